Source: an optimization exercise on an open RTL-to-GDS flow (aim: small area and few clock cycles). Production flows keep margins and buffers that such runs may drop.
RTL that was checked went through simulation tests only; none was proved equivalent to the original.
Order is by start time. A run may have started before the one above it ended, and the first run may already hold edits.
Not every run is shown, and edits may drop behaviour that the tests do not exercise.
The RTL of runs 2 and 3 was laid out without a check of its function.
Power is estimated from default activity; no workload was simulated.

===== flow/config.mk =====
export PLATFORM = sky130hd
export DESIGN_NAME = mips_top
export DESIGN_NICKNAME = mips_top
export VERILOG_FILES = /design/flow/design.v
export SDC_FILE = /design/flow/constraint.sdc
export NUM_CORES = 4
export LEC_CHECK = 0
export CAP_MARGIN = 20
export CORE_MARGIN = 2
export CORE_UTILIZATION = 40
export PLACE_DENSITY = 0.6
export SLEW_MARGIN = 20

===== flow/constraint.sdc =====
create_clock -name core_clock -period 8.0 [get_ports {clk}]
set_input_delay 1.6000 -clock core_clock [delete_from_list [all_inputs] [get_ports {clk}]]
set_output_delay 1.6000 -clock core_clock [all_outputs]
set_load 0.01 [all_outputs]

===== flow/design.v =====
`timescale 1ns / 1ps
module Ctr(
	 input reset, 
    input [5:0] opCode,
    output reg regDst,
    output reg aluSrc,
    output reg memToReg,
    output reg regWrite,
    output reg memRead,
    output reg memWrite,
    output reg branch,
    output reg [1:0] aluOp,
    output reg jump
    );
	always @ (opCode or reset)
	begin
	if(reset)
	begin
				regDst = 0;
				aluSrc = 0;
				memToReg = 0;
				regWrite = 0;
				memRead = 0;
				memWrite = 0;
				branch =0;
				aluOp = 2'b00;
				jump = 0;
	end
	else
	case (opCode)
			6'b000010:
			begin
				regDst = 0;
				aluSrc = 0;
				memToReg = 0;
				regWrite = 0;
				memRead = 0;
				memWrite = 0;
				branch =0;
				aluOp = 2'b00;
				jump = 1;
			end
			6'b000000:
			begin
				regDst = 1;
				aluSrc = 0;
				memToReg = 0;
				regWrite = 1;
				memRead = 0;
				memWrite = 0;
				branch =0;
				aluOp = 2'b10;
				jump = 0;
			end
			6'b100011:
			begin
				regDst = 0;
				aluSrc = 1;
				memToReg = 1;
				regWrite = 1;
				memRead = 1;
				memWrite = 0;
				branch =0;
				aluOp = 2'b00;
				jump = 0;
			end
			6'b101011:
			begin
				regDst = 0;
				aluSrc = 1;
				memToReg = 1;
				regWrite = 0;
				memRead = 0;
				memWrite = 1;
				branch =0;
				aluOp = 2'b00;
				jump = 0;
			end
			6'b000100:
			begin
				regDst = 0;
				aluSrc = 0;
				memToReg = 1;
				regWrite = 0;
				memRead = 0;
				memWrite = 0;
				branch =1;
				aluOp = 2'b01;
				jump = 0;
			end
			default:
			begin
				regDst = 0;
				aluSrc = 0;
				memToReg = 0;
				regWrite = 0;
				memRead = 0;
				memWrite = 0;
				branch =0;
				aluOp = 2'b00;
				jump = 0;
			end
		endcase
		end
endmodule
`timescale 1ns / 1ps
module AluCtr(    
	 input reset,
	 input [1:0] aluOp,
    input [5:0] funct,
    output reg [3:0] aluCtr);
	 always @ (aluOp or funct or reset)
	 if(reset)
		aluCtr=0;
	 else
	 begin
	 casex ({aluOp, funct})
		8'b1xxx0000:aluCtr = 4'b0010;
		8'b1xxx0010:aluCtr = 4'b0110;
		8'b1xxx0100:aluCtr = 4'b0000;
		8'b1xxx0101:aluCtr = 4'b0001;
		8'b1xxx1010:aluCtr = 4'b0111;
		8'bx1xxxxxx:aluCtr = 4'b0110;
		8'b00xxxxxx:aluCtr = 4'b0010;
		default:aluCtr = 4'b1111;
	 endcase
	 end
endmodule
`timescale 1ns / 1ps
module ALU(
	 input reset,
	 input [31:0] input1,
	 input [31:0] input2,
	 input [3:0] aluCtr,
	 output reg zero,
	 output reg[31:0] aluRes);
	 always @ (input1 or input2 or aluCtr or reset)
	 begin 
			if(reset)
			begin
			zero=0;
			aluRes=0;
			end
			else if (aluCtr == 4'b0010)  
			begin
				aluRes = input1 + input2;
				if (aluRes == 0)
					zero = 1;
				else 
					zero = 0;
			end
			else if (aluCtr == 4'b0110) 
			begin
				aluRes = input1 - input2;
				if (aluRes == 0)
					zero = 1;
				else 
					zero = 0;
			end
			else if (aluCtr == 4'b0000) 
			begin
				aluRes = input1 & input2;
				if (aluRes == 0)
					zero = 1;
				else
					zero = 0;
			end
			else if (aluCtr == 4'b0001)  
			begin
				aluRes = input1 | input2;
				if (aluRes == 0)
					zero = 1;
				else 
					zero = 0;
			end
			else if (aluCtr == 4'b0111)  
			begin
				if (input1 < input2)
					aluRes = 1;
				else
					aluRes = 0;
				if (aluRes == 0)
					zero = 1;
				else 
					zero = 0;
			end
			else if (aluCtr == 4'b1100) 
			begin
				aluRes = input1 ^ input2;
				if (aluRes == 0)
					zero = 1;
				else 
					zero = 0;
			end
			else
			begin
				aluRes = 0;
				zero = 1;
			end
	end
endmodule
`timescale 1ns / 1ps
module register(
    input clock_in,
	 input reset,
    input [25:21] readReg1,
    input [20:16] readReg2,
    input [4:0] writeReg,
    input [31:0] writeData,
    input regWrite,
    output reg [31:0] readData1,
    output reg [31:0] readData2,
	 output [7:0] register1,
	 output [7:0] register2,
	 output [7:0] register3,
	 output [7:0] register4);
	 reg [31:0] regFile[15:0];
	assign register1=regFile[1][7:0];
	assign register2=regFile[2][7:0];
	assign register3=regFile[3][7:0];
	assign register4=regFile[4][7:0];
	 always @ (*)
	 begin
		if(reset)
		begin
			readData1=0;
			readData2=0;
		end
		else
		begin
				readData1 = regFile[readReg1[24:21]];
				readData2 = regFile[readReg2[19:16]];
		end
	 end
	 always @ (posedge clock_in)
	 begin
		if(reset)
		begin
		regFile[0] <= 32'b00000000000000000000000000000000;
		regFile[1] <= 32'b00000000000000000000000000000001;
		regFile[2] <= 32'b00000000000000000000000000000010;
		regFile[3] <= 32'b00000000000000000000000000000011;
		regFile[4] <= 32'b00000000000000000000000000000100;
		regFile[5] <= 32'b00000000000000000000000000000101;
		regFile[6] <= 32'b00000000000000000000000000000110;
		regFile[7] <= 32'b00000000000000000000000000000111;	 
		regFile[8] <= 32'b00000000000000000000000000001000;
		regFile[9] <= 32'b00000000000000000000000000001001;
		regFile[10] <= 32'b00000000000000000000000000001010;
		regFile[11] <= 32'b00000000000000000000000000001011;
		regFile[12] <= 32'b00000000000000000000000000001100;
		regFile[13] <= 32'b00000000000000000000000000001101;
		regFile[14] <= 32'b00000000000000000000000000001110;
		regFile[15] <= 32'b00000000000000000000000000001111;
		end
		else
		begin
				if(regWrite == 1)
					regFile[writeReg[3:0]] <= writeData;
		end
	 end
endmodule
`timescale 1ns / 1ps
module signext(
    input [15:0] inst,
	 input reset,
    output reg [31:0] data
    );
	always @ (inst or reset)
	begin 
	if(reset)
		data=0;
		else if (inst[15] == 0)
			data = {16'b0000000000000000,inst};
		else
			data = {16'b1111111111111111,inst};
		end
endmodule
`timescale 1ns / 1ps
module mips_top(
    input         clk,
    input         reset,
    output [31:0] imem_addr,
    input  [31:0] imem_data,
    output [31:0] dmem_addr,
    output [31:0] dmem_wdata,
    output        dmem_we,
    input  [31:0] dmem_rdata
    );
	reg  [31:0] pc;
	wire [31:0] inst = imem_data;
	wire regDst, aluSrc, memToReg, regWrite, memRead, memWrite, branch, jump;
	wire [1:0] aluOp;
	wire [3:0] aluCtr;
	wire [31:0] readData1, readData2, immExt, aluRes;
	wire zero;
	wire [7:0] r1, r2, r3, r4;
	Ctr mainCtr(
		.reset(reset), .opCode(inst[31:26]),
		.regDst(regDst), .aluSrc(aluSrc), .memToReg(memToReg),
		.regWrite(regWrite), .memRead(memRead), .memWrite(memWrite),
		.branch(branch), .aluOp(aluOp), .jump(jump));
	AluCtr aluCtrl(
		.reset(reset), .aluOp(aluOp), .funct(inst[5:0]), .aluCtr(aluCtr));
	wire [4:0]  writeReg  = regDst ? inst[15:11] : inst[20:16];
	wire [31:0] writeData = memToReg ? dmem_rdata : aluRes;
	register regs(
		.clock_in(clk), .reset(reset),
		.readReg1(inst[25:21]), .readReg2(inst[20:16]),
		.writeReg(writeReg), .writeData(writeData), .regWrite(regWrite),
		.readData1(readData1), .readData2(readData2),
		.register1(r1), .register2(r2), .register3(r3), .register4(r4));
	signext ext(.inst(inst[15:0]), .reset(reset), .data(immExt));
	ALU alu(
		.reset(reset), .input1(readData1),
		.input2(aluSrc ? immExt : readData2),
		.aluCtr(aluCtr), .zero(zero), .aluRes(aluRes));
	wire [31:0] pcPlus4  = pc + 32'd4;
	wire [31:0] pcBranch = pcPlus4 + {immExt[29:0], 2'b00};
	wire [31:0] pcJump   = {pcPlus4[31:28], inst[25:0], 2'b00};
	always @(posedge clk)
	begin
		if (reset)
			pc <= 32'd0;
		else if (jump)
			pc <= pcJump;
		else if (branch & zero)
			pc <= pcBranch;
		else
			pc <= pcPlus4;
	end
	assign imem_addr  = pc;
	assign dmem_addr  = aluRes;
	assign dmem_wdata = readData2;
	assign dmem_we    = memWrite;
endmodule

===== flow/run.sh =====
#!/bin/bash
# synth_recipe.tcl (not shown) runs the flow's synth.tcl, then flattens the netlist and writes it again
# the make line also repeats each setting of config.mk as NAME=value (left out here)
make -C /OpenROAD-flow-scripts/flow DESIGN_CONFIG=/design/flow/config.mk WORK_HOME=/design/flow/orfs CLKGATE_MAP_FILE= SYNTH_SCRIPT=/design/flow/synth_recipe.tcl finish

==> run_results.csv, run 1 <==
group,metric,value,unit
synthesis,async_flop_share,0,%
pwr,p_leak,16.91,nW
synthesis,ys_types,91,
timing,max-slew-margin-rel,24.57,%
synthesis,avgSynthCellArea,11.59,um^2
timing,period_share,99.02,%
global_route,antenna_found_initial,1,
routing,drt_wl_total,132.8,mm
die,start_util,40.29,%
job,maxCapViolCount,0,
timing,clock_skew,16.33,ps
global_route,grt_pass1_wl,190.6,mm
timing,timing.hold.ws,614.7,ps
global_route,grt_remaining_overflow,0,
routing,num_vias,29127,
cts,cts_hold_buf,0,
cts,clk_path_buf_depth,3,
timing,max_freq,0.1262,GHz
timing,slew_viol_final,0,
synthesis,synthCells,3068,
cells_and_area,drive_gt1_share,30.98,%
global_route,grt_max_degree,49,
worst_setup_path,ff2ff_setup_slack,1920,ps
die,die_h,302.1,um
cts,cts.sinks,542,
worst_setup_path,timing_worst_setup_path_type,"in2out",
routing,wl_per_cell,27.58,um
timing,hold_viol,0,
place,dpl_worst_slack,-757.7,ps
place,io_buffers,160,
cells_and_area,area_growth,26.21,%
routing,vias_per_cell,6.050,
place,hpwl,90.05,mm
die,rows,109,
pwr,p_per_area,178.8,nW/um^2
routing,antenna_left,0,
synthesis,syn_area,35550,um^2
worst_setup_path,critPathLaunchType,"input port",
pwr,peakVddDrop,0.1403,mV
timing,final.setup.tns,0,ps
cts,clkTransAtPathRegs,60,ps
worst_setup_path,worstPathRequired,6400,ps
timing,tightest_slew,1131,ps
cts,h-tree-depth,2,
cts,clock_latency,650,ps
timing,finalSetupViolCount,0,
global_route,grt_pass1_vias,28725,
routing,drtIter0Drc,3452,
routing,drcViolationCount,0,
synthesis,ys_seq_elements,542,
pwr,fin_total_pwr,8.023,mW
worst_setup_path,reg2reg_depth,22,
die,ioPinCount,163,
synthesis,synth-edff-count,512,
cells_and_area,mostFrequentLayoutCell,"nor2_1",
outcome,run_status,"no timing/DRC/antenna violations",
routing,dr.pass1.iters,6,
cells_and_area,mostFrequentLayoutCells,"nor2_1 (626), buf_4 (523), edfxtp_1 (512)",
die,core_area,88240,um^2
timing,setup_ws,78.78,ps
hold_path,hold_path_class,"reg2reg",
die,die-area,91270,um^2
synthesis,synthFlopType,"edfxtp_1",
die,dieWidth,302.1,um
place,gp_congestion,0.9765,
place,place_area,41930,um^2
cts,numCtsBuffers,57,
global_route,grtUsageTotal,28.63,%
worst_setup_path,worstPathMaxFanout,13,
cts,cts_tree,"yes",
worst_setup_path,arrival,6320,ps
cts,clockRootBuffer,"clkbuf_16",
synthesis,ys_seq_area_share,44.94,%
cells_and_area,final_nets,3797,
cells_and_area,post-route-cell-area,44870,um^2
hold_path,whs_path_depth,3,
timing,layout_min_cycle_time,7921,ps
synthesis,yosysWarnings,6,
worst_setup_path,end_kind,"output pin",
[synthesized netlist by cell type (6+ instances only)]
cell type,instances,area share [%]
nand4_1,16,0.28
buf_1,44,0.46
a21oi_1,136,1.9
o21ai_0,66,0.93
and3_1,16,0.28
mux2i_1,98,2.8
inv_1,109,1.2
nor4_1,12,0.21
o211ai_1,9,0.19
a221oi_1,12,0.30
a211oi_1,68,1.4
nor2_1,631,6.7
a21o_1,26,0.55
buf_2,15,0.21
o21bai_1,19,0.40
a221o_1,7,0.20
and2_1,9,0.16
ha_1,125,4.4
nand2b_1,48,0.84
nor3_1,37,0.52
a211o_1,32,0.79
o21a_1,11,0.23
xor2_1,21,0.52
nand2_1,89,0.94
a31oi_1,16,0.28
xnor2_1,59,1.5
o221ai_1,10,0.25
or2_2,13,0.23
or3_1,7,0.12
edfxtp_1,512,43
clkbuf_1,182,1.9
o31ai_1,13,0.27
nor2b_1,94,1.7
dfxtp_1,30,1.7
nand3_1,57,0.80
mux2_2,6,0.19
o22ai_1,13,0.23
mux4_2,288,18
[report_power, final]
group | leakage (nW) | switching, mW | internal (mW) | total (mW)
clock | 0.903 | 1.22 | 1.51 | 2.73
sequential | 5.50 | 0.0502 | 3.19 | 3.24
combinational | 10.5 | 1.10 | 0.953 | 2.06
[logic make-up (layout without fill, tap and decap cells)]
kind of cell    after synthesis  in the layout  share of synthesized area (%)
simple gates               1053           1053                          13.32
buf+inv                     362            941                          4.002
fa+ha+maj                   128            128                          4.568
compound gates              510            510                          9.996
flops                       542            542                          44.94
xor+xnor                     80             80                          1.971
other cells                   1              3                        0.01055
mux                         392            392                          21.20
[critical path, cell delays in order]
cell and delay [ps]:
buf_16 160, buf_4 170, mux4_2 490, mux4_2 560, nor2b_1 190, mux2i_2 220, ha_1 290, buf_4 170
nor4_2 270, buf_4 160, nand2_1 80, nor3_4 250, o31a_1 300, o21ai_2 100, o211a_4 270, o31a_1 300
a311oi_2 320, a221oi_2 90, buf_4 150, dlymetal6s2s_1 160
[timing repair]
item                                   4_1_cts  5_1_grt
endpoints found under the hold margin        0        0
setup buffers                               27       21
pin swaps                                   29       36
gates cloned                                 1        1
resized for setup                           82       93
setup endpoints to repair                   23       23
[metrics by stage]
step	utilization, %	instances
floorplan	-	3069
global placement	47.51	4659
detailed placement	47.51	4659
CTS	50.27	4791
global route	50.85	4813
finish	50.85	4814
[per-layer routing]
layer	part of all wire (%)	vias to the layer above	wire length (um)	global-route usage, %
met5	0	-	0	0
met4	4.0	0	5356	10.45
met3	10	271	13580	5.042
met2	47	1687	62990	47.62
met1	38	14530	50850	37.63
li1	-	12639	-	-
[path summary, 6_finish.rpt]
path / from / end
worst max-delay path: imem_data[16] / dmem_addr[31]
worst min-delay path: pc[31]$_SDFF_PP0_ / pc[31]$_SDFF_PP0_
worst max register to register: regs.regFile[15][23]$_SDFFCE_PN0P_ / pc[5]$_SDFF_PP0_
worst min register to register: pc[31]$_SDFF_PP0_ / pc[31]$_SDFF_PP0_
[registers in the layout, summed over array words and instances, names as in the netlist]
name	count
pc	30
regs.regFile	512
[final cells by class]
class | instances | area, um^2
Tap cell | 1165 | 1458
Sequential cell | 542 | 15980
Clock inverter | 42 | 432.9
Inverter | 114 | 430.4
Clock buffer | 62 | 1445
Antenna cell | 1 | 2.502
Fill cell | 7672 | 43370
Timing Repair Buffer | 723 | 6306
Multi-Input combinational cell | 2165 | 18820
Testbench counts, summed over its fixed seeds: cycles 74,808.
==> run 2, diff against run 1 <==
==> flow/design.v (replaced) <==
`timescale 1ns / 1ps
module rf_aoi222(input a0, a1, b0, b1, c0, c1, output y);
	assign y = ~((a0 & a1) | (b0 & b1) | (c0 & c1));
endmodule
module rf_nand2(input a, b, output y);
	assign y = ~(a & b);
endmodule
module rf_nand6(input [5:0] a, output y);
	assign y = ~(&a);
endmodule
module rf_sel16(input [15:0] d, input [15:0] s, output y);
	wire [5:0] n;
	rf_aoi222 g0(d[0],  s[0],  d[1],  s[1],  d[2],  s[2],  n[0]);
	rf_aoi222 g1(d[3],  s[3],  d[4],  s[4],  d[5],  s[5],  n[1]);
	rf_aoi222 g2(d[6],  s[6],  d[7],  s[7],  d[8],  s[8],  n[2]);
	rf_aoi222 g3(d[9],  s[9],  d[10], s[10], d[11], s[11], n[3]);
	rf_aoi222 g4(d[12], s[12], d[13], s[13], d[14], s[14], n[4]);
	rf_nand2  g5(d[15], s[15], n[5]);
	rf_nand6  g6(n, y);
endmodule
module rf_read(input [3:0] sel, input [511:0] q, output [31:0] y);
	wire [15:0] oh = 16'd1 << sel;
	genvar i, j;
	generate
		for (j = 0; j < 32; j = j + 1) begin : bit_
			wire [15:0] col;
			for (i = 0; i < 16; i = i + 1) begin : reg_
				assign col[i] = q[32*i + j];
			end
			rf_sel16 m(.d(col), .s(oh), .y(y[j]));
		end
	endgenerate
endmodule
`timescale 1ns / 1ps
module mips_top(
    input         clk,
    input         reset,
    output [31:0] imem_addr,
    input  [31:0] imem_data,
    output [31:0] dmem_addr,
    output [31:0] dmem_wdata,
    output        dmem_we,
    input  [31:0] dmem_rdata
    );
	wire [31:0] inst = imem_data;
	wire [5:0]  op   = inst[31:26];
	wire [3:0]  fn   = inst[3:0];
	wire isR   = (op == 6'b000000);
	wire isLW  = (op == 6'b100011);
	wire isSW  = (op == 6'b101011);
	wire isBEQ = (op == 6'b000100);
	wire isJ   = (op == 6'b000010);
	reg  [31:2] pc;
	reg  [31:0] rf [0:15];
	wire [511:0] q;
	genvar gi;
	generate
		for (gi = 0; gi < 16; gi = gi + 1) begin : rfq
			assign q[32*gi +: 32] = rf[gi];
		end
	endgenerate
	wire [31:0] a, b;
	rf_read rda(.sel(inst[24:21]), .q(q), .y(a));
	rf_read rdb(.sel(inst[19:16]), .q(q), .y(b));
	wire [31:0] imm = {{16{inst[15]}}, inst[15:0]};
	wire        sub  = ~op[5] & (op[2] | fn[1]);
	wire [31:0] bop  = op[5] ? imm : b;
	wire [32:0] sum  = {1'b0, a} + {1'b0, bop ^ {32{sub}}} + {32'd0, sub};
	wire        ltu  = ~sum[32];
	wire        eq   = (sum[31:0] == 32'd0);
	reg  [31:0] rres;
	always @(*) begin
		case (fn)
			4'b0000, 4'b0010: rres = sum[31:0];
			4'b0100:          rres = a & b;
			4'b0101:          rres = a | b;
			4'b1010:          rres = {31'd0, ltu};
			default:          rres = 32'd0;
		endcase
	end
	wire        we   = isR | isLW;
	wire [3:0]  wreg = isR ? inst[14:11] : inst[19:16];
	wire [31:0] wd   = isLW ? dmem_rdata : rres;
	wire [31:0] wd0  = reset ? 32'd0 : wd;
	wire [3:0]  wd1  = reset ? 4'hf : wd[3:0];
	integer k, i;
	always @(posedge clk) begin
		for (k = 0; k < 16; k = k + 1)
			if (reset | (we & (wreg == k))) begin
				rf[k][31:4] <= wd0[31:4];
				for (i = 0; i < 4; i = i + 1)
					rf[k][i] <= ((k >> i) & 1) ? wd1[i] : wd0[i];
			end
	end
	wire [31:2] pc4 = pc + 30'd1;
	wire [31:2] pcb = pc4 + imm[29:0];
	always @(posedge clk) begin
		if (reset)
			pc <= 30'd0;
		else if (isJ)
			pc <= {pc4[31:28], inst[25:0]};
		else if (isBEQ & eq)
			pc <= pcb;
		else
			pc <= pc4;
	end
	assign imem_addr  = {pc, 2'b00};
	assign dmem_addr  = sum[31:0];
	assign dmem_wdata = b;
	assign dmem_we    = isSW & ~reset;
endmodule
--- a/flow/config.mk
+++ b/flow/config.mk
@@ -11,2 +11,3 @@
 export PLACE_DENSITY = 0.6
 export SLEW_MARGIN = 20
+export SYNTH_HIERARCHICAL = 1
==> run 2 against run 1 <==
Against the previous run: maximum frequency up 0.56%; critical path type unchanged; combinational power down 3%; power decreased by 1.1%; still clean; synthesized cell count is 30% lower.
==> run_results.csv, run 2 <==
group,metric,value,unit
synthesis,async_flop_share,0,%
die,core_area,68710,um^2
worst_setup_path,cp_common_cell,"buf_4",
worst_setup_path,crit_start,"imem_data[17]",
synthesis,synth_top_family_by_area,"compound AO/OA/AOI/OAI gates",
worst_setup_path,slowest_stage,"o311ai_1",
timing,max-slew-margin-rel,23.72,%
synthesis,synthCells,2151,
worst_setup_path,end_kind,"output pin",
worst_setup_path,cp_cell_sequence,"dlygate4sd2_1 > buf_4 > nor4b_4 > buf_12 > buf_12 > a222oi_1 > nand3_1 > xor2_1 > o21ai_0 > ha_1 > buf_4 > nor2_1 > nor2_1 > buf_4 > nand2_1 > o311ai_1 > clkdlybuf4s50_1",
synthesis,synth_top_area_cell,"edfxtp_1",
pwr,fin_total_pwr,7.938,mW
timing,clock_skew,28.16,ps
global_route,grt_remaining_overflow,0,
die,die-area,71640,um^2
synthesis,synth-simple-area-share,12.65,%
cts,cts_hold_buf,0,
cts,cts.sinks,542,
routing,dr.pass1.iters,14,
cells_and_area,reg.largest.list,"rf: 512 flops, pc: 30 flops",
cells_and_area,diodes,0,
cells_and_area,nFillCells,5921,
global_route,antenna_found_initial,2,
timing,slew_viol_final,0,
cts,cts_tree,"yes",
worst_setup_path,critPathLaunchType,"input port",
synthesis,synth-edff-count,512,
hold_path,hold_path_class,"reg2reg",
worst_setup_path,worstPathMaxFanout,12,
pwr,p_leak,13.03,nW
synthesis,synth_fa_ha_area_share,4.221,%
die,rows,96,
worst_setup_path,crit_family,"buffers and inverters",
synthesis,synthMuxAreaShare,0.6120,%
cells_and_area,final_nets,2787,
outcome,run_status,"no timing/DRC/antenna violations",
cts,clock_latency,640,ps
routing,wl_per_cell,30.83,um
routing,drcViolationCount,0,
cells_and_area,area_growth,27.67,%
worst_setup_path,cpPeakStageDelay,930,ps
timing,layout_min_cycle_time,7877,ps
worst_setup_path,r2r_start,"rf[12][0]$_DFFE_PP_",
cells_and_area,mostFrequentLayoutCell,"edfxtp_1",
timing,rsz0062_at_grt,"true",
synthesis,synthFlopType,"edfxtp_1",
worst_setup_path,worstPathRequired,6400,ps
synthesis,synth_common_cells,"edfxtp_1 (512), a222oi_1 (321), nand2_1 (138)",
cts,numCtsBuffers,58,
synthesis,ys_seq_area_share,57.45,%
timing,hold_viol,0,
cts,clockRootBuffer,"clkbuf_16",
worst_setup_path,cp.buffers_inverters,7,
synthesis,ys_types,78,
cells_and_area,largest-register,"rf",
pwr,peakVddDrop,0.1727,mV
worst_setup_path,timing_worst_setup_path_type,"in2out",
synthesis,avgSynthCellArea,12.93,um^2
global_route,grtUsageTotal,30.59,%
routing,num_vias,24736,
die,dieWidth,267.7,um
timing,max_freq,0.1269,GHz
timing,period_share,98.47,%
synthesis,yosysWarnings,8,
routing,drt_wl_total,112.0,mm
cells_and_area,mostFrequentLayoutCells,"edfxtp_1 (512), a222oi_1 (321), buf_4 (310)",
cts,clk_path_buf_depth,3,
synthesis,ys_seq_elements,542,
timing,tightest_slew,1140,ps
routing,vias_per_cell,6.812,
timing,finalSetupViolCount,0,
cts,clkTransAtPathRegs,60,ps
synthesis,syn_area,27810,um^2
job,maxCapViolCount,0,
cells_and_area,largest_reg_flops,512,
global_route,grt_pass1_vias,24461,
die,ioPinCount,163,
global_route,grt_pass1_wl,160.3,mm
cts,h-tree-depth,2,
place,io_buffers,160,
routing,drtIter0Drc,5215,
hold_path,hold_path.startpoint,"pc[31]$_SDFF_PP0_",
cells_and_area,fin_util,51.67,%
cells_and_area,drive_gt1_share,20.07,%
synthesis,yosysTopAreaCellShare,55.29,%
die,die_h,267.7,um
place,gp_congestion,0.9532,
synthesis,yosys.area_share.xor_xnor,2.929,%
global_route,grt_max_degree,50,
place,hpwl,73.57,mm
synthesis,synth.area.top_cells,"edfxtp_1 (55%), a222oi_1 (12%), ha_1 (2.9%), and4_1 (2.3%), dfxtp_1 (2.2%)",
pwr,p_per_area,223.6,nW/um^2
worst_setup_path,arrival,6280,ps
die,start_util,40.47,%
routing,antenna_left,0,
synthesis,post-synth-top-count-cell,"edfxtp_1",
synthesis,synth_compound_area_share,20.50,%
## run 2: changes by cell type in the layout (fill, tap and decap cells not counted), moves of 36 or more
cell / previous run / this run
a21oi_1: 118 / 49
a222oi_1: 0 / 321
and4_1: 3 / 70
buf_4: 523 / 310
ha_1: 120 / 64
inv_1: 108 / 31
mux2i_1: 92 / 17
mux4_2: 288 / 0
nand2_1: 78 / 133
nand3_1: 52 / 88
nor2_1: 626 / 110
nor2b_1: 88 / 5
## run 2: cell families after synthesis
| logic type | after synthesis |
|---|---|
| other cells | 1 |
| xor+xnor | 93 |
| fa+ha+maj | 99 |
| mux | 17 |
| flops | 542 |
| buf+inv | 100 |
| simple gates | 611 |
| compound gates | 688 |
## run 2: routing by layer
layer	vias to the layer above	share of wire, %	global-route usage, %
met5	-	0.018	0
met1	11986	38	40.33
li1	10411	-	-
met2	1972	45	48.11
met4	4	5.1	14.72
met3	363	12	6.409
## run 2: final cells by class
type                    instances  area (um^2)  share of cell area [%]
inverters                      32        120.1                  0.3384
flip-flops and latches        542        15980                   45.00
clock buffers                  69         1493                   4.205
well taps                     931         1165                   3.281
multi-input cells            1510        11770                   33.16
repair buffers                510         4667                   13.15
clock inverters                37        306.5                  0.8635
## run 2: path summary, 6_finish.rpt
kind	depth (start not counted)	slack, ps	to
worst max-delay path	17	120	dmem_addr[5]
worst min-delay path	3	600	pc[31]$_SDFF_PP0_
worst max register to register	19	2310	rf[14][30]$_DFFE_PP_
worst min register to register	3	600	pc[31]$_SDFF_PP0_
## run 2: stage by stage
step	setup TNS (ps)	instance area (um^2)	hold WS, ps	setup WS [ps]	std cells
6_report	0	35500	596.7	122.5	3631
5_1_grt	-62.32	35500	658.2	-57.60	3631
4_1_cts	-9.889	35310	609.8	-9.889	3621
3_5_place_dp	-3541	33320	594.1	-479.3	3509
3_3_place_gp	-2593	33320	581.4	-382.1	3509
2_1_floorplan	0	27810	620.0	246.8	2152
## run 2: repair_timing
| action | CTS | global route |
|---|---|---|
| setup buffers | 6 | 7 |
| endpoints found under the setup margin | 17 | 21 |
| cloned | 0 | 1 |
| gates resized for setup | 43 | 39 |
| pin swaps | 17 | 24 |
## run 2: per-module statistics from Yosys (local to each module, per instance), excerpt
module | times used | area (um^2)
mips_top | 1 | 22930
rf_read | 2 | 276.5
rf_nand6 | 64 | 13.76
rf_aoi222 | 320 | 10.01
rf_nand2 | 64 | 3.754
## run 2: tightest hold or removal path, delay by kind of cell (launching register included)
kind          cells  cell delay, ps
mux               1              50
simple gates      1              60
flops             1             350
xor+xnor          1              90
## run 2: power breakdown
part           total (mW)  internal [mW]  switching [mW]  leakage (nW)
combinational        1.99          0.864            1.12          6.63
sequential           3.36           3.27          0.0830          5.51
clock                2.59           1.46            1.14         0.885
==> run 3, diff against run 2 <==
--- a/flow/config.mk
+++ b/flow/config.mk
@@ -8,6 +8,7 @@
 export CAP_MARGIN = 20
 export CORE_MARGIN = 2
-export CORE_UTILIZATION = 40
-export PLACE_DENSITY = 0.6
+export CORE_UTILIZATION = 65
+export GPL_TIMING_DRIVEN = 0
+export PLACE_DENSITY = 0.75
 export SLEW_MARGIN = 20
 export SYNTH_HIERARCHICAL = 1
==> run 3 against run 2 <==
Against the previous run: now fails the layout checks on negative setup slack; utilization is 30 points higher; power is 1.1% lower; clock power is 4% higher; worst setup slack worse by 230 ps; cell count is 15% lower; first-iteration DRC count is 44% higher; hold slack better by 25 ps; critical endpoint is now dmem_addr[26].
==> run_results.csv, run 3 <==
group,metric,value,unit
cells_and_area,reg.largest.list,"rf: 512 flops, pc: 30 flops",
cts,numCtsBuffers,55,
routing,drcViolationCount,0,
timing,max-slew-margin-rel,16.03,%
die,core_area,42040,um^2
routing,drtIter0Drc,7514,
worst_setup_path,end_kind,"output pin",
routing,wl_per_cell,38.55,um
global_route,grt_use_met2,73.98,%
place,hpwl,71.76,mm
worst_setup_path,cp_common_cell,"buf_4",
global_route,grt_max_degree,33,
synthesis,ys_types,78,
worst_setup_path,cpPeakStageDelay,570,ps
cells_and_area,mostFrequentLayoutCells,"edfxtp_1 (512), a222oi_1 (321), clkdlybuf4s50_1 (139)",
synthesis,yosysTopAreaCellShare,55.29,%
job,maxCapViolCount,0,
timing,setup_ws,-110.3,ps
timing,max_freq,0.1233,GHz
synthesis,synth.area.top_cells,"edfxtp_1 (55%), a222oi_1 (12%), ha_1 (2.9%), and4_1 (2.3%), dfxtp_1 (2.2%)",
worst_setup_path,crit_family,"compound AO/OA/AOI/OAI gates",
cells_and_area,area_growth,23.10,%
worst_setup_path,critPathLaunchType,"input port",
die,ioPinCount,163,
cells_and_area,post-route-cell-area,34230,um^2
timing,rsz0062_at_grt,"true",
cts,cts_tree,"yes",
outcome,so_faults,"negative setup slack",
synthesis,synthCells,2151,
worst_setup_path,cp_cell_sequence,"clkbuf_4 > buf_12 > buf_4 > nor4b_4 > buf_4 > a222oi_1 > nand3_1 > xor2_1 > o21ai_0 > ha_2 > o211a_1 > a211oi_4 > a2111o_1 > a31o_4 > o21a_4 > o211ai_1 > buf_4 > clkdlybuf4s50_1",
synthesis,synth_top_area_cell,"edfxtp_1",
die,die_h,210.8,um
synthesis,post-synth-top-count-cell,"edfxtp_1",
cells_and_area,fin_util,81.42,%
global_route,grt_pass1_wl,166.6,mm
global_route,grtUsageTotal,52.83,%
place,dp_cells,2916,
place,gp_congestion,1.009,
timing,layout_min_cycle_time,8110,ps
routing,antenna_left,0,
worst_setup_path,reg2reg_to,"pc[25]$_SDFF_PP0_",
cells_and_area,final_cells,3077,
place,place_area,31500,um^2
pwr,peakVddDrop,0.2220,mV
cts,h-tree-depth,2,
outcome,run_status,"complete, but fails checks",
timing,hold_viol,0,
cts,clock_latency,660,ps
hold_path,holdPathEnd,"pc[31]$_SDFF_PP0_",
routing,drt_wl_total,118.6,mm
routing,num_vias,26341,
worst_setup_path,reg2reg_depth,21,
worst_setup_path,ff2ff_setup_slack,1940,ps
timing,slew_viol_final,0,
timing,finalSetupViolCount,4,
die,dieWidth,210.8,um
die,die-area,44450,um^2
cells_and_area,mostFrequentLayoutCell,"edfxtp_1",
timing,tightest_slew,1259,ps
cells_and_area,drive_gt1_share,13.96,%
cells_and_area,largest-register,"rf",
synthesis,async_flop_share,0,%
cts,cts.sinks,542,
worst_setup_path,worstPathRequired,6400,ps
global_route,grt_remaining_overflow,0,
worst_setup_path,cp.buffers_inverters,6,
hold_path,whs_path_depth,3,
routing,dr.pass1.iters,14,
pwr,p_per_area,229.3,nW/um^2
synthesis,ys_seq_elements,542,
synthesis,synth_common_cells,"edfxtp_1 (512), a222oi_1 (321), nand2_1 (138)",
global_route,use_met1,61.61,%
synthesis,synthFlopType,"edfxtp_1",
worst_setup_path,arrival,6510,ps
cells_and_area,largest_reg_flops,512,
timing,period_share,101.4,%
hold_path,hold_path_class,"reg2reg",
pwr,p_leak,12.22,nW
synthesis,ys_seq_area_share,57.45,%
cts,clk_path_buf_depth,3,
hold_path,hold_path.startpoint,"pc[31]$_SDFF_PP0_",
worst_setup_path,slowest_stage,"nor4b_4",
synthesis,synth-edff-count,512,
place,io_buffers,157,
routing,vias_per_cell,8.561,
timing,final.setup.tns,-173.7,ps
worst_setup_path,worstPathMaxFanout,11,
synthesis,avgSynthCellArea,12.93,um^2
global_route,grt_pass1_vias,25109,
cts,clockRootBuffer,"clkbuf_16",
synthesis,syn_area,27810,um^2
die,rows,75,
global_route,grt_use_met3,26.43,%
synthesis,yosysWarnings,8,
global_route,top_usage_layer,"met2",
cts,clkTransAtPathRegs,60,ps
worst_setup_path,timing_worst_setup_path_type,"in2out",
cts,cts_hold_buf,0,
global_route,antenna_found_initial,9,
worst_setup_path,r2r_start,"rf[0][1]$_DFFE_PP_",
timing,clock_skew,32.86,ps
die,start_util,66.14,%
cells_and_area,final_nets,2616,
[run 3: cell counts after synthesis]
No cell type changed its count.
[run 3: per-layer routing]
layer / part of all wire (%) / vias to the layer above
met5: 0.13 / -
met4: 10 / 10
met3: 19 / 949
met2: 41 / 3092
met1: 30 / 12179
li1: - / 10111
[run 3: worst max path at each step]
stage | start | to | cells past startpoint
floorplan | imem_data[18] | dmem_addr[30] | 13
global placement | imem_data[19] | dmem_addr[30] | 15
detailed placement | imem_data[17] | dmem_addr[30] | 17
CTS | imem_data[21] | dmem_addr[28] | 17
global route | imem_data[19] | dmem_addr[26] | 18
finish | imem_data[19] | dmem_addr[26] | 18
[run 3: modules after synthesis, one instance, submodules excluded, a selection]
module     flops+latches  cells
mips_top             542   1599
rf_nand6               0      2
rf_read                0     20
rf_nand2               0      1
rf_aoi222              0      1
[run 3: cells by family after synthesis]
logic type                 count (synthesis)  synth area share (%)
other                                      1               0.01349
muxes                                     17                0.6120
adders and majority gates                 99                 4.221
AOI/OAI and AO/OA                        688                 20.50
xor gates and xnor gates                  93                 2.929
and+or+nand+nor                          611                 12.65
buffers and inverters                    100                 1.615
DFF                                      542                 57.45
[run 3: worst reg2reg max path, delay by kind of cell (launching register included)]
family | cells | cell delay, ps
AND/OR/NAND/NOR | 6 | 990
flip-flops | 1 | 430
buffers and inverters | 5 | 1080
adder cells (fa/ha/maj) | 1 | 370
AO/OA/AOI/OAI | 9 | 3090
[run 3: power breakdown]
group	internal (mW)	switching, mW
Combinational	0.693	1.11
Clock	1.54	1.15
Sequential	3.27	0.0896
Total	5.51	2.34
[run 3: final cells by class]
cell class,instances,area [um^2]
Clock inverter,39,417.9
Fill cell,2349,7811
Inverter,32,120.1
Multi-Input combinational cell,1516,12060
Tap cell,539,674.4
Clock buffer,63,1428
Buffer,67,369.1
Timing Repair Buffer,269,3163
Sequential cell,542,15980
Antenna cell,10,25.02
[run 3: timing repair]
action	CTS	global route
buffers inserted	28	16
pin swaps	16	16
endpoints found under the setup margin	30	26
gates cloned	6	0
resized for setup	89	71
[run 3: metrics by stage]
| step | total power, mW | hold slack (ps) | setup WS, ps |
|---|---|---|---|
| after floorplan | 4.218 | 620.0 | 246.8 |
| after global placement | 4.859 | 599.7 | -3894 |
| after detailed placement | 4.946 | 597.9 | -1503 |
| after CTS | 7.626 | 630.2 | 11.97 |
| after global routing | 7.967 | 655.0 | -124.2 |
| final | 7.849 | 622.1 | -110.3 |
==> run 4, diff against run 3 <==
==> flow/design.v (replaced) <==
`timescale 1ns / 1ps
module nextpc(
	input         reset,
	input  [31:0] inst,
	input  [29:0] pc,
	input         eq,
	output [29:0] pcn);
	wire sJ, sT, sN, selH, selI, selD, selH2, selI2;
	wire cL, cB;
	wire [15:0] p4;
	wire [16:0] ic;
	assign ic[1] = pc[0];
	c_inv i0(pc[0], p4[0]);
	genvar i;
	generate
		for (i = 1; i < 16; i = i + 1) begin : inc_lo
			c_ha u(pc[i], ic[i], p4[i], ic[i+1]);
		end
	endgenerate
	assign cL = ic[16];
	wire [15:0] pb;
	pc_add16 ab(.a(pc[15:0]), .b(inst[15:0]), .s(pb), .cout(cB));
	wire [13:0] h = pc[29:16];
	wire [13:0] hi, hd;
	wire [14:0] hc;
	assign hc[1] = h[0];
	c_inv i1(h[0], hi[0]);
	generate
		for (i = 1; i < 14; i = i + 1) begin : inc_hi
			c_ha u(h[i], hc[i], hi[i], hc[i+1]);
		end
	endgenerate
	pc_dec14 dc(.h(h), .d(hd));
	nextpc_ctl ctl(.reset(reset), .inst(inst), .eq(eq), .cL(cL), .cB(cB),
		.sJ(sJ), .sT(sT), .sN(sN), .selH(selH), .selI(selI), .selD(selD),
		.selH2(selH2), .selI2(selI2));
	generate
		for (i = 0; i < 30; i = i + 1) begin : nb
			wire x, y;
			if (i < 16) begin : lo
				c_a222oi m(sJ, inst[i], sT, pb[i], sN, p4[i], x);
				c_inv    o(x, pcn[i]);
			end else if (i < 26) begin : mid
				c_a222oi m(h[i-16], selH, hi[i-16], selI, hd[i-16], selD, x);
				c_nand2  n(inst[i], sJ, y);
				c_nand2  o(x, y, pcn[i]);
			end else begin : top
				c_a222oi m(h[i-16], selH2, hi[i-16], selI2, hd[i-16], selD, x);
				c_inv    o(x, pcn[i]);
			end
		end
	endgenerate
endmodule
module nextpc_ctl(
	input  reset,
	input  [31:0] inst,
	input  eq, cL, cB,
	output sJ, sT, sN, selH, selI, selD, selH2, selI2);
	wire [5:0] op = inst[31:26];
	wire s    = inst[15];
	wire isJ  = (op == 6'b000010);
	wire take = (op == 6'b000100) & eq;
	assign sJ = isJ & ~reset;
	assign sT = take & ~reset;
	assign sN = ~isJ & ~take & ~reset;
	wire   sNJ = ~take & ~reset;
	assign selH  = (sN & ~cL) | (sT & (cB == s));
	assign selI  = (sN & cL)  | (sT & cB & ~s);
	assign selD  = sT & ~cB & s;
	assign selH2 = (sNJ & ~cL) | (sT & (cB == s));
	assign selI2 = (sNJ & cL)  | (sT & cB & ~s);
endmodule
module pc_dec14(input [13:0] h, output [13:0] d);
	wire [14:0] bw;    
	wire [14:0] bwn;
	c_inv i0(h[0], d[0]);
	assign bw[1] = d[0];
	genvar i;
	generate
		for (i = 1; i < 14; i = i + 1) begin : st
			if (i % 2 == 1) begin : p
				c_xor2   x(h[i], bw[i], d[i]);
				c_nand2b n(h[i], bw[i], bwn[i+1]);
			end else begin : n
				c_xnor2  x(h[i], bwn[i], d[i]);
				c_nor2   n(bwn[i], h[i], bw[i+1]);
			end
		end
	endgenerate
endmodule
`timescale 1ns / 1ps
module exec(
	input         reset,
	input  [31:0] inst,
	input  [31:0] a,
	input  [31:0] b,
	input  [31:0] rdata,
	output [31:0] addr,
	output        eq,
	output [31:0] wd,
	output [15:0] wen);
	wire en, sub, s_sum, s_ld, s_lt, s_aon, s_orn;
	exec_ctl ctl(.reset(reset), .inst(inst), .en(en), .sub(sub),
		.s_sum(s_sum), .s_ld(s_ld), .s_lt(s_lt), .s_aon(s_aon), .s_orn(s_orn),
		.wen(wen));
	wire [31:0] t;
	wire        th;
	c_a21o th_(inst[31], inst[15], sub, th);
	wire [31:0] k;
	genvar i;
	generate
		for (i = 0; i < 32; i = i + 1) begin : kb
			wire bn;
			if (i < 16) begin : lo
				c_a21o  t_(inst[31], inst[i], sub, t[i]);
			end else begin : hi
				assign t[i] = th;
			end
			c_nand2 g(b[i], en, bn);
			c_xnor2 x(bn, t[i], k[i]);
		end
	endgenerate
	wire [31:0] sum, pn, gn;
	wire        cout;
	alu_add add(.a(a), .k(k), .cin(sub), .sum(sum), .pn(pn), .gn(gn), .cout(cout));
	assign addr = sum;
	exec_eq cmp(.pn(pn), .eq(eq));
	generate
		for (i = 0; i < 32; i = i + 1) begin : rb
			wire x;
			if (i == 0) begin : b0
				exec_r0 m(s_aon, gn[0], s_orn, pn[0], s_lt, cout, x);
			end else begin : bn
				c_o22ai m(s_aon, gn[i], s_orn, pn[i], x);
			end
			c_a221o o(s_ld, rdata[i], s_sum, sum[i], x, wd[i]);
		end
	endgenerate
endmodule
module exec_r0(input s_aon, gn, s_orn, pn, s_lt, cout, output y);
	assign y = ~((s_aon | gn) & (s_orn | pn)) | (s_lt & ~cout);
endmodule
module exec_eq(input [31:0] pn, output eq);
	assign eq = &pn;
endmodule
module exec_ctl(
	input         reset,
	input  [31:0] inst,
	output        en, sub, s_sum, s_ld, s_lt, s_aon, s_orn,
	output [15:0] wen);
	wire [5:0] op = inst[31:26];
	wire [3:0] fn = inst[3:0];
	wire isR  = (op == 6'b000000);
	wire isLW = (op == 6'b100011);
	wire r    = isR & ~reset;
	assign en    = ~op[5];
	assign sub   = ~op[5] & ~op[2] & fn[1];
	assign s_sum = r & (fn[3:2] == 2'b00) & ~fn[0];
	assign s_ld  = isLW & ~reset;
	assign s_lt  = r & (fn == 4'b1010);
	assign s_aon = ~(r & (fn[3:1] == 3'b010));
	assign s_orn = ~(r & (fn == 4'b0101));
	wire [3:0] lo, hi;
	exec_wpre pre(.inst(inst), .isR(isR), .isLW(isLW), .lo(lo), .hi(hi));
	genvar i, j;
	generate
		for (i = 0; i < 4; i = i + 1) begin : h_
			for (j = 0; j < 4; j = j + 1) begin : l_
				c_a21o g(hi[i], lo[j], reset, wen[4*i + j]);
			end
		end
	endgenerate
endmodule
module exec_wpre(input [31:0] inst, input isR, isLW, output [3:0] lo, hi);
	wire       we   = isR | isLW;
	wire [3:0] wreg = isR ? inst[14:11] : inst[19:16];
	assign lo = {4{we}} & (4'd1 << wreg[1:0]);
	assign hi = 4'd1 << wreg[3:2];
endmodule
`timescale 1ns / 1ps
module alu_add(input [31:0] a, input [31:0] k, input cin,
	output [31:0] sum, output [31:0] pn, output [31:0] gn, output cout);
	wire n1;
	wire n2;
	wire n3;
	wire n4;
	wire n5;
	wire n6;
	wire n7;
	wire n8;
	wire n9;
	wire n10;
	wire n11;
	wire n12;
	wire n13;
	wire n14;
	wire n15;
	wire n16;
	wire n17;
	wire n18;
	wire n19;
	wire n20;
	wire n21;
	wire n22;
	wire n23;
	wire n24;
	wire n25;
	wire n26;
	wire n27;
	wire n28;
	wire n29;
	wire n30;
	wire n31;
	wire n32;
	wire n33;
	wire n34;
	wire n35;
	wire n36;
	wire n37;
	wire n38;
	wire n39;
	wire n40;
	wire n41;
	wire n42;
	wire n43;
	wire n44;
	wire n45;
	wire n46;
	wire n47;
	wire n48;
	wire n49;
	wire n50;
	wire n51;
	wire n52;
	wire n53;
	wire n54;
	wire n55;
	wire n56;
	wire n57;
	wire n58;
	wire n59;
	wire n60;
	wire n61;
	wire n62;
	wire n63;
	wire n64;
	wire n65;
	wire n66;
	wire n67;
	wire n68;
	wire n69;
	wire n70;
	wire n71;
	wire n72;
	wire n73;
	wire n74;
	wire n75;
	wire n76;
	wire n77;
	wire n78;
	wire n79;
	wire n80;
	wire n81;
	wire n82;
	wire n83;
	wire n84;
	wire n85;
	wire n86;
	wire n87;
	wire n88;
	wire n89;
	wire n90;
	wire n91;
	wire n92;
	wire n93;
	wire n94;
	wire n95;
	wire n96;
	wire n97;
	wire n98;
	wire n99;
	wire n100;
	wire n101;
	wire n102;
	wire n103;
	wire n104;
	wire n105;
	wire n106;
	wire n107;
	wire n108;
	wire n109;
	wire n110;
	wire n111;
	wire n112;
	wire n113;
	wire n114;
	wire n115;
	wire n116;
	wire n117;
	wire n118;
	wire n119;
	wire n120;
	wire n121;
	wire n122;
	wire n123;
	wire n124;
	wire n125;
	wire n126;
	wire n127;
	wire n128;
	wire n129;
	wire n130;
	wire n131;
	wire n132;
	wire n133;
	wire n134;
	wire n135;
	wire n136;
	wire n137;
	wire n138;
	wire n139;
	wire n140;
	wire n141;
	wire n142;
	wire n143;
	wire n144;
	wire n145;
	wire n146;
	wire n147;
	wire n148;
	wire n149;
	wire n150;
	wire n151;
	wire n152;
	wire n153;
	wire n154;
	wire n155;
	wire n156;
	wire n157;
	wire n158;
	wire n159;
	wire n160;
	wire n161;
	wire n162;
	wire n163;
	wire n164;
	wire n165;
	wire n166;
	wire n167;
	wire n168;
	wire n169;
	wire n170;
	wire n171;
	wire n172;
	wire n173;
	wire n174;
	wire n175;
	wire n176;
	wire n177;
	wire n178;
	wire n179;
	wire n180;
	wire n181;
	wire n182;
	wire n183;
	wire n184;
	wire n185;
	wire n186;
	wire n187;
	wire n188;
	wire n189;
	wire n190;
	wire n191;
	c_xnor2 u1(a[0], k[0], n1);
	c_nand2 u2(a[0], k[0], n2);
	c_xnor2 u3(a[1], k[1], n3);
	c_nand2 u4(a[1], k[1], n4);
	c_xnor2 u5(a[2], k[2], n5);
	c_nand2 u6(a[2], k[2], n6);
	c_xnor2 u7(a[3], k[3], n7);
	c_nand2 u8(a[3], k[3], n8);
	c_xnor2 u9(a[4], k[4], n9);
	c_nand2 u10(a[4], k[4], n10);
	c_xnor2 u11(a[5], k[5], n11);
	c_nand2 u12(a[5], k[5], n12);
	c_xnor2 u13(a[6], k[6], n13);
	c_nand2 u14(a[6], k[6], n14);
	c_xnor2 u15(a[7], k[7], n15);
	c_nand2 u16(a[7], k[7], n16);
	c_xnor2 u17(a[8], k[8], n17);
	c_nand2 u18(a[8], k[8], n18);
	c_xnor2 u19(a[9], k[9], n19);
	c_nand2 u20(a[9], k[9], n20);
	c_xnor2 u21(a[10], k[10], n21);
	c_nand2 u22(a[10], k[10], n22);
	c_xnor2 u23(a[11], k[11], n23);
	c_nand2 u24(a[11], k[11], n24);
	c_xnor2 u25(a[12], k[12], n25);
	c_nand2 u26(a[12], k[12], n26);
	c_xnor2 u27(a[13], k[13], n27);
	c_nand2 u28(a[13], k[13], n28);
	c_xnor2 u29(a[14], k[14], n29);
	c_nand2 u30(a[14], k[14], n30);
	c_xnor2 u31(a[15], k[15], n31);
	c_nand2 u32(a[15], k[15], n32);
	c_xnor2 u33(a[16], k[16], n33);
	c_nand2 u34(a[16], k[16], n34);
	c_xnor2 u35(a[17], k[17], n35);
	c_nand2 u36(a[17], k[17], n36);
	c_xnor2 u37(a[18], k[18], n37);
	c_nand2 u38(a[18], k[18], n38);
	c_xnor2 u39(a[19], k[19], n39);
	c_nand2 u40(a[19], k[19], n40);
	c_xnor2 u41(a[20], k[20], n41);
	c_nand2 u42(a[20], k[20], n42);
	c_xnor2 u43(a[21], k[21], n43);
	c_nand2 u44(a[21], k[21], n44);
	c_xnor2 u45(a[22], k[22], n45);
	c_nand2 u46(a[22], k[22], n46);
	c_xnor2 u47(a[23], k[23], n47);
	c_nand2 u48(a[23], k[23], n48);
	c_xnor2 u49(a[24], k[24], n49);
	c_nand2 u50(a[24], k[24], n50);
	c_xnor2 u51(a[25], k[25], n51);
	c_nand2 u52(a[25], k[25], n52);
	c_xnor2 u53(a[26], k[26], n53);
	c_nand2 u54(a[26], k[26], n54);
	c_xnor2 u55(a[27], k[27], n55);
	c_nand2 u56(a[27], k[27], n56);
	c_xnor2 u57(a[28], k[28], n57);
	c_nand2 u58(a[28], k[28], n58);
	c_xnor2 u59(a[29], k[29], n59);
	c_nand2 u60(a[29], k[29], n60);
	c_xnor2 u61(a[30], k[30], n61);
	c_nand2 u62(a[30], k[30], n62);
	c_xnor2 u63(a[31], k[31], n63);
	c_nand2 u64(a[31], k[31], n64);
	c_inv u65(n1, n65);
	c_nand2 u66(n65, cin, n66);
	c_nand2 u67(n2, n66, n67);
	c_inv u68(n67, n68);
	c_o21ai u69(n3, n68, n4, n69);
	c_o21ai u70(n7, n6, n8, n70);
	c_nor2 u71(n7, n5, n71);
	c_o21ai u72(n11, n10, n12, n72);
	c_nor2 u73(n11, n9, n73);
	c_o21ai u74(n15, n14, n16, n74);
	c_nor2 u75(n15, n13, n75);
	c_o21ai u76(n19, n18, n20, n76);
	c_nor2 u77(n19, n17, n77);
	c_o21ai u78(n23, n22, n24, n78);
	c_nor2 u79(n23, n21, n79);
	c_o21ai u80(n27, n26, n28, n80);
	c_nor2 u81(n27, n25, n81);
	c_o21ai u82(n31, n30, n32, n82);
	c_nor2 u83(n31, n29, n83);
	c_o21ai u84(n35, n34, n36, n84);
	c_nor2 u85(n35, n33, n85);
	c_o21ai u86(n39, n38, n40, n86);
	c_nor2 u87(n39, n37, n87);
	c_o21ai u88(n43, n42, n44, n88);
	c_nor2 u89(n43, n41, n89);
	c_o21ai u90(n47, n46, n48, n90);
	c_nor2 u91(n47, n45, n91);
	c_o21ai u92(n51, n50, n52, n92);
	c_nor2 u93(n51, n49, n93);
	c_o21ai u94(n55, n54, n56, n94);
	c_nor2 u95(n55, n53, n95);
	c_o21ai u96(n59, n58, n60, n96);
	c_nor2 u97(n59, n57, n97);
	c_o21ai u98(n63, n62, n64, n98);
	c_nor2 u99(n63, n61, n99);
	c_a21oi u100(n71, n69, n70, n100);
	c_a21oi u101(n75, n72, n74, n101);
	c_nand2 u102(n75, n73, n102);
	c_a21oi u103(n79, n76, n78, n103);
	c_nand2 u104(n79, n77, n104);
	c_a21oi u105(n83, n80, n82, n105);
	c_nand2 u106(n83, n81, n106);
	c_a21oi u107(n87, n84, n86, n107);
	c_nand2 u108(n87, n85, n108);
	c_a21oi u109(n91, n88, n90, n109);
	c_nand2 u110(n91, n89, n110);
	c_a21oi u111(n95, n92, n94, n111);
	c_nand2 u112(n95, n93, n112);
	c_a21oi u113(n99, n96, n98, n113);
	c_nand2 u114(n99, n97, n114);
	c_o21ai u115(n102, n100, n101, n115);
	c_o21ai u116(n106, n103, n105, n116);
	c_nor2 u117(n106, n104, n117);
	c_o21ai u118(n110, n107, n109, n118);
	c_nor2 u119(n110, n108, n119);
	c_o21ai u120(n114, n111, n113, n120);
	c_nor2 u121(n114, n112, n121);
	c_a21oi u122(n117, n115, n116, n122);
	c_a21oi u123(n121, n118, n120, n123);
	c_nand2 u124(n121, n119, n124);
	c_o21ai u125(n124, n122, n123, n125);
	c_inv u126(n122, n126);
	c_a21oi u127(n119, n126, n118, n127);
	c_inv u128(n115, n128);
	c_o21ai u129(n104, n128, n103, n129);
	c_o21ai u130(n108, n122, n107, n130);
	c_o21ai u131(n112, n127, n111, n131);
	c_inv u132(n100, n132);
	c_a21oi u133(n73, n132, n72, n133);
	c_a21oi u134(n77, n115, n76, n134);
	c_a21oi u135(n81, n129, n80, n135);
	c_a21oi u136(n85, n126, n84, n136);
	c_a21oi u137(n89, n130, n88, n137);
	c_inv u138(n127, n138);
	c_a21oi u139(n93, n138, n92, n139);
	c_a21oi u140(n97, n131, n96, n140);
	c_inv u141(n69, n141);
	c_o21ai u142(n5, n141, n6, n142);
	c_o21ai u143(n9, n100, n10, n143);
	c_o21ai u144(n13, n133, n14, n144);
	c_o21ai u145(n17, n128, n18, n145);
	c_o21ai u146(n21, n134, n22, n146);
	c_inv u147(n129, n147);
	c_o21ai u148(n25, n147, n26, n148);
	c_o21ai u149(n29, n135, n30, n149);
	c_o21ai u150(n33, n122, n34, n150);
	c_o21ai u151(n37, n136, n38, n151);
	c_inv u152(n130, n152);
	c_o21ai u153(n41, n152, n42, n153);
	c_o21ai u154(n45, n137, n46, n154);
	c_o21ai u155(n49, n127, n50, n155);
	c_o21ai u156(n53, n139, n54, n156);
	c_inv u157(n131, n157);
	c_o21ai u158(n57, n157, n58, n158);
	c_o21ai u159(n61, n140, n62, n159);
	c_xnor2 u160(n1, cin, n160);
	c_xnor2 u161(n3, n67, n161);
	c_xnor2 u162(n5, n69, n162);
	c_xnor2 u163(n7, n142, n163);
	c_xor2 u164(n9, n100, n164);
	c_xnor2 u165(n11, n143, n165);
	c_xor2 u166(n13, n133, n166);
	c_xnor2 u167(n15, n144, n167);
	c_xnor2 u168(n17, n115, n168);
	c_xnor2 u169(n19, n145, n169);
	c_xor2 u170(n21, n134, n170);
	c_xnor2 u171(n23, n146, n171);
	c_xnor2 u172(n25, n129, n172);
	c_xnor2 u173(n27, n148, n173);
	c_xor2 u174(n29, n135, n174);
	c_xnor2 u175(n31, n149, n175);
	c_xor2 u176(n33, n122, n176);
	c_xnor2 u177(n35, n150, n177);
	c_xor2 u178(n37, n136, n178);
	c_xnor2 u179(n39, n151, n179);
	c_xnor2 u180(n41, n130, n180);
	c_xnor2 u181(n43, n153, n181);
	c_xor2 u182(n45, n137, n182);
	c_xnor2 u183(n47, n154, n183);
	c_xor2 u184(n49, n127, n184);
	c_xnor2 u185(n51, n155, n185);
	c_xor2 u186(n53, n139, n186);
	c_xnor2 u187(n55, n156, n187);
	c_xnor2 u188(n57, n131, n188);
	c_xnor2 u189(n59, n158, n189);
	c_xor2 u190(n61, n140, n190);
	c_xnor2 u191(n63, n159, n191);
	assign sum[0] = n160;
	assign pn[0] = n1;
	assign gn[0] = n2;
	assign sum[1] = n161;
	assign pn[1] = n3;
	assign gn[1] = n4;
	assign sum[2] = n162;
	assign pn[2] = n5;
	assign gn[2] = n6;
	assign sum[3] = n163;
	assign pn[3] = n7;
	assign gn[3] = n8;
	assign sum[4] = n164;
	assign pn[4] = n9;
	assign gn[4] = n10;
	assign sum[5] = n165;
	assign pn[5] = n11;
	assign gn[5] = n12;
	assign sum[6] = n166;
	assign pn[6] = n13;
	assign gn[6] = n14;
	assign sum[7] = n167;
	assign pn[7] = n15;
	assign gn[7] = n16;
	assign sum[8] = n168;
	assign pn[8] = n17;
	assign gn[8] = n18;
	assign sum[9] = n169;
	assign pn[9] = n19;
	assign gn[9] = n20;
	assign sum[10] = n170;
	assign pn[10] = n21;
	assign gn[10] = n22;
	assign sum[11] = n171;
	assign pn[11] = n23;
	assign gn[11] = n24;
	assign sum[12] = n172;
	assign pn[12] = n25;
	assign gn[12] = n26;
	assign sum[13] = n173;
	assign pn[13] = n27;
	assign gn[13] = n28;
	assign sum[14] = n174;
	assign pn[14] = n29;
	assign gn[14] = n30;
	assign sum[15] = n175;
	assign pn[15] = n31;
	assign gn[15] = n32;
	assign sum[16] = n176;
	assign pn[16] = n33;
	assign gn[16] = n34;
	assign sum[17] = n177;
	assign pn[17] = n35;
	assign gn[17] = n36;
	assign sum[18] = n178;
	assign pn[18] = n37;
	assign gn[18] = n38;
	assign sum[19] = n179;
	assign pn[19] = n39;
	assign gn[19] = n40;
	assign sum[20] = n180;
	assign pn[20] = n41;
	assign gn[20] = n42;
	assign sum[21] = n181;
	assign pn[21] = n43;
	assign gn[21] = n44;
	assign sum[22] = n182;
	assign pn[22] = n45;
	assign gn[22] = n46;
	assign sum[23] = n183;
	assign pn[23] = n47;
	assign gn[23] = n48;
	assign sum[24] = n184;
	assign pn[24] = n49;
	assign gn[24] = n50;
	assign sum[25] = n185;
	assign pn[25] = n51;
	assign gn[25] = n52;
	assign sum[26] = n186;
	assign pn[26] = n53;
	assign gn[26] = n54;
	assign sum[27] = n187;
	assign pn[27] = n55;
	assign gn[27] = n56;
	assign sum[28] = n188;
	assign pn[28] = n57;
	assign gn[28] = n58;
	assign sum[29] = n189;
	assign pn[29] = n59;
	assign gn[29] = n60;
	assign sum[30] = n190;
	assign pn[30] = n61;
	assign gn[30] = n62;
	assign sum[31] = n191;
	assign pn[31] = n63;
	assign gn[31] = n64;
	assign cout = n125;
endmodule
module pc_add16(input [15:0] a, input [15:0] b, output [15:0] s, output cout);
	wire n1;
	wire n2;
	wire n3;
	wire n4;
	wire n5;
	wire n6;
	wire n7;
	wire n8;
	wire n9;
	wire n10;
	wire n11;
	wire n12;
	wire n13;
	wire n14;
	wire n15;
	wire n16;
	wire n17;
	wire n18;
	wire n19;
	wire n20;
	wire n21;
	wire n22;
	wire n23;
	wire n24;
	wire n25;
	wire n26;
	wire n27;
	wire n28;
	wire n29;
	wire n30;
	wire n31;
	wire n32;
	wire n33;
	wire n34;
	wire n35;
	wire n36;
	wire n37;
	wire n38;
	wire n39;
	wire n40;
	wire n41;
	wire n42;
	wire n43;
	wire n44;
	wire n45;
	wire n46;
	wire n47;
	wire n48;
	wire n49;
	wire n50;
	wire n51;
	wire n52;
	wire n53;
	wire n54;
	wire n55;
	wire n56;
	wire n57;
	wire n58;
	wire n59;
	wire n60;
	wire n61;
	wire n62;
	wire n63;
	wire n64;
	wire n65;
	wire n66;
	wire n67;
	wire n68;
	wire n69;
	wire n70;
	wire n71;
	wire n72;
	wire n73;
	wire n74;
	wire n75;
	wire n76;
	wire n77;
	wire n78;
	wire n79;
	c_xnor2 u1(a[0], b[0], n1);
	c_nand2 u2(a[0], b[0], n2);
	c_xnor2 u3(a[1], b[1], n3);
	c_nand2 u4(a[1], b[1], n4);
	c_xnor2 u5(a[2], b[2], n5);
	c_nand2 u6(a[2], b[2], n6);
	c_xnor2 u7(a[3], b[3], n7);
	c_nand2 u8(a[3], b[3], n8);
	c_xnor2 u9(a[4], b[4], n9);
	c_nand2 u10(a[4], b[4], n10);
	c_xnor2 u11(a[5], b[5], n11);
	c_nand2 u12(a[5], b[5], n12);
	c_xnor2 u13(a[6], b[6], n13);
	c_nand2 u14(a[6], b[6], n14);
	c_xnor2 u15(a[7], b[7], n15);
	c_nand2 u16(a[7], b[7], n16);
	c_xnor2 u17(a[8], b[8], n17);
	c_nand2 u18(a[8], b[8], n18);
	c_xnor2 u19(a[9], b[9], n19);
	c_nand2 u20(a[9], b[9], n20);
	c_xnor2 u21(a[10], b[10], n21);
	c_nand2 u22(a[10], b[10], n22);
	c_xnor2 u23(a[11], b[11], n23);
	c_nand2 u24(a[11], b[11], n24);
	c_xnor2 u25(a[12], b[12], n25);
	c_nand2 u26(a[12], b[12], n26);
	c_xnor2 u27(a[13], b[13], n27);
	c_nand2 u28(a[13], b[13], n28);
	c_xnor2 u29(a[14], b[14], n29);
	c_nand2 u30(a[14], b[14], n30);
	c_xnor2 u31(a[15], b[15], n31);
	c_nand2 u32(a[15], b[15], n32);
	c_or2 u33(a[0], b[0], n33);
	c_inv u34(n33, n34);
	c_o21ai u35(n3, n34, n4, n35);
	c_inv u36(n35, n36);
	c_o21ai u37(n5, n36, n6, n37);
	c_inv u38(n37, n38);
	c_o21ai u39(n7, n38, n8, n39);
	c_inv u40(n39, n40);
	c_o21ai u41(n9, n40, n10, n41);
	c_inv u42(n41, n42);
	c_o21ai u43(n11, n42, n12, n43);
	c_inv u44(n43, n44);
	c_o21ai u45(n13, n44, n14, n45);
	c_inv u46(n45, n46);
	c_o21ai u47(n15, n46, n16, n47);
	c_inv u48(n47, n48);
	c_o21ai u49(n17, n48, n18, n49);
	c_inv u50(n49, n50);
	c_o21ai u51(n19, n50, n20, n51);
	c_inv u52(n51, n52);
	c_o21ai u53(n21, n52, n22, n53);
	c_inv u54(n53, n54);
	c_o21ai u55(n23, n54, n24, n55);
	c_inv u56(n55, n56);
	c_o21ai u57(n25, n56, n26, n57);
	c_inv u58(n57, n58);
	c_o21ai u59(n27, n58, n28, n59);
	c_inv u60(n59, n60);
	c_o21ai u61(n29, n60, n30, n61);
	c_inv u62(n61, n62);
	c_o21ai u63(n31, n62, n32, n63);
	c_inv u64(n1, n64);
	c_xnor2 u65(n3, n33, n65);
	c_xnor2 u66(n5, n35, n66);
	c_xnor2 u67(n7, n37, n67);
	c_xnor2 u68(n9, n39, n68);
	c_xnor2 u69(n11, n41, n69);
	c_xnor2 u70(n13, n43, n70);
	c_xnor2 u71(n15, n45, n71);
	c_xnor2 u72(n17, n47, n72);
	c_xnor2 u73(n19, n49, n73);
	c_xnor2 u74(n21, n51, n74);
	c_xnor2 u75(n23, n53, n75);
	c_xnor2 u76(n25, n55, n76);
	c_xnor2 u77(n27, n57, n77);
	c_xnor2 u78(n29, n59, n78);
	c_xnor2 u79(n31, n61, n79);
	assign s[0] = n1;
	assign s[1] = n65;
	assign s[2] = n66;
	assign s[3] = n67;
	assign s[4] = n68;
	assign s[5] = n69;
	assign s[6] = n70;
	assign s[7] = n71;
	assign s[8] = n72;
	assign s[9] = n73;
	assign s[10] = n74;
	assign s[11] = n75;
	assign s[12] = n76;
	assign s[13] = n77;
	assign s[14] = n78;
	assign s[15] = n79;
	assign cout = n63;
endmodule
`timescale 1ns / 1ps
module rf_sel16(input [15:0] d, input [15:0] s, output y);
	wire [5:0] n;
	c_a222oi g0(d[0],  s[0],  d[1],  s[1],  d[2],  s[2],  n[0]);
	c_a222oi g1(d[3],  s[3],  d[4],  s[4],  d[5],  s[5],  n[1]);
	c_a222oi g2(d[6],  s[6],  d[7],  s[7],  d[8],  s[8],  n[2]);
	c_a222oi g3(d[9],  s[9],  d[10], s[10], d[11], s[11], n[3]);
	c_a222oi g4(d[12], s[12], d[13], s[13], d[14], s[14], n[4]);
	c_nand2  g5(d[15], s[15], n[5]);
	rf_nand6 g6(n, y);
endmodule
module rf_nand6(input [5:0] a, output y);
	assign y = ~(&a);
endmodule
module rf_dec(input [3:0] s, output [15:0] oh);
	wire [3:0] lon, hin;
	c_or2   l0(s[1], s[0], lon[0]);
	c_nand2b l1(s[1], s[0], lon[1]);
	c_nand2b l2(s[0], s[1], lon[2]);
	c_nand2 l3(s[1], s[0], lon[3]);
	c_or2   h0(s[3], s[2], hin[0]);
	c_nand2b h1(s[3], s[2], hin[1]);
	c_nand2b h2(s[2], s[3], hin[2]);
	c_nand2 h3(s[3], s[2], hin[3]);
	genvar i, j;
	generate
		for (i = 0; i < 4; i = i + 1) begin : hi_
			for (j = 0; j < 4; j = j + 1) begin : lo_
				c_nor2 g(hin[i], lon[j], oh[4*i + j]);
			end
		end
	endgenerate
endmodule
module rf_read(input [3:0] sel, input [511:0] q, output [31:0] y);
	wire [15:0] oh;
	rf_dec dec(.s(sel), .oh(oh));
	genvar i, j;
	generate
		for (j = 0; j < 32; j = j + 1) begin : bit_
			wire [15:0] col;
			for (i = 0; i < 16; i = i + 1) begin : reg_
				assign col[i] = q[32*i + j];
			end
			rf_sel16 m(.d(col), .s(oh), .y(y[j]));
		end
	endgenerate
endmodule
`timescale 1ns / 1ps
module c_inv   (input a, output y);                 assign y = ~a;                               endmodule
module c_nand2 (input a, b, output y);              assign y = ~(a & b);                         endmodule
module c_nand2b(input an, b, output y);             assign y = ~(~an & b);                       endmodule
module c_nor2  (input a, b, output y);              assign y = ~(a | b);                         endmodule
module c_or2   (input a, b, output y);              assign y = a | b;                            endmodule
module c_xor2  (input a, b, output y);              assign y = a ^ b;                            endmodule
module c_xnor2 (input a, b, output y);              assign y = ~(a ^ b);                         endmodule
module c_a21oi (input a1, a2, b1, output y);        assign y = ~((a1 & a2) | b1);                endmodule
module c_o21ai (input a1, a2, b1, output y);        assign y = ~((a1 | a2) & b1);                endmodule
module c_a21o  (input a1, a2, b1, output y);        assign y = (a1 & a2) | b1;                   endmodule
module c_o22ai (input a1, a2, b1, b2, output y);    assign y = ~((a1 | a2) & (b1 | b2));         endmodule
module c_a222oi(input a1, a2, b1, b2, c1, c2, output y);
	assign y = ~((a1 & a2) | (b1 & b2) | (c1 & c2));
endmodule
module c_a221o (input a1, a2, b1, b2, c1, output y);
	assign y = (a1 & a2) | (b1 & b2) | c1;
endmodule
module c_ha    (input a, b, output s, output c);    assign s = a ^ b; assign c = a & b;          endmodule
`timescale 1ns / 1ps
module mips_top(
    input         clk,
    input         reset,
    output [31:0] imem_addr,
    input  [31:0] imem_data,
    output [31:0] dmem_addr,
    output [31:0] dmem_wdata,
    output        dmem_we,
    input  [31:0] dmem_rdata
    );
	wire [31:0] inst = imem_data;
	reg  [31:2] pc;
	reg  [31:0] rf [0:15];
	wire [511:0] q;
	genvar gi;
	generate
		for (gi = 0; gi < 16; gi = gi + 1) begin : rfq
			assign q[32*gi +: 32] = rf[gi];
		end
	endgenerate
	wire [31:0] a, b;
	rf_read rda(.sel(inst[24:21]), .q(q), .y(a));
	rf_read rdb(.sel(inst[19:16]), .q(q), .y(b));
	wire [31:0] wd;
	wire [15:0] wen;
	wire [31:0] addr;
	wire        eq;
	exec ex(.reset(reset), .inst(inst), .a(a), .b(b), .rdata(dmem_rdata),
		.addr(addr), .eq(eq), .wd(wd), .wen(wen));
	integer k;
	always @(posedge clk)
		for (k = 0; k < 16; k = k + 1)
			if (wen[k]) begin
				rf[k][31:4] <= wd[31:4];
				rf[k][3:0]  <= wd[3:0] | ({4{reset}} & k[3:0]);
			end
	wire [29:0] pcn;
	nextpc np(.reset(reset), .inst(inst), .pc(pc), .eq(eq), .pcn(pcn));
	always @(posedge clk)
		pc <= pcn;
	assign imem_addr  = {pc, 2'b00};
	assign dmem_addr  = addr;
	assign dmem_wdata = b;
	assign dmem_we    = (inst[31:26] == 6'b101011) & ~reset;
endmodule
--- a/flow/config.mk
+++ b/flow/config.mk
@@ -8,7 +8,6 @@
 export CAP_MARGIN = 20
 export CORE_MARGIN = 2
-export CORE_UTILIZATION = 65
-export GPL_TIMING_DRIVEN = 0
-export PLACE_DENSITY = 0.75
+export CORE_UTILIZATION = 40
+export PLACE_DENSITY = 0.6
 export SLEW_MARGIN = 20
 export SYNTH_HIERARCHICAL = 1
==> run 4 against run 3 <==
Against the previous run: the run now finishes clean; synthesized cell count is 14% lower; critical path type unchanged; wire length fell by 18%; hold slack worse by 46 ps; sequential cell count unchanged; utilization decreased by 32 points; clock power fell by 5%.
==> run_results.csv, run 4 <==
group,metric,value,unit
global_route,grt_pass1_vias,20263,
die,die-area,66370,um^2
global_route,grtUsageTotal,28.14,%
cts,numCtsBuffers,57,
routing,drt_wl_total,97.01,mm
cts,clkTransAtPathRegs,60,ps
place,place_area,29170,um^2
pwr,pwr-share-clk,35.9,%
die,core_area,63310,um^2
worst_setup_path,worstPathMaxFanout,9,
place,io_buffers,160,
worst_setup_path,arrival,6230,ps
pwr,pwr-share-comb,18.0,%
cts,cts_hold_buf,0,
cts,cts.sinks,542,
synthesis,synth_common_cells,"edfxtp_1 (512), a222oi_1 (350), nand2_1 (183)",
cells_and_area,area_growth,21.84,%
cells_and_area,final_nets,2243,
pwr,p_per_area,226.4,nW/um^2
synthesis,ys_seq_elements,542,
routing,antenna_left,0,
synthesis,async_flop_share,0,%
cts,clock_latency,630,ps
synthesis,synth-edff-count,512,
global_route,grt_remaining_overflow,0,
routing,drtIter0Drc,4986,
global_route,grt_pass1_wl,137.5,mm
die,ioPinCount,163,
cells_and_area,regArea,15980,um^2
timing,max-slew-margin-rel,26.35,%
cells_and_area,mostFrequentLayoutCells,"edfxtp_1 (512), a222oi_1 (350), nand2_1 (181)",
synthesis,ys_seq_area_share,62.09,%
timing,rsz0062_at_grt,"false",
job,maxCapViolCount,0,
timing,slew_viol_final,0,
pwr,switchingPower,1.924,mW
pwr,peakVddDrop,0.1998,mV
worst_setup_path,timing_worst_setup_path_type,"in2out",
synthesis,synth_top_area_cell,"edfxtp_1",
cells_and_area,fin_util,49.52,%
synthesis,avgSynthCellArea,13.86,um^2
cts,clockRootBuffer,"clkbuf_16",
pwr,p_sw_share,27.11,%
pwr,cellInternalPower,5.173,mW
cells_and_area,largest_reg_flops,512,
die,dieWidth,257.6,um
timing,finalSetupViolCount,0,
global_route,grt_max_degree,33,
timing,tightest_slew,1105,ps
timing,timing.hold.ws,576.1,ps
routing,dr.pass1.iters,14,
worst_setup_path,critPathLaunchType,"input port",
die,die_h,257.6,um
synthesis,synthFlopType,"edfxtp_1",
routing,wl_per_cell,31.89,um
synthesis,ys_types,46,
routing,num_vias,20805,
pwr,fin_total_pwr,7.097,mW
synthesis,yosysTopAreaCellShare,59.75,%
synthesis,synth.area.top_cells,"edfxtp_1 (60%), a222oi_1 (14%), xnor2_1 (4.2%), buf_4 (3.4%), nand2_1 (2.7%)",
cells_and_area,largest-register,"rf",
hold_path,hold_path_class,"reg2reg",
pwr,p_leak,10.93,nW
routing,vias_per_cell,6.839,
timing,layout_min_cycle_time,7831,ps
cts,clk_path_buf_depth,3,
timing,period_share,97.89,%
timing,hold_viol,0,
synthesis,yosysWarnings,8,
outcome,run_status,"no timing/DRC/antenna violations",
timing,clock_skew,28.01,ps
die,start_util,40.64,%
cells_and_area,reg.largest.list,"rf: 512 flops, pc: 30 flops",
cells_and_area,nFillCells,5445,
timing,final.setup.tns,0,ps
worst_setup_path,end_kind,"output pin",
cts,h-tree-depth,2,
cts,cts_tree,"yes",
cells_and_area,drive_gt1_share,17.04,%
cells_and_area,post-route-cell-area,31350,um^2
worst_setup_path,worstPathRequired,6400,ps
timing,max_freq,0.1277,GHz
synthesis,synthCells,1857,
pwr,pwr-share-seq,46.0,%
place,hpwl,60.47,mm
place,gp_congestion,0.9128,
synthesis,post-synth-top-count-cell,"edfxtp_1",
die,rows,92,
cells_and_area,mostFrequentLayoutCell,"edfxtp_1",
global_route,antenna_found_initial,0,
synthesis,syn_area,25730,um^2
cells_and_area,multi_input_area,9031,um^2
routing,drcViolationCount,0,
run 4: cell type report:
class / count / share of cell area (%)
diodes: 1 / 0.007982
multi-input cells: 1147 / 28.81
well taps: 846 / 3.377
clock buffers: 69 / 4.694
repair buffers: 350 / 10.62
clock inverters: 36 / 0.9260
flip-flops and latches: 542 / 50.96
inverters: 51 / 0.6107
run 4: logic make-up after synthesis:
family,share of synthesized area (%)
DFF,62.09
AOI/OAI and AO/OA,18.73
and+or+nand+nor,8.787
buffers and inverters,4.216
xor gates and xnor gates,4.800
adders and majority gates,1.362
other,0.01457
run 4: what timing repair did:
action / in CTS / in global routing
pin swaps: 10 / 13
setup buffers: 7 / 11
hold endpoints to repair: 0 / 0
endpoints found under the setup margin: 12 / 16
resized for setup: 25 / 33
cloned: 1 / 0
run 4: layer usage:
layer	track usage [%]	share of wire, %	vias to the layer above
met5	0	0	-
met4	11.26	4.0	0
met3	8.216	15	267
met2	42.09	44	1721
met1	38.51	38	10249
li1	-	-	8568
run 4: worst paths after layout:
check	from	slack, ps	cells after the start	to
setup / recovery	imem_data[16]	170	23	dmem_addr[19]
hold / removal	pc[2]$_DFF_P_	580	3	pc[2]$_DFF_P_
setup reg to reg	pc[2]$_DFF_P_	1710	37	pc[20]$_DFF_P_
hold reg to reg	pc[2]$_DFF_P_	580	3	pc[2]$_DFF_P_
run 4: Yosys stat by module (local to each module, per instance), excerpt:
module	flip-flops and latches	area [um^2]
exec_r0	0	21.27
c_nand2	0	3.754
rf_nand6	0	13.76
c_a221o	0	10.01
alu_add	0	720.7
c_a222oi	0	10.01
c_a21o	0	7.507
c_inv	0	3.754
c_o21ai	0	5.005
nextpc_ctl	0	162.7
c_ha	0	12.51
mips_top	542	16040
c_or2	0	6.256
exec_wpre	0	156.4
run 4: power by group through the flow:
stage          logic, mW  clock network [mW]  registers (mW)
2_1_floorplan      0.766                   0            3.31
3_3_place_gp        1.22                   0            3.32
3_5_place_dp        1.23                   0            3.32
4_1_cts             1.25                2.57            3.26
5_1_grt             1.34                2.68            3.28
6_report            1.28                2.55            3.27
run 4: critical path, cell delays in order:
cell	delay, ps
clkdlybuf4s50_1	540
nand2b_4	170
buf_4	140
nor2_4	80
buf_4	160
buf_12	140
a222oi_1	320
and4_2	330
nand3_1	150
nand2_1	110
xnor2_1	90
nand2_1	130
o21ai_2	100
a21oi_2	260
o21ai_1	140
buf_4	180
a21oi_2	170
inv_2	90
buf_4	150
a21oi_4	180
o21ai_1	120
xnor2_1	260
clkdlybuf4s50_1	590
run 4: stage by stage:
stage | setup WS [ps] | std cells
after floorplan | 446.4 | 1858
after global placement | -173.7 | 2917
after detailed placement | -235.2 | 2917
after CTS | 5.930 | 3030
after global routing | 39.06 | 3041
final | 168.5 | 3042
Testbench counts for the RTL of run 4, summed over its fixed seeds: cycles 74,808.
==> run 5, diff against run 4 <==
--- a/flow/config.mk
+++ b/flow/config.mk
@@ -8,6 +8,7 @@
 export CAP_MARGIN = 20
 export CORE_MARGIN = 2
-export CORE_UTILIZATION = 40
-export PLACE_DENSITY = 0.6
+export CORE_UTILIZATION = 48
+export GPL_TIMING_DRIVEN = 0
+export PLACE_DENSITY = 0.62
 export SLEW_MARGIN = 20
 export SYNTH_HIERARCHICAL = 1
==> run 5 against run 4 <==
Against the previous run: still clean on timing, DRC and antenna; synthesized cell count is the same; cell area grew 3.4%; global-route usage grew 6.0 points; critical path depth shrank 1; power grew 3.7%; largest cell class unchanged; largest power group unchanged.
==> run_results.csv, run 5 <==
group,metric,value,unit
outcome,run_status,"no timing/DRC/antenna violations",
global_route,antenna_found_initial,0,
timing,tightest_slew,1157,ps
routing,drt_wl_total,98.02,mm
job,maxCapViolCount,0,
die,ioPinCount,163,
cells_and_area,fin_util,61.43,%
worst_setup_path,arrival,6290,ps
pwr,peakVddDrop,0.1820,mV
global_route,grt_max_degree,33,
worst_setup_path,worstPathMaxFanout,15,
timing,timing.hold.ws,566.4,ps
timing,period_share,98.57,%
cts,clock_latency,640,ps
timing,hold_viol,0,
routing,num_vias,21186,
cells_and_area,drive_gt1_share,19.69,%
timing,clock_skew,26.39,ps
synthesis,ys_seq_elements,542,
cells_and_area,final_cells,2928,
cts,clk_path_buf_depth,3,
synthesis,synthFlopType,"edfxtp_1",
synthesis,synth.area.top_cells,"edfxtp_1 (60%), a222oi_1 (14%), xnor2_1 (4.2%), buf_4 (3.4%), nand2_1 (2.7%)",
synthesis,synth-edff-count,512,
global_route,grt_remaining_overflow,0,
worst_setup_path,end_kind,"output pin",
cells_and_area,multi_input_area,9269,um^2
timing,final.setup.tns,0,ps
cells_and_area,diodes,0,
worst_setup_path,critPathLaunchType,"input port",
synthesis,post-synth-top-count-cell,"edfxtp_1",
synthesis,syn_area,25730,um^2
synthesis,yosysWarnings,8,
synthesis,ys_seq_area_share,62.09,%
global_route,grt_pass1_vias,20528,
cells_and_area,regArea,15980,um^2
cts,h-tree-depth,2,
synthesis,synth_compound_area_share,18.73,%
cts,cts.sinks,542,
timing,slew_viol_final,0,
place,dp_cells,2774,
worst_setup_path,worstPathRequired,6400,ps
pwr,p_per_area,227.2,nW/um^2
global_route,grt_pass1_wl,138.3,mm
synthesis,synthCells,1857,
cts,cts_tree,"yes",
synthesis,synth-simple-area-share,8.787,%
die,rows,84,
place,io_buffers,160,
synthesis,synth_top_area_cell,"edfxtp_1",
routing,dr.pass1.iters,11,
cts,clkTransAtPathRegs,60,ps
die,die-area,55470,um^2
global_route,grtUsageTotal,34.10,%
synthesis,avgSynthCellArea,13.86,um^2
synthesis,synthMuxAreaShare,0,%
routing,drtIter0Drc,4985,
cells_and_area,largest-register,"rf",
die,dieWidth,235.5,um
die,start_util,48.77,%
cells_and_area,reg.largest.list,"rf: 512 flops, pc: 30 flops",
synthesis,synth_common_cells,"edfxtp_1 (512), a222oi_1 (350), nand2_1 (183)",
routing,vias_per_cell,7.236,
worst_setup_path,timing_worst_setup_path_type,"in2out",
die,core_area,52760,um^2
cells_and_area,nFillCells,3946,
synthesis,yosys.area_share.xor_xnor,4.800,%
hold_path,hold_path_class,"reg2reg",
timing,finalSetupViolCount,0,
synthesis,synth_fa_ha_area_share,1.362,%
place,gp_congestion,0.8142,
place,hpwl,61.10,mm
pwr,p_leak,11.35,nW
cts,cts_hold_buf,0,
cts,clockRootBuffer,"clkbuf_16",
cts,numCtsBuffers,58,
cells_and_area,largest_reg_flops,512,
cells_and_area,final_nets,2287,
cells_and_area,area_growth,25.96,%
synthesis,synth_top_family_by_area,"compound AO/OA/AOI/OAI gates",
timing,layout_min_cycle_time,7886,ps
synthesis,yosysTopAreaCellShare,59.75,%
timing,max_freq,0.1268,GHz
cells_and_area,mostFrequentLayoutCell,"edfxtp_1",
synthesis,async_flop_share,0,%
routing,drcViolationCount,0,
timing,max-slew-margin-rel,22.87,%
routing,wl_per_cell,33.48,um
routing,antenna_left,0,
synthesis,ys_types,46,
cells_and_area,mostFrequentLayoutCells,"edfxtp_1 (512), a222oi_1 (350), nand2_1 (178)",
die,die_h,235.5,um
-- run 5: cell counts after synthesis --
Identical to the previous run, type by type.
-- run 5: critical path: stages --
cell and delay [ps]:
clkbuf_4 180, or2_4 290, nor2_4 140, buf_4 370
a222oi_1 160, and4_1 250, nand3_1 160, nand2_1 110
xnor2_1 320, xnor2_2 210, nor2_1 150, a21oi_4 320
o21ai_4 130, a21oi_4 270, inv_2 110, a21oi_4 180
o21ai_2 150, a21oi_2 190, o21ai_1 110, xnor2_1 180
buf_4 140, clkdlybuf4s50_1 530
-- run 5: cell type report --
cell class / count / area share [%]
sequential: 542 / 49.29
multi-input combinational: 1146 / 28.60
timing repair buffer: 275 / 10.39
clock buffer: 70 / 4.617
buffer: 119 / 2.757
tap: 688 / 2.656
clock inverter: 37 / 1.093
inverter: 51 / 0.5907
-- run 5: worst paths after layout --
path | from | endpoint | slack [ps] | cells past startpoint
worst max-delay path | imem_data[16] | dmem_addr[31] | 110 | 22
worst min-delay path | pc[18]$_DFF_P_ | pc[18]$_DFF_P_ | 570 | 3
worst max register to register | pc[2]$_DFF_P_ | pc[19]$_DFF_P_ | 1820 | 36
worst min register to register | pc[18]$_DFF_P_ | pc[18]$_DFF_P_ | 570 | 3
-- run 5: logic make-up after synthesis --
| kind of cell | count (synthesis) |
|---|---|
| AOI/OAI and AO/OA | 534 |
| DFF | 542 |
| xor gates and xnor gates | 141 |
| buffers and inverters | 170 |
| other | 1 |
| and+or+nand+nor | 441 |
| adders and majority gates | 28 |
-- run 5: Yosys stat by module (local to each module, per instance), a selection --
module	copies in the design	cells
pc_dec14	1	1
c_nand2	177	1
c_a21oi	18	1
exec_eq	1	11
c_a221o	32	1
c_a21o	33	1
nextpc_ctl	1	24
exec_ctl	1	17
c_xnor2	123	1
c_nor2	56	1
c_or2	5	1
c_ha	28	1
mips_top	1	552
c_xor2	17	1
exec_r0	1	2
-- run 5: what timing repair did --
action | CTS | global route
setup endpoints to repair | 27 | 23
buffers inserted | 40 | 7
gates resized for setup | 75 | 14
pin swaps | 35 | 13
-- run 5: per-stage QoR --
step | worst slack (ps) | cell area [um^2] | total power [mW]
3_3_place_gp | -4416 | 28200 | 4.606
4_1_cts | 19.17 | 32300 | 7.333
2_1_floorplan | 446.4 | 25730 | 4.073
6_report | 114.1 | 32410 | 7.362
3_5_place_dp | -2045 | 29950 | 4.678
5_1_grt | -12.88 | 32410 | 7.565
-- run 5: where the power goes --
group / internal [mW] / switching (mW)
registers: 3.21 / 0.0580
clock network: 1.50 / 1.15
logic: 0.668 / 0.782
-- run 5: routing by layer --
| layer | up-vias | track usage [%] | part of all wire (%) |
|---|---|---|---|
| met5 | - | 0.6061 | 0.046 |
| met4 | 2 | 14.67 | 4.7 |
| met3 | 305 | 10.61 | 15 |
| met2 | 1846 | 50.18 | 43 |
| met1 | 10366 | 46.64 | 37 |
| li1 | 8667 | - | - |
==> run 6, diff against run 5 <==
--- a/flow/design.v
+++ b/flow/design.v
@@ -100,6 +100,6 @@
 	output [31:0] wd,
 	output [15:0] wen);
-	wire en, sub, s_sum, s_ld, s_lt, s_aon, s_orn;
-	exec_ctl ctl(.reset(reset), .inst(inst), .en(en), .sub(sub),
+	wire en, sub, subn, s_sum, s_ld, s_lt, s_aon, s_orn;
+	exec_ctl ctl(.reset(reset), .inst(inst), .en(en), .sub(sub), .subn(subn),
 		.s_sum(s_sum), .s_ld(s_ld), .s_lt(s_lt), .s_aon(s_aon), .s_orn(s_orn),
 		.wen(wen));
@@ -123,5 +123,5 @@
 	wire [31:0] sum, pn, gn;
 	wire        cout;
-	alu_add add(.a(a), .k(k), .cin(sub), .sum(sum), .pn(pn), .gn(gn), .cout(cout));
+	alu_add add(.a(a), .k(k), .cin(sub), .cinn(subn), .sum(sum), .pn(pn), .gn(gn), .cout(cout));
 	assign addr = sum;
 	exec_eq cmp(.pn(pn), .eq(eq));
@@ -147,5 +147,5 @@
 	input         reset,
 	input  [31:0] inst,
-	output        en, sub, s_sum, s_ld, s_lt, s_aon, s_orn,
+	output        en, sub, subn, s_sum, s_ld, s_lt, s_aon, s_orn,
 	output [15:0] wen);
 	wire [5:0] op = inst[31:26];
@@ -156,4 +156,5 @@
 	assign en    = ~op[5];
 	assign sub   = ~op[5] & ~op[2] & fn[1];
+	assign subn  = ~sub;
 	assign s_sum = r & (fn[3:2] == 2'b00) & ~fn[0];
 	assign s_ld  = isLW & ~reset;
@@ -179,5 +180,5 @@
 endmodule
 `timescale 1ns / 1ps
-module alu_add(input [31:0] a, input [31:0] k, input cin,
+module alu_add(input [31:0] a, input [31:0] k, input cin, input cinn,
 	output [31:0] sum, output [31:0] pn, output [31:0] gn, output cout);
 	wire n1;
@@ -372,4 +373,9 @@
 	wire n190;
 	wire n191;
+	wire n192;
+	wire n193;
+	wire n194;
+	wire n195;
+	wire n196;
 	c_xnor2 u1(a[0], k[0], n1);
 	c_nand2 u2(a[0], k[0], n2);
@@ -436,228 +442,233 @@
 	c_xnor2 u63(a[31], k[31], n63);
 	c_nand2 u64(a[31], k[31], n64);
-	c_inv u65(n1, n65);
-	c_nand2 u66(n65, cin, n66);
-	c_nand2 u67(n2, n66, n67);
-	c_inv u68(n67, n68);
-	c_o21ai u69(n3, n68, n4, n69);
-	c_o21ai u70(n7, n6, n8, n70);
-	c_nor2 u71(n7, n5, n71);
-	c_o21ai u72(n11, n10, n12, n72);
-	c_nor2 u73(n11, n9, n73);
-	c_o21ai u74(n15, n14, n16, n74);
-	c_nor2 u75(n15, n13, n75);
-	c_o21ai u76(n19, n18, n20, n76);
-	c_nor2 u77(n19, n17, n77);
-	c_o21ai u78(n23, n22, n24, n78);
-	c_nor2 u79(n23, n21, n79);
-	c_o21ai u80(n27, n26, n28, n80);
-	c_nor2 u81(n27, n25, n81);
-	c_o21ai u82(n31, n30, n32, n82);
-	c_nor2 u83(n31, n29, n83);
-	c_o21ai u84(n35, n34, n36, n84);
-	c_nor2 u85(n35, n33, n85);
-	c_o21ai u86(n39, n38, n40, n86);
-	c_nor2 u87(n39, n37, n87);
-	c_o21ai u88(n43, n42, n44, n88);
-	c_nor2 u89(n43, n41, n89);
-	c_o21ai u90(n47, n46, n48, n90);
-	c_nor2 u91(n47, n45, n91);
-	c_o21ai u92(n51, n50, n52, n92);
-	c_nor2 u93(n51, n49, n93);
-	c_o21ai u94(n55, n54, n56, n94);
-	c_nor2 u95(n55, n53, n95);
-	c_o21ai u96(n59, n58, n60, n96);
-	c_nor2 u97(n59, n57, n97);
-	c_o21ai u98(n63, n62, n64, n98);
-	c_nor2 u99(n63, n61, n99);
-	c_a21oi u100(n71, n69, n70, n100);
-	c_a21oi u101(n75, n72, n74, n101);
-	c_nand2 u102(n75, n73, n102);
-	c_a21oi u103(n79, n76, n78, n103);
-	c_nand2 u104(n79, n77, n104);
-	c_a21oi u105(n83, n80, n82, n105);
-	c_nand2 u106(n83, n81, n106);
-	c_a21oi u107(n87, n84, n86, n107);
-	c_nand2 u108(n87, n85, n108);
-	c_a21oi u109(n91, n88, n90, n109);
-	c_nand2 u110(n91, n89, n110);
-	c_a21oi u111(n95, n92, n94, n111);
-	c_nand2 u112(n95, n93, n112);
-	c_a21oi u113(n99, n96, n98, n113);
-	c_nand2 u114(n99, n97, n114);
-	c_o21ai u115(n102, n100, n101, n115);
-	c_o21ai u116(n106, n103, n105, n116);
-	c_nor2 u117(n106, n104, n117);
-	c_o21ai u118(n110, n107, n109, n118);
-	c_nor2 u119(n110, n108, n119);
-	c_o21ai u120(n114, n111, n113, n120);
-	c_nor2 u121(n114, n112, n121);
-	c_a21oi u122(n117, n115, n116, n122);
-	c_a21oi u123(n121, n118, n120, n123);
-	c_nand2 u124(n121, n119, n124);
-	c_o21ai u125(n124, n122, n123, n125);
-	c_inv u126(n122, n126);
-	c_a21oi u127(n119, n126, n118, n127);
-	c_inv u128(n115, n128);
-	c_o21ai u129(n104, n128, n103, n129);
-	c_o21ai u130(n108, n122, n107, n130);
-	c_o21ai u131(n112, n127, n111, n131);
-	c_inv u132(n100, n132);
-	c_a21oi u133(n73, n132, n72, n133);
-	c_a21oi u134(n77, n115, n76, n134);
-	c_a21oi u135(n81, n129, n80, n135);
-	c_a21oi u136(n85, n126, n84, n136);
-	c_a21oi u137(n89, n130, n88, n137);
-	c_inv u138(n127, n138);
-	c_a21oi u139(n93, n138, n92, n139);
-	c_a21oi u140(n97, n131, n96, n140);
-	c_inv u141(n69, n141);
-	c_o21ai u142(n5, n141, n6, n142);
-	c_o21ai u143(n9, n100, n10, n143);
-	c_o21ai u144(n13, n133, n14, n144);
-	c_o21ai u145(n17, n128, n18, n145);
-	c_o21ai u146(n21, n134, n22, n146);
-	c_inv u147(n129, n147);
-	c_o21ai u148(n25, n147, n26, n148);
-	c_o21ai u149(n29, n135, n30, n149);
-	c_o21ai u150(n33, n122, n34, n150);
-	c_o21ai u151(n37, n136, n38, n151);
-	c_inv u152(n130, n152);
-	c_o21ai u153(n41, n152, n42, n153);
-	c_o21ai u154(n45, n137, n46, n154);
-	c_o21ai u155(n49, n127, n50, n155);
-	c_o21ai u156(n53, n139, n54, n156);
-	c_inv u157(n131, n157);
-	c_o21ai u158(n57, n157, n58, n158);
-	c_o21ai u159(n61, n140, n62, n159);
-	c_xnor2 u160(n1, cin, n160);
-	c_xnor2 u161(n3, n67, n161);
-	c_xnor2 u162(n5, n69, n162);
-	c_xnor2 u163(n7, n142, n163);
-	c_xor2 u164(n9, n100, n164);
-	c_xnor2 u165(n11, n143, n165);
-	c_xor2 u166(n13, n133, n166);
-	c_xnor2 u167(n15, n144, n167);
-	c_xnor2 u168(n17, n115, n168);
-	c_xnor2 u169(n19, n145, n169);
-	c_xor2 u170(n21, n134, n170);
-	c_xnor2 u171(n23, n146, n171);
-	c_xnor2 u172(n25, n129, n172);
-	c_xnor2 u173(n27, n148, n173);
-	c_xor2 u174(n29, n135, n174);
-	c_xnor2 u175(n31, n149, n175);
-	c_xor2 u176(n33, n122, n176);
-	c_xnor2 u177(n35, n150, n177);
-	c_xor2 u178(n37, n136, n178);
-	c_xnor2 u179(n39, n151, n179);
-	c_xnor2 u180(n41, n130, n180);
-	c_xnor2 u181(n43, n153, n181);
-	c_xor2 u182(n45, n137, n182);
-	c_xnor2 u183(n47, n154, n183);
-	c_xor2 u184(n49, n127, n184);
-	c_xnor2 u185(n51, n155, n185);
-	c_xor2 u186(n53, n139, n186);
-	c_xnor2 u187(n55, n156, n187);
-	c_xnor2 u188(n57, n131, n188);
-	c_xnor2 u189(n59, n158, n189);
-	c_xor2 u190(n61, n140, n190);
-	c_xnor2 u191(n63, n159, n191);
-	assign sum[0] = n160;
+	c_o21ai u65(n1, cinn, n2, n65);
+	c_inv u66(n3, n66);
+	c_a21boi u67(n66, n65, n4, n67);
+	c_o21ai u68(n7, n6, n8, n68);
+	c_nor2 u69(n7, n5, n69);
+	c_o21ai u70(n11, n10, n12, n70);
+	c_nor2 u71(n11, n9, n71);
+	c_o21ai u72(n15, n14, n16, n72);
+	c_nor2 u73(n15, n13, n73);
+	c_o21ai u74(n19, n18, n20, n74);
+	c_nor2 u75(n19, n17, n75);
+	c_o21ai u76(n23, n22, n24, n76);
+	c_nor2 u77(n23, n21, n77);
+	c_o21ai u78(n27, n26, n28, n78);
+	c_nor2 u79(n27, n25, n79);
+	c_o21ai u80(n31, n30, n32, n80);
+	c_nor2 u81(n31, n29, n81);
+	c_o21ai u82(n35, n34, n36, n82);
+	c_nor2 u83(n35, n33, n83);
+	c_o21ai u84(n39, n38, n40, n84);
+	c_nor2 u85(n39, n37, n85);
+	c_o21ai u86(n43, n42, n44, n86);
+	c_nor2 u87(n43, n41, n87);
+	c_o21ai u88(n47, n46, n48, n88);
+	c_nor2 u89(n47, n45, n89);
+	c_o21ai u90(n51, n50, n52, n90);
+	c_nor2 u91(n51, n49, n91);
+	c_o21ai u92(n55, n54, n56, n92);
+	c_nor2 u93(n55, n53, n93);
+	c_o21ai u94(n59, n58, n60, n94);
+	c_nor2 u95(n59, n57, n95);
+	c_o21ai u96(n63, n62, n64, n96);
+	c_nor2 u97(n63, n61, n97);
+	c_inv u98(n69, n98);
+	c_o21bai u99(n98, n67, n68, n99);
+	c_a21oi u100(n73, n70, n72, n100);
+	c_nand2 u101(n73, n71, n101);
+	c_a21oi u102(n77, n74, n76, n102);
+	c_nand2 u103(n77, n75, n103);
+	c_a21oi u104(n81, n78, n80, n104);
+	c_nand2 u105(n81, n79, n105);
+	c_a21oi u106(n85, n82, n84, n106);
+	c_nand2 u107(n85, n83, n107);
+	c_a21oi u108(n89, n86, n88, n108);
+	c_nand2 u109(n89, n87, n109);
+	c_a21oi u110(n93, n90, n92, n110);
+	c_nand2 u111(n93, n91, n111);
+	c_a21oi u112(n97, n94, n96, n112);
+	c_nand2 u113(n97, n95, n113);
+	c_inv u114(n101, n114);
+	c_a21boi u115(n114, n99, n100, n115);
+	c_o21ai u116(n105, n102, n104, n116);
+	c_nor2 u117(n105, n103, n117);
+	c_o21ai u118(n109, n106, n108, n118);
+	c_nor2 u119(n109, n107, n119);
+	c_o21ai u120(n113, n110, n112, n120);
+	c_nor2 u121(n113, n111, n121);
+	c_inv u122(n117, n122);
+	c_o21bai u123(n122, n115, n116, n123);
+	c_a21oi u124(n121, n118, n120, n124);
+	c_nand2 u125(n121, n119, n125);
+	c_inv u126(n125, n126);
+	c_a21boi u127(n126, n123, n124, n127);
+	c_a21oi u128(n119, n123, n118, n128);
+	c_o21ai u129(n103, n115, n102, n129);
+	c_inv u130(n107, n130);
+	c_a21boi u131(n130, n123, n106, n131);
+	c_o21ai u132(n111, n128, n110, n132);
+	c_a21oi u133(n71, n99, n70, n133);
+	c_inv u134(n75, n134);
+	c_o21bai u135(n134, n115, n74, n135);
+	c_a21oi u136(n79, n129, n78, n136);
+	c_a21oi u137(n83, n123, n82, n137);
+	c_inv u138(n87, n138);
+	c_o21bai u139(n138, n131, n86, n139);
+	c_inv u140(n91, n140);
+	c_o21bai u141(n140, n128, n90, n141);
+	c_a21oi u142(n95, n132, n94, n142);
+	c_o21ai u143(n5, n67, n6, n143);
+	c_inv u144(n9, n144);
+	c_a21boi u145(n144, n99, n10, n145);
+	c_o21ai u146(n13, n133, n14, n146);
+	c_o21ai u147(n17, n115, n18, n147);
+	c_inv u148(n21, n148);
+	c_a21boi u149(n148, n135, n22, n149);
+	c_inv u150(n25, n150);
+	c_a21boi u151(n150, n129, n26, n151);
+	c_o21ai u152(n29, n136, n30, n152);
+	c_inv u153(n33, n153);
+	c_a21boi u154(n153, n123, n34, n154);
+	c_o21ai u155(n37, n137, n38, n155);
+	c_o21ai u156(n41, n131, n42, n156);
+	c_inv u157(n45, n157);
+	c_a21boi u158(n157, n139, n46, n158);
+	c_o21ai u159(n49, n128, n50, n159);
+	c_inv u160(n53, n160);
+	c_a21boi u161(n160, n141, n54, n161);
+	c_inv u162(n57, n162);
+	c_a21boi u163(n162, n132, n58, n163);
+	c_o21ai u164(n61, n142, n62, n164);
+	c_xnor2 u165(n1, cin, n165);
+	c_xnor2 u166(n3, n65, n166);
+	c_xor2 u167(n5, n67, n167);
+	c_xnor2 u168(n7, n143, n168);
+	c_xnor2 u169(n9, n99, n169);
+	c_xor2 u170(n11, n145, n170);
+	c_xor2 u171(n13, n133, n171);
+	c_xnor2 u172(n15, n146, n172);
+	c_xor2 u173(n17, n115, n173);
+	c_xnor2 u174(n19, n147, n174);
+	c_xnor2 u175(n21, n135, n175);
+	c_xor2 u176(n23, n149, n176);
+	c_xnor2 u177(n25, n129, n177);
+	c_xor2 u178(n27, n151, n178);
+	c_xor2 u179(n29, n136, n179);
+	c_xnor2 u180(n31, n152, n180);
+	c_xnor2 u181(n33, n123, n181);
+	c_xor2 u182(n35, n154, n182);
+	c_xor2 u183(n37, n137, n183);
+	c_xnor2 u184(n39, n155, n184);
+	c_xor2 u185(n41, n131, n185);
+	c_xnor2 u186(n43, n156, n186);
+	c_xnor2 u187(n45, n139, n187);
+	c_xor2 u188(n47, n158, n188);
+	c_xor2 u189(n49, n128, n189);
+	c_xnor2 u190(n51, n159, n190);
+	c_xnor2 u191(n53, n141, n191);
+	c_xor2 u192(n55, n161, n192);
+	c_xnor2 u193(n57, n132, n193);
+	c_xor2 u194(n59, n163, n194);
+	c_xor2 u195(n61, n142, n195);
+	c_xnor2 u196(n63, n164, n196);
+	assign sum[0] = n165;
 	assign pn[0] = n1;
 	assign gn[0] = n2;
-	assign sum[1] = n161;
+	assign sum[1] = n166;
 	assign pn[1] = n3;
 	assign gn[1] = n4;
-	assign sum[2] = n162;
+	assign sum[2] = n167;
 	assign pn[2] = n5;
 	assign gn[2] = n6;
-	assign sum[3] = n163;
+	assign sum[3] = n168;
 	assign pn[3] = n7;
 	assign gn[3] = n8;
-	assign sum[4] = n164;
+	assign sum[4] = n169;
 	assign pn[4] = n9;
 	assign gn[4] = n10;
-	assign sum[5] = n165;
+	assign sum[5] = n170;
 	assign pn[5] = n11;
 	assign gn[5] = n12;
-	assign sum[6] = n166;
+	assign sum[6] = n171;
 	assign pn[6] = n13;
 	assign gn[6] = n14;
-	assign sum[7] = n167;
+	assign sum[7] = n172;
 	assign pn[7] = n15;
 	assign gn[7] = n16;
-	assign sum[8] = n168;
+	assign sum[8] = n173;
 	assign pn[8] = n17;
 	assign gn[8] = n18;
-	assign sum[9] = n169;
+	assign sum[9] = n174;
 	assign pn[9] = n19;
 	assign gn[9] = n20;
-	assign sum[10] = n170;
+	assign sum[10] = n175;
 	assign pn[10] = n21;
 	assign gn[10] = n22;
-	assign sum[11] = n171;
+	assign sum[11] = n176;
 	assign pn[11] = n23;
 	assign gn[11] = n24;
-	assign sum[12] = n172;
+	assign sum[12] = n177;
 	assign pn[12] = n25;
 	assign gn[12] = n26;
-	assign sum[13] = n173;
+	assign sum[13] = n178;
 	assign pn[13] = n27;
 	assign gn[13] = n28;
-	assign sum[14] = n174;
+	assign sum[14] = n179;
 	assign pn[14] = n29;
 	assign gn[14] = n30;
-	assign sum[15] = n175;
+	assign sum[15] = n180;
 	assign pn[15] = n31;
 	assign gn[15] = n32;
-	assign sum[16] = n176;
+	assign sum[16] = n181;
 	assign pn[16] = n33;
 	assign gn[16] = n34;
-	assign sum[17] = n177;
+	assign sum[17] = n182;
 	assign pn[17] = n35;
 	assign gn[17] = n36;
-	assign sum[18] = n178;
+	assign sum[18] = n183;
 	assign pn[18] = n37;
 	assign gn[18] = n38;
-	assign sum[19] = n179;
+	assign sum[19] = n184;
 	assign pn[19] = n39;
 	assign gn[19] = n40;
-	assign sum[20] = n180;
+	assign sum[20] = n185;
 	assign pn[20] = n41;
 	assign gn[20] = n42;
-	assign sum[21] = n181;
+	assign sum[21] = n186;
 	assign pn[21] = n43;
 	assign gn[21] = n44;
-	assign sum[22] = n182;
+	assign sum[22] = n187;
 	assign pn[22] = n45;
 	assign gn[22] = n46;
-	assign sum[23] = n183;
+	assign sum[23] = n188;
 	assign pn[23] = n47;
 	assign gn[23] = n48;
-	assign sum[24] = n184;
+	assign sum[24] = n189;
 	assign pn[24] = n49;
 	assign gn[24] = n50;
-	assign sum[25] = n185;
+	assign sum[25] = n190;
 	assign pn[25] = n51;
 	assign gn[25] = n52;
-	assign sum[26] = n186;
+	assign sum[26] = n191;
 	assign pn[26] = n53;
 	assign gn[26] = n54;
-	assign sum[27] = n187;
+	assign sum[27] = n192;
 	assign pn[27] = n55;
 	assign gn[27] = n56;
-	assign sum[28] = n188;
+	assign sum[28] = n193;
 	assign pn[28] = n57;
 	assign gn[28] = n58;
-	assign sum[29] = n189;
+	assign sum[29] = n194;
 	assign pn[29] = n59;
 	assign gn[29] = n60;
-	assign sum[30] = n190;
+	assign sum[30] = n195;
 	assign pn[30] = n61;
 	assign gn[30] = n62;
-	assign sum[31] = n191;
+	assign sum[31] = n196;
 	assign pn[31] = n63;
 	assign gn[31] = n64;
-	assign cout = n125;
+	assign cout = ~n127;
 endmodule
 module pc_add16(input [15:0] a, input [15:0] b, output [15:0] s, output cout);
@@ -734,11 +745,4 @@
 	wire n71;
 	wire n72;
-	wire n73;
-	wire n74;
-	wire n75;
-	wire n76;
-	wire n77;
-	wire n78;
-	wire n79;
 	c_xnor2 u1(a[0], b[0], n1);
 	c_nand2 u2(a[0], b[0], n2);
@@ -774,67 +778,60 @@
 	c_nand2 u32(a[15], b[15], n32);
 	c_or2 u33(a[0], b[0], n33);
-	c_inv u34(n33, n34);
-	c_o21ai u35(n3, n34, n4, n35);
-	c_inv u36(n35, n36);
-	c_o21ai u37(n5, n36, n6, n37);
-	c_inv u38(n37, n38);
-	c_o21ai u39(n7, n38, n8, n39);
-	c_inv u40(n39, n40);
-	c_o21ai u41(n9, n40, n10, n41);
-	c_inv u42(n41, n42);
-	c_o21ai u43(n11, n42, n12, n43);
-	c_inv u44(n43, n44);
-	c_o21ai u45(n13, n44, n14, n45);
-	c_inv u46(n45, n46);
-	c_o21ai u47(n15, n46, n16, n47);
-	c_inv u48(n47, n48);
-	c_o21ai u49(n17, n48, n18, n49);
-	c_inv u50(n49, n50);
-	c_o21ai u51(n19, n50, n20, n51);
-	c_inv u52(n51, n52);
-	c_o21ai u53(n21, n52, n22, n53);
-	c_inv u54(n53, n54);
-	c_o21ai u55(n23, n54, n24, n55);
-	c_inv u56(n55, n56);
-	c_o21ai u57(n25, n56, n26, n57);
-	c_inv u58(n57, n58);
-	c_o21ai u59(n27, n58, n28, n59);
-	c_inv u60(n59, n60);
-	c_o21ai u61(n29, n60, n30, n61);
-	c_inv u62(n61, n62);
-	c_o21ai u63(n31, n62, n32, n63);
-	c_inv u64(n1, n64);
-	c_xnor2 u65(n3, n33, n65);
-	c_xnor2 u66(n5, n35, n66);
-	c_xnor2 u67(n7, n37, n67);
-	c_xnor2 u68(n9, n39, n68);
-	c_xnor2 u69(n11, n41, n69);
-	c_xnor2 u70(n13, n43, n70);
-	c_xnor2 u71(n15, n45, n71);
-	c_xnor2 u72(n17, n47, n72);
-	c_xnor2 u73(n19, n49, n73);
-	c_xnor2 u74(n21, n51, n74);
-	c_xnor2 u75(n23, n53, n75);
-	c_xnor2 u76(n25, n55, n76);
-	c_xnor2 u77(n27, n57, n77);
-	c_xnor2 u78(n29, n59, n78);
-	c_xnor2 u79(n31, n61, n79);
+	c_inv u34(n3, n34);
+	c_a21boi u35(n34, n33, n4, n35);
+	c_o21ai u36(n5, n35, n6, n36);
+	c_inv u37(n7, n37);
+	c_a21boi u38(n37, n36, n8, n38);
+	c_o21ai u39(n9, n38, n10, n39);
+	c_inv u40(n11, n40);
+	c_a21boi u41(n40, n39, n12, n41);
+	c_o21ai u42(n13, n41, n14, n42);
+	c_inv u43(n15, n43);
+	c_a21boi u44(n43, n42, n16, n44);
+	c_o21ai u45(n17, n44, n18, n45);
+	c_inv u46(n19, n46);
+	c_a21boi u47(n46, n45, n20, n47);
+	c_o21ai u48(n21, n47, n22, n48);
+	c_inv u49(n23, n49);
+	c_a21boi u50(n49, n48, n24, n50);
+	c_o21ai u51(n25, n50, n26, n51);
+	c_inv u52(n27, n52);
+	c_a21boi u53(n52, n51, n28, n53);
+	c_o21ai u54(n29, n53, n30, n54);
+	c_inv u55(n31, n55);
+	c_a21boi u56(n55, n54, n32, n56);
+	c_inv u57(n1, n57);
+	c_xnor2 u58(n3, n33, n58);
+	c_xor2 u59(n5, n35, n59);
+	c_xnor2 u60(n7, n36, n60);
+	c_xor2 u61(n9, n38, n61);
+	c_xnor2 u62(n11, n39, n62);
+	c_xor2 u63(n13, n41, n63);
+	c_xnor2 u64(n15, n42, n64);
+	c_xor2 u65(n17, n44, n65);
+	c_xnor2 u66(n19, n45, n66);
+	c_xor2 u67(n21, n47, n67);
+	c_xnor2 u68(n23, n48, n68);
+	c_xor2 u69(n25, n50, n69);
+	c_xnor2 u70(n27, n51, n70);
+	c_xor2 u71(n29, n53, n71);
+	c_xnor2 u72(n31, n54, n72);
 	assign s[0] = n1;
-	assign s[1] = n65;
-	assign s[2] = n66;
-	assign s[3] = n67;
-	assign s[4] = n68;
-	assign s[5] = n69;
-	assign s[6] = n70;
-	assign s[7] = n71;
-	assign s[8] = n72;
-	assign s[9] = n73;
-	assign s[10] = n74;
-	assign s[11] = n75;
-	assign s[12] = n76;
-	assign s[13] = n77;
-	assign s[14] = n78;
-	assign s[15] = n79;
-	assign cout = n63;
+	assign s[1] = n58;
+	assign s[2] = n59;
+	assign s[3] = n60;
+	assign s[4] = n61;
+	assign s[5] = n62;
+	assign s[6] = n63;
+	assign s[7] = n64;
+	assign s[8] = n65;
+	assign s[9] = n66;
+	assign s[10] = n67;
+	assign s[11] = n68;
+	assign s[12] = n69;
+	assign s[13] = n70;
+	assign s[14] = n71;
+	assign s[15] = n72;
+	assign cout = ~n56;
 endmodule
 `timescale 1ns / 1ps
@@ -852,19 +849,24 @@
 	assign y = ~(&a);
 endmodule
-module rf_dec(input [3:0] s, output [15:0] oh);
-	wire [3:0] lon, hin;
-	c_or2   l0(s[1], s[0], lon[0]);
-	c_nand2b l1(s[1], s[0], lon[1]);
-	c_nand2b l2(s[0], s[1], lon[2]);
-	c_nand2 l3(s[1], s[0], lon[3]);
-	c_or2   h0(s[3], s[2], hin[0]);
-	c_nand2b h1(s[3], s[2], hin[1]);
-	c_nand2b h2(s[2], s[3], hin[2]);
-	c_nand2 h3(s[3], s[2], hin[3]);
+module rf_dec(input [3:0] s, output [15:0] oh0, output [15:0] oh1);
+	wire [3:0] sn, lon, hin;
+	c_inv n0(s[0], sn[0]);
+	c_inv n1(s[1], sn[1]);
+	c_inv n2(s[2], sn[2]);
+	c_inv n3(s[3], sn[3]);
+	c_nand2 l0(sn[1], sn[0], lon[0]);
+	c_nand2 l1(sn[1], s[0],  lon[1]);
+	c_nand2 l2(s[1],  sn[0], lon[2]);
+	c_nand2 l3(s[1],  s[0],  lon[3]);
+	c_nand2 h0(sn[3], sn[2], hin[0]);
+	c_nand2 h1(sn[3], s[2],  hin[1]);
+	c_nand2 h2(s[3],  sn[2], hin[2]);
+	c_nand2 h3(s[3],  s[2],  hin[3]);
 	genvar i, j;
 	generate
 		for (i = 0; i < 4; i = i + 1) begin : hi_
 			for (j = 0; j < 4; j = j + 1) begin : lo_
-				c_nor2 g(hin[i], lon[j], oh[4*i + j]);
+				c_nor2 g0(hin[i], lon[j], oh0[4*i + j]);
+				c_nor2 g1(hin[i], lon[j], oh1[4*i + j]);
 			end
 		end
@@ -872,6 +874,6 @@
 endmodule
 module rf_read(input [3:0] sel, input [511:0] q, output [31:0] y);
-	wire [15:0] oh;
-	rf_dec dec(.s(sel), .oh(oh));
+	wire [15:0] oh0, oh1;
+	rf_dec dec(.s(sel), .oh0(oh0), .oh1(oh1));
 	genvar i, j;
 	generate
@@ -881,5 +883,5 @@
 				assign col[i] = q[32*i + j];
 			end
-			rf_sel16 m(.d(col), .s(oh), .y(y[j]));
+			rf_sel16 m(.d(col), .s(j < 16 ? oh0 : oh1), .y(y[j]));
 		end
 	endgenerate
@@ -894,4 +896,6 @@
 module c_xnor2 (input a, b, output y);              assign y = ~(a ^ b);                         endmodule
 module c_a21oi (input a1, a2, b1, output y);        assign y = ~((a1 & a2) | b1);                endmodule
+module c_a21boi(input a1, a2, b1n, output y);       assign y = ~((a1 & a2) | ~b1n);              endmodule
+module c_o21bai(input a1, a2, b1n, output y);       assign y = ~((a1 | a2) & ~b1n);              endmodule
 module c_o21ai (input a1, a2, b1, output y);        assign y = ~((a1 | a2) & b1);                endmodule
 module c_a21o  (input a1, a2, b1, output y);        assign y = (a1 & a2) | b1;                   endmodule
==> flow/flow/run.sh (new file) <==
#!/bin/bash
# The standard layout, with two changes: the port buffers are buf_2 cells
# (the standard flow picks a slow delay cell).
set -euo pipefail
export BUFFER_PORTS_ARGS="-buffer_cell sky130_fd_sc_hd__buf_2"
bash standard.sh > standard.log 2>&1
==> flow/standard.sh (new file) <==
#!/bin/bash
# synth_recipe.tcl (not shown) runs the flow's synth.tcl, then flattens the netlist and writes it again
# the make line also repeats each setting of config.mk as NAME=value (left out here)
make -C /OpenROAD-flow-scripts/flow DESIGN_CONFIG=/design/flow/config.mk WORK_HOME=/design/flow/orfs CLKGATE_MAP_FILE= SYNTH_SCRIPT=/design/flow/synth_recipe.tcl "${@:-finish}"
--- a/flow/config.mk
+++ b/flow/config.mk
@@ -9,4 +9,6 @@
 export CORE_MARGIN = 2
 export CORE_UTILIZATION = 48
+export CTS_BUF_LIST = sky130_fd_sc_hd__clkbuf_8
+export CTS_CLUSTER_SIZE = 24
 export GPL_TIMING_DRIVEN = 0
 export PLACE_DENSITY = 0.62
removed: flow/run.sh
==> run 6 against run 5 <==
Against the previous run: first-iteration DRC count shrank 11%; clock-buffer cell count grew 21; power fell by 7.9%; cell area decreased by 5.2%; synthesized cell count is 2.3% higher; global-route usage down 3.4 points; register-to-register slack improved by 860 ps; clock power fell by 15%; sequential share of layout area increased by 2.7 points; maximum frequency grew 0.70%.
==> run_results.csv, run 6 <==
group,metric,value,unit
cells_and_area,regArea,15980,um^2
cells_and_area,post-route-cell-area,30710,um^2
synthesis,synth_common_cells,"edfxtp_1 (512), a222oi_1 (350), nand2_1 (194)",
cts,h-tree-depth,3,
global_route,grt_pass1_vias,20154,
cts,cts_tree,"yes",
cts,clockRootBuffer,"clkbuf_8",
cts,clk_path_buf_depth,3,
outcome,run_status,"no timing/DRC/antenna violations",
hold_path,whs_path_depth,3,
worst_setup_path,cp_cell_sequence,"buf_2 > inv_1 > nand2_4 > nor2_2 > buf_8 > a222oi_1 > and4_1 > nand3_1 > nand2_1 > xnor2_1 > xnor2_1 > o21ai_2 > a21boi_2 > o21bai_4 > a21boi_4 > o21bai_4 > a21oi_4 > o21ai_2 > a21oi_2 > o21ai_1 > xnor2_1 > buf_4 > buf_2",
cells_and_area,mostFrequentLayoutCells,"edfxtp_1 (512), a222oi_1 (350), nand2_1 (187)",
worst_setup_path,arrival,6230,ps
synthesis,ys_seq_area_share,61.51,%
cells_and_area,area_growth,18.25,%
global_route,grtUsageTotal,30.72,%
global_route,grt_max_degree,33,
pwr,p_leak,11.30,nW
worst_setup_path,crit_family,"compound AO/OA/AOI/OAI gates",
timing,hold_viol,0,
place,gp_congestion,0.8794,
cts,cts_hold_buf,0,
synthesis,post-synth-top-count-cell,"edfxtp_1",
worst_setup_path,end_kind,"output pin",
global_route,use_met1,42.36,%
cts,clock_latency,690,ps
synthesis,synth-simple-area-share,9.048,%
job,maxCapViolCount,0,
timing,period_share,97.88,%
worst_setup_path,worstPathRequired,6400,ps
pwr,p_per_area,220.9,nW/um^2
synthesis,synthMuxAreaShare,0,%
synthesis,synth_top_family_by_area,"compound AO/OA/AOI/OAI gates",
worst_setup_path,critPathLaunchType,"input port",
place,place_area,28900,um^2
synthesis,avgSynthCellArea,13.68,um^2
synthesis,synth_top_area_cell,"edfxtp_1",
timing,slew_viol_final,0,
cells_and_area,multi_input_area,9234,um^2
cells_and_area,largest_reg_flops,512,
die,die-area,55980,um^2
worst_setup_path,cpPeakStageDelay,340,ps
routing,antenna_left,0,
timing,tightest_slew,1123,ps
die,core_area,53710,um^2
synthesis,synth-edff-count,512,
global_route,grt_remaining_overflow,0,
routing,drtIter0Drc,4435,
cts,numCtsBuffers,88,
synthesis,yosysTopAreaCellShare,59.20,%
synthesis,ys_seq_elements,542,
global_route,grt_pass1_wl,127.9,mm
global_route,top_usage_layer,"met2",
die,start_util,48.35,%
timing,finalSetupViolCount,0,
timing,max_freq,0.1277,GHz
place,hpwl,61.42,mm
global_route,antenna_found_initial,2,
synthesis,synth_compound_area_share,19.01,%
die,die_h,236.6,um
routing,drcViolationCount,0,
synthesis,syn_area,25970,um^2
worst_setup_path,reg2reg_depth,16,
timing,clock_skew,34.21,ps
cells_and_area,nFillCells,4319,
pwr,peakVddDrop,0.1144,mV
synthesis,async_flop_share,0,%
cells_and_area,largest-register,"rf",
worst_setup_path,cp_common_cell,"xnor2_1",
worst_setup_path,slowest_stage,"a222oi_1",
routing,vias_per_cell,6.999,
routing,num_vias,20956,
pwr,fin_total_pwr,6.782,mW
synthesis,synth.area.top_cells,"edfxtp_1 (59%), a222oi_1 (13%), xnor2_1 (3.7%), buf_4 (3.3%), nand2_1 (2.8%)",
place,dp_cells,2829,
synthesis,synthFlopType,"edfxtp_1",
cells_and_area,final_nets,2321,
cells_and_area,drive_gt1_share,26.25,%
synthesis,synthCells,1899,
worst_setup_path,cp.buffers_inverters,5,
worst_setup_path,cp.depth,23,
hold_path,hold_path_class,"reg2reg",
die,rows,85,
die,dieWidth,236.6,um
synthesis,ys_types,48,
worst_setup_path,timing_worst_setup_path_type,"in2out",
place,dpl_worst_slack,-1006,ps
cells_and_area,reg.largest.list,"rf: 512 flops, pc: 30 flops",
die,ioPinCount,163,
timing,final.setup.tns,0,ps
routing,dr.pass1.iters,11,
synthesis,yosys.area_share.xor_xnor,4.755,%
synthesis,yosysWarnings,8,
cts,clkTransAtPathRegs,70,ps
routing,wl_per_cell,29.63,um
cells_and_area,mostFrequentLayoutCell,"edfxtp_1",
cells_and_area,fin_util,57.18,%
global_route,grt_use_met2,47.59,%
worst_setup_path,worstPathMaxFanout,12,
synthesis,synth_fa_ha_area_share,1.349,%
timing,rsz0062_at_grt,"false",
timing,timing.hold.ws,562.7,ps
place,io_buffers,160,
timing,layout_min_cycle_time,7831,ps
cts,cts.sinks,542,
timing,setup_ws,169.3,ps
global_route,grt_use_met3,6.843,%
timing,max-slew-margin-rel,25.15,%
cells_and_area,final_cells,2994,
routing,drt_wl_total,88.70,mm
==> run 6: cell families after synthesis <==
kind of cell / count (synthesis)
AOI/OAI and AO/OA: 535
xor gates and xnor gates: 141
adders and majority gates: 28
buffers and inverters: 179
DFF: 542
other: 1
and+or+nand+nor: 473
==> run 6: modules after synthesis (local to each module, per instance), a selection <==
module    cell area [um^2]  cells  flip-flops and latches  times used
c_nand2              3.754      1                       0         187
c_a21oi              8.758      1                       0          13
exec_r0              21.27      2                       0           1
c_a221o              10.01      1                       0          32
c_ha                 12.51      1                       0          28
c_o21ai              5.005      1                       0          36
exec_eq              68.82     11                       0           1
c_nand2b             6.256      1                       0           6
exec_ctl             110.1     19                       0           1
mips_top             16040    552                     542           1
pc_dec14             7.507      1                       0           1
c_nor2               3.754      1                       0          88
c_a222oi             10.01      1                       0         350
alu_add              724.4     97                       0           1
c_or2                6.256      1                       0           1
==> run 6: worst paths after layout <==
kind	from	to	slack [ps]
worst max-delay path	imem_data[17]	dmem_addr[31]	170
worst min-delay path	pc[18]$_DFF_P_	pc[18]$_DFF_P_	560
worst min register to register	pc[18]$_DFF_P_	pc[18]$_DFF_P_	560
worst max register to register	rf[9][18]$_DFFE_PP_	pc[22]$_DFF_P_	2680
==> run 6: area by class of cell <==
type	count	share of cell area [%]
clock inverter	69	1.222
timing repair buffer	237	6.120
multi-input combinational	1179	30.07
clock buffer	91	4.079
buffer	119	2.909
sequential	542	52.02
tap	696	2.836
inverter	60	0.7334
antenna	1	0.008149
==> run 6: per-layer routing <==
layer | wire length (um) | up-vias
met5 | 11 | -
met4 | 2788 | 2
met3 | 12040 | 193
met2 | 40070 | 1675
met1 | 33790 | 10304
li1 | - | 8782
==> run 6: power breakdown <==
| group | switching [mW] | internal [mW] |
|---|---|---|
| Clock | 1.10 | 1.16 |
| Sequential | 0.0580 | 3.21 |
| Combinational | 0.733 | 0.527 |
| Total | 1.89 | 4.89 |
==> run 6: what timing repair did <==
| item | CTS | global route |
|---|---|---|
| buffers inserted | 0 | 4 |
| pin swaps | 1 | 1 |
| setup endpoints to repair | 16 | 6 |
| cloned | 0 | 0 |
| resized for setup | 22 | 10 |
| endpoints found under the hold margin | 0 | 0 |
==> run 6: tightest hold or removal path, delay by kind of cell (launching register included) <==
family / cells / cell delay (ps)
DFF: 1 / 350
AOI/OAI and AO/OA: 1 / 60
and+or+nand+nor: 1 / 60
buffers and inverters: 1 / 70
Testbench counts for the RTL of run 6, summed over its fixed seeds: cycles 74,808.
==> run 7, diff against run 6 <==
==> flow/flow/run.sh (replaced) <==
#!/bin/bash
# The standard layout, with one change: the port buffers are buf_2 cells
# (the standard flow picks a slow delay cell).
set -euo pipefail
export BUFFER_PORTS_ARGS="-buffer_cell sky130_fd_sc_hd__buf_2"
bash standard.sh > standard.log 2>&1
==> run 7 against run 6 <==
Against the previous run: power stayed put; register-to-register slack barely moved; cell count stayed put; critical endpoint unchanged; highest routed layer unchanged.
==> run_results.csv, run 7 <==
group,metric,value,unit
outcome,run_status,"no timing/DRC/antenna violations",
timing,clock_skew,34.21,ps
routing,dr.pass1.iters,11,
cells_and_area,drive_gt1_share,26.25,%
place,hpwl,61.42,mm
worst_setup_path,cp_common_cell,"xnor2_1",
routing,wl_per_cell,29.63,um
timing,finalSetupViolCount,0,
cts,numCtsBuffers,88,
job,maxCapViolCount,0,
cells_and_area,largest_reg_flops,512,
die,core_area,53710,um^2
routing,vias_per_cell,6.999,
die,ioPinCount,163,
cells_and_area,mostFrequentLayoutCells,"edfxtp_1 (512), a222oi_1 (350), nand2_1 (187)",
routing,drcViolationCount,0,
cts,clk_path_buf_depth,3,
cells_and_area,largest-register,"rf",
hold_path,hold_path_class,"reg2reg",
cts,clock_latency,690,ps
timing,max-slew-margin-rel,25.15,%
synthesis,ys_seq_elements,542,
pwr,peakVddDrop,0.1144,mV
global_route,grt_max_degree,33,
pwr,fin_total_pwr,6.782,mW
cts,clockRootBuffer,"clkbuf_8",
synthesis,avgSynthCellArea,13.68,um^2
synthesis,synthCells,1899,
worst_setup_path,cp_cell_sequence,"buf_2 > inv_1 > nand2_4 > nor2_2 > buf_8 > a222oi_1 > and4_1 > nand3_1 > nand2_1 > xnor2_1 > xnor2_1 > o21ai_2 > a21boi_2 > o21bai_4 > a21boi_4 > o21bai_4 > a21oi_4 > o21ai_2 > a21oi_2 > o21ai_1 > xnor2_1 > buf_4 > buf_2",
routing,antenna_left,0,
synthesis,ys_seq_area_share,61.51,%
worst_setup_path,critPathLaunchType,"input port",
place,dpl_worst_slack,-1006,ps
synthesis,synth_top_area_cell,"edfxtp_1",
synthesis,syn_area,25970,um^2
cells_and_area,reg.largest.list,"rf: 512 flops, pc: 30 flops",
cells_and_area,post-route-cell-area,30710,um^2
synthesis,yosysTopAreaCellShare,59.20,%
synthesis,synth.area.top_cells,"edfxtp_1 (59%), a222oi_1 (13%), xnor2_1 (3.7%), buf_4 (3.3%), nand2_1 (2.8%)",
worst_setup_path,timing_worst_setup_path_type,"in2out",
pwr,p_leak,11.30,nW
timing,hold_viol,0,
die,dieWidth,236.6,um
synthesis,ys_types,48,
cts,h-tree-depth,3,
global_route,grt_pass1_wl,127.9,mm
timing,setup_ws,169.3,ps
synthesis,synthFlopType,"edfxtp_1",
cells_and_area,final_cells,2994,
worst_setup_path,worstPathRequired,6400,ps
worst_setup_path,arrival,6230,ps
timing,tightest_slew,1123,ps
timing,layout_min_cycle_time,7831,ps
global_route,grt_pass1_vias,20154,
worst_setup_path,end_kind,"output pin",
pwr,p_per_area,220.9,nW/um^2
timing,timing.hold.ws,562.7,ps
die,start_util,48.35,%
timing,period_share,97.88,%
timing,max_freq,0.1277,GHz
place,io_buffers,160,
timing,slew_viol_final,0,
die,rows,85,
synthesis,post-synth-top-count-cell,"edfxtp_1",
synthesis,yosysWarnings,8,
cts,cts_tree,"yes",
synthesis,synth-edff-count,512,
global_route,grtUsageTotal,30.72,%
die,die_h,236.6,um
cells_and_area,final_nets,2321,
global_route,grt_remaining_overflow,0,
routing,drt_wl_total,88.70,mm
cells_and_area,mostFrequentLayoutCell,"edfxtp_1",
routing,drtIter0Drc,4435,
synthesis,synth_common_cells,"edfxtp_1 (512), a222oi_1 (350), nand2_1 (194)",
place,place_area,28900,um^2
die,die-area,55980,um^2
worst_setup_path,slowest_stage,"a222oi_1",
place,gp_congestion,0.8794,
cts,clkTransAtPathRegs,70,ps
cells_and_area,area_growth,18.25,%
worst_setup_path,worstPathMaxFanout,12,
cts,cts.sinks,542,
routing,num_vias,20956,
worst_setup_path,cpPeakStageDelay,340,ps
place,dp_cells,2829,
global_route,antenna_found_initial,2,
timing,rsz0062_at_grt,"false",
synthesis,async_flop_share,0,%
cells_and_area,nFillCells,4319,
## run 7: cell counts in the layout (fill, tap and decap cells not counted)
Identical to the previous run, type by type.
## run 7: area by class of cell
type                            instances  area (um^2)  area share, %
Antenna cell                            1        2.502       0.008149
Buffer                                119        893.4          2.909
Clock buffer                           91         1252          4.079
Clock inverter                         69        375.4          1.222
Inverter                               60        225.2         0.7334
Multi-Input combinational cell       1179         9234          30.07
Sequential cell                       542        15980          52.02
Tap cell                              696        870.8          2.836
Timing Repair Buffer                  237         1879          6.120
## run 7: modules after synthesis, one instance, submodules excluded, excerpt
module | flops+latches | area, um^2 | cells | times used
mips_top | 542 | 16040 | 552 | 1
alu_add | 0 | 724.4 | 97 | 1
exec_wpre | 0 | 156.4 | 24 | 1
exec_r0 | 0 | 21.27 | 2 | 1
c_a21boi | 0 | 11.26 | 1 | 19
c_a222oi | 0 | 10.01 | 1 | 350
c_a221o | 0 | 10.01 | 1 | 32
c_a21oi | 0 | 8.758 | 1 | 13
c_xnor2 | 0 | 8.758 | 1 | 111
c_a21o | 0 | 7.507 | 1 | 33
pc_dec14 | 0 | 7.507 | 1 | 1
c_o21bai | 0 | 7.507 | 1 | 5
c_or2 | 0 | 6.256 | 1 | 1
c_o21ai | 0 | 5.005 | 1 | 36
c_nand2 | 0 | 3.754 | 1 | 187
c_inv | 0 | 3.754 | 1 | 55
## run 7: stage by stage
| stage | setup TNS, ps | util [%] |
|---|---|---|
| 2_1_floorplan | 0 | - |
| 3_3_place_gp | -209520 | 51.47 |
| 3_5_place_dp | -13460 | 53.81 |
| 4_1_cts | 0 | 57.02 |
| 5_1_grt | 0 | 57.18 |
| 6_report | 0 | 57.18 |
## run 7: path summary, 6_finish.rpt
path              slack, ps  cells past startpoint        endpoint           startpoint
setup / recovery        170                     23   dmem_addr[31]        imem_data[17]
hold / removal          560                      3  pc[18]$_DFF_P_       pc[18]$_DFF_P_
setup reg to reg       2680                     16  pc[22]$_DFF_P_  rf[9][18]$_DFFE_PP_
hold reg to reg         560                      3  pc[18]$_DFF_P_       pc[18]$_DFF_P_
## run 7: what timing repair did
action,in CTS,in global routing
buffers inserted,0,4
gates resized for setup,22,10
hold buffers,0,0
gates cloned,0,0
setup endpoints to repair,16,6
hold endpoints to repair,0,0
pin swaps,1,1
## run 7: power by group
| group | total [mW] | internal [mW] | switching, mW |
|---|---|---|---|
| sequential | 3.26 | 3.21 | 0.0580 |
| clock | 2.26 | 1.16 | 1.10 |
| combinational | 1.26 | 0.527 | 0.733 |
| total | 6.78 | 4.89 | 1.89 |
## run 7: cells by family after synthesis
kind of cell	count (synthesis)	share of synthesized area (%)
DFF	542	61.51
AOI/OAI and AO/OA	535	19.01
and+or+nand+nor	473	9.048
buffers and inverters	179	4.307
xor gates and xnor gates	141	4.755
adders and majority gates	28	1.349
other	1	0.01444
## run 7: layer usage
| metal | vias up | part of all wire [%] | global-route usage [%] |
|---|---|---|---|
| met5 | - | 0.012 | 0 |
| met4 | 2 | 3.1 | 11.89 |
| met3 | 193 | 14 | 6.843 |
| met2 | 1675 | 45 | 47.59 |
| met1 | 10304 | 38 | 42.36 |
| li1 | 8782 | - | - |
## run 7: worst max-delay path, delay by kind of cell
family | cells | cell delay [ps]
xor+xnor | 3 | 630
compound gates | 10 | 2050
buf+inv | 5 | 870
simple gates | 5 | 1050
==> run 8, diff against run 7 <==
--- a/flow/config.mk
+++ b/flow/config.mk
@@ -9,6 +9,7 @@
 export CORE_MARGIN = 2
 export CORE_UTILIZATION = 48
-export CTS_BUF_LIST = sky130_fd_sc_hd__clkbuf_8
-export CTS_CLUSTER_SIZE = 24
+export CTS_BUF_LIST = sky130_fd_sc_hd__clkbuf_16
+export CTS_CLUSTER_DIAMETER = 80
+export CTS_CLUSTER_SIZE = 28
 export GPL_TIMING_DRIVEN = 0
 export PLACE_DENSITY = 0.62
==> run 8 against run 7 <==
Against the previous run: still clean; cell count fell by 3.7%; wire length fell by 0.85%; first-iteration DRC count fell by 1.2%; area after synthesis did not move; utilization fell by 1.3 points; sequential share of layout area rose by 1.2 points; clock power fell by 24%; clock-buffer cell count fell by 62; critical path depth did not move; worst setup slack improved by 32 ps; sequential power barely moved; non-clock buffer count did not move; largest cell class unchanged; largest power group unchanged; highest routed layer unchanged.
==> run_results.csv, run 8 <==
group,metric,value,unit
die,core_area,53710,um^2
synthesis,avgSynthCellArea,13.68,um^2
synthesis,syn_area,25970,um^2
timing,max-slew-margin-rel,24.89,%
synthesis,synth.area.top_cells,"edfxtp_1 (59%), a222oi_1 (13%), xnor2_1 (3.7%), buf_4 (3.3%), nand2_1 (2.8%)",
worst_setup_path,end_kind,"output pin",
cells_and_area,mostFrequentLayoutCell,"edfxtp_1",
outcome,run_status,"no timing/DRC/antenna violations",
cells_and_area,final_nets,2261,
timing,tightest_slew,1127,ps
synthesis,ys_types,48,
worst_setup_path,cp_common_cell,"xnor2_1",
worst_setup_path,crit_family,"compound AO/OA/AOI/OAI gates",
worst_setup_path,worstPathMaxFanout,12,
global_route,grt_pass1_wl,126.7,mm
die,die_h,236.6,um
synthesis,synthCells,1899,
hold_path,hold_path_class,"reg2reg",
synthesis,yosysWarnings,8,
cells_and_area,fin_util,55.92,%
synthesis,synthFlopType,"edfxtp_1",
job,maxCapViolCount,0,
pwr,p_per_area,207.5,nW/um^2
routing,vias_per_cell,7.148,
timing,timing.hold.ws,572.9,ps
worst_setup_path,reg2reg_depth,16,
worst_setup_path,cpPeakStageDelay,340,ps
cts,cts.sinks,542,
cts,clockRootBuffer,"clkbuf_16",
cells_and_area,area_growth,15.64,%
cells_and_area,mostFrequentLayoutCells,"edfxtp_1 (512), a222oi_1 (350), nand2_1 (187)",
timing,clock_skew,38.19,ps
worst_setup_path,arrival,6200,ps
routing,drcViolationCount,0,
cts,clkTransAtPathRegs,110,ps
routing,drtIter0Drc,4383,
cells_and_area,drive_gt1_share,24.78,%
routing,wl_per_cell,30.50,um
die,rows,85,
timing,period_share,97.48,%
global_route,grt_remaining_overflow,0,
global_route,antenna_found_initial,1,
place,gp_congestion,0.8794,
pwr,p_leak,10.81,nW
worst_setup_path,worstPathRequired,6400,ps
synthesis,synth_top_area_cell,"edfxtp_1",
worst_setup_path,critPathLaunchType,"input port",
worst_setup_path,cp.depth,23,
synthesis,ys_seq_area_share,61.51,%
timing,rsz0062_at_grt,"false",
die,die-area,55980,um^2
pwr,peakVddDrop,0.1837,mV
routing,drt_wl_total,87.95,mm
timing,finalSetupViolCount,0,
die,start_util,48.35,%
synthesis,synth-edff-count,512,
cells_and_area,largest-register,"rf",
worst_setup_path,cp_cell_sequence,"buf_2 > inv_1 > nand2_4 > nor2_2 > buf_8 > a222oi_1 > and4_1 > nand3_1 > nand2_1 > xnor2_1 > xnor2_1 > o21ai_2 > a21boi_2 > o21bai_4 > a21boi_4 > o21bai_4 > a21oi_4 > o21ai_2 > a21oi_2 > o21ai_1 > xnor2_1 > buf_4 > buf_2",
synthesis,yosysTopAreaCellShare,59.20,%
cts,clk_path_buf_depth,3,
die,dieWidth,236.6,um
cells_and_area,post-route-cell-area,30030,um^2
place,place_area,28900,um^2
routing,dr.pass1.iters,12,
timing,hold_viol,0,
cts,clock_latency,630,ps
timing,max_freq,0.1282,GHz
cts,h-tree-depth,1,
worst_setup_path,timing_worst_setup_path_type,"in2out",
cts,cts_tree,"yes",
cts,cts_hold_buf,0,
synthesis,synth_common_cells,"edfxtp_1 (512), a222oi_1 (350), nand2_1 (194)",
cells_and_area,largest_reg_flops,512,
cells_and_area,nFillCells,4348,
timing,slew_viol_final,0,
die,ioPinCount,163,
global_route,grt_max_degree,33,
routing,num_vias,20615,
cells_and_area,reg.largest.list,"rf: 512 flops, pc: 30 flops",
synthesis,ys_seq_elements,542,
cts,numCtsBuffers,28,
routing,antenna_left,0,
worst_setup_path,cp.buffers_inverters,5,
place,dp_cells,2829,
timing,layout_min_cycle_time,7798,ps
global_route,grt_pass1_vias,19645,
synthesis,post-synth-top-count-cell,"edfxtp_1",
worst_setup_path,slowest_stage,"a222oi_1",
place,io_buffers,160,
pwr,fin_total_pwr,6.233,mW
hold_path,whs_path_depth,3,
synthesis,async_flop_share,0,%
cells_and_area,final_cells,2884,
place,hpwl,61.42,mm
global_route,grtUsageTotal,30.24,%
## run 8: changes by cell type in the layout (fill, tap and decap cells not counted), sizes merged
cell,change
inv,-28
bufinv,-2
clkinvlp,+3
clkinv,-21
clkbuf,-62
## run 8: metrics by stage
stage / setup TNS, ps / setup slack [ps]
2_1_floorplan: 0 / 773.0
3_5_place_dp: -13460 / -1006
5_1_grt: 0 / 8.397
4_1_cts: 0 / 15.12
3_3_place_gp: -209520 / -1787
6_report: 0 / 201.7
## run 8: area by class of cell
| cell class | instances | area [um^2] | area share (%) |
|---|---|---|---|
| inverters | 60 | 225.2 | 0.7499 |
| flip-flops and latches | 542 | 15980 | 53.19 |
| multi-input cells | 1179 | 9219 | 30.70 |
| clock buffers | 29 | 725.7 | 2.416 |
| clock inverters | 21 | 241.5 | 0.8041 |
| plain buffers | 119 | 893.4 | 2.975 |
| well taps | 696 | 870.8 | 2.900 |
| diodes | 1 | 2.502 | 0.008332 |
| repair buffers | 237 | 1879 | 6.258 |
## run 8: tightest hold or removal path, cell delays in order, from the launching register on
cell and delay [ps]:
dfxtp_1 370, inv_1 70, a222oi_1 60, nand2_1 60
## run 8: metal layers
layer	vias up	routed length [um]	GRT usage, %
met5	-	18	0
li1	8615	-	-
met1	10210	33860	42.42
met2	1578	39660	47.25
met4	2	2969	9.666
met3	210	11440	6.388
## run 8: modules after synthesis, one instance, submodules excluded, a selection
module / area (um^2) / cells inside
c_a222oi: 10.01 / 1
c_nor2: 3.754 / 1
rf_nand6: 13.76 / 2
c_a21boi: 11.26 / 1
c_ha: 12.51 / 1
c_inv: 3.754 / 1
exec_wpre: 156.4 / 24
c_or2: 6.256 / 1
## run 8: kinds of logic after synthesis
group,share of synthesized area [%]
xor+xnor,4.755
simple gates,9.048
buf+inv,4.307
other cells,0.01444
flops,61.51
fa+ha+maj,1.349
compound gates,19.01
## run 8: power breakdown
part	internal (mW)	total (mW)	switching [mW]
Sequential	3.20	3.26	0.0580
Clock	0.735	1.71	0.979
Combinational	0.527	1.26	0.734
## run 8: path summary, 6_finish.rpt
path,slack [ps],end,start
setup / recovery,200,dmem_addr[31],imem_data[17]
hold / removal,570,pc[18]$_DFF_P_,pc[18]$_DFF_P_
setup reg to reg,2630,pc[22]$_DFF_P_,rf[9][18]$_DFFE_PP_
hold reg to reg,570,pc[18]$_DFF_P_,pc[18]$_DFF_P_
## run 8: timing repair
item / CTS / global route
buffers inserted: 0 / 4
resized for setup: 20 / 9
setup endpoints to repair: 16 / 6
pin swaps: 1 / 1
==> run 9, diff against run 8 <==
==> flow/flow/run.sh (replaced) <==
#!/bin/bash
# The standard layout, with one change: the port buffers are buf_1 cells
# (the standard flow picks a slow delay cell).
set -euo pipefail
export BUFFER_PORTS_ARGS="-buffer_cell sky130_fd_sc_hd__buf_1"
bash standard.sh > standard.log 2>&1
--- a/flow/config.mk
+++ b/flow/config.mk
@@ -10,6 +10,6 @@
 export CORE_UTILIZATION = 48
 export CTS_BUF_LIST = sky130_fd_sc_hd__clkbuf_16
-export CTS_CLUSTER_DIAMETER = 80
-export CTS_CLUSTER_SIZE = 28
+export CTS_CLUSTER_DIAMETER = 60
+export CTS_CLUSTER_SIZE = 24
 export GPL_TIMING_DRIVEN = 0
 export PLACE_DENSITY = 0.62
==> run 9 against run 8 <==
Against the previous run: maximum frequency about the same; clock-buffer cell count is 12 higher; hold slack worse by 2.1 ps; clock power increased by 25%; combinational power about the same; sequential power about the same; via count decreased by 0.41%; die area is the same; area after synthesis is the same; utilization rose by 0.40 points; sequential share of layout area shrank 0.37 points; wire length is essentially flat; critical path type unchanged; largest cell class unchanged.
==> run_results.csv, run 9 <==
group,metric,value,unit
routing,drtIter0Drc,4548,
timing,setup_ws,196.9,ps
routing,num_vias,20530,
routing,drcViolationCount,0,
synthesis,synth_common_cells,"edfxtp_1 (512), a222oi_1 (350), nand2_1 (194)",
place,gp_congestion,0.9103,
synthesis,avgSynthCellArea,13.68,um^2
cts,clock_latency,600,ps
cells_and_area,mostFrequentLayoutCell,"edfxtp_1",
cells_and_area,nFillCells,4333,
cts,clk_path_buf_depth,3,
worst_setup_path,reg2reg_depth,15,
pwr,cellInternalPower,4.769,mW
routing,antenna_left,0,
hold_path,holdPathEnd,"pc[18]$_DFF_P_",
timing,rsz0062_at_grt,"false",
cells_and_area,area_growth,16.46,%
cts,h-tree-depth,2,
pwr,p_sw_share,27.97,%
synthesis,synth_top_area_cell,"edfxtp_1",
cells_and_area,mostFrequentLayoutCells,"edfxtp_1 (512), a222oi_1 (350), nand2_1 (185)",
timing,layout_min_cycle_time,7803,ps
worst_setup_path,r2r_start,"rf[12][18]$_DFFE_PP_",
pwr,pwr-share-seq,49.2,%
cts,cts.sinks,542,
global_route,grt_pass1_vias,19737,
synthesis,yosysWarnings,8,
pwr,peakVddDrop,0.1388,mV
worst_setup_path,end_kind,"output pin",
die,rows,85,
worst_setup_path,ff2ff_setup_slack,2720,ps
worst_setup_path,critPathLaunchType,"input port",
timing,finalSetupViolCount,0,
global_route,antenna_found_initial,3,
synthesis,yosysTopAreaCellShare,59.20,%
pwr,switchingPower,1.852,mW
cts,numCtsBuffers,39,
timing,period_share,97.54,%
synthesis,synthFlopType,"edfxtp_1",
place,io_buffers,160,
worst_setup_path,reg2reg_to,"pc[20]$_DFF_P_",
routing,wl_per_cell,30.36,um
cells_and_area,regArea,15980,um^2
job,maxCapViolCount,0,
outcome,run_status,"no timing/DRC/antenna violations",
die,dieWidth,236.6,um
cells_and_area,largest_reg_flops,512,
timing,clock_skew,39.39,ps
timing,max_freq,0.1282,GHz
synthesis,synth.area.top_cells,"edfxtp_1 (59%), a222oi_1 (13%), xnor2_1 (3.7%), buf_4 (3.3%), nand2_1 (2.8%)",
place,dpl_worst_slack,-1335,ps
worst_setup_path,worstPathRequired,6400,ps
die,start_util,48.35,%
synthesis,post-synth-top-count-cell,"edfxtp_1",
timing,slew_viol_final,0,
cells_and_area,largest-register,"rf",
die,ioPinCount,163,
cells_and_area,drive_gt1_share,18.52,%
timing,hold_viol,0,
cells_and_area,final_nets,2270,
synthesis,async_flop_share,0,%
timing,tightest_slew,1164,ps
cells_and_area,diodes,0,
pwr,pwr-share-clk,32.1,%
worst_setup_path,worstPathMaxFanout,11,
cts,clockRootBuffer,"clkbuf_16",
hold_path,hold_path.startpoint,"pc[18]$_DFF_P_",
synthesis,ys_seq_area_share,61.51,%
synthesis,ys_types,48,
global_route,grt_pass1_wl,126.3,mm
pwr,pwr-share-comb,18.7,%
die,core_area,53710,um^2
timing,max-slew-margin-rel,21.71,%
die,die-area,55980,um^2
cells_and_area,multi_input_area,9243,um^2
routing,vias_per_cell,7.082,
global_route,grtUsageTotal,30.40,%
place,hpwl,60.72,mm
cts,cts_hold_buf,0,
global_route,grt_remaining_overflow,0,
cts,cts_tree,"yes",
timing,final.setup.tns,0,ps
hold_path,hold_path_class,"reg2reg",
cts,clkTransAtPathRegs,70,ps
synthesis,ys_seq_elements,542,
synthesis,synthCells,1899,
global_route,grt_max_degree,33,
routing,drt_wl_total,88.02,mm
worst_setup_path,arrival,6200,ps
routing,dr.pass1.iters,13,
synthesis,syn_area,25970,um^2
synthesis,synth-edff-count,512,
pwr,p_per_area,218.9,nW/um^2
cells_and_area,reg.largest.list,"rf: 512 flops, pc: 30 flops",
hold_path,whs_path_depth,3,
pwr,p_leak,10.49,nW
die,die_h,236.6,um
worst_setup_path,timing_worst_setup_path_type,"in2out",
run 9: cell types whose count changed in the layout (fill, tap and decap cells not counted), moves of 3 or more:
cell       delta
clkbuf_16    +12
clkinv_8      +4
buf_6         -8
buf_1       +154
buf_2       -156
buf_8         +5
inv_1         -3
inv_6         +4
clkinv_1      +3
run 9: power groups by stage:
stage | sequential (mW) | clock (mW) | combinational [mW]
2_1_floorplan | 3.31 | 0 | 0.776
3_3_place_gp | 3.32 | 0 | 1.12
3_5_place_dp | 3.32 | 0 | 1.19
4_1_cts | 3.26 | 2.15 | 1.20
5_1_grt | 3.27 | 2.26 | 1.30
6_report | 3.26 | 2.13 | 1.24
run 9: worst max-delay path: stages:
cell	delay, ps
buf_2	180
inv_1	190
nand2_4	170
nor2_2	480
buf_8	240
a222oi_1	120
and4_1	220
nand3_1	220
nand2_1	110
xnor2_1	320
xnor2_2	150
o21ai_2	190
a21boi_2	130
o21bai_4	280
a21boi_4	140
o21bai_4	310
a21oi_4	130
o21ai_2	290
a21oi_2	110
o21ai_1	180
xnor2_1	140
buf_4	130
buf_1	140
run 9: Yosys stat by module, one instance, submodules excluded, a selection:
module | times used | cells inside
exec_eq | 1 | 11
c_nand2b | 6 | 1
c_a21o | 33 | 1
c_o22ai | 31 | 1
c_ha | 28 | 1
mips_top | 1 | 552
c_o21bai | 5 | 1
pc_dec14 | 1 | 1
nextpc_ctl | 1 | 24
c_a222oi | 350 | 1
c_a21boi | 19 | 1
c_nor2 | 88 | 1
rf_nand6 | 64 | 2
c_inv | 55 | 1
c_a221o | 32 | 1
pc_add16 | 1 | 17
run 9: worst max path at each step:
stage                              from             to  slack, ps  depth (start not counted)
final                     imem_data[17]  dmem_addr[31]        200                         23
after global routing      imem_data[17]  dmem_addr[31]         40                         23
after CTS                 imem_data[21]  dmem_addr[31]          4                         21
after detailed placement  imem_data[17]  dmem_addr[31]      -1330                         22
after global placement    imem_data[17]  dmem_addr[31]      -2080                         21
after floorplan           imem_data[16]  dmem_addr[31]        770                         20
run 9: cells by family after synthesis:
group	share of synthesized area (%)
AND/OR/NAND/NOR	9.048
adder cells (fa/ha/maj)	1.349
flip-flops	61.51
AO/OA/AOI/OAI	19.01
XOR/XNOR	4.755
other	0.01444
buffers and inverters	4.307
run 9: timing repair:
item                       4_1_cts  5_1_grt
setup buffers                    0        4
resized for setup               30        9
setup endpoints to repair       20        9
pin swaps                        0        1
run 9: stage by stage:
stage / util [%] / power [mW] / instances / hold slack (ps) / area (um^2)
5_1_grt: 56.31 / 6.827 / 2899 / 603.1 / 30250
4_1_cts: 56.17 / 6.611 / 2895 / 566.4 / 30170
3_5_place_dp: 53.44 / 4.505 / 2827 / 554.1 / 28700
2_1_floorplan: - / 4.082 / 1900 / 548.3 / 25970
6_report: 56.31 / 6.622 / 2899 / 570.8 / 30250
3_3_place_gp: 51.10 / 4.437 / 2756 / 530.7 / 27450
run 9: layout make-up:
class,instances,share of cell area [%]
Multi-Input combinational cell,1179,30.56
Inverter,60,0.7446
Sequential cell,542,52.82
Clock inverter,27,1.076
Clock buffer,41,3.392
Timing Repair Buffer,235,5.576
Tap cell,696,2.879
Buffer,119,2.954
run 9: routing by layer:
layer / wire length [um] / share of wire, % / GRT usage, %
met5: 41 / 0.047 / 0.2597
met3: 11610 / 13 / 8.125
met2: 39880 / 45 / 47.30
met1: 33530 / 38 / 40.95
met4: 2967 / 3.4 / 11.43
==> run 10, diff against run 9 <==
--- a/flow/design.v
+++ b/flow/design.v
@@ -121,8 +121,8 @@
 		end
 	endgenerate
-	wire [31:0] sum, pn, gn;
+	wire [31:0] sum = addr;
+	wire [31:0] pn, gn;
 	wire        cout;
-	alu_add add(.a(a), .k(k), .cin(sub), .cinn(subn), .sum(sum), .pn(pn), .gn(gn), .cout(cout));
-	assign addr = sum;
+	alu_add add(.a(a), .k(k), .cin(sub), .cinn(subn), .sum(addr), .pn(pn), .gn(gn), .cout(cout));
 	exec_eq cmp(.pn(pn), .eq(eq));
 	generate
@@ -182,68 +182,4 @@
 module alu_add(input [31:0] a, input [31:0] k, input cin, input cinn,
 	output [31:0] sum, output [31:0] pn, output [31:0] gn, output cout);
-	wire n1;
-	wire n2;
-	wire n3;
-	wire n4;
-	wire n5;
-	wire n6;
-	wire n7;
-	wire n8;
-	wire n9;
-	wire n10;
-	wire n11;
-	wire n12;
-	wire n13;
-	wire n14;
-	wire n15;
-	wire n16;
-	wire n17;
-	wire n18;
-	wire n19;
-	wire n20;
-	wire n21;
-	wire n22;
-	wire n23;
-	wire n24;
-	wire n25;
-	wire n26;
-	wire n27;
-	wire n28;
-	wire n29;
-	wire n30;
-	wire n31;
-	wire n32;
-	wire n33;
-	wire n34;
-	wire n35;
-	wire n36;
-	wire n37;
-	wire n38;
-	wire n39;
-	wire n40;
-	wire n41;
-	wire n42;
-	wire n43;
-	wire n44;
-	wire n45;
-	wire n46;
-	wire n47;
-	wire n48;
-	wire n49;
-	wire n50;
-	wire n51;
-	wire n52;
-	wire n53;
-	wire n54;
-	wire n55;
-	wire n56;
-	wire n57;
-	wire n58;
-	wire n59;
-	wire n60;
-	wire n61;
-	wire n62;
-	wire n63;
-	wire n64;
 	wire n65;
 	wire n66;
@@ -346,133 +282,101 @@
 	wire n163;
 	wire n164;
-	wire n165;
-	wire n166;
-	wire n167;
-	wire n168;
-	wire n169;
-	wire n170;
-	wire n171;
-	wire n172;
-	wire n173;
-	wire n174;
-	wire n175;
-	wire n176;
-	wire n177;
-	wire n178;
-	wire n179;
-	wire n180;
-	wire n181;
-	wire n182;
-	wire n183;
-	wire n184;
-	wire n185;
-	wire n186;
-	wire n187;
-	wire n188;
-	wire n189;
-	wire n190;
-	wire n191;
-	wire n192;
-	wire n193;
-	wire n194;
-	wire n195;
-	wire n196;
-	c_xnor2 u1(a[0], k[0], n1);
-	c_nand2 u2(a[0], k[0], n2);
-	c_xnor2 u3(a[1], k[1], n3);
-	c_nand2 u4(a[1], k[1], n4);
-	c_xnor2 u5(a[2], k[2], n5);
-	c_nand2 u6(a[2], k[2], n6);
-	c_xnor2 u7(a[3], k[3], n7);
-	c_nand2 u8(a[3], k[3], n8);
-	c_xnor2 u9(a[4], k[4], n9);
-	c_nand2 u10(a[4], k[4], n10);
-	c_xnor2 u11(a[5], k[5], n11);
-	c_nand2 u12(a[5], k[5], n12);
-	c_xnor2 u13(a[6], k[6], n13);
-	c_nand2 u14(a[6], k[6], n14);
-	c_xnor2 u15(a[7], k[7], n15);
-	c_nand2 u16(a[7], k[7], n16);
-	c_xnor2 u17(a[8], k[8], n17);
-	c_nand2 u18(a[8], k[8], n18);
-	c_xnor2 u19(a[9], k[9], n19);
-	c_nand2 u20(a[9], k[9], n20);
-	c_xnor2 u21(a[10], k[10], n21);
-	c_nand2 u22(a[10], k[10], n22);
-	c_xnor2 u23(a[11], k[11], n23);
-	c_nand2 u24(a[11], k[11], n24);
-	c_xnor2 u25(a[12], k[12], n25);
-	c_nand2 u26(a[12], k[12], n26);
-	c_xnor2 u27(a[13], k[13], n27);
-	c_nand2 u28(a[13], k[13], n28);
-	c_xnor2 u29(a[14], k[14], n29);
-	c_nand2 u30(a[14], k[14], n30);
-	c_xnor2 u31(a[15], k[15], n31);
-	c_nand2 u32(a[15], k[15], n32);
-	c_xnor2 u33(a[16], k[16], n33);
-	c_nand2 u34(a[16], k[16], n34);
-	c_xnor2 u35(a[17], k[17], n35);
-	c_nand2 u36(a[17], k[17], n36);
-	c_xnor2 u37(a[18], k[18], n37);
-	c_nand2 u38(a[18], k[18], n38);
-	c_xnor2 u39(a[19], k[19], n39);
-	c_nand2 u40(a[19], k[19], n40);
-	c_xnor2 u41(a[20], k[20], n41);
-	c_nand2 u42(a[20], k[20], n42);
-	c_xnor2 u43(a[21], k[21], n43);
-	c_nand2 u44(a[21], k[21], n44);
-	c_xnor2 u45(a[22], k[22], n45);
-	c_nand2 u46(a[22], k[22], n46);
-	c_xnor2 u47(a[23], k[23], n47);
-	c_nand2 u48(a[23], k[23], n48);
-	c_xnor2 u49(a[24], k[24], n49);
-	c_nand2 u50(a[24], k[24], n50);
-	c_xnor2 u51(a[25], k[25], n51);
-	c_nand2 u52(a[25], k[25], n52);
-	c_xnor2 u53(a[26], k[26], n53);
-	c_nand2 u54(a[26], k[26], n54);
-	c_xnor2 u55(a[27], k[27], n55);
-	c_nand2 u56(a[27], k[27], n56);
-	c_xnor2 u57(a[28], k[28], n57);
-	c_nand2 u58(a[28], k[28], n58);
-	c_xnor2 u59(a[29], k[29], n59);
-	c_nand2 u60(a[29], k[29], n60);
-	c_xnor2 u61(a[30], k[30], n61);
-	c_nand2 u62(a[30], k[30], n62);
-	c_xnor2 u63(a[31], k[31], n63);
-	c_nand2 u64(a[31], k[31], n64);
-	c_o21ai u65(n1, cinn, n2, n65);
-	c_inv u66(n3, n66);
-	c_a21boi u67(n66, n65, n4, n67);
-	c_o21ai u68(n7, n6, n8, n68);
-	c_nor2 u69(n7, n5, n69);
-	c_o21ai u70(n11, n10, n12, n70);
-	c_nor2 u71(n11, n9, n71);
-	c_o21ai u72(n15, n14, n16, n72);
-	c_nor2 u73(n15, n13, n73);
-	c_o21ai u74(n19, n18, n20, n74);
-	c_nor2 u75(n19, n17, n75);
-	c_o21ai u76(n23, n22, n24, n76);
-	c_nor2 u77(n23, n21, n77);
-	c_o21ai u78(n27, n26, n28, n78);
-	c_nor2 u79(n27, n25, n79);
-	c_o21ai u80(n31, n30, n32, n80);
-	c_nor2 u81(n31, n29, n81);
-	c_o21ai u82(n35, n34, n36, n82);
-	c_nor2 u83(n35, n33, n83);
-	c_o21ai u84(n39, n38, n40, n84);
-	c_nor2 u85(n39, n37, n85);
-	c_o21ai u86(n43, n42, n44, n86);
-	c_nor2 u87(n43, n41, n87);
-	c_o21ai u88(n47, n46, n48, n88);
-	c_nor2 u89(n47, n45, n89);
-	c_o21ai u90(n51, n50, n52, n90);
-	c_nor2 u91(n51, n49, n91);
-	c_o21ai u92(n55, n54, n56, n92);
-	c_nor2 u93(n55, n53, n93);
-	c_o21ai u94(n59, n58, n60, n94);
-	c_nor2 u95(n59, n57, n95);
-	c_o21ai u96(n63, n62, n64, n96);
-	c_nor2 u97(n63, n61, n97);
+	c_xnor2 u1(a[0], k[0], pn[0]);
+	c_nand2 u2(a[0], k[0], gn[0]);
+	c_xnor2 u3(a[1], k[1], pn[1]);
+	c_nand2 u4(a[1], k[1], gn[1]);
+	c_xnor2 u5(a[2], k[2], pn[2]);
+	c_nand2 u6(a[2], k[2], gn[2]);
+	c_xnor2 u7(a[3], k[3], pn[3]);
+	c_nand2 u8(a[3], k[3], gn[3]);
+	c_xnor2 u9(a[4], k[4], pn[4]);
+	c_nand2 u10(a[4], k[4], gn[4]);
+	c_xnor2 u11(a[5], k[5], pn[5]);
+	c_nand2 u12(a[5], k[5], gn[5]);
+	c_xnor2 u13(a[6], k[6], pn[6]);
+	c_nand2 u14(a[6], k[6], gn[6]);
+	c_xnor2 u15(a[7], k[7], pn[7]);
+	c_nand2 u16(a[7], k[7], gn[7]);
+	c_xnor2 u17(a[8], k[8], pn[8]);
+	c_nand2 u18(a[8], k[8], gn[8]);
+	c_xnor2 u19(a[9], k[9], pn[9]);
+	c_nand2 u20(a[9], k[9], gn[9]);
+	c_xnor2 u21(a[10], k[10], pn[10]);
+	c_nand2 u22(a[10], k[10], gn[10]);
+	c_xnor2 u23(a[11], k[11], pn[11]);
+	c_nand2 u24(a[11], k[11], gn[11]);
+	c_xnor2 u25(a[12], k[12], pn[12]);
+	c_nand2 u26(a[12], k[12], gn[12]);
+	c_xnor2 u27(a[13], k[13], pn[13]);
+	c_nand2 u28(a[13], k[13], gn[13]);
+	c_xnor2 u29(a[14], k[14], pn[14]);
+	c_nand2 u30(a[14], k[14], gn[14]);
+	c_xnor2 u31(a[15], k[15], pn[15]);
+	c_nand2 u32(a[15], k[15], gn[15]);
+	c_xnor2 u33(a[16], k[16], pn[16]);
+	c_nand2 u34(a[16], k[16], gn[16]);
+	c_xnor2 u35(a[17], k[17], pn[17]);
+	c_nand2 u36(a[17], k[17], gn[17]);
+	c_xnor2 u37(a[18], k[18], pn[18]);
+	c_nand2 u38(a[18], k[18], gn[18]);
+	c_xnor2 u39(a[19], k[19], pn[19]);
+	c_nand2 u40(a[19], k[19], gn[19]);
+	c_xnor2 u41(a[20], k[20], pn[20]);
+	c_nand2 u42(a[20], k[20], gn[20]);
+	c_xnor2 u43(a[21], k[21], pn[21]);
+	c_nand2 u44(a[21], k[21], gn[21]);
+	c_xnor2 u45(a[22], k[22], pn[22]);
+	c_nand2 u46(a[22], k[22], gn[22]);
+	c_xnor2 u47(a[23], k[23], pn[23]);
+	c_nand2 u48(a[23], k[23], gn[23]);
+	c_xnor2 u49(a[24], k[24], pn[24]);
+	c_nand2 u50(a[24], k[24], gn[24]);
+	c_xnor2 u51(a[25], k[25], pn[25]);
+	c_nand2 u52(a[25], k[25], gn[25]);
+	c_xnor2 u53(a[26], k[26], pn[26]);
+	c_nand2 u54(a[26], k[26], gn[26]);
+	c_xnor2 u55(a[27], k[27], pn[27]);
+	c_nand2 u56(a[27], k[27], gn[27]);
+	c_xnor2 u57(a[28], k[28], pn[28]);
+	c_nand2 u58(a[28], k[28], gn[28]);
+	c_xnor2 u59(a[29], k[29], pn[29]);
+	c_nand2 u60(a[29], k[29], gn[29]);
+	c_xnor2 u61(a[30], k[30], pn[30]);
+	c_nand2 u62(a[30], k[30], gn[30]);
+	c_xnor2 u63(a[31], k[31], pn[31]);
+	c_nand2 u64(a[31], k[31], gn[31]);
+	c_o21ai u65(pn[0], cinn, gn[0], n65);
+	c_inv u66(pn[1], n66);
+	c_a21boi u67(n66, n65, gn[1], n67);
+	c_o21ai u68(pn[3], gn[2], gn[3], n68);
+	c_nor2 u69(pn[3], pn[2], n69);
+	c_o21ai u70(pn[5], gn[4], gn[5], n70);
+	c_nor2 u71(pn[5], pn[4], n71);
+	c_o21ai u72(pn[7], gn[6], gn[7], n72);
+	c_nor2 u73(pn[7], pn[6], n73);
+	c_o21ai u74(pn[9], gn[8], gn[9], n74);
+	c_nor2 u75(pn[9], pn[8], n75);
+	c_o21ai u76(pn[11], gn[10], gn[11], n76);
+	c_nor2 u77(pn[11], pn[10], n77);
+	c_o21ai u78(pn[13], gn[12], gn[13], n78);
+	c_nor2 u79(pn[13], pn[12], n79);
+	c_o21ai u80(pn[15], gn[14], gn[15], n80);
+	c_nor2 u81(pn[15], pn[14], n81);
+	c_o21ai u82(pn[17], gn[16], gn[17], n82);
+	c_nor2 u83(pn[17], pn[16], n83);
+	c_o21ai u84(pn[19], gn[18], gn[19], n84);
+	c_nor2 u85(pn[19], pn[18], n85);
+	c_o21ai u86(pn[21], gn[20], gn[21], n86);
+	c_nor2 u87(pn[21], pn[20], n87);
+	c_o21ai u88(pn[23], gn[22], gn[23], n88);
+	c_nor2 u89(pn[23], pn[22], n89);
+	c_o21ai u90(pn[25], gn[24], gn[25], n90);
+	c_nor2 u91(pn[25], pn[24], n91);
+	c_o21ai u92(pn[27], gn[26], gn[27], n92);
+	c_nor2 u93(pn[27], pn[26], n93);
+	c_o21ai u94(pn[29], gn[28], gn[29], n94);
+	c_nor2 u95(pn[29], pn[28], n95);
+	c_o21ai u96(pn[31], gn[30], gn[31], n96);
+	c_nor2 u97(pn[31], pn[30], n97);
 	c_inv u98(n69, n98);
 	c_o21bai u99(n98, n67, n68, n99);
@@ -520,158 +424,61 @@
 	c_o21bai u141(n140, n128, n90, n141);
 	c_a21oi u142(n95, n132, n94, n142);
-	c_o21ai u143(n5, n67, n6, n143);
-	c_inv u144(n9, n144);
-	c_a21boi u145(n144, n99, n10, n145);
-	c_o21ai u146(n13, n133, n14, n146);
-	c_o21ai u147(n17, n115, n18, n147);
-	c_inv u148(n21, n148);
-	c_a21boi u149(n148, n135, n22, n149);
-	c_inv u150(n25, n150);
-	c_a21boi u151(n150, n129, n26, n151);
-	c_o21ai u152(n29, n136, n30, n152);
-	c_inv u153(n33, n153);
-	c_a21boi u154(n153, n123, n34, n154);
-	c_o21ai u155(n37, n137, n38, n155);
-	c_o21ai u156(n41, n131, n42, n156);
-	c_inv u157(n45, n157);
-	c_a21boi u158(n157, n139, n46, n158);
-	c_o21ai u159(n49, n128, n50, n159);
-	c_inv u160(n53, n160);
-	c_a21boi u161(n160, n141, n54, n161);
-	c_inv u162(n57, n162);
-	c_a21boi u163(n162, n132, n58, n163);
-	c_o21ai u164(n61, n142, n62, n164);
-	c_xnor2 u165(n1, cin, n165);
-	c_xnor2 u166(n3, n65, n166);
-	c_xor2 u167(n5, n67, n167);
-	c_xnor2 u168(n7, n143, n168);
-	c_xnor2 u169(n9, n99, n169);
-	c_xor2 u170(n11, n145, n170);
-	c_xor2 u171(n13, n133, n171);
-	c_xnor2 u172(n15, n146, n172);
-	c_xor2 u173(n17, n115, n173);
-	c_xnor2 u174(n19, n147, n174);
-	c_xnor2 u175(n21, n135, n175);
-	c_xor2 u176(n23, n149, n176);
-	c_xnor2 u177(n25, n129, n177);
-	c_xor2 u178(n27, n151, n178);
-	c_xor2 u179(n29, n136, n179);
-	c_xnor2 u180(n31, n152, n180);
-	c_xnor2 u181(n33, n123, n181);
-	c_xor2 u182(n35, n154, n182);
-	c_xor2 u183(n37, n137, n183);
-	c_xnor2 u184(n39, n155, n184);
-	c_xor2 u185(n41, n131, n185);
-	c_xnor2 u186(n43, n156, n186);
-	c_xnor2 u187(n45, n139, n187);
-	c_xor2 u188(n47, n158, n188);
-	c_xor2 u189(n49, n128, n189);
-	c_xnor2 u190(n51, n159, n190);
-	c_xnor2 u191(n53, n141, n191);
-	c_xor2 u192(n55, n161, n192);
-	c_xnor2 u193(n57, n132, n193);
-	c_xor2 u194(n59, n163, n194);
-	c_xor2 u195(n61, n142, n195);
-	c_xnor2 u196(n63, n164, n196);
-	assign sum[0] = n165;
-	assign pn[0] = n1;
-	assign gn[0] = n2;
-	assign sum[1] = n166;
-	assign pn[1] = n3;
-	assign gn[1] = n4;
-	assign sum[2] = n167;
-	assign pn[2] = n5;
-	assign gn[2] = n6;
-	assign sum[3] = n168;
-	assign pn[3] = n7;
-	assign gn[3] = n8;
-	assign sum[4] = n169;
-	assign pn[4] = n9;
-	assign gn[4] = n10;
-	assign sum[5] = n170;
-	assign pn[5] = n11;
-	assign gn[5] = n12;
-	assign sum[6] = n171;
-	assign pn[6] = n13;
-	assign gn[6] = n14;
-	assign sum[7] = n172;
-	assign pn[7] = n15;
-	assign gn[7] = n16;
-	assign sum[8] = n173;
-	assign pn[8] = n17;
-	assign gn[8] = n18;
-	assign sum[9] = n174;
-	assign pn[9] = n19;
-	assign gn[9] = n20;
-	assign sum[10] = n175;
-	assign pn[10] = n21;
-	assign gn[10] = n22;
-	assign sum[11] = n176;
-	assign pn[11] = n23;
-	assign gn[11] = n24;
-	assign sum[12] = n177;
-	assign pn[12] = n25;
-	assign gn[12] = n26;
-	assign sum[13] = n178;
-	assign pn[13] = n27;
-	assign gn[13] = n28;
-	assign sum[14] = n179;
-	assign pn[14] = n29;
-	assign gn[14] = n30;
-	assign sum[15] = n180;
-	assign pn[15] = n31;
-	assign gn[15] = n32;
-	assign sum[16] = n181;
-	assign pn[16] = n33;
-	assign gn[16] = n34;
-	assign sum[17] = n182;
-	assign pn[17] = n35;
-	assign gn[17] = n36;
-	assign sum[18] = n183;
-	assign pn[18] = n37;
-	assign gn[18] = n38;
-	assign sum[19] = n184;
-	assign pn[19] = n39;
-	assign gn[19] = n40;
-	assign sum[20] = n185;
-	assign pn[20] = n41;
-	assign gn[20] = n42;
-	assign sum[21] = n186;
-	assign pn[21] = n43;
-	assign gn[21] = n44;
-	assign sum[22] = n187;
-	assign pn[22] = n45;
-	assign gn[22] = n46;
-	assign sum[23] = n188;
-	assign pn[23] = n47;
-	assign gn[23] = n48;
-	assign sum[24] = n189;
-	assign pn[24] = n49;
-	assign gn[24] = n50;
-	assign sum[25] = n190;
-	assign pn[25] = n51;
-	assign gn[25] = n52;
-	assign sum[26] = n191;
-	assign pn[26] = n53;
-	assign gn[26] = n54;
-	assign sum[27] = n192;
-	assign pn[27] = n55;
-	assign gn[27] = n56;
-	assign sum[28] = n193;
-	assign pn[28] = n57;
-	assign gn[28] = n58;
-	assign sum[29] = n194;
-	assign pn[29] = n59;
-	assign gn[29] = n60;
-	assign sum[30] = n195;
-	assign pn[30] = n61;
-	assign gn[30] = n62;
-	assign sum[31] = n196;
-	assign pn[31] = n63;
-	assign gn[31] = n64;
+	c_o21ai u143(pn[2], n67, gn[2], n143);
+	c_inv u144(pn[4], n144);
+	c_a21boi u145(n144, n99, gn[4], n145);
+	c_o21ai u146(pn[6], n133, gn[6], n146);
+	c_o21ai u147(pn[8], n115, gn[8], n147);
+	c_inv u148(pn[10], n148);
+	c_a21boi u149(n148, n135, gn[10], n149);
+	c_inv u150(pn[12], n150);
+	c_a21boi u151(n150, n129, gn[12], n151);
+	c_o21ai u152(pn[14], n136, gn[14], n152);
+	c_inv u153(pn[16], n153);
+	c_a21boi u154(n153, n123, gn[16], n154);
+	c_o21ai u155(pn[18], n137, gn[18], n155);
+	c_o21ai u156(pn[20], n131, gn[20], n156);
+	c_inv u157(pn[22], n157);
+	c_a21boi u158(n157, n139, gn[22], n158);
+	c_o21ai u159(pn[24], n128, gn[24], n159);
+	c_inv u160(pn[26], n160);
+	c_a21boi u161(n160, n141, gn[26], n161);
+	c_inv u162(pn[28], n162);
+	c_a21boi u163(n162, n132, gn[28], n163);
+	c_o21ai u164(pn[30], n142, gn[30], n164);
+	c_xnor2 u165(pn[0], cin, sum[0]);
+	c_xnor2 u166(pn[1], n65, sum[1]);
+	c_xor2 u167(pn[2], n67, sum[2]);
+	c_xnor2 u168(pn[3], n143, sum[3]);
+	c_xnor2 u169(pn[4], n99, sum[4]);
+	c_xor2 u170(pn[5], n145, sum[5]);
+	c_xor2 u171(pn[6], n133, sum[6]);
+	c_xnor2 u172(pn[7], n146, sum[7]);
+	c_xor2 u173(pn[8], n115, sum[8]);
+	c_xnor2 u174(pn[9], n147, sum[9]);
+	c_xnor2 u175(pn[10], n135, sum[10]);
+	c_xor2 u176(pn[11], n149, sum[11]);
+	c_xnor2 u177(pn[12], n129, sum[12]);
+	c_xor2 u178(pn[13], n151, sum[13]);
+	c_xor2 u179(pn[14], n136, sum[14]);
+	c_xnor2 u180(pn[15], n152, sum[15]);
+	c_xnor2 u181(pn[16], n123, sum[16]);
+	c_xor2 u182(pn[17], n154, sum[17]);
+	c_xor2 u183(pn[18], n137, sum[18]);
+	c_xnor2 u184(pn[19], n155, sum[19]);
+	c_xor2 u185(pn[20], n131, sum[20]);
+	c_xnor2 u186(pn[21], n156, sum[21]);
+	c_xnor2 u187(pn[22], n139, sum[22]);
+	c_xor2 u188(pn[23], n158, sum[23]);
+	c_xor2 u189(pn[24], n128, sum[24]);
+	c_xnor2 u190(pn[25], n159, sum[25]);
+	c_xnor2 u191(pn[26], n141, sum[26]);
+	c_xor2 u192(pn[27], n161, sum[27]);
+	c_xnor2 u193(pn[28], n132, sum[28]);
+	c_xor2 u194(pn[29], n163, sum[29]);
+	c_xor2 u195(pn[30], n142, sum[30]);
+	c_xnor2 u196(pn[31], n164, sum[31]);
 	assign cout = ~n127;
 endmodule
 module pc_add16(input [15:0] a, input [15:0] b, output [15:0] s, output cout);
-	wire n1;
 	wire n2;
 	wire n3;
@@ -730,20 +537,5 @@
 	wire n56;
 	wire n57;
-	wire n58;
-	wire n59;
-	wire n60;
-	wire n61;
-	wire n62;
-	wire n63;
-	wire n64;
-	wire n65;
-	wire n66;
-	wire n67;
-	wire n68;
-	wire n69;
-	wire n70;
-	wire n71;
-	wire n72;
-	c_xnor2 u1(a[0], b[0], n1);
+	c_xnor2 u1(a[0], b[0], s[0]);
 	c_nand2 u2(a[0], b[0], n2);
 	c_xnor2 u3(a[1], b[1], n3);
@@ -801,36 +593,20 @@
 	c_inv u55(n31, n55);
 	c_a21boi u56(n55, n54, n32, n56);
-	c_inv u57(n1, n57);
-	c_xnor2 u58(n3, n33, n58);
-	c_xor2 u59(n5, n35, n59);
-	c_xnor2 u60(n7, n36, n60);
-	c_xor2 u61(n9, n38, n61);
-	c_xnor2 u62(n11, n39, n62);
-	c_xor2 u63(n13, n41, n63);
-	c_xnor2 u64(n15, n42, n64);
-	c_xor2 u65(n17, n44, n65);
-	c_xnor2 u66(n19, n45, n66);
-	c_xor2 u67(n21, n47, n67);
-	c_xnor2 u68(n23, n48, n68);
-	c_xor2 u69(n25, n50, n69);
-	c_xnor2 u70(n27, n51, n70);
-	c_xor2 u71(n29, n53, n71);
-	c_xnor2 u72(n31, n54, n72);
-	assign s[0] = n1;
-	assign s[1] = n58;
-	assign s[2] = n59;
-	assign s[3] = n60;
-	assign s[4] = n61;
-	assign s[5] = n62;
-	assign s[6] = n63;
-	assign s[7] = n64;
-	assign s[8] = n65;
-	assign s[9] = n66;
-	assign s[10] = n67;
-	assign s[11] = n68;
-	assign s[12] = n69;
-	assign s[13] = n70;
-	assign s[14] = n71;
-	assign s[15] = n72;
+	c_inv u57(s[0], n57);
+	c_xnor2 u58(n3, n33, s[1]);
+	c_xor2 u59(n5, n35, s[2]);
+	c_xnor2 u60(n7, n36, s[3]);
+	c_xor2 u61(n9, n38, s[4]);
+	c_xnor2 u62(n11, n39, s[5]);
+	c_xor2 u63(n13, n41, s[6]);
+	c_xnor2 u64(n15, n42, s[7]);
+	c_xor2 u65(n17, n44, s[8]);
+	c_xnor2 u66(n19, n45, s[9]);
+	c_xor2 u67(n21, n47, s[10]);
+	c_xnor2 u68(n23, n48, s[11]);
+	c_xor2 u69(n25, n50, s[12]);
+	c_xnor2 u70(n27, n51, s[13]);
+	c_xor2 u71(n29, n53, s[14]);
+	c_xnor2 u72(n31, n54, s[15]);
 	assign cout = ~n56;
 endmodule
==> flow/flow/run.sh (replaced) <==
#!/bin/bash
# The standard layout, with one change: the port buffers are buf_2 cells
# (the standard flow picks a slow delay cell).
set -euo pipefail
export BUFFER_PORTS_ARGS="-buffer_cell sky130_fd_sc_hd__buf_2"
bash standard.sh > standard.log 2>&1
--- a/flow/config.mk
+++ b/flow/config.mk
@@ -10,6 +10,6 @@
 export CORE_UTILIZATION = 48
 export CTS_BUF_LIST = sky130_fd_sc_hd__clkbuf_16
-export CTS_CLUSTER_DIAMETER = 60
-export CTS_CLUSTER_SIZE = 24
+export CTS_CLUSTER_DIAMETER = 80
+export CTS_CLUSTER_SIZE = 28
 export GPL_TIMING_DRIVEN = 0
 export PLACE_DENSITY = 0.62
==> run 10 against run 9 <==
Against the previous run: critical endpoint unchanged; non-clock buffer count decreased by 104; combinational power decreased by 15%; first-iteration DRC count increased by 3.3%; wire length decreased by 1.8%; clock skew decreased by 13 ps; register-to-register slack got worse by 20 ps; critical path type unchanged; clock-buffer cell count decreased by 12; largest power group unchanged; worst setup slack got worse by 85 ps; via count decreased by 1.7%.
==> run_results.csv, run 10 <==
group,metric,value,unit
job,maxCapViolCount,0,
cts,cts_tree,"yes",
global_route,antenna_found_initial,4,
routing,drt_wl_total,86.46,mm
global_route,grt_remaining_overflow,0,
timing,max-slew-margin-rel,30.23,%
worst_setup_path,end_kind,"output pin",
synthesis,synth-edff-count,512,
cells_and_area,final_nets,2155,
synthesis,syn_area,25130,um^2
synthesis,yosysTopAreaCellShare,61.18,%
pwr,pwr-share-seq,53.7,%
hold_path,hold_path_class,"reg2reg",
cells_and_area,nFillCells,4100,
pwr,pwr-share-clk,28.8,%
die,ioPinCount,163,
cells_and_area,largest_reg_flops,512,
routing,vias_per_cell,7.306,
synthesis,yosysWarnings,8,
pwr,p_per_area,207.3,nW/um^2
cts,cts.sinks,542,
die,core_area,51510,um^2
die,die-area,54200,um^2
synthesis,synthFlopType,"edfxtp_1",
cts,numCtsBuffers,28,
global_route,grt_pass1_wl,124.6,mm
cells_and_area,drive_gt1_share,21.12,%
place,io_buffers,160,
outcome,run_status,"no timing/DRC/antenna violations",
timing,period_share,98.60,%
pwr,pwr-share-comb,17.5,%
synthesis,avgSynthCellArea,14.06,um^2
timing,max_freq,0.1268,GHz
cells_and_area,area_growth,16.47,%
cells_and_area,mostFrequentLayoutCell,"edfxtp_1",
timing,timing.hold.ws,573.2,ps
pwr,p_leak,10.33,nW
synthesis,synth_top_area_cell,"edfxtp_1",
cts,h-tree-depth,1,
global_route,grtUsageTotal,31.16,%
cells_and_area,largest-register,"rf",
cts,clk_path_buf_depth,3,
global_route,grt_pass1_vias,19361,
cts,clockRootBuffer,"clkbuf_16",
routing,dr.pass1.iters,10,
die,start_util,48.79,%
timing,clock_skew,26.75,ps
routing,wl_per_cell,31.29,um
synthesis,synth.area.top_cells,"edfxtp_1 (61%), a222oi_1 (14%), xnor2_1 (3.9%), nand2_1 (2.9%), dfxtp_1 (2.4%)",
synthesis,synth_common_cells,"edfxtp_1 (512), a222oi_1 (350), nand2_1 (194)",
die,dieWidth,232.8,um
place,dp_cells,2699,
pwr,p_sw_share,28.76,%
worst_setup_path,critPathLaunchType,"input port",
routing,drcViolationCount,0,
global_route,grt_max_degree,33,
timing,layout_min_cycle_time,7888,ps
timing,hold_viol,0,
cts,clock_latency,620,ps
cts,clkTransAtPathRegs,80,ps
worst_setup_path,timing_worst_setup_path_type,"in2out",
pwr,cellInternalPower,4.322,mW
cells_and_area,fin_util,56.82,%
synthesis,ys_types,48,
synthesis,ys_seq_area_share,63.57,%
die,die_h,232.8,um
routing,num_vias,20187,
place,gp_congestion,0.9442,
cells_and_area,final_cells,2763,
routing,drtIter0Drc,4698,
cells_and_area,reg.largest.list,"rf: 512 flops, pc: 30 flops",
worst_setup_path,worstPathRequired,6400,ps
synthesis,async_flop_share,0,%
synthesis,ys_seq_elements,542,
synthesis,synthCells,1787,
pwr,switchingPower,1.745,mW
synthesis,post-synth-top-count-cell,"edfxtp_1",
place,hpwl,59.78,mm
worst_setup_path,arrival,6290,ps
timing,slew_viol_final,0,
pwr,peakVddDrop,0.1761,mV
worst_setup_path,worstPathMaxFanout,16,
timing,finalSetupViolCount,0,
die,rows,83,
routing,antenna_left,0,
timing,tightest_slew,1037,ps
timing,rsz0062_at_grt,"false",
cells_and_area,mostFrequentLayoutCells,"edfxtp_1 (512), a222oi_1 (350), nand2_1 (187)",
run 10: changes by cell type after synthesis:
| cell | delta |
|---|---|
| buf_4 | -112 |
run 10: cell type report:
class,instances,area (um^2),area share (%)
plain buffers,7,52.55,0.1796
inverters,60,225.2,0.7695
diodes,4,10.01,0.03420
repair buffers,243,1911,6.528
multi-input cells,1179,9261,31.64
well taps,680,850.8,2.907
flip-flops and latches,542,15980,54.59
clock buffers,29,725.7,2.480
clock inverters,19,255.2,0.8721
run 10: path summary, 6_finish.rpt:
path	start	end	slack, ps	cells after the start
setup / recovery	imem_data[19]	dmem_addr[31]	110	18
hold / removal	pc[18]$_DFF_P_	pc[18]$_DFF_P_	570	3
setup reg to reg	rf[12][16]$_DFFE_PP_	pc[24]$_DFF_P_	2700	14
hold reg to reg	pc[18]$_DFF_P_	pc[18]$_DFF_P_	570	3
run 10: modules after synthesis (local to each module, per instance), a selection:
| module | copies in the design | flops+latches | cells inside | area, um^2 |
|---|---|---|---|---|
| c_a222oi | 350 | 0 | 1 | 10.01 |
| c_o21ai | 36 | 0 | 1 | 5.005 |
| nextpc_ctl | 1 | 0 | 24 | 162.7 |
| c_o21bai | 5 | 0 | 1 | 7.507 |
| mips_top | 1 | 542 | 552 | 16040 |
| exec_eq | 1 | 0 | 11 | 68.82 |
| c_nand2b | 6 | 0 | 1 | 6.256 |
run 10: through the flow:
stage                     setup TNS (ps)  area, um^2  worst slack (ps)  total power [mW]
after floorplan                        0       25130             793.1             3.878
after global placement           -256640       26780             -1781             4.259
after detailed placement          -31730       28010             -1285             4.323
after CTS                              0       29140             15.28             6.037
after global routing                   0       29260             3.142             6.239
final                                  0       29270             111.7             6.068
run 10: critical path, cell delays in order:
cell and delay [ps]:
buf_2 180, inv_1 110, nand2_1 360, nor2_2 920, a222oi_1 220, nand3_1 170, nand2_1 80, xnor2_1 190
xnor2_1 700, o21ai_1 240, a21oi_2 210, o21ai_1 170, a21oi_4 240, o21ai_2 150, a21oi_2 180, o21ai_1 130
xnor2_2 260, buf_2 170
run 10: what timing repair did:
item | in CTS | in global routing
setup buffers | 3 | 9
pin swaps | 1 | 5
setup endpoints to repair | 19 | 6
hold buffers | 0 | 0
gates resized for setup | 28 | 9
run 10: kinds of logic (layout without fill, tap and decap cells):
| family | count (synthesis) | after routing | share of synthesized area (%) |
|---|---|---|---|
| AOI/OAI and AO/OA | 535 | 535 | 19.65 |
| buffers and inverters | 67 | 358 | 1.105 |
| DFF | 542 | 542 | 63.57 |
| and+or+nand+nor | 473 | 473 | 9.351 |
| other | 1 | 6 | 0.01492 |
| adders and majority gates | 28 | 28 | 1.394 |
| xor gates and xnor gates | 141 | 141 | 4.914 |
run 10: power by group through the flow:
stage	Combinational [mW]	Sequential, mW	Clock [mW]
after global routing	1.12	3.27	1.85
after floorplan	0.571	3.31	0
final	1.06	3.26	1.75
after global placement	0.941	3.32	0
after detailed placement	1.00	3.32	0
after CTS	1.02	3.26	1.76
run 10: metal layers:
metal | global-route usage, % | wire length, um | vias to the layer above
met5 | 1.379 | 126 | -
met3 | 8.578 | 12370 | 214
met4 | 10.65 | 2979 | 6
li1 | - | - | 8394
met1 | 43.24 | 32840 | 9946
met2 | 47.15 | 38150 | 1627
Testbench counts for the RTL of run 10, summed over its fixed seeds: cycles 74,808.
==> run 11, diff against run 10 <==
--- a/flow/design.v
+++ b/flow/design.v
@@ -99,9 +99,10 @@
 	output        eq,
 	output [31:0] wd,
-	output [15:0] wen);
+	output [15:0] wen0,
+	output [15:0] wen1);
 	wire en, sub, subn, s_sum, s_ld, s_lt, s_aon, s_orn;
 	exec_ctl ctl(.reset(reset), .inst(inst), .en(en), .sub(sub), .subn(subn),
 		.s_sum(s_sum), .s_ld(s_ld), .s_lt(s_lt), .s_aon(s_aon), .s_orn(s_orn),
-		.wen(wen));
+		.wen0(wen0), .wen1(wen1));
 	wire [31:0] t;
 	wire        th;
@@ -148,5 +149,6 @@
 	input  [31:0] inst,
 	output        en, sub, subn, s_sum, s_ld, s_lt, s_aon, s_orn,
-	output [15:0] wen);
+	output [15:0] wen0,
+	output [15:0] wen1);
 	wire [5:0] op = inst[31:26];
 	wire [3:0] fn = inst[3:0];
@@ -168,5 +170,6 @@
 		for (i = 0; i < 4; i = i + 1) begin : h_
 			for (j = 0; j < 4; j = j + 1) begin : l_
-				c_a21o g(hi[i], lo[j], reset, wen[4*i + j]);
+				c_a21o g0(hi[i], lo[j], reset, wen0[4*i + j]);
+				c_a21o g1(hi[i], lo[j], reset, wen1[4*i + j]);
 			end
 		end
@@ -709,16 +712,20 @@
 	rf_read rdb(.sel(inst[19:16]), .q(q), .y(b));
 	wire [31:0] wd;
-	wire [15:0] wen;
+	wire [15:0] wen0, wen1;
 	wire [31:0] addr;
 	wire        eq;
 	exec ex(.reset(reset), .inst(inst), .a(a), .b(b), .rdata(dmem_rdata),
-		.addr(addr), .eq(eq), .wd(wd), .wen(wen));
+		.addr(addr), .eq(eq), .wd(wd), .wen0(wen0), .wen1(wen1));
 	integer k;
 	always @(posedge clk)
 		for (k = 0; k < 16; k = k + 1)
-			if (wen[k]) begin
-				rf[k][31:4] <= wd[31:4];
+		begin
+			if (wen0[k]) begin
+				rf[k][15:4] <= wd[15:4];
 				rf[k][3:0]  <= wd[3:0] | ({4{reset}} & k[3:0]);
 			end
+			if (wen1[k])
+				rf[k][31:16] <= wd[31:16];
+		end
 	wire [29:0] pcn;
 	nextpc np(.reset(reset), .inst(inst), .pc(pc), .eq(eq), .pcn(pcn));
==> run 11 against run 10 <==
Against the previous run: die area is 0.41% higher; first-iteration DRC count fell by 11%; critical endpoint unchanged; global-route usage down 1.0 points; utilization fell by 1.5 points; sequential power about the same; clock power barely moved; still clean on timing, DRC and antenna.
==> run_results.csv, run 11 <==
group,metric,value,unit
outcome,run_status,"no timing/DRC/antenna violations",
routing,drtIter0Drc,4179,
worst_setup_path,worstPathMaxFanout,10,
timing,setup_ws,145.6,ps
synthesis,ys_seq_area_share,63.31,%
worst_setup_path,crit_family,"compound AO/OA/AOI/OAI gates",
timing,max-slew-margin-rel,19.62,%
synthesis,async_flop_share,0,%
worst_setup_path,reg2reg_depth,14,
cts,clockRootBuffer,"clkbuf_16",
cts,cts_hold_buf,0,
timing,clock_skew,43.32,ps
routing,wl_per_cell,30.80,um
routing,num_vias,19786,
hold_path,hold_path_class,"reg2reg",
cells_and_area,diodes,0,
synthesis,ys_seq_elements,542,
timing,hold_viol,0,
worst_setup_path,worstPathRequired,6400,ps
routing,dr.pass1.iters,11,
global_route,grt_remaining_overflow,0,
synthesis,synth_top_area_cell,"edfxtp_1",
global_route,grtUsageTotal,30.16,%
timing,tightest_slew,1202,ps
worst_setup_path,critPathLaunchType,"input port",
die,dieWidth,233.3,um
worst_setup_path,arrival,6250,ps
cells_and_area,area_growth,14.54,%
job,maxCapViolCount,0,
cts,cts.sinks,542,
place,gp_congestion,0.8916,
cells_and_area,nFillCells,4179,
pwr,p_leak,10.22,nW
cells_and_area,largest_reg_flops,512,
timing,slew_viol_final,0,
worst_setup_path,cpPeakStageDelay,500,ps
cts,clk_path_buf_depth,3,
die,rows,84,
synthesis,synth_common_cells,"edfxtp_1 (512), a222oi_1 (350), nand2_1 (194)",
die,core_area,52240,um^2
place,dpl_worst_slack,-894.7,ps
timing,finalSetupViolCount,0,
cells_and_area,final_nets,2139,
pwr,peakVddDrop,0.1971,mV
synthesis,avgSynthCellArea,14.01,um^2
global_route,grt_max_degree,41,
timing,period_share,98.18,%
worst_setup_path,slowest_stage,"xnor2_1",
cells_and_area,final_cells,2749,
timing,max_freq,0.1273,GHz
synthesis,synth-edff-count,512,
cells_and_area,mostFrequentLayoutCells,"edfxtp_1 (512), a222oi_1 (350), nand2_1 (186)",
worst_setup_path,crit_end,"dmem_addr[31]",
cells_and_area,drive_gt1_share,19.17,%
worst_setup_path,ff2ff_setup_slack,2850,ps
cts,numCtsBuffers,29,
cts,h-tree-depth,1,
timing,final.setup.tns,0,ps
synthesis,synthCells,1801,
worst_setup_path,end_kind,"output pin",
global_route,grt_pass1_wl,121.1,mm
cts,clkTransAtPathRegs,80,ps
pwr,p_per_area,209.4,nW/um^2
synthesis,yosysTopAreaCellShare,60.93,%
cts,clock_latency,630,ps
synthesis,syn_area,25230,um^2
global_route,antenna_found_initial,0,
die,start_util,48.31,%
worst_setup_path,r2r_start,"rf[9][30]$_DFFE_PP_",
routing,drt_wl_total,84.67,mm
cts,post-cts-setup-buffers,0,
synthesis,ys_types,46,
synthesis,yosysWarnings,8,
pwr,fin_total_pwr,6.052,mW
die,die-area,54420,um^2
synthesis,synth.area.top_cells,"edfxtp_1 (61%), a222oi_1 (14%), xnor2_1 (3.9%), nand2_1 (2.9%), dfxtp_1 (2.4%)",
cells_and_area,reg.largest.list,"rf: 512 flops, pc: 30 flops",
place,io_buffers,160,
timing,timing.hold.ws,582.8,ps
routing,vias_per_cell,7.198,
place,hpwl,58.57,mm
worst_setup_path,cp.buffers_inverters,4,
worst_setup_path,cp_cell_sequence,"buf_2 > inv_1 > nand2_4 > nor2_4 > buf_8 > a222oi_1 > and4_1 > nand3_1 > nand2_1 > xnor2_1 > xnor2_1 > o21ai_1 > a21oi_2 > a21boi_4 > o21bai_4 > a21oi_2 > o21ai_2 > a21oi_2 > o21ai_1 > xnor2_1 > buf_2",
routing,drcViolationCount,0,
worst_setup_path,crit_start,"imem_data[17]",
cells_and_area,largest-register,"rf",
cells_and_area,mostFrequentLayoutCell,"edfxtp_1",
worst_setup_path,reg2reg_to,"pc[19]$_DFF_P_",
worst_setup_path,timing_worst_setup_path_type,"in2out",
worst_setup_path,cp.depth,21,
cts,cts_tree,"yes",
place,dp_cells,2702,
timing,layout_min_cycle_time,7854,ps
synthesis,synthFlopType,"edfxtp_1",
die,die_h,233.3,um
routing,antenna_left,0,
die,ioPinCount,163,
synthesis,post-synth-top-count-cell,"edfxtp_1",
global_route,grt_pass1_vias,19258,
run 11: through the flow:
stage	cell area (um^2)	util (%)
after floorplan	25240	-
after global placement	26900	51.49
after detailed placement	27690	53.00
after CTS	28820	55.17
after global routing	28900	55.33
final	28900	55.33
run 11: how the worst min path moves through the flow:
stage / depth (start not counted) / from / end
5_1_grt: 3 / pc[18]$_DFF_P_ / pc[18]$_DFF_P_
3_5_place_dp: 3 / pc[18]$_DFF_P_ / pc[18]$_DFF_P_
6_report: 3 / pc[2]$_DFF_P_ / pc[2]$_DFF_P_
2_1_floorplan: 3 / pc[18]$_DFF_P_ / pc[18]$_DFF_P_
3_3_place_gp: 3 / pc[2]$_DFF_P_ / pc[2]$_DFF_P_
4_1_cts: 3 / pc[18]$_DFF_P_ / pc[18]$_DFF_P_
run 11: modules after synthesis, one instance, submodules excluded, a selection:
module | flops+latches | area, um^2 | copies in the design | cells inside
alu_add | 0 | 3.754 | 1 | 1
c_xor2 | 0 | 8.758 | 29 | 1
c_ha | 0 | 12.51 | 28 | 1
pc_dec14 | 0 | 7.507 | 1 | 1
c_a21o | 0 | 7.507 | 49 | 1
c_nand2b | 0 | 6.256 | 6 | 1
c_a221o | 0 | 10.01 | 32 | 1
c_o21bai | 0 | 7.507 | 5 | 1
c_or2 | 0 | 6.256 | 1 | 1
exec_r0 | 0 | 21.27 | 1 | 2
exec_wpre | 0 | 140.1 | 1 | 22
pc_add16 | 0 | 3.754 | 1 | 1
nextpc_ctl | 0 | 162.7 | 1 | 24
c_nor2 | 0 | 3.754 | 88 | 1
c_nand2 | 0 | 3.754 | 187 | 1
run 11: worst reg2reg max path, stage by stage, from the launching register on:
cell and delay (ps):
edfxtp_1 410, a222oi_1 360, and4_1 370, nand3_1 220, nand2_1 150, xnor2_1 100, xnor2_1 560, nand4_1 210
or4_1 610, nor2_1 170, nand3b_1 270, or4b_1 580, a31oi_1 720, a222oi_1 260, nand2_1 130
run 11: power by group:
group | internal [mW] | switching [mW]
Clock | 0.777 | 1.00
Sequential | 3.20 | 0.0572
Combinational | 0.329 | 0.685
Total | 4.31 | 1.74
run 11: cell families after synthesis:
group	synth area share, %
compound gates	20.01
flops	63.31
simple gates	9.268
xor+xnor	4.894
buf+inv	1.116
fa+ha+maj	1.388
other cells	0.01486
run 11: routing by layer:
metal / routed length (um) / track usage, % / vias up
li1: - / - / 8400
met1: 31710 / 40.07 / 9762
met2: 38510 / 48.21 / 1442
met3: 11900 / 8.179 / 182
met4: 2552 / 9.534 / 0
met5: 0 / 0 / -
run 11: cell type report:
class                           count  area (um^2)  share of cell area, %
Clock inverter                     18        279.0                 0.9654
Buffer                              7        52.55                 0.1818
Timing Repair Buffer              212         1395                  4.827
Inverter                           61        229.0                 0.7922
Multi-Input combinational cell   1192         9385                  32.47
Tap cell                          688        860.8                  2.978
Sequential cell                   542        15980                  55.27
Clock buffer                       29        725.7                  2.511
run 11: what timing repair did:
action	in CTS	in global routing
resized for setup	28	13
setup endpoints to repair	16	6
endpoints found under the hold margin	0	0
Testbench counts for the RTL of run 11, summed over its fixed seeds: cycles 74,808.
==> run 12, diff against run 11 <==
--- a/flow/config.mk
+++ b/flow/config.mk
@@ -8,10 +8,10 @@
 export CAP_MARGIN = 20
 export CORE_MARGIN = 2
-export CORE_UTILIZATION = 48
+export CORE_UTILIZATION = 56
 export CTS_BUF_LIST = sky130_fd_sc_hd__clkbuf_16
 export CTS_CLUSTER_DIAMETER = 80
 export CTS_CLUSTER_SIZE = 28
 export GPL_TIMING_DRIVEN = 0
-export PLACE_DENSITY = 0.62
+export PLACE_DENSITY = 0.7
 export SLEW_MARGIN = 20
 export SYNTH_HIERARCHICAL = 1
==> run 12 against run 11 <==
Against the previous run: clock power is 5% lower; area after synthesis stayed put; first-iteration DRC count is 25% higher; cell count is 3.4% lower; die area is 14% lower; highest routed layer unchanged; clock-buffer cell count stayed put; cell area is 0.35% lower; register-to-register slack worse by 220 ps; sequential cell count stayed put; worst setup slack worse by 13 ps; wire length is 1.4% lower; non-clock buffer count is 5 higher.
==> run_results.csv, run 12 <==
group,metric,value,unit
die,core_area,44320,um^2
worst_setup_path,worstPathMaxFanout,16,
worst_setup_path,worstPathRequired,6400,ps
worst_setup_path,arrival,6270,ps
routing,drcViolationCount,0,
die,die_h,216.3,um
timing,period_share,98.35,%
timing,max_freq,0.1271,GHz
cts,cts_tree,"yes",
cts,clockRootBuffer,"clkbuf_16",
cells_and_area,diodes,0,
timing,hold_viol,0,
timing,clock_skew,26.90,ps
worst_setup_path,end_kind,"output pin",
cts,clkTransAtPathRegs,90,ps
cells_and_area,final_cells,2655,
cells_and_area,drive_gt1_share,19.29,%
die,rows,77,
place,dp_cells,2596,
timing,max-slew-margin-rel,24.70,%
cells_and_area,fin_util,64.99,%
pwr,p_sw_share,28.91,%
worst_setup_path,cp_cell_sequence,"buf_2 > inv_1 > nand2_1 > nor2_4 > a222oi_1 > nand3_1 > nand2_1 > xnor2_1 > xnor2_2 > o21ai_1 > a21boi_2 > o21bai_4 > a21boi_4 > o21bai_4 > buf_12 > a21oi_4 > o21ai_1 > a21oi_2 > o21ai_1 > xnor2_1 > buf_2",
synthesis,synth_top_area_cell,"edfxtp_1",
worst_setup_path,critPathLaunchType,"input port",
cts,cts.sinks,542,
place,io_buffers,160,
routing,antenna_left,0,
timing,tightest_slew,1128,ps
cts,clock_latency,620,ps
pwr,cellInternalPower,4.260,mW
routing,drt_wl_total,83.47,mm
die,ioPinCount,163,
cells_and_area,largest_reg_flops,512,
synthesis,synth_common_cells,"edfxtp_1 (512), a222oi_1 (350), nand2_1 (194)",
synthesis,post-synth-top-count-cell,"edfxtp_1",
synthesis,synth.area.top_cells,"edfxtp_1 (61%), a222oi_1 (14%), xnor2_1 (3.9%), nand2_1 (2.9%), dfxtp_1 (2.4%)",
timing,timing.hold.ws,575.6,ps
worst_setup_path,reg2reg_depth,14,
timing,layout_min_cycle_time,7868,ps
hold_path,whs_path_depth,3,
worst_setup_path,cpPeakStageDelay,590,ps
pwr,p_leak,10.22,nW
hold_path,hold_path_class,"reg2reg",
global_route,grt_remaining_overflow,0,
synthesis,synthFlopType,"edfxtp_1",
cells_and_area,largest-register,"rf",
routing,dr.pass1.iters,8,
worst_setup_path,cp.buffers_inverters,4,
cts,clk_path_buf_depth,3,
pwr,pwr-share-clk,28.3,%
global_route,grt_pass1_wl,120.4,mm
synthesis,yosysWarnings,8,
timing,final.setup.tns,0,ps
timing,slew_viol_final,0,
synthesis,ys_seq_elements,542,
die,start_util,56.94,%
synthesis,async_flop_share,0,%
synthesis,ys_types,46,
cells_and_area,nFillCells,3184,
pwr,peakVddDrop,0.1604,mV
synthesis,ys_seq_area_share,63.31,%
worst_setup_path,crit_family,"compound AO/OA/AOI/OAI gates",
global_route,grtUsageTotal,34.64,%
outcome,run_status,"no timing/DRC/antenna violations",
routing,drtIter0Drc,5210,
cells_and_area,mostFrequentLayoutCells,"edfxtp_1 (512), a222oi_1 (350), nand2_1 (187)",
pwr,switchingPower,1.733,mW
pwr,pwr-share-comb,17.4,%
cts,numCtsBuffers,29,
routing,num_vias,20253,
timing,finalSetupViolCount,0,
cells_and_area,final_nets,2144,
pwr,p_per_area,208.1,nW/um^2
global_route,grt_max_degree,41,
worst_setup_path,timing_worst_setup_path_type,"in2out",
pwr,pwr-share-seq,54.4,%
worst_setup_path,slowest_stage,"nor2_4",
global_route,grt_pass1_vias,19101,
synthesis,syn_area,25230,um^2
place,hpwl,55.53,mm
cells_and_area,mostFrequentLayoutCell,"edfxtp_1",
die,dieWidth,216.3,um
worst_setup_path,ff2ff_setup_slack,2630,ps
timing,rsz0062_at_grt,"false",
die,die-area,46770,um^2
synthesis,synth-edff-count,512,
worst_setup_path,cp.depth,21,
place,gp_congestion,0.9188,
synthesis,yosysTopAreaCellShare,60.93,%
synthesis,avgSynthCellArea,14.01,um^2
cells_and_area,reg.largest.list,"rf: 512 flops, pc: 30 flops",
routing,wl_per_cell,31.44,um
cells_and_area,area_growth,14.15,%
job,maxCapViolCount,0,
routing,vias_per_cell,7.628,
global_route,antenna_found_initial,0,
pwr,fin_total_pwr,5.993,mW
worst_setup_path,cp_common_cell,"o21ai_1",
synthesis,synthCells,1801,
cts,h-tree-depth,1,
run 12: power groups by stage:
| stage | clock, mW | sequential (mW) | combinational (mW) |
|---|---|---|---|
| after detailed placement | 0 | 3.32 | 0.962 |
| after global placement | 0 | 3.31 | 0.930 |
| after floorplan | 0 | 3.30 | 0.574 |
| after global routing | 1.81 | 3.27 | 1.09 |
| final | 1.69 | 3.26 | 1.04 |
| after CTS | 1.70 | 3.26 | 0.983 |
run 12: worst register-to-register path: stages (launching register included):
cell and delay (ps):
edfxtp_1 400, a222oi_1 380, and4_1 350, nand3_1 250
nand2_1 170, xnor2_1 110, xnor2_1 600, nand4_1 250
or4_1 640, nor2_1 170, nand3b_1 270, or4b_1 570
a31oi_1 740, a222oi_1 270, nand2_1 140
run 12: cell families (layout without fill, tap and decap cells):
kind of cell	Yosys count	count (layout)	synth area share [%]
AOI/OAI and AO/OA	551	551	20.01
DFF	542	542	63.31
and+or+nand+nor	470	470	9.268
xor gates and xnor gates	141	141	4.894
buffers and inverters	68	329	1.116
adders and majority gates	28	28	1.388
other	1	2	0.01486
run 12: routing by layer:
layer	vias up	track usage (%)	part of all wire (%)
li1	8408	-	-
met3	225	7.874	15
met5	-	0	0
met1	9930	48.66	36
met2	1690	53.19	45
met4	0	12.76	3.3
run 12: area by class of cell:
| type | instances | area (um^2) | area share, % |
|---|---|---|---|
| repair buffers | 217 | 1410 | 4.896 |
| clock buffers | 29 | 725.7 | 2.520 |
| well taps | 592 | 740.7 | 2.572 |
| plain buffers | 7 | 52.55 | 0.1825 |
| flip-flops and latches | 542 | 15980 | 55.46 |
| clock inverters | 15 | 237.7 | 0.8254 |
| multi-input cells | 1192 | 9432 | 32.75 |
| inverters | 61 | 229.0 | 0.7950 |
run 12: what timing repair did:
item | 4_1_cts | 5_1_grt
setup endpoints to repair | 18 | 7
pin swaps | 1 | 5
hold buffers | 0 | 0
resized for setup | 32 | 15
buffers inserted | 1 | 14
run 12: Yosys stat by module, one instance, submodules excluded, a selection:
module | cell area (um^2) | flip-flops and latches | copies in the design | cells inside
c_xor2 | 8.758 | 0 | 29 | 1
c_nand2b | 6.256 | 0 | 6 | 1
c_nor2 | 3.754 | 0 | 88 | 1
alu_add | 3.754 | 0 | 1 | 1
c_a21oi | 8.758 | 0 | 13 | 1
mips_top | 16040 | 542 | 1 | 552
c_a21boi | 11.26 | 0 | 19 | 1
c_o22ai | 6.256 | 0 | 31 | 1
c_o21ai | 5.005 | 0 | 36 | 1
c_a221o | 10.01 | 0 | 32 | 1
exec_r0 | 21.27 | 0 | 1 | 2
c_or2 | 6.256 | 0 | 1 | 1
nextpc_ctl | 162.7 | 0 | 1 | 24
run 12: metrics by stage:
stage / area [um^2] / setup WS (ps)
after floorplan: 25240 / 793.1
after global placement: 26780 / -1594
after detailed placement: 27450 / -1299
after CTS: 28580 / 5.072
after global routing: 28800 / 11.12
final: 28800 / 132.3
run 12: worst paths after layout:
| kind | startpoint | endpoint |
|---|---|---|
| worst min register to register | pc[18]$_DFF_P_ | pc[18]$_DFF_P_ |
| worst min-delay path | pc[18]$_DFF_P_ | pc[18]$_DFF_P_ |
| worst max register to register | rf[12][30]$_DFFE_PP_ | pc[27]$_DFF_P_ |
| worst max-delay path | imem_data[18] | dmem_addr[31] |
==> run 13, diff against run 12 <==
--- a/flow/config.mk
+++ b/flow/config.mk
@@ -8,10 +8,10 @@
 export CAP_MARGIN = 20
 export CORE_MARGIN = 2
-export CORE_UTILIZATION = 56
+export CORE_UTILIZATION = 48
 export CTS_BUF_LIST = sky130_fd_sc_hd__clkbuf_16
 export CTS_CLUSTER_DIAMETER = 80
 export CTS_CLUSTER_SIZE = 28
 export GPL_TIMING_DRIVEN = 0
-export PLACE_DENSITY = 0.7
-export SLEW_MARGIN = 20
+export PLACE_DENSITY = 0.62
+export SLEW_MARGIN = 0
 export SYNTH_HIERARCHICAL = 1
==> run 13 against run 12 <==
Against the previous run: still clean; non-clock buffer count up 5; sequential share of layout area down 0.084 points; sequential cell count unchanged; hold slack is essentially flat; largest cell class unchanged.
==> run_results.csv, run 13 <==
group,metric,value,unit
outcome,run_status,"no timing/DRC/antenna violations",
routing,wl_per_cell,30.81,um
die,die-area,54420,um^2
place,gp_congestion,0.8916,
timing,tightest_slew,1101,ps
global_route,use_met1,41.79,%
synthesis,synth.area.top_cells,"edfxtp_1 (61%), a222oi_1 (14%), xnor2_1 (3.9%), nand2_1 (2.9%), dfxtp_1 (2.4%)",
worst_setup_path,end_kind,"output pin",
pwr,p_sw_share,29.00,%
worst_setup_path,timing_worst_setup_path_type,"in2out",
timing,max_freq,0.1276,GHz
cells_and_area,final_cells,2760,
cells_and_area,final_nets,2149,
global_route,grt_max_degree,41,
cts,clock_latency,620,ps
worst_setup_path,worstPathMaxFanout,9,
die,core_area,52240,um^2
global_route,grt_pass1_vias,19253,
die,ioPinCount,163,
place,hpwl,57.61,mm
cells_and_area,area_growth,14.32,%
global_route,grt_use_met3,5.725,%
global_route,grt_remaining_overflow,0,
cts,cts.sinks,542,
timing,hold_viol,0,
synthesis,synthFlopType,"edfxtp_1",
synthesis,synth-edff-count,512,
pwr,fin_total_pwr,5.982,mW
routing,vias_per_cell,7.216,
routing,antenna_left,0,
timing,rsz0062_at_grt,"false",
pwr,p_per_area,207.4,nW/um^2
timing,clock_skew,34.17,ps
synthesis,ys_seq_area_share,63.31,%
cells_and_area,mostFrequentLayoutCell,"edfxtp_1",
synthesis,yosysTopAreaCellShare,60.93,%
global_route,grtUsageTotal,30.20,%
cells_and_area,reg.largest.list,"rf: 512 flops, pc: 30 flops",
synthesis,yosysWarnings,8,
routing,dr.pass1.iters,13,
pwr,peakVddDrop,0.1885,mV
cells_and_area,fin_util,55.22,%
pwr,switchingPower,1.735,mW
cells_and_area,largest-register,"rf",
place,io_buffers,160,
timing,max-slew-margin-rel,26.53,%
timing,layout_min_cycle_time,7837,ps
cts,numCtsBuffers,29,
global_route,grt_pass1_wl,121.4,mm
pwr,pwr-share-seq,54.5,%
pwr,pwr-share-comb,17.0,%
routing,drt_wl_total,85.03,mm
synthesis,post-synth-top-count-cell,"edfxtp_1",
worst_setup_path,critPathLaunchType,"input port",
pwr,cellInternalPower,4.247,mW
synthesis,ys_types,46,
synthesis,synth_common_cells,"edfxtp_1 (512), a222oi_1 (350), nand2_1 (194)",
routing,num_vias,19915,
timing,period_share,97.96,%
cells_and_area,largest_reg_flops,512,
pwr,p_leak,10.25,nW
hold_path,hold_path_class,"reg2reg",
routing,drcViolationCount,0,
synthesis,synthCells,1801,
cts,clk_path_buf_depth,3,
cts,clkTransAtPathRegs,100,ps
timing,finalSetupViolCount,0,
global_route,top_usage_layer,"met2",
worst_setup_path,worstPathRequired,6400,ps
place,dp_cells,2698,
cts,clockRootBuffer,"clkbuf_16",
synthesis,synth_top_area_cell,"edfxtp_1",
die,start_util,48.31,%
cts,h-tree-depth,1,
die,rows,84,
synthesis,syn_area,25230,um^2
job,maxCapViolCount,0,
worst_setup_path,arrival,6240,ps
global_route,antenna_found_initial,0,
synthesis,async_flop_share,0,%
die,dieWidth,233.3,um
synthesis,ys_seq_elements,542,
routing,drtIter0Drc,4046,
die,die_h,233.3,um
cells_and_area,drive_gt1_share,18.59,%
synthesis,avgSynthCellArea,14.01,um^2
cells_and_area,nFillCells,4226,
pwr,pwr-share-clk,28.5,%
global_route,grt_use_met2,47.98,%
cells_and_area,mostFrequentLayoutCells,"edfxtp_1 (512), a222oi_1 (350), nand2_1 (186)",
cts,cts_tree,"yes",
timing,slew_viol_final,0,
run 13: cell counts after synthesis:
No cell type changed its count.
run 13: what timing repair did:
item | CTS | global route
setup endpoints to repair | 17 | 5
hold buffers | 0 | 0
gates cloned | 0 | 0
gates resized for setup | 25 | 19
buffers inserted | 9 | 0
pin swaps | 3 | 0
run 13: path summary, 6_finish.rpt:
path / startpoint / end / slack [ps] / cells after the start
min reg2reg: pc[18]$_DFF_P_ / pc[18]$_DFF_P_ / 580 / 3
max reg2reg: rf[9][16]$_DFFE_PP_ / pc[18]$_DFF_P_ / 2810 / 14
max: imem_data[17] / dmem_addr[31] / 160 / 20
min: pc[18]$_DFF_P_ / pc[18]$_DFF_P_ / 580 / 3
run 13: routing by layer:
metal | wire [um] | vias to the layer above
met2 | 38910 | 1364
met5 | 0 | -
met4 | 2626 | 0
met3 | 10480 | 191
met1 | 33010 | 9953
li1 | - | 8407
run 13: cell type report:
cell class                      instances  area [um^2]  area share [%]
Antenna cell                            1        2.502        0.008675
Buffer                                  7        52.55          0.1822
Clock buffer                           29        725.7           2.516
Clock inverter                         18        221.5          0.7677
Inverter                               61        229.0          0.7938
Multi-Input combinational cell       1192         9296           32.23
Sequential cell                       542        15980           55.38
Tap cell                              688        860.8           2.984
Timing Repair Buffer                  222         1483           5.140
run 13: power by group through the flow:
stage	clock network, mW	logic, mW	registers [mW]
2_1_floorplan	0	0.574	3.30
3_3_place_gp	0	0.939	3.31
3_5_place_dp	0	0.970	3.32
4_1_cts	1.72	0.985	3.26
5_1_grt	1.82	1.07	3.27
6_report	1.71	1.02	3.26
run 13: Yosys stat by module, one instance, submodules excluded, excerpt:
module | area [um^2] | cells inside | times used | flip-flops and latches
c_nor2 | 3.754 | 1 | 88 | 0
nextpc_ctl | 162.7 | 24 | 1 | 0
pc_add16 | 3.754 | 1 | 1 | 0
c_ha | 12.51 | 1 | 28 | 0
c_o22ai | 6.256 | 1 | 31 | 0
c_inv | 3.754 | 1 | 55 | 0
pc_dec14 | 7.507 | 1 | 1 | 0
exec_r0 | 21.27 | 2 | 1 | 0
mips_top | 16040 | 552 | 1 | 542
run 13: stage by stage:
step	setup WS, ps	TNS (ps)	area, um^2	hold slack, ps
2_1_floorplan	793.1	0	25240	548.3
3_3_place_gp	-1670	-150200	26900	531.8
3_5_place_dp	-1153	-21860	27610	544.8
4_1_cts	5.912	0	28730	569.7
5_1_grt	4.380	0	28840	606.5
6_report	163.0	0	28850	575.2
run 13: critical path: stages:
cell	delay (ps)
buf_2	180
inv_1	120
nand2_2	230
nor2_1	800
buf_6	250
a222oi_1	90
and4_1	240
nand3_1	160
nand2_1	90
xnor2_1	150
xnor2_1	700
nor2_1	210
nand2_1	140
nor2_1	80
a21oi_2	260
o21ai_2	160
a21oi_2	180
o21ai_1	110
xnor2_1	280
buf_2	190
run 13: kinds of logic after synthesis:
| logic type | Yosys count | synth area share, % |
|---|---|---|
| AO/OA/AOI/OAI | 551 | 20.01 |
| flip-flops | 542 | 63.31 |
| AND/OR/NAND/NOR | 470 | 9.268 |
| XOR/XNOR | 141 | 4.894 |
| buffers and inverters | 68 | 1.116 |
| adder cells (fa/ha/maj) | 28 | 1.388 |
| other | 1 | 0.01486 |
==> run 14, diff against run 13 <==
--- a/flow/config.mk
+++ b/flow/config.mk
@@ -12,5 +12,5 @@
 export CTS_CLUSTER_DIAMETER = 80
 export CTS_CLUSTER_SIZE = 28
-export GPL_TIMING_DRIVEN = 0
+export GPL_TIMING_DRIVEN = 1
 export PLACE_DENSITY = 0.62
 export SLEW_MARGIN = 0
==> run 14 against run 13 <==
Against the previous run: combinational power about the same; sequential cell count unchanged; sequential power about the same; area after synthesis unchanged; non-clock buffer count increased by 27; critical path depth increased by 2; clock skew decreased by 3.7 ps; wire length increased by 0.97%; highest routed layer is now met5; via count increased by 1.1%.
==> run_results.csv, run 14 <==
group,metric,value,unit
synthesis,ys_seq_elements,542,
pwr,peakVddDrop,0.1917,mV
cells_and_area,mostFrequentLayoutCells,"edfxtp_1 (512), a222oi_1 (350), nand2_1 (193)",
hold_path,hold_path_class,"reg2reg",
pwr,p_per_area,212.8,nW/um^2
cells_and_area,largest_reg_flops,512,
worst_setup_path,arrival,6100,ps
place,dp_cells,2738,
routing,drtIter0Drc,4887,
routing,top_layer_used,"met5",
global_route,grt_remaining_overflow,0,
die,die-area,54420,um^2
synthesis,yosysWarnings,8,
global_route,grt_max_degree,48,
worst_setup_path,crit_start,"imem_data[16]",
timing,rsz0062_at_grt,"false",
timing,finalSetupViolCount,0,
cts,cts_hold_buf,0,
cells_and_area,area_growth,14.04,%
timing,layout_min_cycle_time,7700,ps
job,maxCapViolCount,0,
cts,clock_latency,630,ps
pwr,p_leak,10.37,nW
cells_and_area,drive_gt1_share,17.50,%
routing,wl_met3,12.17,mm
worst_setup_path,worstPathRequired,6400,ps
global_route,antenna_found_initial,1,
cells_and_area,largest-register,"rf",
routing,dr.pass1.iters,11,
synthesis,post-synth-top-count-cell,"edfxtp_1",
global_route,grt_pass1_vias,19102,
cts,clkTransAtPathRegs,90,ps
timing,tightest_slew,1041,ps
cts,cts_tree,"yes",
place,place_area,27590,um^2
cts,post-cts-setup-buffers,0,
worst_setup_path,end_kind,"output pin",
outcome,run_status,"no timing/DRC/antenna violations",
worst_setup_path,reg2reg_to,"pc[26]$_DFF_P_",
routing,num_vias,20138,
cts,clk_path_buf_depth,3,
timing,clock_skew,30.51,ps
die,start_util,48.31,%
cts,numCtsBuffers,30,
synthesis,synthFlopType,"edfxtp_1",
die,rows,84,
synthesis,synth.area.top_cells,"edfxtp_1 (61%), a222oi_1 (14%), xnor2_1 (3.9%), nand2_1 (2.9%), dfxtp_1 (2.4%)",
worst_setup_path,cpPeakStageDelay,440,ps
worst_setup_path,ff2ff_setup_slack,2480,ps
worst_setup_path,timing_worst_setup_path_type,"in2out",
timing,max_freq,0.1299,GHz
synthesis,syn_area,25230,um^2
cells_and_area,final_cells,2792,
worst_setup_path,crit_end,"dmem_addr[31]",
worst_setup_path,worstPathMaxFanout,12,
cells_and_area,reg.largest.list,"rf: 512 flops, pc: 30 flops",
routing,wl_per_cell,30.75,um
timing,slew_viol_final,0,
routing,drt_wl_total,85.86,mm
worst_setup_path,cp_cell_sequence,"buf_2 > inv_1 > nand2_1 > nor2_2 > buf_4 > a222oi_1 > and4_1 > nand3_1 > nand2_1 > xnor2_1 > xnor2_1 > nor2_1 > a21oi_2 > o21ai_1 > o21bai_1 > buf_4 > a21oi_2 > o21ai_1 > a21oi_2 > o21ai_1 > xnor2_1 > buf_2",
place,hpwl,57.22,mm
cts,clockRootBuffer,"clkbuf_16",
die,dieWidth,233.3,um
synthesis,avgSynthCellArea,14.01,um^2
timing,max-slew-margin-rel,30.58,%
routing,drcViolationCount,0,
synthesis,async_flop_share,0,%
worst_setup_path,reg2reg_depth,14,
worst_setup_path,critPathLaunchType,"input port",
synthesis,synth-edff-count,512,
die,die_h,233.3,um
die,ioPinCount,163,
cells_and_area,final_nets,2177,
cts,cts.sinks,542,
timing,hold_viol,0,
synthesis,synthCells,1801,
routing,wl_met2,37.78,mm
cells_and_area,post-route-cell-area,28780,um^2
synthesis,synth_common_cells,"edfxtp_1 (512), a222oi_1 (350), nand2_1 (194)",
worst_setup_path,r2r_start,"rf[12][30]$_DFFE_PP_",
global_route,grtUsageTotal,30.52,%
global_route,grt_pass1_wl,122.5,mm
synthesis,yosysTopAreaCellShare,60.93,%
cts,cts-resized-gates,0,
place,io_buffers,160,
timing,period_share,96.26,%
worst_setup_path,slowest_stage,"xnor2_1",
cells_and_area,fin_util,55.09,%
synthesis,ys_seq_area_share,63.31,%
cts,h-tree-depth,1,
die,core_area,52240,um^2
routing,wl_met1,33.49,mm
synthesis,ys_types,46,
synthesis,synth_top_area_cell,"edfxtp_1",
place,gp_congestion,0.9460,
cells_and_area,mostFrequentLayoutCell,"edfxtp_1",
routing,antenna_left,0,
routing,vias_per_cell,7.213,
run 14: worst min path at each step:
stage	cells after the start	startpoint	end	slack (ps)
final	3	pc[2]$_DFF_P_	pc[2]$_DFF_P_	570
after global routing	2	pc[31]$_DFF_P_	pc[31]$_DFF_P_	610
after CTS	3	pc[2]$_DFF_P_	pc[2]$_DFF_P_	570
after detailed placement	3	pc[2]$_DFF_P_	pc[2]$_DFF_P_	550
after global placement	3	pc[2]$_DFF_P_	pc[2]$_DFF_P_	540
after floorplan	3	pc[18]$_DFF_P_	pc[18]$_DFF_P_	550
run 14: kinds of logic (layout without fill, tap and decap cells):
kind of cell | after synthesis | in the layout | share of synthesized area (%)
XOR/XNOR | 141 | 141 | 4.894
other | 1 | 3 | 0.01486
AND/OR/NAND/NOR | 470 | 470 | 9.268
buffers and inverters | 68 | 369 | 1.116
AO/OA/AOI/OAI | 551 | 551 | 20.01
flip-flops | 542 | 542 | 63.31
adder cells (fa/ha/maj) | 28 | 28 | 1.388
run 14: through the flow:
stage          hold WS (ps)  total power, mW  worst slack [ps]  TNS, ps
2_1_floorplan         548.3            3.879             793.1        0
3_3_place_gp          540.2            4.287             130.1        0
3_5_place_dp          547.1            4.303            -6.608   -6.608
4_1_cts               569.7            6.119             31.61        0
5_1_grt               612.9            6.317             17.69        0
6_report              572.4            6.124             299.5        0
run 14: per-layer routing:
| metal | track usage, % | vias up |
|---|---|---|
| met3 | 7.251 | 169 |
| met1 | 43.09 | 9892 |
| met2 | 46.49 | 1617 |
| met4 | 10.05 | 2 |
| met5 | 0 | - |
| li1 | - | 8458 |
run 14: area by class of cell:
cell class	count	area, um^2
Fill cell	4231	23460
Multi-Input combinational cell	1192	9082
Tap cell	688	860.8
Timing Repair Buffer	256	1525
Clock inverter	21	324.1
Sequential cell	542	15980
Inverter	61	229.0
Antenna cell	1	2.502
Clock buffer	31	775.7
run 14: power breakdown:
group	total (mW)	switching, mW	internal (mW)
Combinational	1.01	0.673	0.334
Sequential	3.26	0.0613	3.20
Clock	1.85	1.02	0.830
Total	6.12	1.76	4.37
run 14: modules after synthesis (local to each module, per instance), a selection:
module	times used	cells inside	flops+latches	area, um^2
c_o21bai	5	1	0	7.507
mips_top	1	552	542	16040
c_or2	1	1	0	6.256
exec_wpre	1	22	0	140.1
alu_add	1	1	0	3.754
pc_dec14	1	1	0	7.507
c_a221o	32	1	0	10.01
run 14: worst max-delay path: cells and delay by family:
kind	cells	cell delay (ps)
AO/OA/AOI/OAI	8	1560
buffers and inverters	5	900
AND/OR/NAND/NOR	6	1260
XOR/XNOR	3	750
==> run 15, diff against run 14 <==
--- a/flow/config.mk
+++ b/flow/config.mk
@@ -14,4 +14,4 @@
 export GPL_TIMING_DRIVEN = 1
 export PLACE_DENSITY = 0.62
-export SLEW_MARGIN = 0
+export SLEW_MARGIN = 20
 export SYNTH_HIERARCHICAL = 1
==> run 15 against run 14 <==
Against the previous run: still clean; sequential share of layout area hardly changed; clock power about the same; cell area is essentially flat; synthesized cell count unchanged; sequential power about the same; first-iteration DRC count is 3.8% lower; utilization about the same; critical path type unchanged; critical endpoint unchanged; largest cell class unchanged.
==> run_results.csv, run 15 <==
group,metric,value,unit
outcome,run_status,"no timing/DRC/antenna violations",
worst_setup_path,end_kind,"output pin",
synthesis,async_flop_share,0,%
hold_path,whs_path_depth,3,
timing,setup_ws,204.2,ps
die,dieWidth,233.3,um
cts,clockRootBuffer,"clkbuf_16",
cts,cts_tree,"yes",
pwr,pwr-share-clk,30.5,%
cells_and_area,drive_gt1_share,17.33,%
worst_setup_path,cpPeakStageDelay,600,ps
synthesis,yosysTopAreaCellShare,60.93,%
timing,timing.hold.ws,575.0,ps
timing,tightest_slew,1028,ps
routing,drtIter0Drc,4699,
die,die-area,54420,um^2
worst_setup_path,timing_worst_setup_path_type,"in2out",
cells_and_area,multi_input_area,9067,um^2
cells_and_area,largest_reg_flops,512,
routing,drt_wl_total,85.92,mm
synthesis,synthCells,1801,
cts,numCtsBuffers,30,
timing,final.setup.tns,0,ps
synthesis,syn_area,25230,um^2
cells_and_area,post-route-cell-area,28750,um^2
routing,dr.pass1.iters,13,
worst_setup_path,worstPathMaxFanout,8,
pwr,p_leak,10.36,nW
job,maxCapViolCount,0,
cts,clk_path_buf_depth,3,
die,die_h,233.3,um
global_route,grt_pass1_wl,122.7,mm
cts,clkTransAtPathRegs,90,ps
timing,slew_viol_final,0,
place,gp_congestion,0.9460,
place,hpwl,57.32,mm
pwr,fin_total_pwr,6.142,mW
hold_path,hold_path_class,"reg2reg",
synthesis,post-synth-top-count-cell,"edfxtp_1",
synthesis,ys_types,46,
cells_and_area,regArea,15980,um^2
cells_and_area,mostFrequentLayoutCell,"edfxtp_1",
pwr,pwr-share-comb,16.3,%
die,start_util,48.31,%
synthesis,yosysWarnings,8,
routing,vias_per_cell,7.165,
pwr,pwr-share-seq,53.1,%
worst_setup_path,reg2reg_depth,14,
cts,h-tree-depth,1,
worst_setup_path,crit_family,"compound AO/OA/AOI/OAI gates",
cells_and_area,nFillCells,4237,
pwr,p_per_area,213.6,nW/um^2
place,place_area,27580,um^2
synthesis,synth-edff-count,512,
global_route,grt_max_degree,48,
synthesis,synth_top_area_cell,"edfxtp_1",
pwr,cellInternalPower,4.394,mW
pwr,switchingPower,1.748,mW
cells_and_area,mostFrequentLayoutCells,"edfxtp_1 (512), a222oi_1 (350), nand2_1 (194)",
timing,hold_viol,0,
place,dpl_worst_slack,66.84,ps
timing,clock_skew,43.63,ps
timing,max-slew-margin-rel,30.89,%
global_route,antenna_found_initial,2,
synthesis,synth.area.top_cells,"edfxtp_1 (61%), a222oi_1 (14%), xnor2_1 (3.9%), nand2_1 (2.9%), dfxtp_1 (2.4%)",
worst_setup_path,slowest_stage,"nor2_1",
die,core_area,52240,um^2
timing,max_freq,0.1283,GHz
synthesis,synthFlopType,"edfxtp_1",
cells_and_area,largest-register,"rf",
routing,num_vias,19982,
worst_setup_path,critPathLaunchType,"input port",
cells_and_area,final_nets,2175,
pwr,p_sw_share,28.46,%
synthesis,avgSynthCellArea,14.01,um^2
timing,finalSetupViolCount,0,
cts,cts_hold_buf,0,
timing,period_share,97.45,%
worst_setup_path,arrival,6200,ps
synthesis,synth_common_cells,"edfxtp_1 (512), a222oi_1 (350), nand2_1 (194)",
cells_and_area,reg.largest.list,"rf: 512 flops, pc: 30 flops",
routing,antenna_left,0,
worst_setup_path,worstPathRequired,6400,ps
synthesis,ys_seq_area_share,63.31,%
cts,cts.sinks,542,
cells_and_area,area_growth,13.95,%
global_route,grt_pass1_vias,19207,
pwr,peakVddDrop,0.1814,mV
worst_setup_path,cp.depth,23,
die,rows,84,
global_route,grtUsageTotal,30.57,%
routing,wl_per_cell,30.81,um
worst_setup_path,cp_cell_sequence,"buf_2 > inv_1 > nand2_1 > buf_4 > nor2_1 > a222oi_1 > nand3_1 > nand2_1 > xnor2_1 > xnor2_1 > o21ai_1 > a21boi_2 > o21bai_1 > buf_4 > a21boi_2 > o21bai_1 > buf_4 > a21oi_2 > o21ai_1 > a21oi_2 > o21ai_1 > xnor2_1 > buf_2",
cts,clock_latency,640,ps
die,ioPinCount,163,
worst_setup_path,cp.buffers_inverters,6,
routing,drcViolationCount,0,
global_route,grt_remaining_overflow,0,
synthesis,ys_seq_elements,542,
timing,layout_min_cycle_time,7796,ps
place,io_buffers,160,
[run 15: cell counts after synthesis]
No cell type changed its count.
[run 15: worst min-delay path: stages, from the launching register on]
cell      delay, ps
dfxtp_1         370
inv_1            70
a222oi_1         70
inv_1            50
[run 15: final timing paths]
| check | endpoint | from | slack (ps) |
|---|---|---|---|
| hold / removal | pc[2]$_DFF_P_ | pc[2]$_DFF_P_ | 580 |
| hold reg to reg | pc[2]$_DFF_P_ | pc[2]$_DFF_P_ | 580 |
| setup reg to reg | pc[26]$_DFF_P_ | rf[12][30]$_DFFE_PP_ | 2450 |
| setup / recovery | dmem_addr[31] | imem_data[17] | 200 |
[run 15: logic make-up (layout without fill, tap and decap cells)]
| logic type | after synthesis | count (layout) | share of synthesized area (%) |
|---|---|---|---|
| AO/OA/AOI/OAI | 551 | 551 | 20.01 |
| flip-flops | 542 | 542 | 63.31 |
| AND/OR/NAND/NOR | 470 | 470 | 9.268 |
| XOR/XNOR | 141 | 141 | 4.894 |
| buffers and inverters | 68 | 366 | 1.116 |
| adder cells (fa/ha/maj) | 28 | 28 | 1.388 |
| other | 1 | 3 | 0.01486 |
[run 15: timing repair]
action / 4_1_cts / 5_1_grt
setup buffers: 0 / 0
gates resized for setup: 0 / 15
endpoints found under the setup margin: 0 / 9
[run 15: area by class of cell]
class | instances | area share, %
diodes | 1 | 0.008703
repair buffers | 254 | 5.239
multi-input cells | 1192 | 31.54
clock inverters | 20 | 1.166
inverters | 61 | 0.7963
well taps | 688 | 2.994
clock buffers | 31 | 2.698
flip-flops and latches | 542 | 55.56
[run 15: power groups by stage]
stage | registers (mW) | clock network, mW | logic, mW
3_5_place_dp | 3.33 | 0 | 0.978
6_report | 3.26 | 1.87 | 1.00
4_1_cts | 3.26 | 1.90 | 0.982
5_1_grt | 3.28 | 2.00 | 1.07
2_1_floorplan | 3.30 | 0 | 0.574
3_3_place_gp | 3.32 | 0 | 0.968
[run 15: per-module statistics from Yosys (local to each module, per instance), excerpt]
module     cell area (um^2)  cells inside  flops+latches
pc_dec14              7.507             1              0
alu_add               3.754             1              0
rf_nand6              13.76             2              0
exec_wpre             140.1            22              0
c_xor2                8.758             1              0
c_a21oi               8.758             1              0
c_a21o                7.507             1              0
exec_eq               68.82            11              0
c_a221o               10.01             1              0
mips_top              16040           552            542
c_a21boi              11.26             1              0
c_nand2b              6.256             1              0
c_o21ai               5.005             1              0
c_ha                  12.51             1              0
exec_r0               21.27             2              0
[run 15: per-stage QoR]
stage | util, % | std cells
detailed placement | 52.80 | 2737
global route | 55.04 | 2788
finish | 55.04 | 2789
global placement | 52.80 | 2737
floorplan | - | 1802
CTS | 54.93 | 2788
[run 15: routing by layer]
layer  wire [um]  track usage [%]  vias up
met4        2370            9.674        4
met3       11850            7.629      168
met1       33710            42.89     9817
met5          28                0        -
met2       37970            46.79     1537
li1            -                -     8456
==> run 16, diff against run 15 <==
--- a/flow/config.mk
+++ b/flow/config.mk
@@ -10,8 +10,8 @@
 export CORE_UTILIZATION = 48
 export CTS_BUF_LIST = sky130_fd_sc_hd__clkbuf_16
-export CTS_CLUSTER_DIAMETER = 80
-export CTS_CLUSTER_SIZE = 28
+export CTS_CLUSTER_DIAMETER = 90
+export CTS_CLUSTER_SIZE = 30
 export GPL_TIMING_DRIVEN = 1
 export PLACE_DENSITY = 0.62
-export SLEW_MARGIN = 20
+export SLEW_MARGIN = 0
 export SYNTH_HIERARCHICAL = 1
==> run 16 against run 15 <==
Against the previous run: synthesized cell count unchanged; sequential cell count unchanged; critical path type unchanged; clock power decreased by 14%.
==> run_results.csv, run 16 <==
group,metric,value,unit
global_route,grt_pass1_wl,122.6,mm
cts,clock_latency,620,ps
global_route,grt_pass1_vias,18976,
cts,h-tree-depth,1,
cells_and_area,largest-register,"rf",
synthesis,post-synth-top-count-cell,"edfxtp_1",
pwr,pwr-share-seq,55.6,%
cells_and_area,drive_gt1_share,17.03,%
pwr,peakVddDrop,0.1667,mV
cells_and_area,largest_reg_flops,512,
routing,drtIter0Drc,4712,
timing,timing.hold.ws,577.4,ps
place,io_buffers,160,
pwr,fin_total_pwr,5.867,mW
timing,rsz0062_at_grt,"false",
pwr,p_per_area,205.7,nW/um^2
timing,period_share,95.70,%
routing,drt_wl_total,85.67,mm
synthesis,async_flop_share,0,%
timing,hold_viol,0,
pwr,p_sw_share,28.75,%
routing,drcViolationCount,0,
routing,dr.pass1.iters,12,
cells_and_area,multi_input_area,9080,um^2
cells_and_area,final_cells,2779,
cells_and_area,area_growth,13.02,%
cts,clkTransAtPathRegs,100,ps
place,gp_congestion,0.9460,
synthesis,syn_area,25230,um^2
timing,final.setup.tns,0,ps
synthesis,ys_types,46,
worst_setup_path,r2r_start,"rf[12][30]$_DFFE_PP_",
worst_setup_path,timing_worst_setup_path_type,"in2out",
synthesis,ys_seq_area_share,63.31,%
global_route,antenna_found_initial,0,
synthesis,yosysTopAreaCellShare,60.93,%
worst_setup_path,worstPathMaxFanout,9,
die,ioPinCount,163,
global_route,grt_remaining_overflow,0,
die,core_area,52240,um^2
synthesis,synth_top_area_cell,"edfxtp_1",
cells_and_area,mostFrequentLayoutCells,"edfxtp_1 (512), a222oi_1 (350), nand2_1 (193)",
timing,slew_viol_final,0,
timing,max-slew-margin-rel,30.54,%
die,die_h,233.3,um
synthesis,synth-edff-count,512,
job,maxCapViolCount,0,
synthesis,ys_seq_elements,542,
synthesis,synthCells,1801,
pwr,switchingPower,1.687,mW
synthesis,avgSynthCellArea,14.01,um^2
cells_and_area,final_nets,2173,
timing,setup_ws,344.1,ps
die,rows,84,
pwr,cellInternalPower,4.180,mW
cells_and_area,diodes,0,
global_route,grtUsageTotal,30.51,%
synthesis,yosysWarnings,8,
die,die-area,54420,um^2
die,start_util,48.31,%
routing,antenna_left,0,
cts,clockRootBuffer,"clkbuf_16",
hold_path,hold_path_class,"reg2reg",
synthesis,synthFlopType,"edfxtp_1",
global_route,grt_max_degree,48,
cts,numCtsBuffers,26,
cells_and_area,regArea,15980,um^2
worst_setup_path,worstPathRequired,6400,ps
timing,clock_skew,32.97,ps
routing,wl_per_cell,30.83,um
cells_and_area,nFillCells,4249,
pwr,p_leak,10.26,nW
hold_path,hold_path.startpoint,"pc[2]$_DFF_P_",
timing,tightest_slew,1042,ps
worst_setup_path,crit_start,"imem_data[17]",
cells_and_area,mostFrequentLayoutCell,"edfxtp_1",
die,dieWidth,233.3,um
place,hpwl,57.22,mm
timing,layout_min_cycle_time,7656,ps
place,dpl_worst_slack,-6.608,ps
routing,num_vias,20159,
routing,vias_per_cell,7.254,
pwr,pwr-share-comb,17.1,%
timing,max_freq,0.1306,GHz
cts,clk_path_buf_depth,3,
cts,cts_tree,"yes",
timing,finalSetupViolCount,0,
cells_and_area,reg.largest.list,"rf: 512 flops, pc: 30 flops",
cts,cts.sinks,542,
synthesis,synth.area.top_cells,"edfxtp_1 (61%), a222oi_1 (14%), xnor2_1 (3.9%), nand2_1 (2.9%), dfxtp_1 (2.4%)",
worst_setup_path,critPathLaunchType,"input port",
outcome,run_status,"no timing/DRC/antenna violations",
worst_setup_path,end_kind,"output pin",
pwr,pwr-share-clk,27.2,%
place,dp_cells,2738,
synthesis,synth_common_cells,"edfxtp_1 (512), a222oi_1 (350), nand2_1 (194)",
worst_setup_path,arrival,6060,ps
-- run 16: cell counts after synthesis --
No cell type changed its count.
-- run 16: area by class of cell --
| class | instances | share of cell area [%] |
|---|---|---|
| clock buffer | 26 | 2.281 |
| clock inverter | 14 | 0.6888 |
| inverter | 61 | 0.8029 |
| multi-input combinational | 1192 | 31.84 |
| sequential | 542 | 56.02 |
| tap | 688 | 3.019 |
| timing repair buffer | 256 | 5.348 |
-- run 16: cells by family after synthesis --
group	count (synthesis)	share of synthesized area, %
AND/OR/NAND/NOR	470	9.268
buffers and inverters	68	1.116
flip-flops	542	63.31
adder cells (fa/ha/maj)	28	1.388
XOR/XNOR	141	4.894
AO/OA/AOI/OAI	551	20.01
other	1	0.01486
-- run 16: through the flow --
stage / util (%) / cell area (um^2)
final: 54.59 / 28520
after global placement: 52.80 / 27580
after global routing: 54.59 / 28520
after detailed placement: 52.82 / 27590
after CTS: 54.44 / 28440
after floorplan: - / 25240
-- run 16: worst max-delay path, cell delays in order --
cell and delay, ps:
buf_2 210, nand2_1 290, nor2_2 490, buf_4 270, a222oi_1 90, and4_1 280
nand3_1 130, nand2_1 80, xnor2_1 230, xnor2_1 150, buf_4 160, o21ai_1 60
o21bai_1 150, buf_4 160, a21boi_2 250, o21bai_1 120, buf_4 200, a21oi_2 240
o21ai_1 200, a21oi_2 190, o21ai_1 100, xnor2_1 230, buf_2 160
-- run 16: repair_timing --
| item | 4_1_cts | 5_1_grt |
|---|---|---|
| resized for setup | 0 | 19 |
| hold buffers | 0 | 0 |
| setup endpoints to repair | 0 | 9 |
| setup buffers | 0 | 0 |
-- run 16: path summary, 6_finish.rpt --
kind / endpoint / slack (ps) / cells past startpoint
worst max-delay path: dmem_addr[31] / 340 / 23
worst min-delay path: pc[2]$_DFF_P_ / 580 / 3
worst max register to register: pc[26]$_DFF_P_ / 2520 / 14
worst min register to register: pc[2]$_DFF_P_ / 580 / 3
-- run 16: Yosys stat by module (local to each module, per instance), excerpt --
module	cell area, um^2	flops+latches
c_ha	12.51	0
c_inv	3.754	0
c_nor2	3.754	0
exec_ctl	110.1	0
pc_dec14	7.507	0
c_o21bai	7.507	0
rf_nand6	13.76	0
c_nand2	3.754	0
alu_add	3.754	0
exec_eq	68.82	0
c_o21ai	5.005	0
nextpc_ctl	162.7	0
exec_wpre	140.1	0
c_xnor2	8.758	0
-- run 16: power by group through the flow --
| stage | registers, mW | logic [mW] | clock network, mW |
|---|---|---|---|
| after floorplan | 3.30 | 0.574 | 0 |
| after global placement | 3.32 | 0.968 | 0 |
| after detailed placement | 3.32 | 0.978 | 0 |
| after CTS | 3.26 | 0.982 | 1.62 |
| after global routing | 3.27 | 1.07 | 1.71 |
| final | 3.26 | 1.00 | 1.60 |
-- run 16: per-layer routing --
layer  part of all wire, %  track usage [%]
met4                   2.7            8.857
met5                     0                0
met1                    39            43.59
met3                    14            6.836
met2                    44            46.75
==> run 17, diff against run 16 <==
--- a/flow/config.mk
+++ b/flow/config.mk
@@ -6,5 +6,5 @@
 export NUM_CORES = 4
 export LEC_CHECK = 0
-export CAP_MARGIN = 20
+export CAP_MARGIN = 10
 export CORE_MARGIN = 2
 export CORE_UTILIZATION = 48
==> run 17 against run 16 <==
Against the previous run: still clean on timing, DRC and antenna; clock-buffer cell count increased by 1; register-to-register slack lost 40 ps; cell count grew 0.14%; combinational power barely moved; utilization increased by 0.17 points.
==> run_results.csv, run 17 <==
group,metric,value,unit
timing,final.setup.tns,0,ps
die,start_util,48.31,%
hold_path,whs_path_depth,3,
die,rows,84,
cts,cts_tree,"yes",
die,ioPinCount,163,
synthesis,syn_area,25230,um^2
cells_and_area,final_nets,2172,
synthesis,synth_top_area_cell,"edfxtp_1",
synthesis,ys_seq_area_share,63.31,%
place,io_buffers,160,
die,core_area,52240,um^2
timing,hold_viol,0,
synthesis,ys_seq_elements,542,
job,maxCapViolCount,0,
cells_and_area,mostFrequentLayoutCells,"edfxtp_1 (512), a222oi_1 (350), nand2_1 (194)",
worst_setup_path,timing_worst_setup_path_type,"in2out",
timing,layout_min_cycle_time,7770,ps
synthesis,synth-edff-count,512,
hold_path,hold_path.startpoint,"pc[2]$_DFF_P_",
timing,max-slew-margin-rel,16.67,%
routing,antenna_left,0,
pwr,peakVddDrop,0.1995,mV
timing,tightest_slew,1245,ps
cells_and_area,area_growth,13.38,%
cells_and_area,multi_input_area,9067,um^2
timing,period_share,97.13,%
cts,clock_latency,630,ps
worst_setup_path,arrival,6170,ps
cells_and_area,largest-register,"rf",
cts,cts_hold_buf,0,
routing,num_vias,20136,
cells_and_area,drive_gt1_share,17.01,%
timing,rsz0062_at_grt,"false",
routing,wl_per_cell,30.85,um
timing,slew_viol_final,0,
synthesis,post-synth-top-count-cell,"edfxtp_1",
global_route,grt_pass1_wl,123.2,mm
worst_setup_path,reg2reg_depth,14,
pwr,pwr-share-comb,16.7,%
synthesis,async_flop_share,0,%
cts,clk_path_buf_depth,3,
worst_setup_path,crit_start,"imem_data[16]",
cells_and_area,mostFrequentLayoutCell,"edfxtp_1",
hold_path,hold_path_class,"reg2reg",
worst_setup_path,worstPathRequired,6400,ps
synthesis,ys_types,46,
global_route,grt_max_degree,48,
routing,dr.pass1.iters,13,
pwr,switchingPower,1.719,mW
die,dieWidth,233.3,um
synthesis,synthCells,1801,
cts,h-tree-depth,1,
cells_and_area,largest_reg_flops,512,
outcome,run_status,"no timing/DRC/antenna violations",
pwr,p_sw_share,28.69,%
cells_and_area,fin_util,54.77,%
global_route,grtUsageTotal,30.60,%
timing,max_freq,0.1287,GHz
place,gp_congestion,0.9460,
pwr,cellInternalPower,4.272,mW
routing,drt_wl_total,85.85,mm
cells_and_area,regArea,15980,um^2
cells_and_area,reg.largest.list,"rf: 512 flops, pc: 30 flops",
timing,finalSetupViolCount,0,
pwr,p_per_area,209.4,nW/um^2
synthesis,synth_common_cells,"edfxtp_1 (512), a222oi_1 (350), nand2_1 (194)",
pwr,pwr-share-seq,54.5,%
pwr,p_leak,10.28,nW
synthesis,avgSynthCellArea,14.01,um^2
global_route,grt_pass1_vias,19089,
synthesis,synth.area.top_cells,"edfxtp_1 (61%), a222oi_1 (14%), xnor2_1 (3.9%), nand2_1 (2.9%), dfxtp_1 (2.4%)",
routing,vias_per_cell,7.235,
pwr,pwr-share-clk,28.8,%
cts,cts.sinks,542,
routing,drcViolationCount,0,
worst_setup_path,worstPathMaxFanout,12,
worst_setup_path,end_kind,"output pin",
worst_setup_path,r2r_start,"rf[12][30]$_DFFE_PP_",
place,hpwl,57.27,mm
synthesis,yosysTopAreaCellShare,60.93,%
routing,drtIter0Drc,4499,
die,die_h,233.3,um
place,dp_cells,2737,
synthesis,yosysWarnings,8,
global_route,grt_remaining_overflow,0,
global_route,antenna_found_initial,2,
cells_and_area,final_cells,2783,
cells_and_area,nFillCells,4265,
cts,numCtsBuffers,27,
cts,clockRootBuffer,"clkbuf_16",
die,die-area,54420,um^2
worst_setup_path,critPathLaunchType,"input port",
timing,clock_skew,31.00,ps
synthesis,synthFlopType,"edfxtp_1",
cts,clkTransAtPathRegs,100,ps
-- run 17: cell counts after synthesis --
No cell type changed its count.
-- run 17: path summary, 6_finish.rpt --
check / endpoint / slack [ps]
worst min-delay path: pc[2]$_DFF_P_ / 580
worst max register to register: pc[20]$_DFF_P_ / 2480
worst min register to register: pc[2]$_DFF_P_ / 580
worst max-delay path: dmem_addr[31] / 230
-- run 17: power by group through the flow --
| stage | registers, mW | logic, mW | clock network (mW) |
|---|---|---|---|
| after floorplan | 3.30 | 0.574 | 0 |
| after global placement | 3.32 | 0.968 | 0 |
| after detailed placement | 3.33 | 0.979 | 0 |
| after CTS | 3.26 | 0.982 | 1.74 |
| after global routing | 3.28 | 1.07 | 1.84 |
| final | 3.26 | 1.00 | 1.72 |
-- run 17: modules after synthesis (local to each module, per instance), excerpt --
module / flip-flops and latches / copies in the design / area, um^2
pc_dec14: 0 / 1 / 7.507
c_inv: 0 / 55 / 3.754
c_ha: 0 / 28 / 12.51
c_a222oi: 0 / 350 / 10.01
c_nand2: 0 / 187 / 3.754
c_a21oi: 0 / 13 / 8.758
mips_top: 542 / 1 / 16040
c_nand2b: 0 / 6 / 6.256
alu_add: 0 / 1 / 3.754
c_a221o: 0 / 32 / 10.01
exec_ctl: 0 / 1 / 110.1
exec_r0: 0 / 1 / 21.27
nextpc_ctl: 0 / 1 / 162.7
c_xor2: 0 / 29 / 8.758
exec_wpre: 0 / 1 / 140.1
-- run 17: critical path: stages --
cell      delay, ps
buf_2           220
inv_1            90
nand2_1         320
nor2_2          170
buf_4           240
a222oi_1        360
and4_1          290
nand3_1         150
nand2_1         120
xnor2_1         100
xnor2_1         460
o21ai_1         190
a21oi_2         140
a21boi_2        280
o21bai_1        110
buf_4           200
a21oi_2         230
o21ai_1         200
a21oi_2         200
o21ai_1         100
xnor2_1         230
buf_2           160
-- run 17: cell type report --
| type | instances | area share [%] |
|---|---|---|
| multi-input cells | 1192 | 31.69 |
| inverters | 61 | 0.8004 |
| diodes | 2 | 0.01749 |
| repair buffers | 254 | 5.266 |
| well taps | 688 | 3.009 |
| flip-flops and latches | 542 | 55.84 |
| clock buffers | 27 | 2.362 |
| clock inverters | 17 | 1.010 |
-- run 17: timing repair --
item                       CTS  global route
setup endpoints to repair    0            11
buffers inserted             0             0
gates resized for setup      0            17
hold endpoints to repair     0             0
-- run 17: logic make-up (layout without fill, tap and decap cells) --
kind of cell,Yosys count,count (layout),share of synthesized area [%]
DFF,542,542,63.31
buffers and inverters,68,359,1.116
adders and majority gates,28,28,1.388
other,1,4,0.01486
and+or+nand+nor,470,470,9.268
AOI/OAI and AO/OA,551,551,20.01
xor gates and xnor gates,141,141,4.894
-- run 17: layer usage --
layer  share of wire [%]  track usage (%)
met1                  39            43.63
met5               0.031                0
met2                  45            46.93
met3                  14            6.714
met4                 2.7            9.256
-- run 17: metrics by stage --
stage | power [mW] | worst slack (ps) | hold slack, ps | cell area, um^2
floorplan | 3.879 | 793.1 | 548.3 | 25240
global placement | 4.287 | 130.1 | 540.2 | 27580
detailed placement | 4.304 | 67.63 | 543.5 | 27580
CTS | 5.985 | 41.75 | 567.4 | 28540
global route | 6.185 | 2.100 | 612.6 | 28600
finish | 5.991 | 230.0 | 576.8 | 28610
==> run 18, diff against run 17 <==
==> flow/flow/run.sh (replaced) <==
#!/bin/bash
# The standard layout, with one change: the port buffers are buf_1 cells
# (the standard flow picks a slow delay cell).
set -euo pipefail
export BUFFER_PORTS_ARGS="-buffer_cell sky130_fd_sc_hd__buf_1"
bash standard.sh > standard.log 2>&1
--- a/flow/config.mk
+++ b/flow/config.mk
@@ -6,5 +6,5 @@
 export NUM_CORES = 4
 export LEC_CHECK = 0
-export CAP_MARGIN = 10
+export CAP_MARGIN = 20
 export CORE_MARGIN = 2
 export CORE_UTILIZATION = 48
==> run 18 against run 17 <==
Against the previous run: cell count up 0.83%; sequential share of layout area is 0.076 points higher; worst setup slack got worse by 11 ps; clock-buffer cell count decreased by 2; die area unchanged; utilization decreased by 0.074 points; global-route usage is 0.22 points lower; power is 3.4% lower.
==> run_results.csv, run 18 <==
group,metric,value,unit
outcome,run_status,"no timing/DRC/antenna violations",
place,dpl_worst_slack,-161.5,ps
cells_and_area,fin_util,54.69,%
routing,wl_met2,38.52,mm
cts,clkTransAtPathRegs,100,ps
global_route,grt_max_degree,48,
cts,clock_latency,600,ps
timing,setup_ws,218.9,ps
worst_setup_path,cpPeakStageDelay,630,ps
routing,drt_wl_total,85.79,mm
synthesis,ys_seq_area_share,63.31,%
cts,clk_path_buf_depth,3,
worst_setup_path,worstPathMaxFanout,12,
routing,num_vias,20168,
die,ioPinCount,163,
cells_and_area,area_growth,13.22,%
cells_and_area,largest-register,"rf",
die,dieWidth,233.3,um
timing,period_share,97.26,%
worst_setup_path,arrival,6180,ps
timing,clock_skew,24.45,ps
routing,drcViolationCount,0,
global_route,grt_pass1_vias,19138,
timing,max_freq,0.1285,GHz
worst_setup_path,timing_worst_setup_path_type,"in2out",
cells_and_area,mostFrequentLayoutCell,"edfxtp_1",
routing,wl_met3,12.49,mm
die,rows,84,
routing,dr.pass1.iters,13,
routing,antenna_left,0,
synthesis,avgSynthCellArea,14.01,um^2
hold_path,whs_path_depth,3,
global_route,grtUsageTotal,30.38,%
timing,tightest_slew,1170,ps
worst_setup_path,cp_cell_sequence,"buf_1 > nand2_1 > nor2_2 > a222oi_1 > and4_1 > nand3_1 > nand2_1 > xnor2_1 > xnor2_2 > inv_1 > a21boi_2 > o21bai_1 > a21boi_2 > o21bai_1 > buf_4 > a21oi_2 > o21ai_1 > a21oi_2 > o21ai_1 > xnor2_1 > buf_1",
synthesis,yosysTopAreaCellShare,60.93,%
global_route,antenna_found_initial,4,
synthesis,syn_area,25230,um^2
worst_setup_path,reg2reg_depth,15,
die,die_h,233.3,um
worst_setup_path,worstPathRequired,6400,ps
cts,numCtsBuffers,25,
cells_and_area,diodes,0,
synthesis,synth_top_area_cell,"edfxtp_1",
hold_path,hold_path_class,"reg2reg",
cells_and_area,mostFrequentLayoutCells,"edfxtp_1 (512), a222oi_1 (350), nand2_1 (194)",
die,die-area,54420,um^2
routing,vias_per_cell,7.187,
routing,wl_per_cell,30.57,um
routing,wl_met1,32.51,mm
worst_setup_path,end_kind,"output pin",
pwr,p_per_area,202.5,nW/um^2
synthesis,synth_common_cells,"edfxtp_1 (512), a222oi_1 (350), nand2_1 (194)",
global_route,grt_remaining_overflow,0,
timing,max-slew-margin-rel,21.71,%
place,gp_congestion,0.9046,
worst_setup_path,critPathLaunchType,"input port",
routing,top_layer_used,"met5",
timing,finalSetupViolCount,0,
global_route,grt_pass1_wl,122.3,mm
timing,hold_viol,0,
pwr,p_leak,9.898,nW
synthesis,synthFlopType,"edfxtp_1",
cells_and_area,drive_gt1_share,11.28,%
timing,layout_min_cycle_time,7781,ps
worst_setup_path,slowest_stage,"nor2_2",
synthesis,synth.area.top_cells,"edfxtp_1 (61%), a222oi_1 (14%), xnor2_1 (3.9%), nand2_1 (2.9%), dfxtp_1 (2.4%)",
cts,clockRootBuffer,"clkbuf_16",
cts,h-tree-depth,1,
synthesis,post-synth-top-count-cell,"edfxtp_1",
die,start_util,48.31,%
cts,cts.sinks,542,
timing,slew_viol_final,0,
place,io_buffers,160,
pwr,peakVddDrop,0.1531,mV
synthesis,async_flop_share,0,%
cells_and_area,reg.largest.list,"rf: 512 flops, pc: 30 flops",
routing,drtIter0Drc,4892,
die,core_area,52240,um^2
synthesis,ys_seq_elements,542,
synthesis,synth-edff-count,512,
synthesis,synthCells,1801,
job,maxCapViolCount,0,
place,hpwl,58.77,mm
cts,cts_tree,"yes",
synthesis,yosysWarnings,8,
cells_and_area,largest_reg_flops,512,
synthesis,ys_types,46,
cells_and_area,final_nets,2204,
==> run 18: cell counts after synthesis <==
Identical to the previous run, type by type.
==> run 18: final timing paths <==
check / slack (ps) / endpoint / from
hold / removal: 580 / pc[18]$_DFF_P_ / pc[18]$_DFF_P_
setup reg to reg: 2840 / pc[19]$_DFF_P_ / rf[9][30]$_DFFE_PP_
hold reg to reg: 580 / pc[18]$_DFF_P_ / pc[18]$_DFF_P_
setup / recovery: 220 / dmem_addr[31] / imem_data[17]
==> run 18: per-module statistics from Yosys (local to each module, per instance), excerpt <==
| module | cells | area, um^2 | times used | flops+latches |
|---|---|---|---|---|
| nextpc_ctl | 24 | 162.7 | 1 | 0 |
| exec_ctl | 19 | 110.1 | 1 | 0 |
| exec_r0 | 2 | 21.27 | 1 | 0 |
| rf_nand6 | 2 | 13.76 | 64 | 0 |
| c_a21boi | 1 | 11.26 | 19 | 0 |
| c_a221o | 1 | 10.01 | 32 | 0 |
| c_a222oi | 1 | 10.01 | 350 | 0 |
| c_xor2 | 1 | 8.758 | 29 | 0 |
| c_a21oi | 1 | 8.758 | 13 | 0 |
| c_or2 | 1 | 6.256 | 1 | 0 |
| c_o21ai | 1 | 5.005 | 36 | 0 |
| c_nand2 | 1 | 3.754 | 187 | 0 |
| c_nor2 | 1 | 3.754 | 88 | 0 |
| c_inv | 1 | 3.754 | 55 | 0 |
==> run 18: cell families after synthesis <==
logic type / Yosys count / share of synthesized area (%)
flops: 542 / 63.31
simple gates: 470 / 9.268
xor+xnor: 141 / 4.894
fa+ha+maj: 28 / 1.388
buf+inv: 68 / 1.116
other cells: 1 / 0.01486
compound gates: 551 / 20.01
==> run 18: worst max-delay path: cells and delay by family <==
family          cells  cell delay [ps]
xor+xnor            3              760
buf+inv             4              700
simple gates        5             1370
compound gates      9             1730
==> run 18: layout make-up <==
| type | instances | area [um^2] |
|---|---|---|
| clock buffer | 25 | 625.6 |
| clock inverter | 10 | 145.1 |
| fill | 4301 | 23670 |
| multi-input combinational | 1192 | 9138 |
| sequential | 542 | 15980 |
| inverter | 61 | 229.0 |
| timing repair buffer | 288 | 1597 |
| tap | 688 | 860.8 |
==> run 18: metal layers <==
metal / track usage, % / vias to the layer above
met1: 41.94 / 9936
met5: 1.379 / -
met3: 8.179 / 159
met2: 47.10 / 1565
met4: 8.678 / 4
li1: - / 8504
==> run 18: metrics by stage <==
step / hold slack, ps / power [mW] / setup TNS, ps / instance area [um^2] / instances
after global placement: 533.2 / 4.272 / -25.10 / 27590 / 2762
after floorplan: 548.3 / 3.879 / 0 / 25240 / 1802
final: 577.8 / 5.787 / 0 / 28570 / 2806
after CTS: 574.0 / 5.759 / 0 / 28400 / 2800
after global routing: 618.1 / 5.965 / -3.020 / 28570 / 2806
after detailed placement: 548.6 / 4.286 / -186.7 / 27620 / 2765
==> run 18: power breakdown <==
| part | internal [mW] | total (mW) | switching (mW) |
|---|---|---|---|
| logic | 0.323 | 1.01 | 0.685 |
| registers | 3.20 | 3.26 | 0.0599 |
| clock network | 0.605 | 1.52 | 0.912 |
| total | 4.13 | 5.79 | 1.66 |
==> run 18: repair_timing <==
action | 4_1_cts | 5_1_grt
hold buffers | 0 | 0
endpoints found under the setup margin | 2 | 6
buffers inserted | 0 | 3
gates resized for setup | 5 | 27
pin swaps | 0 | 2

separate check: timing with driven ports:
In the flow no input, the clock included, has a driving cell. The finished layouts below were timed again as built, in two steps.
Step 1 sets driving cells, clkbuf_16 on the clock port and buf_2 on the other inputs (assumed; they add their load-dependent delay and slew).
Step 2 times the ports against the registers' clock, not the clock port: input delays grow and output delays shrink by t, the midpoint of the rising clock arrivals with the driver on.
Three values: ideal ports, drivers, drivers and shift; two values: the first two.
run | shift t [ns] | setup WS [ns] | worst setup path after step 2 | slew at the worst register clock pin (ns)
run 1 | 0.712 | 0.079 / -0.032 / -0.244 | input to register | 0.07 / 0.07
run 2 | 0.700 | 0.123 / 0.061 / 0.061 | input to output | 0.06 / 0.06
run 3 | 0.703 | -0.110 / -0.155 / -0.155 | input to output | 0.07 / 0.07
run 4 | 0.675 | 0.169 / 0.128 / 0.040 | input to register | 0.07 / 0.07
run 5 | 0.694 | 0.114 / 0.087 / -0.038 | input to register | 0.07 / 0.07
run 6 | 0.724 | 0.169 / 0.147 / 0.147 | input to output | 0.07 / 0.07
run 7 | 0.724 | 0.169 / 0.147 / 0.147 | input to output | 0.07 / 0.07
run 8 | 0.674 | 0.202 / 0.179 / 0.179 | input to output | 0.11 / 0.11
run 9 | 0.650 | 0.197 / 0.166 / 0.166 | input to output | 0.09 / 0.09
run 10 | 0.671 | 0.112 / 0.091 / 0.091 | input to output | 0.11 / 0.11
run 11 | 0.667 | 0.146 / 0.120 / 0.120 | input to output | 0.11 / 0.11
run 12 | 0.663 | 0.132 / 0.105 / 0.105 | input to output | 0.11 / 0.11
run 13 | 0.665 | 0.163 / 0.142 / 0.142 | input to output | 0.11 / 0.11
run 14 | 0.686 | 0.300 / 0.267 / 0.267 | input to output | 0.11 / 0.11
run 15 | 0.679 | 0.204 / 0.172 / 0.172 | input to output | 0.11 / 0.11
run 16 | 0.667 | 0.344 / 0.314 / 0.314 | input to output | 0.11 / 0.11
run 17 | 0.677 | 0.230 / 0.207 / 0.207 | input to output | 0.11 / 0.11
run 18 | 0.653 | 0.219 / 0.152 / 0.152 | input to output | 0.11 / 0.11
With both steps, setup timing fails in run 1 and run 5, where it was met with ideal ports. The setup slack of run 1, which loses most, moves by -0.111 ns with the drivers and by -0.323 ns with both steps.
